Context: an optimization exercise on an open-source flow, tuned for small area. The choices shown serve that exercise and are no tape-out recipe.
At most, simulation tests tie the RTL to the original design; equivalence was not proved.
Runs are listed by start time; runs that overlapped did not see each other's results, and the first one shown may already differ from the original design.
Some runs may be left out. An edit can pass the tests and still lose a function that they never use.
Function not checked in runs 5 to 8, 14, 16 and 22: the RTL went through the layout flow alone.
No driver is modelled on the clock port, so clocking that relies on it looks cheaper here than on a real chip.
Power and IR drop assume default switching activity.

--- design/flow/design.v ---
module two_bit_sync (
	input 	wire	clk				,
	input 	wire    rst           	,
	input	wire 	async_signal	,
	output  wire    sync_signal   
);
reg t1 , t2 ;  
always @(posedge clk or negedge rst) begin 
	if(!rst)begin
		t1 <= 'b0 ;
		t2 <= 'b0 ;
	end else begin
		t1 <= async_signal ;
		t2 <= t1 ;
	end
end
assign sync_signal = t2 ;
endmodule
module FSM (
	input 	wire 			clk  			, 
	input   wire            rst  			, 
	input   wire            load 			,
	output  reg             adder_en		,
	output 	reg		[1:0]	select_mux_1	,  
	output  reg     [1:0]   select_mux_2	,
	output  reg             valid_out      ,
	output  reg         	shift_load_en	
);
localparam state_reg_width 			=	3 ;
localparam [state_reg_width-1:0]	s0	= 3'd0,
									s1 	= 3'd1,
									s2  = 3'd2,
									s3  = 3'd3,
									s4  = 3'd4;
reg [state_reg_width-1:0] current_state , next_state ;
reg                       valid_comb ;
always @(posedge clk or negedge rst ) begin
    if (!rst) begin
        current_state <= s0;
        valid_out     <= 1'b0;
    end else begin
        current_state <= next_state;
        valid_out     <= valid_comb;
    end
end
always @(*) begin
	shift_load_en 	= 'b0 ;
	select_mux_1  	= 'b0 ;
	select_mux_2  	= 'b0 ;
	adder_en 	   	= 'b1 ;
	valid_comb    	= 'b0 ;
	next_state    	= s0  ;
    case (current_state)    
		s0:begin
			if(load == 'd1) begin
				next_state 	= s1	;
				shift_load_en	= 'd1	;
			end else begin 
				next_state 	= s0	;
			end		
		end
		s1:begin
			adder_en       	= 'b0 ;
			select_mux_1 	= 'd0 ;
			select_mux_2 	= 'd0 ;
			next_state		= s2  ; 
		end
		s2:begin
			select_mux_1 	= 'd1 ;
			select_mux_2 	= 'd1 ;
			next_state		= s3  ; 
		end
		s3:begin
			select_mux_1 	= 'd2 ;
			select_mux_2 	= 'd2 ;
			next_state  = s4 ;
		end
		s4:begin
			select_mux_1 	= 'd3 ;
			select_mux_2 	= 'd3 ;
			valid_comb    	= 'd1 ;
			if(load == 'd1) begin
				shift_load_en	= 'd1	;
				next_state		= s1  ;	
			end else begin
				next_state  = s0 ;
			end			
		end
    endcase
end								
endmodule
module shift_reg (
	input 	wire 						clk 			, 
	input 	wire 						rst 		  	,
	input 	wire 						shift_load_en 	,
	input 	wire signed 	[11:0] 		DATA_IN 		,
	output 	wire signed 	[47:0]		shift_reg_out
);
integer i ;
reg  [11:0]		DATA_OUT_BANK [3:0] ;
always @(posedge clk or negedge rst ) begin
	if (!rst) begin
		for(i = 0 ; i < 4 ; i = i + 1) begin
			DATA_OUT_BANK [i] <= 'b0 ;
		end
	end else if (shift_load_en) begin
		DATA_OUT_BANK [0] <= DATA_IN ;
		for(i = 1 ; i < 4 ; i = i + 1) begin
			DATA_OUT_BANK[i] <= DATA_OUT_BANK[i-1] ;
		end
    end
end
assign shift_reg_out = {DATA_OUT_BANK[3], DATA_OUT_BANK[2], DATA_OUT_BANK[1], DATA_OUT_BANK[0]} ;
endmodule
module Mux_4_to_1 ( 
	input 	wire [11:0] 	i1,i2,i3,i4 ,
	input	wire [1:0] 		select		 ,
	output 	reg  [11:0]		mux_out
);
	always @(*)begin
		case(select)
			'd0: 	mux_out =  i1;
			'd1:	mux_out =  i2;
			'd2:	mux_out =  i3;
			'd3:	mux_out =  i4;
			default:mux_out =  i1;
		endcase
	end
endmodule
module multilpier (
	input 	wire signed		[11:0] 	x,y,
	output  wire signed 	[23:0] 	mul_out
);
	assign  mul_out = x * y;
endmodule
module add(
	input 	wire 			    clk			, 
	input   wire                rst			,
	input   wire                adder_en	,
	input 	wire signed	[11:0] 	a 			,
	output 	reg  signed	[11:0] 	sum
);
always @(posedge clk or negedge rst ) begin
    if (!rst) begin
        sum <= 'b0 		;
    end else if (adder_en) begin
        sum <= a + sum	;
	end else begin
		sum <= a ;
	end  
end
endmodule
module top_FFE(
	input 	wire 						clk  			, 
	input   wire            			rst  			, 
	input   wire            			load 			,    
	input 	wire signed		[11:0]  	DATA_IN			,
	output  wire                        valid_out      ,
	output 	wire signed		[11:0]  	DATA_OUT  
);
	wire	[1:0]	select_mux_1 	;
	wire 	[1:0]	select_mux_2 	;
	wire    		shift_load_en 	; 
	wire            adder_en  	    ;
	wire 			sync_load     	;
	wire    signed   [11:0]	 mux1_out 		;
	wire 	signed	 [11:0]  mux2_out 		;
	wire signed	[23:0] 	mul_out	 ;
	wire signed	[11:0] 	reg_h0	=	12'h020	, 
						reg_h1	=	12'hff0	, 
						reg_h2	=	12'h00a	, 
						reg_h3	=	12'hffc	; 
	wire signed	[47:0] 	shift_reg      ;
	two_bit_sync U_sync_two_bit (
		.clk 			(clk)		,
		.rst 		   	(rst)      	,
		.async_signal 	(load)		,
		.sync_signal  	(sync_load)
	);
	FSM inst0 (
	  .clk				(clk)			,
	  .rst				(rst)			,
	  .adder_en        (adder_en)    	,
	  .load				(sync_load)	,
	  .valid_out       (valid_out)   	,
	  .select_mux_1	(select_mux_1)	,
	  .select_mux_2	(select_mux_2)	,
	  .shift_load_en	(shift_load_en)
	);
	shift_reg U_shift_reg(
		.clk				(clk)				,
		.rst				(rst)				,
		.shift_load_en		(shift_load_en)	,
		.DATA_IN			(DATA_IN)          	,
		.shift_reg_out   	(shift_reg)  
	);
	Mux_4_to_1  Mux_1(
		.i1			(shift_reg[11:0])	,
		.i2			(shift_reg[23:12])	,
		.i3			(shift_reg[35:24])	,
		.i4			(shift_reg[47:36]) ,
		.select		(select_mux_1)	,
		.mux_out	(mux1_out)
	);
	Mux_4_to_1  Mux_2(
		.i1			(reg_h0)		,
		.i2			(reg_h1)		,
		.i3			(reg_h2)		,
		.i4			(reg_h3) 		,
		.select		(select_mux_2)	,
		.mux_out	(mux2_out)
	);
	multilpier mul_inst (
		.x		 (mux1_out),
		.y		 (mux2_out),
		.mul_out(mul_out)
	);		
	add adder(
		.clk				(clk)			,
		.rst				(rst)			,
		.adder_en        	(adder_en)    	,	
		.a					(mul_out[17:6]),
		.sum				(DATA_OUT)
	);
endmodule
--- design/flow/run.sh ---
#!/bin/bash
# synth_recipe.tcl (not shown) runs the flow's synth.tcl, then flattens the netlist and writes it again
# the make line also repeats each setting of config.mk as NAME=value (left out here)
make -C /OpenROAD-flow-scripts/flow DESIGN_CONFIG=/design/flow/config.mk WORK_HOME=/design/flow/orfs CLKGATE_MAP_FILE= SYNTH_SCRIPT=/design/flow/synth_recipe.tcl finish
--- design/flow/config.mk ---
export PLATFORM = sky130hd
export DESIGN_NAME = top_FFE
export DESIGN_NICKNAME = top_FFE
export VERILOG_FILES = /design/flow/design.v
export SDC_FILE = /design/flow/constraint.sdc
export NUM_CORES = 4
export LEC_CHECK = 0
export CAP_MARGIN = 20
export CORE_MARGIN = 2
export CORE_UTILIZATION = 40
export PLACE_DENSITY = 0.6
export SLEW_MARGIN = 20
--- design/flow/constraint.sdc ---
create_clock -name core_clock -period 10.0 [get_ports {clk}]
set_input_delay 2.0000 -clock core_clock [delete_from_list [all_inputs] [get_ports {clk}]]
set_output_delay 2.0000 -clock core_clock [all_outputs]
set_load 0.01 [all_outputs]
==> results of run 1 <==
==> worst min path at each step <==
stage | startpoint | end | slack (ns) | depth (start not counted)
floorplan | U_sync_two_bit.t1 | U_sync_two_bit.t2 | 0.33 | 0
global placement | U_sync_two_bit.t1 | U_sync_two_bit.t2 | 0.34 | 0
detailed placement | U_sync_two_bit.t1 | U_sync_two_bit.t2 | 0.34 | 0
CTS | U_sync_two_bit.t1 | U_sync_two_bit.t2 | 0.35 | 0
global route | U_sync_two_bit.t1 | U_sync_two_bit.t2 | 0.35 | 0
finish | U_sync_two_bit.t1 | U_sync_two_bit.t2 | 0.35 | 0
==> state kept, by name, summed over array words and instances, names as in the netlist <==
name and flops:
inst0.current_state 3, U_sync_two_bit.t1 1, U_sync_two_bit.t2 1, adder.sum 12, inst0.valid_out 1, U_shift_reg.DATA_OUT_BANK 48
==> cell families after synthesis <==
logic type	share of synthesized area
AOI/OAI and AO/OA	0.08372
DFF	0.2434
adders and majority gates	0.3566
buffers and inverters	0.08224
and+or+nand+nor	0.08759
other	0.0005527
xor gates and xnor gates	0.05182
muxes	0.09404
==> synth_stat cells, drive strengths merged (8+ instances only) <==
master,count
dfrtp,66
o21ai,17
and2,22
a21oi,26
xnor2,28
nor3,8
a21o,10
inv,127
clkbuf,10
nand2,21
ha,67
nor2,42
mux2,54
fa,79
==> worst reg2reg max path, delay by kind of cell (launching register included) <==
kind	cells	cell delay (ns)
fa+ha+maj	7	2.88
simple gates	5	1.70
mux	1	0.08
buf+inv	3	0.18
compound gates	9	1.85
xor+xnor	3	0.51
flops	1	0.50
==> metrics by stage <==
step	instance area, um^2	utilization	setup WS [ns]	hold slack, ns	std cells
finish	7570	0.4565	2.174	0.3508	903
global route	7570	0.4565	1.527	0.3545	903
CTS	7570	0.4565	2.207	0.3527	903
detailed placement	7267	0.4382	2.207	0.3403	887
global placement	7267	0.4382	2.451	0.3352	887
floorplan	6785	-	2.982	0.3312	653
==> final cells by class <==
type | instances | area, um^2 | share of cell area
clock buffers | 9 | 225.2 | 0.02975
multi-input cells | 445 | 4583 | 0.6055
repair buffers | 29 | 280.3 | 0.03702
well taps | 220 | 275.3 | 0.03636
clock inverters | 7 | 77.57 | 0.01025
inverters | 127 | 476.7 | 0.06298
flip-flops and latches | 66 | 1652 | 0.2182
==> layer usage <==
layer | vias to the layer above | GRT usage | routed length, um
li1 | 2157 | - | -
met1 | 2207 | 0.2198 | 6112
met2 | 76 | 0.2815 | 6638
met3 | 12 | 0.03326 | 455
met4 | 0 | 0.03801 | 138
met5 | - | 0 | 0
==> impl_metrics.csv, run 1 <==
group,metric,value,unit
clock_tree,worst_skew_pair.late_latency,0.34,ns
logic_synthesis,ys_warn_count,6,
worst_setup_path,cpLargestDelayFamily,"adder cells",
layout,nFillCells,1576,
detailed_routing,antenna_left,0,
worst_setup_path,rr_startpoint,"inst0.current_state[1]",
logic_synthesis,synthFlopType,"dfrtp_1",
logic_synthesis,synthesis.nets,814,
timing,fin_crit,7.826,ns
detailed_routing,vias_per_cell,4.930,
global_routing,grt_pass1_wl,23730,um
layout,drive_gt1_frac,0.1288,
timing,finalSetupViolCount,0,
global_routing,grt_start_max_net_pins,67,
logic_synthesis,yosysUniqueCellTypes,49,
floorplan,design.die.area,18020,um^2
detailed_routing,drc,0,
worst_setup_path,cp.required,10.22,ns
clock_tree,post_cts_buffers,0,
layout,final_cell_mix,"127 x inv_1, 79 x fa_1, 67 x ha_1, 66 x dfrtp_1, 54 x mux2_2",
clock_tree,post_cts_resized,0,
global_routing,track_usage,0.1659,
worst_setup_path,cp_data_arrival_time,8.05,ns
placed_design,hpwl,11180,um
clock_tree,clkSlewWorstSetupHoldPaths,0.06,ns
floorplan,initial_core_util,0.4092,
timing,worst_pin_slew,0.8374,ns
worst_setup_path,critPathCapture,"adder.sum[11]",
detailed_routing,via_count,4452,
floorplan,placementRows,47,
detailed_routing,routedWlPerCell,14.78,um
worst_setup_path,cp-start-kind,"flip-flop",
logic_synthesis,async_flop_share,1.000,
floorplan,ios,28,
layout,nNetsFinal,839,
worst_setup_path,reg2reg_depth,28,
timing,post-route-period-util,0.7826,
logic_synthesis,syn_area_per_cell,10.39,um^2
worst_setup_path,startpoint,"inst0.current_state[1]",
floorplan,die_h,134.2,um
worst_setup_path,critical_path.max_fanout,11,
worst_setup_path,cpPeakStageDelay,0.64,ns
logic_synthesis,syn_area,6785,um^2
logic_synthesis,synthCells,653,
timing,maxSlewViolCount,0,
clock_tree,postCtsHoldBufs,0,
worst_setup_path,cp_num_buf_inv,3,
clock_tree,htreeDepth,3,
worst_setup_path,r2r_slack,2.17,ns
timing,rsz0062_at_grt,"no",
logic_synthesis,synth_edf_count,0,
timing,fmax,0.1278,GHz
clock_tree,cts-root-buf,"clkbuf_16",
detailed_routing,drt_iter0_markers,248,
timing,final_hold_viol_count,0,
layout,syn_to_final_growth,11.56,%
hold_path,hold_path_class,"flip-flop to flip-flop",
floorplan,die_x,134.2,um
clock_tree,max-clock-path-buffers,2,
logic_synthesis,ys_ff_latch,66,
global_routing,grt_pass1_vias,4829,
worst_setup_path,crit_top_cell,"fa_1",
layout,mostFrequentLayoutCell,"inv_1",
worst_setup_path,timing.rr.end,"adder.sum[11]",
clock_tree,cts_tree,"done",
logic_synthesis,ys_seq_area_frac,0.2434,
detailed_routing,drt-total-wl,13350,um
placed_design,port_buffers,27,
run,maxCapViolations,0,
timing,fin_tns_setup,0,ns
floorplan,design.core.area,16580,um^2
worst_setup_path,critical_path_class,"flip-flop to flip-flop",
run_status,status,"finished clean",
worst_setup_path,worst-path-stages,28,
logic_synthesis,synth_top_area_cell,"dfrtp_1",
logic_synthesis,synth_area_leaders,"dfrtp_1 24%, fa_1 23%, ha_1 12%, mux2_2 9.0%, inv_1 7.0%",
worst_setup_path,worst_path_max_delay_cell,"nor2_1",
layout,insertedDiodeCount,0,
clock_tree,cts_num_sinks,66,
worst_setup_path,end_kind,"flip-flop",
placed_design,place.gp.congestion,0.9615,
clock_tree,numCtsBuffers,9,
logic_synthesis,netlist.area_leader.share,0.2434,
timing,slew_headroom,0.4417,
global_routing,grt_antenna_before_repair,0,
detailed_routing,dr.pass1.iters,4,
global_routing,grt_overflow,0,
timing,clock_skew,0.007082,ns
Power of run 1 is not shown: default switching activity piles up to over one toggle a cycle in this logic, so the estimate is an artifact.
==> run 2: changes to the inputs <==
==> design/flow/design.v (replaced) <==
module top_FFE(
	input  wire               clk,
	input  wire               rst,
	input  wire               load,
	input  wire signed [11:0] DATA_IN,
	output reg                valid_out,
	output reg  signed [11:0] DATA_OUT
);
	reg t1, t2;
	always @(posedge clk or negedge rst) begin
		if (!rst) begin
			t1 <= 1'b0;
			t2 <= 1'b0;
		end else begin
			t1 <= load;
			t2 <= t1;
		end
	end
	reg  [2:0] s;
	wire       open_s = (s == 3'd0) | (s == 3'd4);
	wire       accept = open_s & t2;
	always @(posedge clk or negedge rst) begin
		if (!rst) begin
			s         <= 3'd0;
			valid_out <= 1'b0;
		end else begin
			valid_out <= (s == 3'd4);
			if (open_s) s <= accept ? 3'd1 : 3'd0;
			else        s <= s + 3'd1;
		end
	end
	reg [11:0] x0, x1;
	reg [8:0]  x2h;
	reg        c2, z2;
	reg [7:0]  x3h;
	reg        z3;
	wire       c1 = ({x1[2:0], 2'b00} + {1'b0, x1[4:0]}) >= 7'd32;
	always @(posedge clk or negedge rst) begin
		if (!rst) begin
			x0  <= 12'd0;
			x1  <= 12'd0;
			x2h <= 9'd0;
			c2  <= 1'b0;
			z2  <= 1'b1;
			x3h <= 8'd0;
			z3  <= 1'b1;
		end else if (accept) begin
			x0  <= DATA_IN;
			x1  <= x0;
			x2h <= x1[11:3];
			c2  <= c1;
			z2  <= (x1[3:0] == 4'd0);
			x3h <= x2h[8:1];
			z3  <= z2;
		end
	end
	wire [11:0] tA = {x0[11], x0[11:1]};
	wire [11:0] tB = ~{{2{x1[11]}}, x1[11:2]};
	wire        cB = (x1[1:0] == 2'd0);
	wire [11:0] tC = {{3{x2h[8]}}, x2h};
	wire [11:0] tD = {{5{x2h[8]}}, x2h[8:2]};
	wire [11:0] tE = ~{{4{x3h[7]}}, x3h};
	reg  [11:0] op1, op2;
	reg         cin;
	always @(*) begin
		op1 = DATA_OUT;
		op2 = tE;
		cin = z3;
		case (s)
			3'd1: begin op1 = tA; op2 = tD; cin = 1'b0; end
			3'd2: begin op2 = tB; cin = cB; end
			3'd3: begin op2 = tC; cin = c2; end
			default: ;
		endcase
	end
	always @(posedge clk) DATA_OUT <= op1 + op2 + {11'd0, cin};
endmodule
==> run 2 against run 1 <==
Compared with the run above:
- critical path depth is 16 lower
- flip-flop and latch count is 4 lower
- synthesized cell count is 58% lower
- register-to-register slack better by 4.4 ns
- sequential share of layout area is 20 points higher
- die area is 54% lower
- design area is 52% lower
- synthesized area is 55% lower
- routed wire length is 52% lower
- setup slack better by 4.4 ns
- core utilization is 3.9 points higher
- via count is 53% lower
- critical path type unchanged
- largest cell class is now registers
==> impl_metrics.csv, run 2 <==
group,metric,value,unit
detailed_routing,dr.pass1.iters,4,
floorplan,design.die.area,8288,um^2
floorplan,design.core.area,7292,um^2
layout,nNetsFinal,336,
detailed_routing,routedWlPerCell,15.69,um
placed_design,hpwl,4291,um
worst_setup_path,cp_num_buf_inv,0,
logic_synthesis,ys_seq_area_frac,0.4930,
timing,clock_skew,0.008984,ns
hold_path,worstHoldStart,"t1",
timing,whs,0.3523,ns
worst_setup_path,cpLargestDelayFamily,"compound AO/OA/AOI/OAI gates",
logic_synthesis,synth_most_common_cell,"dfrtp_1",
timing,maxSlewViolCount,0,
detailed_routing,drt_iter0_markers,76,
logic_synthesis,synthAdderAreaFrac,0.08753,
timing,fmax,0.2902,GHz
clock_tree,worst_skew_pair.late_latency,0.35,ns
worst_setup_path,rr_startpoint,"s[0]",
global_routing,grt_pass1_wl,10630,um
timing,finalSetupViolCount,0,
logic_synthesis,netlist.area_leader.share,0.3964,
clock_tree,max-clock-path-buffers,2,
logic_synthesis,ys_warn_count,1,
worst_setup_path,cp_data_arrival_time,3.69,ns
timing,worst_pin_slew,0.6713,ns
detailed_routing,via_count,2110,
worst_setup_path,cpPeakStageDelay,0.44,ns
floorplan,die_x,91.04,um
clock_tree,postCtsHoldBufs,0,
worst_setup_path,path_cells,"ha_1 -> ha_1 -> nor2_1 -> and2_1 -> a2111oi_0 -> a21oi_1 -> ha_1 -> and2_1 -> and3_1 -> a221o_1 -> a31o_1 -> xnor2_1",
layout,mostFrequentLayoutCell,"dfrtp_1",
clock_tree,cts_tree,"done",
logic_synthesis,synthesis.nets,306,
global_routing,track_usage,0.1669,
worst_setup_path,startpoint,"s[0]",
detailed_routing,antenna_left,0,
logic_synthesis,synth_commonest_cells,"48 x dfrtp_1, 41 x mux2_2, 38 x nand2_1, 18 x ha_1, 13 x nor2_1",
logic_synthesis,ys_ff_latch,62,
logic_synthesis,synthCells,271,
logic_synthesis,muxShareOfSynthArea,0.1590,
worst_setup_path,end_kind,"flip-flop",
logic_synthesis,async_flop_share,0.8065,
placed_design,place.gp.congestion,0.8270,
logic_synthesis,syn_area,3030,um^2
clock_tree,htreeDepth,3,
timing,fin_tns_setup,0,ns
hold_path,hold_path_class,"flip-flop to flip-flop",
logic_synthesis,synth_top_family_by_area,"multiplexers",
detailed_routing,drc,0,
timing,fin_crit,3.446,ns
timing,slew_headroom,0.5525,
global_routing,grt_pass1_vias,2111,
worst_setup_path,worst_path_max_delay_cell,"a2111oi_0",
layout,nFillCells,709,
worst_setup_path,critical_path_class,"flip-flop to flip-flop",
timing,post-route-period-util,0.3446,
clock_tree,post_cts_buffers,0,
timing,rsz0062_at_grt,"no",
layout,syn_to_final_growth,19.20,%
floorplan,placementRows,31,
layout,insertedDiodeCount,0,
layout,drive_gt1_frac,0.2157,
worst_setup_path,critical_path.max_fanout,12,
logic_synthesis,synth_area_leaders,"dfrtp_1 40%, mux2_2 15%, dfxtp_1 7.9%, ha_1 7.4%, nand2_1 4.7%",
global_routing,grt_start_max_net_pins,51,
worst_setup_path,crit_top_cell,"ha_1",
timing,final_hold_viol_count,0,
logic_synthesis,synthFlopType,"dfrtp_1",
clock_tree,clkSlewWorstSetupHoldPaths,0.07,ns
clock_tree,cts_num_sinks,62,
detailed_routing,drt-total-wl,6355,um
worst_setup_path,cp-start-kind,"flip-flop",
logic_synthesis,synth-compound-area-share,0.1111,
clock_tree,post_cts_resized,0,
floorplan,initial_core_util,0.4156,
placed_design,port_buffers,27,
layout,final_cell_mix,"48 x dfrtp_1, 41 x mux2_2, 37 x nand2_1, 26 x clkdlybuf4s50_1, 18 x ha_1",
logic_synthesis,synth_edf_count,0,
logic_synthesis,synth-simple-area-share,0.09703,
global_routing,grt_antenna_before_repair,0,
logic_synthesis,synthXorXnorAreaFrac,0.02890,
floorplan,ios,28,
global_routing,grt_overflow,0,
detailed_routing,vias_per_cell,5.210,
clock_tree,numCtsBuffers,9,
floorplan,die_h,91.04,um
logic_synthesis,yosysUniqueCellTypes,38,
layout,reg.largest.list,"DATA_OUT (12), x0 (12), x1 (12)",
worst_setup_path,cp.required,10.25,ns
run_status,status,"finished clean",
clock_tree,cts-root-buf,"clkbuf_8",
logic_synthesis,synth_top_area_cell,"dfrtp_1",
run,maxCapViolations,0,
logic_synthesis,syn_area_per_cell,11.18,um^2
run 2: changes by cell type in the layout (fill, tap and decap cells not counted), sizes merged, moves of 15 or more:
cell   change
inv      -120
fa        -77
ha        -49
nor2      -29
xnor2     -23
dfrtp     -18
and2      -17
nand2     +17
a21oi     -15
run 2: kinds of logic (layout without fill, tap and decap cells):
family                   count (synthesis)  in the layout
AND/OR/NAND/NOR                         68             68
AO/OA/AOI/OAI                           50             50
flip-flops                              62             62
buffers and inverters                   18             53
adder cells (fa/ha/maj)                 20             20
multiplexers                            43             43
XOR/XNOR                                10             10
run 2: path summary, 6_finish.rpt:
path / cells after the start / to / slack (ns)
worst max-delay path: 12 / DATA_OUT[11] / 6.55
worst min-delay path: 0 / t2 / 0.35
worst max register to register: 12 / DATA_OUT[11] / 6.55
worst min register to register: 0 / t2 / 0.35
max in group asynchronous: 2 / x3h[6] / 7.78
min in group asynchronous: 2 / valid_out / 1.75
run 2: area by class of cell:
cell class | instances | area, um^2 | share of cell area
clock inverters | 3 | 42.54 | 0.01178
multi-input cells | 191 | 1473 | 0.4077
flip-flops and latches | 62 | 1494 | 0.4136
clock buffers | 13 | 168.9 | 0.04676
repair buffers | 29 | 280.3 | 0.07759
inverters | 8 | 30.03 | 0.008313
well taps | 99 | 123.9 | 0.03429
run 2: worst register-to-register path, stage by stage, from the launching register on:
cell and delay [ns]:
dfrtp_1 0.39, ha_1 0.18, ha_1 0.39, nor2_1 0.11
and2_1 0.27, a2111oi_0 0.44, a21oi_1 0.08, ha_1 0.34
and2_1 0.21, and3_1 0.21, a221o_1 0.37, a31o_1 0.25
xnor2_1 0.12
run 2: stage by stage:
step	utilization	std cells	setup WS (ns)	cell area (um^2)
floorplan	-	271	6.881	3030
global placement	0.4657	389	6.687	3396
detailed placement	0.4657	389	6.602	3396
CTS	0.4947	405	6.550	3607
global route	0.4954	405	6.307	3612
finish	0.4954	405	6.554	3612
run 2: routing by layer:
layer,GRT usage,share of wire,up-vias
li1,-,-,1006
met5,0,0,-
met3,0.04149,0.039,15
met4,0.08586,0.028,0
met1,0.2104,0.45,1042
met2,0.2654,0.48,47
Power of run 2 is left out for the same reason.
==> run 3: changes to the inputs <==
==> design/flow/design.v (replaced) <==
module top_FFE(
	input  wire               clk,
	input  wire               rst,
	input  wire               load,
	input  wire signed [11:0] DATA_IN,
	output reg                valid_out,
	output reg  signed [11:0] DATA_OUT
);
	reg t1, t2;
	always @(posedge clk or negedge rst) begin
		if (!rst) begin
			t1 <= 1'b0;
			t2 <= 1'b0;
		end else begin
			t1 <= load;
			t2 <= t1;
		end
	end
	reg        busy;
	reg  [1:0] p;
	reg  [1:0] cnt;
	wire       last   = busy & (p == 2'd3);
	wire       accept = (~busy | last) & t2;
	always @(posedge clk or negedge rst) begin
		if (!rst) begin
			busy      <= 1'b0;
			p         <= 2'd0;
			valid_out <= 1'b0;
			cnt       <= 2'd0;
		end else begin
			busy      <= accept | (busy & ~last);
			p         <= p + {1'b0, busy};
			valid_out <= last;
			if (last & (cnt != 2'd3)) cnt <= cnt + 2'd1;
		end
	end
	reg [11:0] x0, x1;
	reg [8:0]  x2h;
	reg        c2, z2;
	reg [7:0]  x3h;
	reg        z3;
	wire       k2 = x1[2] & x1[0];
	wire       k3 = (x1[3] & x1[1]) | ((x1[3] ^ x1[1]) & k2);
	wire       c1 = (x1[4] & x1[2]) | ((x1[4] ^ x1[2]) & k3);
	always @(posedge clk) begin
		if (accept) begin
			x0  <= DATA_IN;
			x1  <= x0;
			x2h <= x1[11:3];
			c2  <= c1;
			z2  <= (x1[3:0] == 4'd0);
		end
		x3h <= x2h[8:1];
		z3  <= z2;
	end
	wire s1 = busy & (p == 2'd0);
	wire s2 = (p == 2'd1);
	wire s3 = (p == 2'd2);
	wire s4 = (p == 2'd3);
	wire m1 = (cnt != 2'd0);    
	wire m2 = cnt[1];           
	wire m3 = (cnt == 2'd3);    
	wire [11:0] tA = {x0[11], x0[11:1]};
	wire [11:0] tB = ~{{2{x1[11]}}, x1[11:2]};
	wire        cB = (x1[1:0] == 2'd0);
	wire [11:0] tC = {{3{x2h[8]}}, x2h};
	wire [11:0] tD = {{5{x2h[8]}}, x2h[8:2]};
	wire [11:0] tE = ~{{4{x3h[7]}}, x3h};
	wire        eE = s1 & m3;
	wire        eB = s2 & m1;
	wire        eC = s3 & m2;
	wire        eD = s4 & m2;
	wire [11:0] op1 = s1 ? tA : DATA_OUT;
	wire [11:0] op2 = ({12{eE}} & tE) | ({12{eB}} & tB) |
	                  ({12{eC}} & tC) | ({12{eD}} & tD);
	wire        cin = (eE & z3) | (eB & cB) | (eC & c2);
	wire [12:0] cy;
	wire [11:0] sum;
	assign cy[0] = cin;
	genvar i;
	generate
		for (i = 0; i < 12; i = i + 1) begin : g_add
			assign sum[i]  = op1[i] ^ op2[i] ^ cy[i];
			assign cy[i+1] = (op1[i] & op2[i]) | (cy[i] & (op1[i] ^ op2[i]));
		end
	endgenerate
	always @(posedge clk) DATA_OUT <= sum;
endmodule
==> run 3 against run 2 <==
Compared with the run above:
- register-to-register slack got worse by 2.8 ns
- sequential share of layout area increased by 12 points
- hold slack about the same
- core utilization increased by 0.35 points
- flip-flop and latch count increased by 2
- global-route usage decreased by 2.6 points
- non-clock buffer count decreased by 1
- die area decreased by 14%
==> impl_metrics.csv, run 3 <==
group,metric,value,unit
run_status,status,"finished clean",
logic_synthesis,synthFlopType,"edfxtp_1",
worst_setup_path,crit_top_cell,"fa_1",
logic_synthesis,synthCells,173,
pwr,powerDensity,349.5,nW/um^2
pwr,ir_worst_vdd,0.0001672,V
pwr,power_leakage,1.174,nW
layout,syn_to_final_growth,21.56,%
global_routing,grt_pass1_wl,7534,um
worst_setup_path,reg2reg_depth,18,
worst_setup_path,cp-start-kind,"flip-flop",
layout,nNetsFinal,238,
layout,nFillCells,547,
logic_synthesis,async_flop_share,0.1250,
detailed_routing,via_count,1458,
timing,final_hold_viol_count,0,
logic_synthesis,ys_ff_latch,64,
detailed_routing,vias_per_cell,5.045,
worst_setup_path,end_kind,"flip-flop",
worst_setup_path,worst_path_max_delay_cell,"nor3b_4",
timing,rsz0062_at_grt,"no",
layout,regArea,1672,um^2
clock_tree,numCtsBuffers,9,
logic_synthesis,synth_commonest_cells,"35 x edfxtp_1, 21 x dfxtp_1, 13 x nor2_1, 12 x inv_1, 12 x mux2i_1",
clock_tree,htreeDepth,3,
timing,fin_tns_setup,0,ns
timing,clock_skew,0.006577,ns
logic_synthesis,synth_area_leaders,"edfxtp_1 41%, dfxtp_1 16%, fa_1 8.5%, dfrtp_1 7.8%, mux2i_1 4.7%",
detailed_routing,antenna_left,0,
placed_design,hpwl,3063,um
logic_synthesis,synth_edf_count,35,
timing,maxSlewViolCount,0,
worst_setup_path,cpPeakStageDelay,0.85,ns
worst_setup_path,timing.rr.end,"DATA_OUT[11]",
layout,drive_gt1_frac,0.1321,
detailed_routing,dr.pass1.iters,4,
worst_setup_path,path_cells,"nor3b_4 -> nand2_2 -> o221ai_1 -> fa_1 -> inv_1 -> fa_1 -> fa_1 -> fa_1 -> fa_1 -> fa_1 -> fa_1 -> fa_1 -> fa_1 -> inv_1 -> fa_1 -> fa_1 -> xor2_1 -> xnor2_1",
timing,fin_crit,6.210,ns
worst_setup_path,rr_startpoint,"p[0]",
worst_setup_path,critical_path.max_fanout,19,
global_routing,grt_overflow,0,
run,maxCapViolations,0,
clock_tree,postCtsHoldBufs,0,
global_routing,grt_pass1_vias,1540,
timing,finalSetupViolCount,0,
layout,final_cell_mix,"35 x edfxtp_1, 27 x clkdlybuf4s50_1, 21 x dfxtp_1, 13 x nor2_1",
logic_synthesis,synthesis.nets,204,
worst_setup_path,critical_path_class,"flip-flop to flip-flop",
floorplan,placementRows,29,
timing,worst_pin_slew,0.9094,ns
logic_synthesis,synth_most_common_cell,"edfxtp_1",
worst_setup_path,r2r_slack,3.79,ns
floorplan,initial_core_util,0.4104,
hold_path,whs_path_depth,0,
global_routing,grt_antenna_before_repair,0,
clock_tree,worst_skew_pair.late_latency,0.35,ns
clock_tree,clkSlewWorstSetupHoldPaths,0.07,ns
layout,reg.largest.list,"DATA_OUT (12), x0 (12), x1 (12)",
worst_setup_path,cp_data_arrival_time,6.49,ns
clock_tree,max-clock-path-buffers,2,
timing,fmax,0.1610,GHz
detailed_routing,routedWlPerCell,15.22,um
floorplan,die_x,84.26,um
clock_tree,post_cts_buffers,0,
layout,mostFrequentLayoutCell,"edfxtp_1",
logic_synthesis,syn_area_per_cell,14.89,um^2
clock_tree,post_cts_resized,0,
placed_design,dp_cells,272,
logic_synthesis,yosysUniqueCellTypes,38,
floorplan,die_h,84.26,um
logic_synthesis,ys_seq_area_frac,0.6489,
detailed_routing,drt_iter0_markers,95,
hold_path,hold_path_class,"flip-flop to flip-flop",
timing,slew_headroom,0.3931,
layout,insertedDiodeCount,0,
floorplan,design.core.area,6277,um^2
logic_synthesis,syn_area,2576,um^2
global_routing,track_usage,0.1412,
floorplan,design.die.area,7099,um^2
hold_path,holdPathEnd,"t2",
logic_synthesis,netlist.area_leader.share,0.4080,
timing,post-route-period-util,0.6210,
floorplan,ios,28,
worst_setup_path,cp.required,10.28,ns
clock_tree,cts_tree,"done",
layout,layoutNonFillerInstCount,289,
clock_tree,cts_num_sinks,64,
clock_tree,cts-root-buf,"clkbuf_8",
hold_path,worstHoldStart,"t1",
logic_synthesis,synth_top_area_cell,"edfxtp_1",
layout,multi_input_area,833.3,um^2
logic_synthesis,ys_warn_count,1,
detailed_routing,drc,0,
placed_design,place.gp.congestion,0.8134,
placed_design,port_buffers,27,
global_routing,grt_start_max_net_pins,36,
detailed_routing,drt-total-wl,4399,um
==> run 3: cell count changes after synthesis, sizes merged, moves of 8 or more <==
cell and change:
ha -13, dfrtp -40, mux2 -37, o21ai -8, mux2i +10, nand2 -28
edfxtp +35, dfxtp +9, a21oi -9, fa +9
==> run 3: cells by family (layout without fill, tap and decap cells) <==
| kind of cell | Yosys count | after routing | synth area share |
|---|---|---|---|
| AOI/OAI and AO/OA | 21 | 21 | 0.06265 |
| and+or+nand+nor | 35 | 35 | 0.06897 |
| buffers and inverters | 17 | 56 | 0.03205 |
| adders and majority gates | 16 | 16 | 0.1098 |
| DFF | 64 | 64 | 0.6489 |
| xor gates and xnor gates | 4 | 4 | 0.01360 |
| muxes | 16 | 16 | 0.06411 |
==> run 3: stage by stage <==
stage / instance area, um^2 / utilization / hold WS (ns) / total power [W] / setup WS [ns]
2_1_floorplan: 2576 / - / 0.3233 / 0.0007488 / 4.555
3_3_place_gp: 2917 / 0.4646 / 0.3371 / 0.0008790 / 3.847
3_5_place_dp: 2917 / 0.4646 / 0.3388 / 0.0008897 / 3.744
4_1_cts: 3104 / 0.4945 / 0.3579 / 0.001106 / 3.723
5_1_grt: 3132 / 0.4989 / 0.3630 / 0.001188 / 3.503
6_report: 3132 / 0.4989 / 0.3523 / 0.001095 / 3.790
==> run 3: worst max-delay path by stage <==
stage	end	cells past startpoint	slack, ns	from
after detailed placement	DATA_OUT[11]	18	3.74	p[0]
final	DATA_OUT[11]	18	3.79	p[0]
after global placement	DATA_OUT[11]	18	3.85	p[0]
after CTS	DATA_OUT[11]	18	3.72	p[0]
after floorplan	DATA_OUT[11]	19	4.55	cnt[1]
after global routing	DATA_OUT[11]	18	3.50	p[0]
==> run 3: worst max-delay path, delay by kind of cell (launching register included) <==
| family | cells | cell delay, ns |
|---|---|---|
| and+or+nand+nor | 2 | 1.15 |
| AOI/OAI and AO/OA | 1 | 0.31 |
| xor gates and xnor gates | 2 | 0.30 |
| DFF | 1 | 0.62 |
| buffers and inverters | 2 | 0.13 |
| adders and majority gates | 11 | 3.62 |
==> run 3: metal layers <==
metal  vias to the layer above  wire, um  GRT usage
met5                         -         0          0
met4                         0        87    0.06598
met2                        42      2254     0.2330
met3                        10       277    0.05506
li1                        680         -          -
met1                       726      1780     0.1617
==> run 3: area by class of cell <==
type,instances,share of cell area
multi-input cells,92,0.2661
flip-flops and latches,64,0.5338
clock buffers,10,0.04075
clock inverters,6,0.01918
inverters,12,0.01438
well taps,77,0.03076
repair buffers,28,0.09509
==> run 3: power breakdown <==
| group | total (W) | internal (W) | switching (W) |
|---|---|---|---|
| logic | 0.000433 | 0.000213 | 0.000219 |
| clock network | 0.000211 | 0.000114 | 0.0000970 |
| registers | 0.000451 | 0.000385 | 0.0000670 |
| total | 0.00109 | 0.000712 | 0.000383 |
==> run 4: changes to the inputs <==
--- a/design/flow/config.mk
+++ b/design/flow/config.mk
@@ -9,4 +9,7 @@
 export CORE_MARGIN = 2
-export CORE_UTILIZATION = 40
-export PLACE_DENSITY = 0.6
+export CORE_UTILIZATION = 60
+export CTS_BUF_LIST = sky130_fd_sc_hd__clkbuf_4
+export CTS_CLUSTER_DIAMETER = 100
+export CTS_CLUSTER_SIZE = 30
+export PLACE_DENSITY = 0.8
 export SLEW_MARGIN = 20
==> run 4 against run 3 <==
Compared with the run above:
- still clean on timing, DRC and antenna
- flip-flop and latch count is the same
- clock skew grew 0.0027 ns
- die area shrank 32%
- design area shrank 2.9%
- core utilization grew 25 points
- via count grew 1.6%
- routed wire length grew 3.1%
- synthesized area is the same
- first-iteration DRC count grew 48%
- synthesized cell count is the same
- sequential share of layout area grew 1.6 points
- clock power shrank about 20%
- critical endpoint unchanged
- largest cell class unchanged
- largest power group unchanged
==> impl_metrics.csv, run 4 <==
group,metric,value,unit
run,maxCapViolations,0,
placed_design,dp_cells,245,
logic_synthesis,ys_seq_area_frac,0.6489,
detailed_routing,top_layer,"met4",
pwr,power.switching,0.0003856,W
pwr,intPower,0.0006800,W
clock_tree,post_cts_resized,0,
floorplan,die_x,69.53,um
global_routing,grt_start_max_net_pins,36,
clock_tree,max-clock-path-buffers,2,
worst_setup_path,cp_num_buf_inv,2,
layout,nFillCells,268,
layout,final_cell_mix,"35 x edfxtp_1, 27 x clkdlybuf4s50_1, 21 x dfxtp_1, 13 x nor2_1",
timing,whs,0.3575,ns
logic_synthesis,ys_ff_latch,64,
detailed_routing,routedWlPerCell,17.31,um
worst_setup_path,cpPeakStageDelay,0.83,ns
clock_tree,cts-root-buf,"clkbuf_4",
worst_setup_path,worst_path_max_delay_cell,"nor3b_4",
pwr,power_leakage,1.160,nW
logic_synthesis,synth_area_leaders,"edfxtp_1 41%, dfxtp_1 16%, fa_1 8.5%, dfrtp_1 7.8%, mux2i_1 4.7%",
layout,drive_gt1_frac,0.1321,
timing,finalSetupViolCount,0,
worst_setup_path,cp-start-kind,"flip-flop",
clock_tree,post_cts_buffers,0,
worst_setup_path,critical_path_class,"flip-flop to flip-flop",
layout,mostFrequentLayoutCell,"edfxtp_1",
pwr,p_comb_frac,0.418,
clock_tree,htreeDepth,3,
pwr,p_clk_frac,0.158,
worst_setup_path,cpLargestDelayFamily,"adder cells",
worst_setup_path,end_kind,"flip-flop",
logic_synthesis,synth_commonest_cells,"35 x edfxtp_1, 21 x dfxtp_1, 13 x nor2_1, 12 x inv_1, 12 x mux2i_1",
detailed_routing,dr_wl_met3,218,um
logic_synthesis,synth_top_area_cell,"edfxtp_1",
clock_tree,clkSlewWorstSetupHoldPaths,0.10,ns
placed_design,place.gp.congestion,0.8609,
placed_design,hpwl,3121,um
worst_setup_path,cp_data_arrival_time,6.62,ns
logic_synthesis,synthCells,173,
global_routing,grt_pass1_vias,1553,
worst_setup_path,critical_path.max_fanout,19,
logic_synthesis,async_flop_share,0.1250,
pwr,switching_share,0.3619,
detailed_routing,met1Wirelength,1739,um
timing,fmax,0.1594,GHz
detailed_routing,antenna_left,0,
clock_tree,cts_tree,"done",
timing,fin_crit,6.275,ns
worst_setup_path,reg2reg_depth,18,
global_routing,grt_overflow,0,
worst_setup_path,rr_startpoint,"p[0]",
floorplan,die_h,69.53,um
layout,layoutNonFillerInstCount,262,
logic_synthesis,synthFlopType,"edfxtp_1",
layout,syn_to_final_growth,18.07,%
logic_synthesis,yosysUniqueCellTypes,38,
placed_design,detailed_place.area,2883,um^2
floorplan,placementRows,23,
global_routing,grt_antenna_before_repair,0,
run_status,status,"finished clean",
hold_path,worstHoldStart,"z2",
worst_setup_path,cp.required,10.34,ns
timing,fin_ws,3.725,ns
hold_path,holdPathEnd,"z3",
layout,reg.largest.list,"DATA_OUT (12), x0 (12), x1 (12)",
timing,slew_headroom,0.4040,
detailed_routing,dr.pass1.iters,4,
timing,fin_tns_setup,0,ns
floorplan,initial_core_util,0.6349,
detailed_routing,drt-total-wl,4536,um
hold_path,hold_path_class,"flip-flop to flip-flop",
hold_path,whs_path_depth,0,
timing,rsz0062_at_grt,"no",
logic_synthesis,synth_edf_count,35,
layout,nNetsFinal,238,
timing,post-route-period-util,0.6275,
timing,clock_skew,0.009279,ns
logic_synthesis,syn_area,2576,um^2
pwr,ir_worst_vdd,0.0001986,V
clock_tree,worst_skew_pair.late_latency,0.41,ns
clock_tree,cts_num_sinks,64,
floorplan,design.die.area,4834,um^2
floorplan,design.core.area,4058,um^2
timing,worst_pin_slew,0.8931,ns
worst_setup_path,startpoint,"p[0]",
logic_synthesis,synthesis.nets,204,
global_routing,track_usage,0.2123,
placed_design,port_buffers,27,
pwr,powerDensity,350.3,nW/um^2
logic_synthesis,ys_warn_count,1,
detailed_routing,drt_iter0_markers,141,
worst_setup_path,timing.rr.end,"DATA_OUT[11]",
detailed_routing,met2_length,2419,um
global_routing,grt_pass1_wl,7555,um
worst_setup_path,crit_top_cell,"fa_1",
logic_synthesis,syn_area_per_cell,14.89,um^2
timing,maxSlewViolCount,0,
clock_tree,numCtsBuffers,9,
floorplan,ios,28,
detailed_routing,vias_per_cell,5.653,
timing,final_hold_viol_count,0,
clock_tree,postCtsHoldBufs,0,
layout,fin_area,3042,um^2
logic_synthesis,synth_most_common_cell,"edfxtp_1",
pwr,seq_power_share,0.424,
detailed_routing,drc,0,
worst_setup_path,r2r_slack,3.72,ns
detailed_routing,via_count,1481,
layout,insertedDiodeCount,0,
logic_synthesis,netlist.area_leader.share,0.4080,
placed_design,dp_slack,3.706,ns
worst_setup_path,path_cells,"nor3b_4 -> nand2_2 -> o221ai_1 -> fa_1 -> inv_1 -> fa_1 -> fa_1 -> fa_1 -> fa_1 -> fa_1 -> fa_1 -> fa_1 -> fa_1 -> inv_1 -> fa_1 -> fa_1 -> xor2_1 -> xnor2_1",
## run 4: cell counts after synthesis
No cell type changed its count.
## run 4: worst max-delay path by stage
stage | to | slack (ns) | depth (start not counted)
2_1_floorplan | DATA_OUT[11] | 4.55 | 19
3_3_place_gp | DATA_OUT[11] | 3.92 | 18
3_5_place_dp | DATA_OUT[11] | 3.71 | 18
4_1_cts | DATA_OUT[11] | 3.70 | 18
5_1_grt | DATA_OUT[11] | 3.35 | 18
6_report | DATA_OUT[11] | 3.72 | 18
## run 4: metrics by stage
| step | total power, W | utilization |
|---|---|---|
| global route | 0.001161 | 0.7496 |
| CTS | 0.001069 | 0.7428 |
| floorplan | 0.0007488 | - |
| global placement | 0.0008687 | 0.7105 |
| detailed placement | 0.0008913 | 0.7105 |
| finish | 0.001066 | 0.7496 |
## run 4: cells by family (layout without fill, tap and decap cells)
kind of cell,count (synthesis),in the layout,synth area share
AOI/OAI and AO/OA,21,21,0.06265
xor gates and xnor gates,4,4,0.01360
adders and majority gates,16,16,0.1098
buffers and inverters,17,56,0.03205
DFF,64,64,0.6489
muxes,16,16,0.06411
and+or+nand+nor,35,35,0.06897
## run 4: metal layers
layer  global-route usage  vias to the layer above
li1                     -                      686
met1               0.2487                      727
met2               0.3536                       53
met3              0.05669                       15
met4               0.1198                        0
met5                    0                        -
## run 4: layout make-up
class,count,area (um^2),area share
Sequential cell,64,1672,0.5496
Inverter,12,45.04,0.01481
Clock buffer,11,82.58,0.02715
Tap cell,50,62.56,0.02057
Multi-Input combinational cell,92,833.3,0.2740
Timing Repair Buffer,28,297.8,0.09790
Clock inverter,5,48.80,0.01604
## run 4: power by group through the flow
| stage | logic (W) | registers (W) | clock network, W |
|---|---|---|---|
| global route | 0.000513 | 0.000464 | 0.000184 |
| CTS | 0.000445 | 0.000453 | 0.000172 |
| detailed placement | 0.000434 | 0.000457 | 0 |
| finish | 0.000446 | 0.000452 | 0.000168 |
| floorplan | 0.000305 | 0.000444 | 0 |
| global placement | 0.000416 | 0.000453 | 0 |
==> run 5: changes to the inputs <==
==> design/flow/design.v (replaced) <==
module top_FFE(
	input  wire               clk,
	input  wire               rst,
	input  wire               load,
	input  wire signed [11:0] DATA_IN,
	output wire               valid_out,
	output reg  signed [11:0] DATA_OUT
);
	reg t1, t2;
	always @(posedge clk or negedge rst) begin
		if (!rst) begin
			t1 <= 1'b0;
			t2 <= 1'b0;
		end else begin
			t1 <= load;
			t2 <= t1;
		end
	end
	reg  a, b, c;
	wire open_s = ~c & (~b | a);           
	wire accept = open_s & t2;
	always @(posedge clk or negedge rst) begin
		if (!rst) begin
			a <= 1'b0;
			b <= 1'b0;
			c <= 1'b0;
		end else begin
			a <= b;
			b <= c;
			c <= (c & ~(a & b)) | accept;
		end
	end
	assign valid_out = a & ~b;
	wire s1 = ~b & c;
	wire s2 = ~a & b & c;
	wire s3 = a & b & c;
	wire s4 = a & b & ~c;
	reg  [1:0] cnt;
	always @(posedge clk or negedge rst) begin
		if (!rst) begin
			cnt <= 2'b00;
		end else if (s4) begin
			cnt[1] <= cnt[1] | cnt[0];
			cnt[0] <= ~cnt[1];
		end
	end
	wire m1 = cnt[1] | cnt[0];    
	wire m2 = cnt[1];             
	wire m3 = cnt[1] & ~cnt[0];   
	reg [11:0] x0, x1;
	reg [8:0]  x2h;
	reg        c2, z2;
	reg [7:0]  x3h;
	reg        z3;
	wire       k2 = x1[2] & x1[0];
	wire       k3 = (x1[3] & x1[1]) | ((x1[3] | x1[1]) & k2);
	wire       c1 = (x1[4] & x1[2]) | ((x1[4] | x1[2]) & k3);
	always @(posedge clk) begin
		if (accept) begin
			x0  <= DATA_IN;
			x1  <= x0;
			x2h <= x1[11:3];
			c2  <= c1;
			z2  <= ~|x1[3:0];
		end
		x3h <= x2h[8:1];
		z3  <= z2;
	end
	wire [11:0] tA = {x0[11], x0[11:1]};
	wire [11:0] tB = ~{{2{x1[11]}}, x1[11:2]};
	wire        cB = ~|x1[1:0];
	wire [11:0] tC = {{3{x2h[8]}}, x2h};
	wire [11:0] tD = {{5{x2h[8]}}, x2h[8:2]};
	wire [11:0] tE = ~{{4{x3h[7]}}, x3h};
	wire        eE = s1 & m3;
	wire        eB = s2 & m1;
	wire        eC = s3 & m2;
	wire        eD = s4 & m2;
	wire [11:0] op1 = s1 ? tA : DATA_OUT;
	wire [11:0] op2 = ({12{eE}} & tE) | ({12{eB}} & tB) |
	                  ({12{eC}} & tC) | ({12{eD}} & tD);
	wire        cin = (eE & z3) | (eB & cB) | (eC & c2);
	wire [12:0] cy;
	wire [11:0] sum;
	assign cy[0] = cin;
	genvar i;
	generate
		for (i = 0; i < 12; i = i + 1) begin : g_add
			assign sum[i]  = op1[i] ^ op2[i] ^ cy[i];
			assign cy[i+1] = (op1[i] & op2[i]) | (op1[i] & cy[i]) | (op2[i] & cy[i]);
		end
	endgenerate
	always @(posedge clk) DATA_OUT <= sum;
endmodule
==> design/flow/flow/run.sh (new file) <==
#!/bin/bash
# Standard layout (standard.sh), with two changes passed to ORFS's scripts:
# port buffers use the smallest buffer cell, and clock tree synthesis
# inserts no dummy loads and uses small clock buffers.
export BUFFER_PORTS_ARGS="-buffer_cell sky130_fd_sc_hd__buf_1"
export CTS_ARGS="-sink_clustering_enable -repair_clock_nets -dont_use_dummy_load -buf_list sky130_fd_sc_hd__clkbuf_4 -sink_clustering_size 30 -sink_clustering_max_diameter 100"
bash standard.sh > standard.log 2>&1
==> design/flow/standard.sh (new file) <==
#!/bin/bash
# synth_recipe.tcl (not shown) runs the flow's synth.tcl, then flattens the netlist and writes it again
# the make line also repeats each setting of config.mk as NAME=value (left out here)
make -C /OpenROAD-flow-scripts/flow DESIGN_CONFIG=/design/flow/config.mk WORK_HOME=/design/flow/orfs CLKGATE_MAP_FILE= SYNTH_SCRIPT=/design/flow/synth_recipe.tcl "${@:-finish}"
--- a/design/flow/config.mk
+++ b/design/flow/config.mk
@@ -10,5 +10,2 @@
 export CORE_UTILIZATION = 60
-export CTS_BUF_LIST = sky130_fd_sc_hd__clkbuf_4
-export CTS_CLUSTER_DIAMETER = 100
-export CTS_CLUSTER_SIZE = 30
 export PLACE_DENSITY = 0.8
removed: design/flow/run.sh
==> run 5 against run 4 <==
Compared with the run above:
- setup slack got worse by 0.27 ns
- critical path type unchanged
- synthesized area decreased by 3.8%
- non-clock buffer count unchanged
==> impl_metrics.csv, run 5 <==
group,metric,value,unit
placed_design,place.gp.congestion,0.7118,
clock_tree,cts-root-buf,"clkbuf_4",
worst_setup_path,r2r_slack,3.46,ns
worst_setup_path,end_kind,"flip-flop",
timing,fin_crit,6.541,ns
logic_synthesis,synth_most_common_cell,"edfxtp_1",
floorplan,placementRows,23,
timing,maxSlewViolCount,0,
hold_path,holdPathEnd,"z3",
detailed_routing,vias_per_cell,5.531,
logic_synthesis,synth_top_area_cell,"edfxtp_1",
floorplan,die_x,68.28,um
floorplan,design.core.area,4000,um^2
layout,syn_to_final_growth,8.278,%
detailed_routing,drt-total-wl,3895,um
layout,nNetsFinal,223,
logic_synthesis,synth_commonest_cells,"35 x edfxtp_1, 21 x dfxtp_1, 15 x mux2i_1, 15 x nor2_1, 13 x inv_1",
global_routing,grt_antenna_before_repair,0,
placed_design,hpwl,2649,um
worst_setup_path,cp_data_arrival_time,6.83,ns
floorplan,ios,28,
global_routing,track_usage,0.2021,
detailed_routing,dr.pass1.iters,4,
global_routing,grt_pass1_wl,6430,um
clock_tree,post_cts_resized,0,
floorplan,die_h,68.28,um
clock_tree,post_cts_buffers,0,
global_routing,grt_overflow,0,
logic_synthesis,synth_edf_count,35,
layout,insertedDiodeCount,0,
detailed_routing,drc,0,
clock_tree,numCtsBuffers,9,
timing,post-route-period-util,0.6541,
worst_setup_path,path_cells,"nand2b_4 -> nand3b_4 -> o22a_1 -> o21ai_1 -> fa_1 -> inv_1 -> fa_1 -> fa_1 -> fa_1 -> fa_1 -> fa_1 -> fa_1 -> fa_1 -> fa_1 -> fa_1 -> fa_1 -> xor2_1 -> xnor2_1",
layout,drive_gt1_frac,0.08718,
hold_path,whs_path_depth,0,
detailed_routing,via_count,1355,
hold_path,worstHoldStart,"z2",
clock_tree,worst_skew_pair.late_latency,0.39,ns
run_status,status,"finished clean",
timing,fin_ws,3.459,ns
logic_synthesis,ys_seq_area_frac,0.6643,
clock_tree,max-clock-path-buffers,2,
logic_synthesis,ys_ff_latch,63,
worst_setup_path,rr_startpoint,"c",
timing,fmax,0.1529,GHz
layout,reg.largest.list,"DATA_OUT (12), x0 (12), x1 (12)",
logic_synthesis,synthFlopType,"edfxtp_1",
placed_design,dp_slack,3.448,ns
timing,clock_skew,0.01693,ns
clock_tree,clkSlewWorstSetupHoldPaths,0.09,ns
logic_synthesis,yosysUniqueCellTypes,38,
timing,fin_tns_setup,0,ns
detailed_routing,routedWlPerCell,15.90,um
layout,final_cell_mix,"35 x edfxtp_1, 27 x buf_1, 21 x dfxtp_1, 15 x mux2i_1, 15 x nor2_1",
global_routing,grt_start_max_net_pins,36,
logic_synthesis,netlist.area_leader.share,0.4240,
detailed_routing,drt_iter0_markers,106,
worst_setup_path,worst_path_max_delay_cell,"dfrtp_1",
logic_synthesis,syn_area_per_cell,15.11,um^2
timing,worst_pin_slew,0.7379,ns
layout,mostFrequentLayoutCell,"edfxtp_1",
timing,final_hold_viol_count,0,
logic_synthesis,synth_area_leaders,"edfxtp_1 42%, dfxtp_1 17%, fa_1 8.9%, dfrtp_1 7.1%, mux2i_1 6.1%",
timing,finalSetupViolCount,0,
worst_setup_path,cp.required,10.28,ns
timing,slew_headroom,0.5081,
worst_setup_path,reg2reg_depth,18,
worst_setup_path,critical_path.max_fanout,18,
layout,nFillCells,299,
timing,rsz0062_at_grt,"no",
logic_synthesis,synthCells,164,
worst_setup_path,critical_path_class,"flip-flop to flip-flop",
hold_path,hold_path_class,"flip-flop to flip-flop",
clock_tree,htreeDepth,3,
run,maxCapViolations,0,
logic_synthesis,synthesis.nets,190,
clock_tree,cts_tree,"done",
floorplan,initial_core_util,0.6196,
logic_synthesis,ys_warn_count,1,
detailed_routing,antenna_left,0,
worst_setup_path,cp-start-kind,"flip-flop",
worst_setup_path,cpPeakStageDelay,0.83,ns
clock_tree,cts_num_sinks,63,
placed_design,port_buffers,27,
global_routing,grt_pass1_vias,1363,
floorplan,design.die.area,4661,um^2
worst_setup_path,timing.rr.end,"DATA_OUT[11]",
clock_tree,postCtsHoldBufs,0,
worst_setup_path,crit_top_cell,"fa_1",
logic_synthesis,syn_area,2479,um^2
logic_synthesis,async_flop_share,0.1111,
==> run 5: cell count changes after synthesis, sizes merged, moves of 3 or more <==
cell | before | now
mux2i | 12 | 15
a21oi | 2 | 5
ha | 5 | 0
nor2b | 0 | 3
mux2 | 4 | 1
nand2 | 10 | 2
o22ai | 3 | 7
buf | 3 | 6
o21ai | 5 | 2
==> run 5: critical path, delay by kind of cell (launching register included) <==
kind | cells | cell delay, ns
AOI/OAI and AO/OA | 2 | 0.34
adders and majority gates | 11 | 4.30
and+or+nand+nor | 2 | 0.59
DFF | 1 | 0.83
buffers and inverters | 1 | 0.06
xor gates and xnor gates | 2 | 0.31
==> run 5: worst max-delay path by stage <==
stage	from	endpoint	slack (ns)	depth (start not counted)
floorplan	b	DATA_OUT[11]	4.13	20
global placement	c	DATA_OUT[11]	3.57	18
detailed placement	c	DATA_OUT[11]	3.45	18
CTS	c	DATA_OUT[11]	3.46	18
global route	c	DATA_OUT[11]	3.11	18
finish	c	DATA_OUT[11]	3.46	18
==> run 5: layout make-up <==
type                    instances  area, um^2  share of cell area
clock buffers                   9       67.56             0.02517
inverters                      13       48.80             0.01818
well taps                      50       62.56             0.02331
repair buffers                 28       108.9             0.04056
multi-input cells              82       749.5              0.2793
flip-flops and latches         63        1647              0.6135
==> run 5: through the flow <==
step	area [um^2]	utilization	hold WS [ns]	cells
after floorplan	2479	-	0.3233	164
after global placement	2616	0.6541	0.3278	236
after detailed placement	2616	0.6541	0.3333	236
after CTS	2684	0.6709	0.3543	245
after global routing	2684	0.6709	0.3557	245
final	2684	0.6709	0.3512	245
==> run 5: cells by family (layout without fill, tap and decap cells) <==
kind of cell             Yosys count  after routing  share of synthesized area
AO/OA/AOI/OAI                     22             22                    0.06259
XOR/XNOR                           3              3                    0.01060
adder cells (fa/ha/maj)           12             12                    0.09288
AND/OR/NAND/NOR                   29             29                    0.06916
flip-flops                        63             63                     0.6643
multiplexers                      16             16                    0.06512
buffers and inverters             19             50                    0.03534
==> run 5: layer usage <==
layer	global-route usage	part of all wire	wire length, um
met5	0	0	0
met2	0.2816	0.46	1783
met4	0.1125	0.020	79
met3	0.06579	0.045	174
met1	0.2805	0.48	1857
Power of run 5 is not shown: the default activity estimate is doubtful for this run.
==> run 6: changes to the inputs <==
==> design/flow/flow/run.sh (replaced) <==
#!/bin/bash
# Standard layout (standard.sh), with two changes passed to ORFS's scripts:
# port buffers use the smallest buffer cell, and clock tree synthesis
# inserts no dummy loads and uses small clock buffers.
export BUFFER_PORTS_ARGS="-buffer_cell sky130_fd_sc_hd__buf_1"
export CTS_ARGS="-sink_clustering_enable -repair_clock_nets -dont_use_dummy_load -buf_list sky130_fd_sc_hd__clkbuf_8 -sink_clustering_size 64 -sink_clustering_max_diameter 200"
bash standard.sh > standard.log 2>&1
==> run 6 against run 5 <==
Compared with the run above:
- synthesized area is the same
- first-iteration DRC count decreased by 20%
- critical path type unchanged
- via count rose by 0.22%
- highest routed layer unchanged
- still clean on timing, DRC and antenna
- final cell count stayed put
- non-clock buffer count unchanged
- routed wire length grew 4.0%
- synthesized cell count unchanged
- critical path depth unchanged
- core utilization up 1.4 points
- maximum frequency is 0.15% higher
==> impl_metrics.csv, run 6 <==
group,metric,value,unit
run_status,status,"finished clean",
detailed_routing,top_layer,"met4",
detailed_routing,met1Wirelength,1867,um
clock_tree,cts_tree,"done",
detailed_routing,met2_length,1850,um
global_routing,grt_start_max_net_pins,36,
floorplan,placementRows,23,
layout,nNetsFinal,223,
floorplan,die_x,68.28,um
logic_synthesis,ys_seq_area_frac,0.6643,
placed_design,port_buffers,27,
timing,fin_crit,6.531,ns
global_routing,grt_pass1_vias,1384,
logic_synthesis,synthFlopType,"edfxtp_1",
logic_synthesis,synth_area_leaders,"edfxtp_1 42%, dfxtp_1 17%, fa_1 8.9%, dfrtp_1 7.1%, mux2i_1 6.1%",
detailed_routing,routedWlPerCell,16.53,um
worst_setup_path,critical_path_class,"flip-flop to flip-flop",
placed_design,hpwl,2649,um
layout,syn_to_final_growth,10.55,%
global_routing,grt_pass1_wl,6796,um
clock_tree,worst_skew_pair.late_latency,0.34,ns
detailed_routing,drc,0,
logic_synthesis,async_flop_share,0.1111,
logic_synthesis,synth_commonest_cells,"35 x edfxtp_1, 21 x dfxtp_1, 15 x mux2i_1, 15 x nor2_1, 13 x inv_1",
floorplan,die_h,68.28,um
clock_tree,post_cts_resized,0,
timing,post-route-period-util,0.6531,
layout,final_cell_mix,"35 x edfxtp_1, 27 x buf_1, 21 x dfxtp_1, 15 x mux2i_1, 15 x nor2_1",
detailed_routing,via_count,1358,
worst_setup_path,cp-start-kind,"flip-flop",
worst_setup_path,cp.required,10.22,ns
timing,fmax,0.1531,GHz
timing,fin_tns_setup,0,ns
worst_setup_path,cp_data_arrival_time,6.75,ns
timing,clock_skew,0.01356,ns
timing,slew_headroom,0.5217,
floorplan,design.core.area,4000,um^2
clock_tree,numCtsBuffers,9,
logic_synthesis,syn_area,2479,um^2
timing,maxSlewViolCount,0,
clock_tree,cts_num_sinks,63,
logic_synthesis,yosysUniqueCellTypes,38,
logic_synthesis,ys_warn_count,1,
global_routing,grt_overflow,0,
placed_design,place.gp.congestion,0.7118,
worst_setup_path,critical_path.max_fanout,18,
detailed_routing,drt_iter0_markers,85,
detailed_routing,dr_wl_met3,226,um
logic_synthesis,synthesis.nets,190,
layout,fin_area,2740,um^2
clock_tree,max-clock-path-buffers,2,
layout,drive_gt1_frac,0.08718,
clock_tree,htreeDepth,3,
logic_synthesis,synthCells,164,
floorplan,design.die.area,4661,um^2
worst_setup_path,crit_top_cell,"fa_1",
worst_setup_path,path_cells,"nand2b_4 -> nand3b_4 -> o22a_1 -> o21ai_1 -> fa_1 -> inv_1 -> fa_1 -> fa_1 -> fa_1 -> fa_1 -> fa_1 -> fa_1 -> fa_1 -> fa_1 -> fa_1 -> fa_1 -> xor2_1 -> xnor2_1",
timing,rsz0062_at_grt,"no",
logic_synthesis,netlist.area_leader.share,0.4240,
worst_setup_path,cpPeakStageDelay,0.80,ns
logic_synthesis,synth_most_common_cell,"edfxtp_1",
clock_tree,postCtsHoldBufs,0,
detailed_routing,vias_per_cell,5.543,
detailed_routing,drt-total-wl,4051,um
global_routing,track_usage,0.2144,
clock_tree,clkSlewWorstSetupHoldPaths,0.06,ns
clock_tree,post_cts_buffers,0,
hold_path,hold_path_class,"flip-flop to flip-flop",
worst_setup_path,worst_path_max_delay_cell,"dfrtp_1",
run,maxCapViolations,0,
logic_synthesis,synth_top_area_cell,"edfxtp_1",
floorplan,initial_core_util,0.6196,
placed_design,detailed_place.area,2616,um^2
floorplan,ios,28,
timing,finalSetupViolCount,0,
detailed_routing,antenna_left,0,
worst_setup_path,end_kind,"flip-flop",
clock_tree,cts-root-buf,"clkbuf_8",
global_routing,grt_antenna_before_repair,0,
detailed_routing,dr.pass1.iters,4,
logic_synthesis,ys_ff_latch,63,
layout,mostFrequentLayoutCell,"edfxtp_1",
timing,final_hold_viol_count,0,
logic_synthesis,synth_edf_count,35,
timing,worst_pin_slew,0.7174,ns
layout,insertedDiodeCount,0,
layout,nFillCells,292,
logic_synthesis,syn_area_per_cell,15.11,um^2
layout,reg.largest.list,"DATA_OUT (12), x0 (12), x1 (12)",
## run 6: changes by cell type in the layout (fill, tap and decap cells not counted)
cell,previous run,this run
clkbuf_8,0,9
clkbuf_4,9,0
## run 6: path summary, 6_finish.rpt
path                            startpoint            to  slack (ns)  depth (start not counted)
worst max-delay path                     c  DATA_OUT[11]        3.47                         18
worst min-delay path                    z2            z3        0.34                          0
worst max register to register           c  DATA_OUT[11]        3.47                         18
worst min register to register          z2            z3        0.34                          0
max in group asynchronous              rst        cnt[1]        8.19                          1
min in group asynchronous              rst            t2        1.54                          1
## run 6: through the flow
| step | util | worst slack, ns | hold WS [ns] | cells |
|---|---|---|---|---|
| after floorplan | - | 4.128 | 0.3233 | 164 |
| after global placement | 0.6541 | 3.575 | 0.3278 | 236 |
| after detailed placement | 0.6541 | 3.448 | 0.3333 | 236 |
| after CTS | 0.6850 | 3.458 | 0.3454 | 245 |
| after global routing | 0.6850 | 3.090 | 0.3454 | 245 |
| final | 0.6850 | 3.469 | 0.3429 | 245 |
## run 6: worst max-delay path: cells and delay by family (launching register included)
family	cells	cell delay [ns]
DFF	1	0.80
xor gates and xnor gates	2	0.32
AOI/OAI and AO/OA	2	0.34
adders and majority gates	11	4.31
and+or+nand+nor	2	0.59
buffers and inverters	1	0.06
## run 6: cell families (layout without fill, tap and decap cells)
group	count (synthesis)	in the layout	synth area share
flip-flops	63	63	0.6643
XOR/XNOR	3	3	0.01060
AO/OA/AOI/OAI	22	22	0.06259
adder cells (fa/ha/maj)	12	12	0.09288
AND/OR/NAND/NOR	29	29	0.06916
buffers and inverters	19	50	0.03534
multiplexers	16	16	0.06512
## run 6: layout make-up
class                      instances  area, um^2  share of cell area
inverter                          13       48.80             0.01781
tap                               50       62.56             0.02283
clock buffer                       9       123.9             0.04521
sequential                        63        1647              0.6009
multi-input combinational         82       749.5              0.2735
timing repair buffer              28       108.9             0.03973
## run 6: per-layer routing
| layer | GRT usage | up-vias |
|---|---|---|
| li1 | - | 639 |
| met1 | 0.2920 | 670 |
| met2 | 0.2985 | 38 |
| met3 | 0.08224 | 11 |
| met4 | 0.1125 | 0 |
| met5 | 0 | - |
Power of run 6 is not shown: the default activity estimate is doubtful for this run.
==> run 7: changes to the inputs <==
==> design/flow/flow/run.sh (replaced) <==
#!/bin/bash
# Standard layout (standard.sh), with two changes passed to ORFS's scripts:
# port buffers use the smallest buffer cell, and clock tree synthesis
# inserts no dummy loads and uses small clock buffers.
export BUFFER_PORTS_ARGS="-buffer_cell sky130_fd_sc_hd__buf_1"
export CTS_ARGS="-sink_clustering_enable -repair_clock_nets -dont_use_dummy_load -buf_list sky130_fd_sc_hd__clkbuf_16 -root_buf sky130_fd_sc_hd__clkbuf_16 -sink_clustering_size 100 -sink_clustering_max_diameter 500 -sink_clustering_levels 1"
bash standard.sh > standard.log 2>&1
==> run 7 against run 6 <==
Compared with the run above:
- via count up 1.0%
- first-iteration DRC count up 31%
- design area rose by 3.7%
- flip-flop and latch count unchanged
- sequential share of layout area shrank 2.1 points
- clock skew decreased by 0.0038 ns
- critical path depth unchanged
- synthesized cell count unchanged
- largest cell class unchanged
- register-to-register slack lost 0.13 ns
- synthesized area unchanged
- still clean on timing, DRC and antenna
- clock-buffer cell count stayed put
- final cell count stayed put
==> impl_metrics.csv, run 7 <==
group,metric,value,unit
worst_setup_path,cpPeakStageDelay,0.84,ns
detailed_routing,drc,0,
logic_synthesis,async_flop_share,0.1111,
floorplan,initial_core_util,0.6196,
timing,fin_tns_setup,0,ns
floorplan,die_x,68.28,um
global_routing,grt_start_max_net_pins,36,
layout,syn_to_final_growth,14.64,%
clock_tree,numCtsBuffers,9,
logic_synthesis,synthFlopType,"edfxtp_1",
global_routing,grt_overflow,0,
clock_tree,postCtsHoldBufs,0,
global_routing,grt_antenna_before_repair,0,
layout,mostFrequentLayoutCell,"edfxtp_1",
layout,final_cell_mix,"35 x edfxtp_1, 27 x buf_1, 21 x dfxtp_1, 15 x mux2i_1, 15 x nor2_1",
clock_tree,post_cts_buffers,0,
placed_design,place.gp.congestion,0.7118,
logic_synthesis,synth_edf_count,35,
detailed_routing,routedWlPerCell,17.73,um
worst_setup_path,cpLargestDelayFamily,"adder cells",
floorplan,placementRows,23,
logic_synthesis,syn_area,2479,um^2
layout,nNetsFinal,223,
worst_setup_path,path_cells,"nand2b_4 -> nand3b_4 -> o22a_1 -> o21ai_1 -> fa_1 -> inv_1 -> fa_1 -> fa_1 -> fa_1 -> fa_1 -> fa_1 -> fa_1 -> fa_1 -> fa_1 -> fa_1 -> fa_1 -> xor2_1 -> xnor2_1",
logic_synthesis,ys_ff_latch,63,
run_status,status,"finished clean",
clock_tree,worst_skew_pair.late_latency,0.32,ns
placed_design,dp_cells,236,
logic_synthesis,syn_area_per_cell,15.11,um^2
clock_tree,cts_tree,"done",
logic_synthesis,yosysUniqueCellTypes,38,
worst_setup_path,cp.required,10.20,ns
floorplan,design.core.area,4000,um^2
logic_synthesis,synthCells,164,
placed_design,port_buffers,27,
logic_synthesis,ys_warn_count,1,
worst_setup_path,end_kind,"flip-flop",
hold_path,hold_path_class,"flip-flop to flip-flop",
detailed_routing,drt-total-wl,4345,um
timing,final_hold_viol_count,0,
worst_setup_path,critical_path_class,"flip-flop to flip-flop",
timing,fmax,0.1502,GHz
worst_setup_path,timing.rr.end,"DATA_OUT[11]",
layout,reg.largest.list,"DATA_OUT (12), x0 (12), x1 (12)",
timing,rsz0062_at_grt,"no",
detailed_routing,via_count,1372,
layout,nFillCells,274,
worst_setup_path,reg2reg_depth,18,
logic_synthesis,synth_most_common_cell,"edfxtp_1",
logic_synthesis,ys_seq_area_frac,0.6643,
logic_synthesis,synth_area_leaders,"edfxtp_1 42%, dfxtp_1 17%, fa_1 8.9%, dfrtp_1 7.1%, mux2i_1 6.1%",
global_routing,track_usage,0.2236,
placed_design,hpwl,2649,um
floorplan,design.die.area,4661,um^2
timing,worst_pin_slew,0.7705,ns
timing,clock_skew,0.009757,ns
clock_tree,post_cts_resized,0,
worst_setup_path,crit_top_cell,"fa_1",
detailed_routing,vias_per_cell,5.600,
global_routing,grt_pass1_wl,7024,um
worst_setup_path,worst_path_max_delay_cell,"dfrtp_1",
worst_setup_path,rr_startpoint,"c",
logic_synthesis,synth_top_area_cell,"edfxtp_1",
hold_path,worstHoldStart,"z2",
worst_setup_path,critical_path.max_fanout,18,
clock_tree,cts_num_sinks,63,
floorplan,die_h,68.28,um
layout,insertedDiodeCount,0,
hold_path,holdPathEnd,"z3",
clock_tree,max-clock-path-buffers,2,
detailed_routing,dr.pass1.iters,5,
hold_path,whs_path_depth,0,
timing,post-route-period-util,0.6660,
logic_synthesis,netlist.area_leader.share,0.4240,
layout,drive_gt1_frac,0.08718,
layout,fin_area,2841,um^2
layout,layoutNonFillerInstCount,245,
floorplan,ios,28,
timing,finalSetupViolCount,0,
clock_tree,cts-root-buf,"clkbuf_16",
run,maxCapViolations,0,
detailed_routing,drt_iter0_markers,111,
logic_synthesis,synth_commonest_cells,"35 x edfxtp_1, 21 x dfxtp_1, 15 x mux2i_1, 15 x nor2_1, 13 x inv_1",
timing,maxSlewViolCount,0,
layout,fin_util,0.7104,
worst_setup_path,cp_num_buf_inv,1,
global_routing,grt_pass1_vias,1418,
timing,fin_crit,6.660,ns
worst_setup_path,cp_data_arrival_time,6.86,ns
detailed_routing,antenna_left,0,
worst_setup_path,r2r_slack,3.34,ns
clock_tree,clkSlewWorstSetupHoldPaths,0.05,ns
logic_synthesis,synthesis.nets,190,
worst_setup_path,cp-start-kind,"flip-flop",
clock_tree,htreeDepth,3,
placed_design,detailed_place.area,2616,um^2
timing,slew_headroom,0.4863,
## run 7: layout make-up
type | count | area, um^2 | share of cell area
clock buffer | 9 | 225.2 | 0.07926
tap | 50 | 62.56 | 0.02202
inverter | 13 | 48.80 | 0.01717
timing repair buffer | 28 | 108.9 | 0.03831
multi-input combinational | 82 | 749.5 | 0.2638
sequential | 63 | 1647 | 0.5795
## run 7: metal layers
layer | vias to the layer above | part of all wire | GRT usage | wire length, um
met4 | 0 | 0.013 | 0.1175 | 55
met1 | 701 | 0.46 | 0.2984 | 2020
met5 | - | 0 | 0 | 0
met2 | 26 | 0.49 | 0.3240 | 2114
met3 | 5 | 0.036 | 0.07730 | 155
li1 | 640 | - | - | -
## run 7: how the worst max path moves through the flow
stage | from | endpoint | slack, ns | cells after the start
after floorplan | b | DATA_OUT[11] | 4.13 | 20
after global placement | c | DATA_OUT[11] | 3.57 | 18
after detailed placement | c | DATA_OUT[11] | 3.45 | 18
after CTS | c | DATA_OUT[11] | 3.35 | 18
after global routing | c | DATA_OUT[11] | 3.03 | 18
final | c | DATA_OUT[11] | 3.34 | 18
## run 7: stage by stage
step	worst slack (ns)	hold slack, ns
after CTS	3.353	0.3450
final	3.340	0.3430
after detailed placement	3.448	0.3333
after floorplan	4.128	0.3233
after global routing	3.030	0.3449
after global placement	3.575	0.3278
## run 7: kinds of logic (layout without fill, tap and decap cells)
kind of cell	count (synthesis)	count (layout)	synth area share
flops	63	63	0.6643
mux	16	16	0.06512
compound gates	22	22	0.06259
simple gates	29	29	0.06916
fa+ha+maj	12	12	0.09288
xor+xnor	3	3	0.01060
buf+inv	19	50	0.03534
## run 7: worst register-to-register path, cell delays in order (launching register included)
cell	delay, ns
dfrtp_1	0.84
nand2b_4	0.30
nand3b_4	0.32
o22a_1	0.24
o21ai_1	0.11
fa_1	0.20
inv_1	0.06
fa_1	0.46
fa_1	0.46
fa_1	0.45
fa_1	0.39
fa_1	0.38
fa_1	0.41
fa_1	0.42
fa_1	0.41
fa_1	0.39
fa_1	0.39
xor2_1	0.18
xnor2_1	0.14
Power of run 7 is not shown: the default activity estimate is doubtful for this run.
==> run 8: changes to the inputs <==
--- a/design/flow/design.v
+++ b/design/flow/design.v
@@ -79,8 +79,8 @@
 	wire [11:0] op1 = s1 ? tA : DATA_OUT;
-	wire [11:0] op2 = ({12{eE}} & tE) | ({12{eB}} & tB) |
-	                  ({12{eC}} & tC) | ({12{eD}} & tD);
+	wire [11:0] op2 = ({12{eE}} & tE) | ({12{eB}} & tB) | ({12{eC}} & tC) | ({12{eD}} & tD);
 	wire        cin = (eE & z3) | (eB & cB) | (eC & c2);
-	wire [12:0] cy;
-	wire [11:0] sum;
-	assign cy[0] = cin;
+	wire [11:0] n1 = ~op1, n2 = ~op2;
+	wire [12:0] ncy;
+	wire [11:0] nsum;
+	assign ncy[0] = ~cin;
 	genvar i;
@@ -88,7 +88,7 @@
 		for (i = 0; i < 12; i = i + 1) begin : g_add
-			assign sum[i]  = op1[i] ^ op2[i] ^ cy[i];
-			assign cy[i+1] = (op1[i] & op2[i]) | (op1[i] & cy[i]) | (op2[i] & cy[i]);
+			assign nsum[i]  = n1[i] ^ n2[i] ^ ncy[i];
+			assign ncy[i+1] = (n1[i] & n2[i]) | (n1[i] & ncy[i]) | (n2[i] & ncy[i]);
 		end
 	endgenerate
-	always @(posedge clk) DATA_OUT <= sum;
+	always @(posedge clk) DATA_OUT <= ~nsum;
 endmodule
==> design/flow/flow/run.sh (replaced) <==
#!/bin/bash
# Standard layout (standard.sh), with two changes passed to ORFS's scripts:
# port buffers use the smallest buffer cell, and clock tree synthesis
# inserts no dummy loads and uses small clock buffers.
export BUFFER_PORTS_ARGS="-buffer_cell sky130_fd_sc_hd__buf_1"
export CTS_ARGS="-sink_clustering_enable -repair_clock_nets -dont_use_dummy_load -buf_list sky130_fd_sc_hd__clkbuf_4 -sink_clustering_size 30 -sink_clustering_max_diameter 100"
bash standard.sh > standard.log 2>&1
==> run 8 against run 7 <==
Compared with the run above:
- die area decreased by 1.4%
- critical path type unchanged
- sequential share of layout area increased by 4.0 points
- synthesized area decreased by 1.5%
- hold slack improved by 0.0086 ns
- still clean on timing, DRC and antenna
- core utilization decreased by 4.1 points
- first-iteration DRC count decreased by 50%
==> impl_metrics.csv, run 8 <==
group,metric,value,unit
run_status,status,"finished clean",
global_routing,track_usage,0.2086,
timing,fin_crit,7.306,ns
worst_setup_path,critical_path_class,"flip-flop to flip-flop",
detailed_routing,via_count,1336,
timing,worst_pin_slew,0.9227,ns
clock_tree,cts_num_sinks,63,
hold_path,whs_path_depth,0,
worst_setup_path,timing.rr.end,"DATA_OUT[11]",
worst_setup_path,end_kind,"flip-flop",
timing,post-route-period-util,0.7306,
logic_synthesis,ys_warn_count,1,
placed_design,hpwl,2776,um
timing,fin_tns_setup,0,ns
logic_synthesis,syn_area,2442,um^2
timing,slew_headroom,0.3843,
logic_synthesis,synth_top_area_cell,"edfxtp_1",
detailed_routing,routedWlPerCell,16.59,um
global_routing,grt_start_max_net_pins,22,
detailed_routing,drt-total-wl,4047,um
clock_tree,postCtsHoldBufs,0,
clock_tree,numCtsBuffers,9,
clock_tree,max-clock-path-buffers,2,
floorplan,ios,28,
logic_synthesis,async_flop_share,0.1111,
timing,maxSlewViolCount,0,
clock_tree,post_cts_resized,0,
floorplan,placementRows,23,
logic_synthesis,syn_area_per_cell,14.98,um^2
placed_design,place.gp.congestion,0.7991,
timing,finalSetupViolCount,0,
layout,drive_gt1_frac,0.07216,
clock_tree,cts_tree,"done",
layout,reg.largest.list,"DATA_OUT (12), x0 (12), x1 (12)",
logic_synthesis,ys_ff_latch,63,
global_routing,grt_pass1_wl,6555,um
logic_synthesis,synth_most_common_cell,"edfxtp_1",
clock_tree,clkSlewWorstSetupHoldPaths,0.10,ns
worst_setup_path,cp-start-kind,"flip-flop",
worst_setup_path,cp.required,10.29,ns
detailed_routing,drt_iter0_markers,55,
worst_setup_path,critical_path.max_fanout,19,
clock_tree,post_cts_buffers,0,
layout,fin_area,2658,um^2
worst_setup_path,reg2reg_depth,18,
logic_synthesis,synth_area_leaders,"edfxtp_1 43%, dfxtp_1 17%, fa_1 9.0%, dfrtp_1 7.2%, mux2i_1 6.1%",
layout,final_cell_mix,"35 x edfxtp_1, 27 x buf_1, 21 x dfxtp_1, 16 x nor2_1, 15 x mux2i_1",
detailed_routing,antenna_left,0,
placed_design,port_buffers,27,
worst_setup_path,cp_data_arrival_time,7.60,ns
floorplan,design.core.area,3971,um^2
global_routing,grt_antenna_before_repair,0,
layout,mostFrequentLayoutCell,"edfxtp_1",
timing,whs,0.3516,ns
layout,fin_util,0.6692,
floorplan,initial_core_util,0.6150,
layout,syn_to_final_growth,8.812,%
detailed_routing,vias_per_cell,5.475,
logic_synthesis,synthCells,163,
placed_design,detailed_place.area,2590,um^2
logic_synthesis,yosysUniqueCellTypes,37,
layout,nFillCells,266,
logic_synthesis,synthesis.nets,189,
global_routing,grt_pass1_vias,1414,
hold_path,hold_path_class,"flip-flop to flip-flop",
timing,fmax,0.1369,GHz
clock_tree,htreeDepth,3,
timing,rsz0062_at_grt,"no",
worst_setup_path,r2r_slack,2.69,ns
run,maxCapViolations,0,
worst_setup_path,rr_startpoint,"c",
logic_synthesis,synth_edf_count,35,
logic_synthesis,synth_commonest_cells,"35 x edfxtp_1, 21 x dfxtp_1, 16 x nor2_1, 15 x mux2i_1, 14 x inv_1",
timing,final_hold_viol_count,0,
hold_path,worstHoldStart,"z2",
floorplan,die_h,67.80,um
clock_tree,worst_skew_pair.late_latency,0.39,ns
detailed_routing,dr.pass1.iters,4,
floorplan,die_x,67.80,um
clock_tree,cts-root-buf,"clkbuf_4",
global_routing,grt_overflow,0,
timing,clock_skew,0.02641,ns
logic_synthesis,synthFlopType,"edfxtp_1",
logic_synthesis,ys_seq_area_frac,0.6742,
floorplan,design.die.area,4597,um^2
logic_synthesis,netlist.area_leader.share,0.4303,
hold_path,holdPathEnd,"z3",
detailed_routing,drc,0,
layout,nNetsFinal,222,
layout,insertedDiodeCount,0,
[run 8: worst max-delay path by stage]
stage | endpoint | start | slack, ns
5_1_grt | DATA_OUT[11] | c | 2.37
4_1_cts | DATA_OUT[11] | c | 2.68
6_report | DATA_OUT[11] | c | 2.69
3_3_place_gp | DATA_OUT[11] | c | 2.84
3_5_place_dp | DATA_OUT[11] | c | 2.71
2_1_floorplan | DATA_OUT[11] | b | 3.50
[run 8: cell families after synthesis]
group	share of synthesized area
flip-flops	0.6742
AND/OR/NAND/NOR	0.05277
AO/OA/AOI/OAI	0.06916
buffers and inverters	0.03637
multiplexers	0.06608
adder cells (fa/ha/maj)	0.09426
XOR/XNOR	0.007173
[run 8: layer usage]
| metal | vias up | global-route usage | part of all wire |
|---|---|---|---|
| met1 | 652 | 0.2511 | 0.46 |
| met5 | - | 0 | 0 |
| met3 | 6 | 0.09500 | 0.049 |
| met2 | 38 | 0.3186 | 0.48 |
| met4 | 0 | 0.1025 | 0.0099 |
| li1 | 640 | - | - |
[run 8: cell type report]
type	instances	area [um^2]	share of cell area
Timing Repair Buffer	28	108.9	0.04096
Tap cell	50	62.56	0.02354
Sequential cell	63	1647	0.6196
Inverter	14	52.55	0.01977
Clock buffer	9	67.56	0.02542
Multi-Input combinational cell	80	719.4	0.2707
[run 8: worst max-delay path, cell delays in order (launching register included)]
cell	delay [ns]
dfrtp_1	0.83
nand2b_4	0.29
or3b_1	0.59
o22a_1	0.27
o21ai_0	0.11
fa_1	0.22
inv_1	0.05
fa_1	0.38
fa_1	0.43
fa_1	0.46
fa_1	0.47
fa_1	0.47
fa_1	0.47
fa_1	0.47
fa_1	0.47
fa_1	0.47
fa_1	0.45
xor2_1	0.19
xnor2_1	0.13
[run 8: stage by stage]
step | cells | setup slack [ns]
after floorplan | 163 | 3.501
after global placement | 235 | 2.842
after detailed placement | 235 | 2.712
after CTS | 244 | 2.680
after global routing | 244 | 2.371
final | 244 | 2.694
Power of run 8 is not shown: the default activity estimate is doubtful for this run.
==> run 9: changes to the inputs <==
--- a/design/flow/design.v
+++ b/design/flow/design.v
@@ -75,8 +75,8 @@
 	wire        eE = s1 & m3;
-	wire        eB = s2 & m1;
-	wire        eC = s3 & m2;
+	wire        eC = s2 & m2;
+	wire        eB = s3 & m1;
 	wire        eD = s4 & m2;
 	wire [11:0] op1 = s1 ? tA : DATA_OUT;
-	wire [11:0] op2 = ({12{eE}} & tE) | ({12{eB}} & tB) | ({12{eC}} & tC) | ({12{eD}} & tD);
-	wire        cin = (eE & z3) | (eB & cB) | (eC & c2);
+	wire [11:0] op2 = ({12{eE}} & tE) | ({12{eC}} & tC) | ({12{eB}} & tB) | ({12{eD}} & tD);
+	wire        cin = (eE & z3) | (eC & c2) | (eB & cB);
 	wire [11:0] n1 = ~op1, n2 = ~op2;
==> run 9 against run 8 <==
Compared with the run above:
- via count up 1.6%
- flip-flop and latch count unchanged
- routed wire length down 1.3%
- first-iteration DRC count up 58%
- non-clock buffer count unchanged
- synthesized cell count down 4.3%
- clock-buffer cell count unchanged
- setup slack better by 0.55 ns
- clock skew up 0.0081 ns
- hold slack worse by 0.00068 ns
- critical endpoint unchanged
- highest routed layer unchanged
==> impl_metrics.csv, run 9 <==
group,metric,value,unit
timing,final_hold_viol_count,0,
layout,nNetsFinal,217,
timing,fin_tns_setup,0,ns
worst_setup_path,end_kind,"flip-flop",
detailed_routing,vias_per_cell,5.682,
logic_synthesis,synth_area_leaders,"edfxtp_1 43%, dfxtp_1 17%, fa_1 9.1%, dfrtp_1 7.2%, mux2i_1 3.7%",
clock_tree,postCtsHoldBufs,0,
timing,finalSetupViolCount,0,
layout,nFillCells,274,
logic_synthesis,synthCells,156,
timing,post-route-period-util,0.6760,
logic_synthesis,yosysUniqueCellTypes,34,
logic_synthesis,synth_commonest_cells,"35 x edfxtp_1, 21 x dfxtp_1, 13 x nor2_1, 12 x inv_1, 11 x fa_1",
detailed_routing,via_count,1358,
layout,drive_gt1_frac,0.07937,
worst_setup_path,reg2reg_depth,16,
detailed_routing,antenna_left,0,
logic_synthesis,synthesis.nets,182,
timing,maxSlewViolCount,0,
timing,slew_headroom,0.4363,
clock_tree,max-clock-path-buffers,2,
logic_synthesis,synth_edf_count,35,
floorplan,placementRows,23,
placed_design,hpwl,2785,um
detailed_routing,drt_iter0_markers,87,
clock_tree,htreeDepth,3,
logic_synthesis,ys_seq_area_frac,0.6780,
global_routing,grt_overflow,0,
placed_design,detailed_place.area,2570,um^2
logic_synthesis,ys_warn_count,1,
floorplan,initial_core_util,0.6160,
global_routing,track_usage,0.2097,
clock_tree,worst_skew_pair.late_latency,0.40,ns
logic_synthesis,async_flop_share,0.1111,
detailed_routing,routedWlPerCell,16.71,um
worst_setup_path,critical_path_class,"flip-flop to flip-flop",
floorplan,die_h,67.62,um
hold_path,whs_path_depth,0,
layout,reg.largest.list,"DATA_OUT (12), x0 (12), x1 (12)",
global_routing,grt_pass1_vias,1426,
clock_tree,cts-root-buf,"clkbuf_4",
timing,clock_skew,0.03451,ns
clock_tree,cts_num_sinks,63,
floorplan,design.die.area,4572,um^2
layout,multi_input_area,706.9,um^2
worst_setup_path,cp-start-kind,"flip-flop",
run,maxCapViolations,0,
layout,regArea,1647,um^2
detailed_routing,drc,0,
logic_synthesis,synth_top_area_cell,"edfxtp_1",
logic_synthesis,synthFlopType,"edfxtp_1",
floorplan,die_x,67.62,um
placed_design,port_buffers,27,
worst_setup_path,critical_path.max_fanout,11,
layout,syn_to_final_growth,8.604,%
logic_synthesis,netlist.area_leader.share,0.4328,
clock_tree,post_cts_buffers,0,
layout,fin_util,0.6690,
run_status,status,"finished clean",
clock_tree,clkSlewWorstSetupHoldPaths,0.09,ns
global_routing,grt_start_max_net_pins,23,
floorplan,design.core.area,3943,um^2
logic_synthesis,ys_ff_latch,63,
placed_design,place.gp.congestion,0.8638,
layout,final_cell_mix,"35 x edfxtp_1, 27 x buf_1, 21 x dfxtp_1, 12 x nor2_1, 12 x inv_1",
layout,insertedDiodeCount,0,
detailed_routing,dr.pass1.iters,4,
hold_path,hold_path_class,"flip-flop to flip-flop",
clock_tree,post_cts_resized,0,
clock_tree,numCtsBuffers,9,
logic_synthesis,syn_area_per_cell,15.57,um^2
timing,fin_crit,6.760,ns
logic_synthesis,syn_area,2429,um^2
worst_setup_path,cp_data_arrival_time,7.04,ns
detailed_routing,drt-total-wl,3994,um
timing,worst_pin_slew,0.8446,ns
global_routing,grt_antenna_before_repair,0,
global_routing,grt_pass1_wl,6672,um
clock_tree,cts_tree,"done",
layout,fin_area,2638,um^2
logic_synthesis,synth_most_common_cell,"edfxtp_1",
timing,rsz0062_at_grt,"no",
layout,mostFrequentLayoutCell,"edfxtp_1",
floorplan,ios,28,
worst_setup_path,cp.required,10.28,ns
timing,fmax,0.1479,GHz
## run 9: cell types whose count changed after synthesis, sizes merged, moves of 2 or more
cell   change
a21oi      -2
a22o       +5
inv        -2
mux2i      -6
nor2       -2
o21ai      -2
o221a      -2
## run 9: worst paths after layout
path | slack (ns) | end | startpoint
max | 3.24 | DATA_OUT[11] | c
min | 0.35 | z3 | z2
max reg2reg | 3.24 | DATA_OUT[11] | c
min reg2reg | 0.35 | z3 | z2
max in group asynchronous | 8.24 | t1 | rst
min in group asynchronous | 1.49 | c | rst
## run 9: metrics by stage
step                hold slack (ns)  std cells  setup slack (ns)
CTS                          0.3559        239             3.206
global route                 0.3618        239             2.875
floorplan                    0.3233        156             3.832
finish                       0.3509        239             3.240
global placement             0.3335        230             3.429
detailed placement           0.3289        230             3.215
## run 9: metal layers
metal,part of all wire,track usage,wire [um],vias to the layer above
met4,0.014,0.09439,56,0
li1,-,-,-,623
met1,0.43,0.2623,1702,692
met2,0.50,0.3186,1992,38
met3,0.061,0.08833,243,5
met5,0,0,0,-
## run 9: cell families (layout without fill, tap and decap cells)
kind of cell	count (synthesis)	after routing	synth area share
buffers and inverters	16	49	0.03194
AO/OA/AOI/OAI	25	25	0.08192
XOR/XNOR	3	3	0.01082
AND/OR/NAND/NOR	27	27	0.06080
flip-flops	63	63	0.6780
adder cells (fa/ha/maj)	12	12	0.09480
multiplexers	10	10	0.04173
## run 9: area by class of cell
| class | count | share of cell area |
|---|---|---|
| Sequential cell | 63 | 0.6243 |
| Multi-Input combinational cell | 77 | 0.2680 |
| Timing Repair Buffer | 28 | 0.04127 |
| Clock buffer | 9 | 0.02562 |
| Tap cell | 50 | 0.02372 |
| Inverter | 12 | 0.01708 |
## run 9: critical path, stage by stage (launching register included)
cell	delay [ns]
dfrtp_1	0.61
nand4bb_1	0.51
o221ai_1	0.42
fa_1	0.23
inv_1	0.05
fa_1	0.39
fa_1	0.44
fa_1	0.46
fa_1	0.46
fa_1	0.46
fa_1	0.48
fa_1	0.47
fa_1	0.47
fa_1	0.46
fa_1	0.44
xor2_1	0.18
xnor2_1	0.13
Power of run 9 is not shown: the default activity estimate is doubtful for this run.
==> run 10: changes to the inputs <==
--- a/design/flow/config.mk
+++ b/design/flow/config.mk
@@ -7,2 +7,3 @@
 export LEC_CHECK = 0
+export ABC_AREA = 1
 export CAP_MARGIN = 20
==> run 10 against run 9 <==
Compared with the run above:
- still clean
- first-iteration DRC count rose by 66%
- routed wire length rose by 4.0%
- die area rose by 1.7%
- synthesized cell count rose by 27%
- flip-flop and latch count did not move
- global-route usage rose by 0.43 points
- register-to-register slack improved by 0.20 ns
- critical path depth rose by 4
- via count rose by 9.4%
- core utilization rose by 1.2 points
- highest routed layer unchanged
==> impl_metrics.csv, run 10 <==
group,metric,value,unit
run_status,status,"finished clean",
clock_tree,htreeDepth,3,
timing,clock_skew,0.02775,ns
layout,mostFrequentLayoutCell,"edfxtp_1",
clock_tree,cts_tree,"done",
logic_synthesis,synth_top_family_by_area,"simple AND/OR/NAND/NOR gates",
logic_synthesis,synth-compound-area-share,0.04150,
logic_synthesis,yosysUniqueCellTypes,25,
detailed_routing,drc,0,
detailed_routing,routedWlPerCell,14.63,um
clock_tree,max-clock-path-buffers,2,
logic_synthesis,synth_edf_count,35,
logic_synthesis,synthFlopType,"edfxtp_1",
worst_setup_path,cp-start-kind,"flip-flop",
floorplan,ios,28,
detailed_routing,dr.pass1.iters,4,
detailed_routing,drt-total-wl,4155,um
global_routing,grt_overflow,0,
logic_synthesis,synth_commonest_cells,"35 x edfxtp_1, 31 x nand2_1, 24 x inv_1, 21 x dfxtp_1, 18 x nor2_1",
logic_synthesis,syn_area_per_cell,12.49,um^2
floorplan,die_x,68.19,um
layout,nNetsFinal,262,
floorplan,design.die.area,4650,um^2
worst_setup_path,end_kind,"flip-flop",
detailed_routing,via_count,1485,
worst_setup_path,critical_path_class,"flip-flop to flip-flop",
logic_synthesis,synthAdderAreaFrac,0.08907,
logic_synthesis,synth_top_area_cell,"edfxtp_1",
logic_synthesis,ys_ff_latch,63,
clock_tree,post_cts_buffers,0,
logic_synthesis,synth_most_common_cell,"edfxtp_1",
placed_design,port_buffers,27,
timing,finalSetupViolCount,0,
detailed_routing,vias_per_cell,5.229,
floorplan,design.core.area,3971,um^2
detailed_routing,drt_iter0_markers,144,
worst_setup_path,reg2reg_depth,20,
global_routing,grt_start_max_net_pins,25,
layout,layoutNonFillerInstCount,284,
timing,whs,0.3532,ns
logic_synthesis,muxShareOfSynthArea,0.04099,
global_routing,grt_antenna_before_repair,0,
worst_setup_path,cp_data_arrival_time,6.84,ns
placed_design,place.gp.congestion,0.8639,
timing,worst_pin_slew,0.6350,ns
global_routing,track_usage,0.2140,
detailed_routing,antenna_left,0,
timing,fin_tns_setup,0,ns
timing,rsz0062_at_grt,"no",
floorplan,initial_core_util,0.6226,
logic_synthesis,synthesis.nets,224,
logic_synthesis,syn_area,2472,um^2
logic_synthesis,synthXorXnorAreaFrac,0,
floorplan,die_h,68.19,um
clock_tree,cts_num_sinks,63,
clock_tree,numCtsBuffers,9,
run,maxCapViolations,0,
timing,fmax,0.1524,GHz
clock_tree,cts-root-buf,"clkbuf_4",
floorplan,placementRows,23,
logic_synthesis,synth-simple-area-share,0.1154,
worst_setup_path,critical_path.max_fanout,12,
layout,reg.largest.list,"DATA_OUT (12), x0 (12), x1 (12)",
hold_path,hold_path_class,"flip-flop to flip-flop",
clock_tree,clkSlewWorstSetupHoldPaths,0.08,ns
logic_synthesis,netlist.area_leader.share,0.4251,
worst_setup_path,cp.required,10.28,ns
logic_synthesis,ys_warn_count,1,
placed_design,dp_cells,275,
layout,fin_util,0.6815,
hold_path,whs_path_depth,0,
logic_synthesis,async_flop_share,0.1111,
timing,final_hold_viol_count,0,
clock_tree,postCtsHoldBufs,0,
layout,insertedDiodeCount,0,
layout,nFillCells,306,
timing,fin_crit,6.560,ns
layout,syn_to_final_growth,9.464,%
placed_design,hpwl,3000,um
logic_synthesis,synth_area_leaders,"edfxtp_1 43%, dfxtp_1 17%, fa_1 8.9%, dfrtp_1 7.1%, nand2_1 4.7%",
timing,maxSlewViolCount,0,
logic_synthesis,ys_seq_area_frac,0.6660,
layout,final_cell_mix,"35 x edfxtp_1, 31 x nand2_1, 27 x buf_1, 24 x inv_1, 21 x dfxtp_1",
global_routing,grt_pass1_vias,1457,
clock_tree,worst_skew_pair.late_latency,0.39,ns
timing,post-route-period-util,0.6560,
global_routing,grt_pass1_wl,6713,um
timing,slew_headroom,0.5757,
logic_synthesis,synthCells,198,
clock_tree,post_cts_resized,0,
layout,drive_gt1_frac,0.09402,
==> run 10: kinds of logic after synthesis <==
family,Yosys count
buf+inv,30
simple gates,65
fa+ha+maj,11
compound gates,19
flops,63
mux,10
==> run 10: worst paths after layout <==
check	start	end	slack, ns
max	b	DATA_OUT[11]	3.44
min	t1	t2	0.35
max reg2reg	b	DATA_OUT[11]	3.44
min reg2reg	t1	t2	0.35
max in group asynchronous	rst	t1	8.22
min in group asynchronous	rst	cnt[0]	1.50
==> run 10: metal layers <==
| layer | vias up | share of wire | track usage |
|---|---|---|---|
| met3 | 7 | 0.051 | 0.07237 |
| met1 | 708 | 0.46 | 0.2886 |
| met5 | - | 0 | 0 |
| met2 | 40 | 0.48 | 0.3083 |
| li1 | 730 | - | - |
| met4 | 0 | 0.016 | 0.1125 |
==> run 10: area by class of cell <==
class                   count  area [um^2]  share of cell area
clock buffers               9        67.56             0.02497
repair buffers             28        108.9             0.04022
well taps                  50        62.56             0.02312
flip-flops and latches     63         1647              0.6084
inverters                  29        108.9             0.04022
multi-input cells         105        711.9              0.2631
==> run 10: worst max-delay path, cell delays in order, from the launching register on <==
cell and delay [ns]:
dfrtp_1 0.44, inv_2 0.12, nand2_1 0.38, mux2_2 0.38, fa_1 0.17, inv_1 0.05
fa_1 0.38, fa_1 0.44, fa_1 0.47, fa_1 0.46, fa_1 0.46, fa_1 0.47
fa_1 0.47, fa_1 0.46, fa_1 0.47, fa_1 0.45, nand3b_1 0.17, nand2_1 0.09
inv_1 0.04, nand2_1 0.06, nand2_1 0.05
==> run 10: per-stage QoR <==
step,instance area (um^2),worst slack [ns]
after global placement,2639,3.557
after CTS,2706,3.380
final,2706,3.440
after global routing,2706,3.058
after detailed placement,2639,3.384
after floorplan,2472,3.965
Power of run 10 is not shown: the default activity estimate is doubtful for this run.
==> run 11: changes to the inputs <==
--- a/design/flow/config.mk
+++ b/design/flow/config.mk
@@ -7,7 +7,6 @@
 export LEC_CHECK = 0
-export ABC_AREA = 1
 export CAP_MARGIN = 20
 export CORE_MARGIN = 2
-export CORE_UTILIZATION = 60
-export PLACE_DENSITY = 0.8
+export CORE_UTILIZATION = 75
+export PLACE_DENSITY = 0.9
 export SLEW_MARGIN = 20
==> run 11 against run 10 <==
Compared with the run above:
- sequential share of layout area grew 1.8 points
- global-route usage grew 4.5 points
- first-iteration DRC count grew 6.9%
- still clean
==> impl_metrics.csv, run 11 <==
group,metric,value,unit
run_status,status,"finished clean",
floorplan,initial_core_util,0.7890,
detailed_routing,vias_per_cell,5.798,
clock_tree,max-clock-path-buffers,2,
worst_setup_path,critical_path_class,"flip-flop to flip-flop",
placed_design,port_buffers,27,
floorplan,die_h,60.91,um
layout,syn_to_final_growth,8.295,%
worst_setup_path,critical_path.max_fanout,11,
layout,nNetsFinal,217,
timing,post-route-period-util,0.6812,
clock_tree,numCtsBuffers,9,
detailed_routing,via_count,1351,
logic_synthesis,ys_seq_area_frac,0.6780,
clock_tree,cts-root-buf,"clkbuf_4",
logic_synthesis,synthCells,156,
timing,worst_pin_slew,0.8720,ns
worst_setup_path,cp-start-kind,"flip-flop",
global_routing,grt_pass1_vias,1338,
detailed_routing,top_layer,"met4",
logic_synthesis,synth_top_area_cell,"edfxtp_1",
hold_path,whs_path_depth,0,
clock_tree,worst_skew_pair.late_latency,0.39,ns
timing,rsz0062_at_grt,"no",
placed_design,hpwl,2785,um
global_routing,grt_overflow,0,
detailed_routing,met1Wirelength,1636,um
logic_synthesis,ys_ff_latch,63,
timing,fin_ws,3.188,ns
clock_tree,cts_num_sinks,63,
worst_setup_path,cpLargestDelayFamily,"adder cells",
logic_synthesis,syn_area,2429,um^2
floorplan,ios,28,
global_routing,grt_antenna_before_repair,0,
logic_synthesis,synth_edf_count,35,
timing,finalSetupViolCount,0,
detailed_routing,dr_wl_met3,369,um
worst_setup_path,path_cells,"nand2_1 -> nor2_1 -> a22oi_1 -> o221ai_1 -> fa_1 -> inv_1 -> fa_1 -> fa_1 -> fa_1 -> fa_1 -> fa_1 -> fa_1 -> fa_1 -> fa_1 -> fa_1 -> fa_1 -> xor2_1 -> xnor2_1",
timing,fin_crit,6.812,ns
layout,mostFrequentLayoutCell,"edfxtp_1",
floorplan,die_x,60.91,um
worst_setup_path,worst_path_max_delay_cell,"dfrtp_1",
floorplan,placementRows,20,
logic_synthesis,ys_warn_count,1,
logic_synthesis,synthFlopType,"edfxtp_1",
worst_setup_path,cp_num_buf_inv,1,
logic_synthesis,syn_area_per_cell,15.57,um^2
detailed_routing,drt_iter0_markers,154,
layout,nFillCells,164,
layout,fin_area,2630,um^2
clock_tree,postCtsHoldBufs,0,
placed_design,dp_slack,3.201,ns
layout,layoutNonFillerInstCount,233,
timing,maxSlewViolCount,0,
worst_setup_path,reg2reg_depth,18,
global_routing,grt_pass1_wl,6389,um
timing,fin_tns_setup,0,ns
logic_synthesis,synthesis.nets,182,
layout,drive_gt1_frac,0.07937,
hold_path,hold_path_class,"flip-flop to flip-flop",
detailed_routing,drt-total-wl,3969,um
clock_tree,post_cts_resized,0,
logic_synthesis,synth_area_leaders,"edfxtp_1 43%, dfxtp_1 17%, fa_1 9.1%, dfrtp_1 7.2%, mux2i_1 3.7%",
clock_tree,clkSlewWorstSetupHoldPaths,0.08,ns
logic_synthesis,netlist.area_leader.share,0.4328,
floorplan,design.die.area,3709,um^2
placed_design,detailed_place.area,2562,um^2
run,maxCapViolations,0,
worst_setup_path,cpPeakStageDelay,0.59,ns
floorplan,design.core.area,3078,um^2
layout,final_cell_mix,"35 x edfxtp_1, 27 x buf_1, 21 x dfxtp_1, 12 x nor2_1, 12 x inv_1",
global_routing,track_usage,0.2590,
logic_synthesis,synth_most_common_cell,"edfxtp_1",
detailed_routing,routedWlPerCell,17.03,um
detailed_routing,dr.pass1.iters,4,
worst_setup_path,worst-path-stages,18,
layout,insertedDiodeCount,0,
timing,final_hold_viol_count,0,
layout,reg.largest.list,"DATA_OUT (12), x0 (12), x1 (12)",
timing,fmax,0.1468,GHz
detailed_routing,drc,0,
worst_setup_path,crit_top_cell,"fa_1",
logic_synthesis,async_flop_share,0.1111,
global_routing,grt_start_max_net_pins,37,
worst_setup_path,cp_data_arrival_time,7.08,ns
clock_tree,htreeDepth,3,
timing,clock_skew,0.03621,ns
clock_tree,cts_tree,"done",
detailed_routing,met2_length,1910,um
logic_synthesis,synth_commonest_cells,"35 x edfxtp_1, 21 x dfxtp_1, 13 x nor2_1, 12 x inv_1, 11 x fa_1",
logic_synthesis,yosysUniqueCellTypes,34,
placed_design,place.gp.congestion,0.8358,
clock_tree,post_cts_buffers,0,
worst_setup_path,end_kind,"flip-flop",
placed_design,dp_cells,224,
worst_setup_path,cp.required,10.26,ns
detailed_routing,antenna_left,0,
timing,slew_headroom,0.4181,
## run 11: path summary, 6_finish.rpt
check / from / end / slack (ns)
worst min-delay path: z2 / z3 / 0.35
max in group asynchronous: rst / a / 8.22
worst max-delay path: c / DATA_OUT[11] / 3.19
worst max register to register: c / DATA_OUT[11] / 3.19
min in group asynchronous: rst / t2 / 1.50
worst min register to register: z2 / z3 / 0.35
## run 11: worst register-to-register path, delay by kind of cell (launching register included)
family / cells / cell delay, ns
and+or+nand+nor: 2 / 0.64
DFF: 1 / 0.59
AOI/OAI and AO/OA: 2 / 0.36
adders and majority gates: 11 / 4.76
xor gates and xnor gates: 2 / 0.31
buffers and inverters: 1 / 0.06
## run 11: logic make-up after synthesis
group / synth area share
flops: 0.6780
mux: 0.04173
compound gates: 0.08192
fa+ha+maj: 0.09480
buf+inv: 0.03194
xor+xnor: 0.01082
simple gates: 0.06080
## run 11: per-layer routing
layer | track usage | vias up
met5 | 0 | -
met4 | 0.08696 | 0
met3 | 0.1407 | 8
met2 | 0.3825 | 68
met1 | 0.3314 | 648
li1 | - | 627
## run 11: cell type report
type                    instances  area, um^2  share of cell area
clock buffers                   9       67.56             0.02569
inverters                      12       45.04             0.01713
multi-input cells              77       706.9              0.2688
flip-flops and latches         63        1647              0.6261
well taps                      44       55.05             0.02093
repair buffers                 28       108.9             0.04139
## run 11: metrics by stage
stage,utilization,hold slack [ns]
3_5_place_dp,0.8325,0.3306
6_report,0.8545,0.3516
3_3_place_gp,0.8325,0.3366
5_1_grt,0.8545,0.3562
2_1_floorplan,-,0.3233
4_1_cts,0.8545,0.3540
Power of run 11 is not shown: the default activity estimate is doubtful for this run.
==> run 12: changes to the inputs <==
==> design/flow/flow/run.sh (replaced) <==
#!/bin/bash
# Standard layout (standard.sh), with these changes:
# - ABC maps the logic with an area-oriented script (a copy of ORFS's
#   scripts folder with only abc_speed.script replaced),
# - port buffers use the smallest buffer cell,
# - clock tree synthesis inserts no dummy loads and uses clkbuf_4.
set -e
rm -rf scripts_abc
cp -r "$FLOW_HOME/scripts" scripts_abc
cp flow/abc.script scripts_abc/abc_speed.script
export BUFFER_PORTS_ARGS="-buffer_cell sky130_fd_sc_hd__buf_1"
export CTS_ARGS="-sink_clustering_enable -repair_clock_nets -dont_use_dummy_load -buf_list sky130_fd_sc_hd__clkbuf_4 -sink_clustering_size 30 -sink_clustering_max_diameter 100"
bash standard.sh SCRIPTS_DIR="$PWD/scripts_abc" finish > standard.log 2>&1
==> design/flow/flow/abc.script (new file) <==
&get -n
&st
&dch
&nf -a
&put
--- a/design/flow/config.mk
+++ b/design/flow/config.mk
@@ -9,4 +9,4 @@
 export CORE_MARGIN = 2
-export CORE_UTILIZATION = 75
-export PLACE_DENSITY = 0.9
+export CORE_UTILIZATION = 60
+export PLACE_DENSITY = 0.8
 export SLEW_MARGIN = 20
==> run 12 against run 11 <==
Compared with the run above:
- still clean
- final cell count is 3.9% higher
- via count is 1.7% higher
- non-clock buffer count is 1 higher
- routed wire length is 0.76% lower
- die area is 20% higher
- critical path depth stayed put
- synthesized area is 2.6% lower
- setup slack better by 0.15 ns
- design area is 0.71% lower
- global-route usage is 4.6 points lower
- flip-flop and latch count stayed put
- synthesized cell count stayed put
- critical path type unchanged
- highest routed layer unchanged
==> impl_metrics.csv, run 12 <==
group,metric,value,unit
run_status,status,"finished clean",
detailed_routing,drt_iter0_markers,91,
worst_setup_path,critical_path.max_fanout,10,
global_routing,grt_overflow,0,
timing,fin_tns_setup,0,ns
timing,final_hold_viol_count,0,
detailed_routing,routedWlPerCell,16.28,um
logic_synthesis,syn_area_per_cell,15.16,um^2
timing,worst_pin_slew,0.8488,ns
worst_setup_path,worst_path_max_delay_cell,"nand4bb_1",
detailed_routing,antenna_left,0,
timing,rsz0062_at_grt,"no",
timing,clock_skew,0.03246,ns
placed_design,detailed_place.area,2544,um^2
global_routing,grt_start_max_net_pins,20,
placed_design,port_buffers,27,
timing,fin_crit,6.659,ns
logic_synthesis,synth_commonest_cells,"35 x edfxtp_1, 21 x dfxtp_1, 15 x clkinv_1, 11 x fa_1, 10 x nand2_1",
layout,nNetsFinal,222,
logic_synthesis,synth_top_area_cell,"edfxtp_1",
worst_setup_path,crit_top_cell,"fa_1",
worst_setup_path,startpoint,"b",
layout,syn_to_final_growth,10.42,%
floorplan,design.die.area,4460,um^2
timing,post-route-period-util,0.6659,
worst_setup_path,cpPeakStageDelay,0.51,ns
global_routing,grt_antenna_before_repair,0,
timing,fin_ws,3.341,ns
logic_synthesis,ys_warn_count,1,
timing,slew_headroom,0.4335,
clock_tree,clkSlewWorstSetupHoldPaths,0.08,ns
hold_path,worstHoldStart,"t1",
logic_synthesis,syn_area,2365,um^2
floorplan,ios,28,
logic_synthesis,synth_most_common_cell,"edfxtp_1",
layout,final_cell_mix,"35 x edfxtp_1, 27 x buf_1, 21 x dfxtp_1, 15 x clkinv_1, 11 x fa_1",
floorplan,die_x,66.78,um
clock_tree,postCtsHoldBufs,0,
detailed_routing,vias_per_cell,5.678,
floorplan,die_h,66.78,um
worst_setup_path,critical_path_class,"flip-flop to flip-flop",
layout,reg.largest.list,"DATA_OUT (12), x0 (12), x1 (12)",
worst_setup_path,end_kind,"flip-flop",
layout,mostFrequentLayoutCell,"edfxtp_1",
global_routing,track_usage,0.2131,
clock_tree,cts-root-buf,"clkbuf_4",
worst_setup_path,cp_data_arrival_time,6.97,ns
logic_synthesis,ys_ff_latch,63,
logic_synthesis,synth_area_leaders,"edfxtp_1 44%, dfxtp_1 18%, fa_1 9.3%, dfrtp_1 7.4%, mux2i_1 3.8%",
worst_setup_path,path_cells,"nand4bb_1 -> nor2_1 -> a221oi_1 -> o21ai_0 -> fa_1 -> clkinv_1 -> fa_1 -> fa_1 -> fa_1 -> fa_1 -> fa_1 -> fa_1 -> fa_1 -> fa_1 -> fa_1 -> fa_1 -> xnor2_1 -> xnor2_1",
hold_path,hold_path_class,"flip-flop to flip-flop",
clock_tree,cts_num_sinks,63,
layout,drive_gt1_frac,0.06186,
clock_tree,cts_tree,"done",
clock_tree,worst_skew_pair.late_latency,0.39,ns
placed_design,place.gp.congestion,0.8196,
global_routing,grt_pass1_vias,1419,
layout,fin_util,0.7027,
clock_tree,numCtsBuffers,9,
logic_synthesis,ys_seq_area_frac,0.6963,
clock_tree,post_cts_buffers,0,
logic_synthesis,synthCells,156,
placed_design,dp_slack,3.353,ns
logic_synthesis,async_flop_share,0.1111,
logic_synthesis,yosysUniqueCellTypes,27,
logic_synthesis,synthesis.nets,182,
worst_setup_path,cp.required,10.31,ns
timing,fmax,0.1502,GHz
logic_synthesis,synth_edf_count,35,
timing,maxSlewViolCount,0,
placed_design,hpwl,2823,um
clock_tree,htreeDepth,3,
global_routing,grt_pass1_wl,6472,um
detailed_routing,via_count,1374,
floorplan,design.core.area,3716,um^2
detailed_routing,dr.pass1.iters,4,
detailed_routing,drc,0,
run,maxCapViolations,0,
worst_setup_path,cp-start-kind,"flip-flop",
logic_synthesis,synthFlopType,"edfxtp_1",
clock_tree,max-clock-path-buffers,2,
layout,insertedDiodeCount,0,
floorplan,placementRows,22,
logic_synthesis,netlist.area_leader.share,0.4444,
timing,finalSetupViolCount,0,
clock_tree,post_cts_resized,0,
layout,fin_area,2611,um^2
worst_setup_path,rr_startpoint,"b",
floorplan,initial_core_util,0.6364,
detailed_routing,drt-total-wl,3939,um
run 12: cell type report:
class                      count  area (um^2)
clock buffer                   9        67.56
fill                         273         1105
inverter                      15        56.30
multi-input combinational     78        664.4
sequential                    63         1647
tap                           48        60.06
timing repair buffer          29        116.4
run 12: final timing paths:
path | slack [ns] | cells after the start | to
worst max-delay path | 3.34 | 18 | DATA_OUT[11]
min in group asynchronous | 1.49 | 1 | c
max in group asynchronous | 8.26 | 1 | b
worst min register to register | 0.36 | 0 | t2
worst min-delay path | 0.36 | 0 | t2
worst max register to register | 3.34 | 18 | DATA_OUT[11]
run 12: worst max-delay path, delay by kind of cell (launching register included):
kind            cells  cell delay (ns)
compound gates      2             0.21
xor+xnor            2             0.33
fa+ha+maj          11             4.76
buf+inv             1             0.08
flops               1             0.48
simple gates        2             0.72
run 12: layer usage:
layer	vias to the layer above	track usage	share of wire
met1	684	0.2324	0.39
met5	-	0	0
met3	7	0.1064	0.054
met2	43	0.3525	0.53
li1	640	-	-
met4	0	0.08673	0.018
run 12: cells by family (layout without fill, tap and decap cells):
kind of cell             count (synthesis)  in the layout  synth area share
AND/OR/NAND/NOR                         26             26           0.05556
XOR/XNOR                                 2              2          0.007409
multiplexers                            10             10           0.04286
AO/OA/AOI/OAI                           29             29           0.08096
buffers and inverters                   15             53           0.02381
flip-flops                              63             63            0.6963
adder cells (fa/ha/maj)                 11             11           0.09312
run 12: per-stage QoR:
stage	std cells	hold slack, ns
detailed placement	233	0.3411
global placement	233	0.3325
finish	242	0.3633
global route	242	0.3750
floorplan	156	0.3233
CTS	242	0.3617
Power of run 12 is not shown: the default activity estimate is doubtful for this run.
==> run 13: changes to the inputs <==
==> design/flow/flow/abc.script (replaced) <==
&get -n
&st
&dch
&nf -a
&st
&syn2
&if -g -K 6
&synch2
&nf -a
&st
&dch
&nf -a
&put
==> run 13 against run 12 <==
Compared with the run above:
- setup slack got worse by 0.069 ns
- first-iteration DRC count decreased by 33%
- global-route usage increased by 0.68 points
- via count decreased by 1.8%
- non-clock buffer count decreased by 1
- flip-flop and latch count unchanged
==> impl_metrics.csv, run 13 <==
group,metric,value,unit
logic_synthesis,synthFlopType,"edfxtp_1",
logic_synthesis,ys_seq_area_frac,0.6956,
timing,fin_crit,6.728,ns
timing,clock_skew,0.02617,ns
worst_setup_path,cp-start-kind,"flip-flop",
worst_setup_path,critical_path.max_fanout,11,
clock_tree,cts-root-buf,"clkbuf_4",
floorplan,design.core.area,3716,um^2
clock_tree,cts_num_sinks,63,
global_routing,grt_start_max_net_pins,23,
clock_tree,worst_skew_pair.late_latency,0.39,ns
worst_setup_path,cp_data_arrival_time,6.99,ns
timing,fmax,0.1486,GHz
logic_synthesis,synth_edf_count,35,
logic_synthesis,synth_area_leaders,"edfxtp_1 44%, dfxtp_1 18%, fa_1 9.3%, dfrtp_1 7.4%, mux2i_1 3.8%",
layout,syn_to_final_growth,10.10,%
worst_setup_path,worst_path_max_delay_cell,"dfrtp_1",
clock_tree,postCtsHoldBufs,0,
timing,final_hold_viol_count,0,
clock_tree,clkSlewWorstSetupHoldPaths,0.09,ns
layout,multi_input_area,670.6,um^2
worst_setup_path,crit_top_cell,"fa_1",
layout,final_cell_mix,"35 x edfxtp_1, 27 x buf_1, 21 x dfxtp_1, 14 x clkinv_1",
floorplan,placementRows,22,
clock_tree,cts_tree,"done",
global_routing,track_usage,0.2198,
worst_setup_path,end_kind,"flip-flop",
detailed_routing,vias_per_cell,5.598,
clock_tree,htreeDepth,3,
worst_setup_path,cpPeakStageDelay,0.53,ns
layout,drive_gt1_frac,0.05699,
floorplan,die_x,66.81,um
logic_synthesis,synthesis.nets,182,
timing,worst_pin_slew,0.9542,ns
detailed_routing,drt_iter0_markers,61,
logic_synthesis,synth_most_common_cell,"edfxtp_1",
timing,fin_tns_setup,0,ns
logic_synthesis,ys_ff_latch,63,
logic_synthesis,syn_area,2367,um^2
logic_synthesis,synth_top_area_cell,"edfxtp_1",
floorplan,initial_core_util,0.6370,
global_routing,grt_antenna_before_repair,0,
clock_tree,max-clock-path-buffers,2,
logic_synthesis,synthCells,156,
floorplan,die_h,66.81,um
timing,rsz0062_at_grt,"no",
timing,maxSlewViolCount,0,
hold_path,hold_path_class,"flip-flop to flip-flop",
worst_setup_path,cpLargestDelayFamily,"adder cells",
logic_synthesis,syn_area_per_cell,15.17,um^2
detailed_routing,dr.pass1.iters,4,
worst_setup_path,critical_path_class,"flip-flop to flip-flop",
layout,mostFrequentLayoutCell,"edfxtp_1",
layout,reg.largest.list,"DATA_OUT (12), x0 (12), x1 (12)",
timing,post-route-period-util,0.6728,
global_routing,grt_pass1_vias,1403,
detailed_routing,via_count,1349,
logic_synthesis,async_flop_share,0.1111,
detailed_routing,routedWlPerCell,16.31,um
placed_design,hpwl,2794,um
layout,regArea,1647,um^2
layout,insertedDiodeCount,0,
worst_setup_path,cp_num_buf_inv,1,
run,maxCapViolations,0,
logic_synthesis,synth_commonest_cells,"35 x edfxtp_1, 21 x dfxtp_1, 14 x clkinv_1, 11 x a21oi_1, 11 x fa_1",
logic_synthesis,yosysUniqueCellTypes,28,
clock_tree,post_cts_resized,0,
logic_synthesis,ys_warn_count,1,
detailed_routing,drt-total-wl,3930,um
global_routing,grt_overflow,0,
worst_setup_path,path_cells,"o2111ai_1 -> o211ai_1 -> fa_1 -> clkinv_1 -> fa_1 -> fa_1 -> fa_1 -> fa_1 -> fa_1 -> fa_1 -> fa_1 -> fa_1 -> fa_1 -> fa_1 -> xor2_1 -> xnor2_1",
floorplan,design.die.area,4464,um^2
run_status,status,"finished clean",
clock_tree,numCtsBuffers,9,
detailed_routing,antenna_left,0,
placed_design,port_buffers,27,
timing,slew_headroom,0.3632,
timing,finalSetupViolCount,0,
layout,nNetsFinal,221,
floorplan,ios,28,
layout,nFillCells,257,
placed_design,place.gp.congestion,0.8327,
worst_setup_path,cp.required,10.26,ns
logic_synthesis,netlist.area_leader.share,0.4440,
clock_tree,post_cts_buffers,0,
global_routing,grt_pass1_wl,6665,um
detailed_routing,drc,0,
run 13: cell types whose count changed after synthesis, moves of 2 or more:
cell / before / now
a21oi_1: 9 / 11
nand2_1: 10 / 8
nor2_1: 8 / 10
o21ai_0: 6 / 3
o22ai_1: 0 / 2
run 13: metrics by stage:
stage	util	area [um^2]	hold WS (ns)	cells	worst slack [ns]
after floorplan	-	2367	0.3233	156	3.761
after global placement	0.6832	2539	0.3346	232	3.463
after detailed placement	0.6832	2539	0.3440	232	3.227
after CTS	0.7013	2606	0.3515	241	3.229
after global routing	0.7013	2606	0.3709	241	2.851
final	0.7013	2606	0.3447	241	3.272
run 13: routing by layer:
metal | track usage | wire length [um] | vias up
met2 | 0.3538 | 2078 | 38
li1 | - | - | 639
met5 | 0 | 0 | -
met3 | 0.09122 | 223 | 6
met4 | 0.08418 | 55 | 0
met1 | 0.2648 | 1573 | 666
run 13: worst reg2reg max path, delay by kind of cell, from the launching register on:
family | cells | cell delay (ns)
xor gates and xnor gates | 2 | 0.31
buffers and inverters | 1 | 0.08
AOI/OAI and AO/OA | 2 | 0.96
adders and majority gates | 11 | 4.75
DFF | 1 | 0.53
run 13: worst paths after layout:
kind,endpoint,from,depth (start not counted),slack (ns)
setup / recovery,DATA_OUT[11],c,16,3.27
hold / removal,t2,t1,0,0.34
setup reg to reg,DATA_OUT[11],c,16,3.27
hold reg to reg,t2,t1,0,0.34
max in group asynchronous,c,rst,1,8.24
min in group asynchronous,cnt[0],rst,1,1.48
run 13: cell families after synthesis:
kind of cell	after synthesis	share of synthesized area
compound gates	28	0.07769
fa+ha+maj	11	0.09302
mux	10	0.04281
buf+inv	14	0.02220
simple gates	27	0.05761
xor+xnor	3	0.01110
flops	63	0.6956
run 13: area by class of cell:
class                      instances  area share
inverter                          14     0.02016
timing repair buffer              28     0.04177
clock buffer                       9     0.02592
sequential                        63      0.6318
multi-input combinational         79      0.2573
tap                               48     0.02304
Power of run 13 is not shown: the default activity estimate is doubtful for this run.
==> run 14: changes to the inputs <==
--- a/design/flow/design.v
+++ b/design/flow/design.v
@@ -74,3 +74,3 @@
 	wire [11:0] tE = ~{{4{x3h[7]}}, x3h};
-	wire        eE = s1 & m3;
+	wire        eA = s1 & 1'b1;
 	wire        eC = s2 & m2;
@@ -78,9 +78,8 @@
 	wire        eD = s4 & m2;
-	wire [11:0] op1 = s1 ? tA : DATA_OUT;
-	wire [11:0] op2 = ({12{eE}} & tE) | ({12{eC}} & tC) | ({12{eB}} & tB) | ({12{eD}} & tD);
-	wire        cin = (eE & z3) | (eC & c2) | (eB & cB);
-	wire [11:0] n1 = ~op1, n2 = ~op2;
-	wire [12:0] ncy;
-	wire [11:0] nsum;
-	assign ncy[0] = ~cin;
+	wire [11:0] op1 = s1 ? (tE & {12{m3}}) : DATA_OUT;
+	wire [11:0] op2 = ({12{eA}} & tA) | ({12{eC}} & tC) | ({12{eB}} & tB) | ({12{eD}} & tD);
+	wire        cin = (eC & c2) | (eB & cB) | (s1 & m3 & z3);
+	wire [12:0] cy;
+	wire [11:0] sum;
+	assign cy[0] = cin;
 	genvar i;
@@ -88,7 +87,7 @@
 		for (i = 0; i < 12; i = i + 1) begin : g_add
-			assign nsum[i]  = n1[i] ^ n2[i] ^ ncy[i];
-			assign ncy[i+1] = (n1[i] & n2[i]) | (n1[i] & ncy[i]) | (n2[i] & ncy[i]);
+			assign sum[i]  = op1[i] ^ op2[i] ^ cy[i];
+			assign cy[i+1] = (op1[i] & op2[i]) | (op1[i] & cy[i]) | (op2[i] & cy[i]);
 		end
 	endgenerate
-	always @(posedge clk) DATA_OUT <= ~nsum;
+	always @(posedge clk) DATA_OUT <= sum;
 endmodule
==> run 14 against run 13 <==
Compared with the run above:
- maximum frequency is 2.9% higher
- sequential share of layout area is 0.30 points higher
- setup slack improved by 0.19 ns
- register-to-register slack improved by 0.19 ns
- critical path depth up 1
- largest cell class unchanged
- non-clock buffer count unchanged
- synthesized area decreased by 0.53%
- first-iteration DRC count is 9.8% higher
- routed wire length shrank 11%
- flip-flop and latch count is the same
- final cell count is 3.7% higher
==> impl_metrics.csv, run 14 <==
group,metric,value,unit
clock_tree,cts_num_sinks,63,
logic_synthesis,synth_edf_count,35,
floorplan,placementRows,22,
logic_synthesis,synth_most_common_cell,"edfxtp_1",
worst_setup_path,cp.required,10.30,ns
worst_setup_path,end_kind,"flip-flop",
clock_tree,postCtsHoldBufs,0,
global_routing,grt_pass1_wl,5913,um
timing,worst_pin_slew,0.7274,ns
layout,syn_to_final_growth,10.15,%
logic_synthesis,netlist.area_leader.share,0.4463,
detailed_routing,via_count,1364,
placed_design,port_buffers,27,
clock_tree,htreeDepth,3,
layout,nNetsFinal,230,
floorplan,initial_core_util,0.6337,
clock_tree,post_cts_buffers,0,
timing,fin_tns_setup,0,ns
logic_synthesis,async_flop_share,0.1111,
detailed_routing,vias_per_cell,5.456,
timing,finalSetupViolCount,0,
worst_setup_path,critical_path.max_fanout,11,
timing,slew_headroom,0.5141,
timing,fmax,0.1529,GHz
clock_tree,cts-root-buf,"clkbuf_4",
logic_synthesis,ys_warn_count,1,
global_routing,track_usage,0.1926,
layout,final_cell_mix,"35 x edfxtp_1, 27 x buf_1, 22 x a21oi_1, 21 x dfxtp_1, 14 x nor2_1",
layout,regArea,1647,um^2
logic_synthesis,synthFlopType,"edfxtp_1",
hold_path,hold_path_class,"flip-flop to flip-flop",
clock_tree,post_cts_resized,0,
clock_tree,numCtsBuffers,9,
global_routing,grt_antenna_before_repair,0,
layout,mostFrequentLayoutCell,"edfxtp_1",
worst_setup_path,critical_path_class,"flip-flop to flip-flop",
run_status,status,"finished clean",
floorplan,design.core.area,3716,um^2
detailed_routing,dr.pass1.iters,4,
logic_synthesis,synth_commonest_cells,"35 x edfxtp_1, 22 x a21oi_1, 21 x dfxtp_1, 15 x nor2_1",
logic_synthesis,synth_area_leaders,"edfxtp_1 45%, dfxtp_1 18%, fa_1 9.4%, dfrtp_1 7.4%, a21oi_1 4.7%",
clock_tree,clkSlewWorstSetupHoldPaths,0.09,ns
clock_tree,max-clock-path-buffers,2,
global_routing,grt_overflow,0,
logic_synthesis,ys_seq_area_frac,0.6993,
placed_design,hpwl,2548,um
global_routing,grt_start_max_net_pins,36,
run,maxCapViolations,0,
timing,maxSlewViolCount,0,
detailed_routing,drt-total-wl,3483,um
clock_tree,worst_skew_pair.late_latency,0.37,ns
placed_design,place.gp.congestion,0.8226,
worst_setup_path,cp-start-kind,"flip-flop",
global_routing,grt_pass1_vias,1369,
detailed_routing,routedWlPerCell,13.93,um
logic_synthesis,syn_area_per_cell,14.27,um^2
logic_synthesis,synth_top_area_cell,"edfxtp_1",
logic_synthesis,ys_ff_latch,63,
floorplan,design.die.area,4442,um^2
logic_synthesis,synthCells,165,
layout,nFillCells,274,
clock_tree,cts_tree,"done",
layout,multi_input_area,661.9,um^2
layout,reg.largest.list,"DATA_OUT (12), x0 (12), x1 (12)",
detailed_routing,antenna_left,0,
layout,insertedDiodeCount,0,
worst_setup_path,cp_data_arrival_time,6.84,ns
floorplan,ios,28,
logic_synthesis,syn_area,2355,um^2
logic_synthesis,synthesis.nets,191,
timing,rsz0062_at_grt,"no",
timing,post-route-period-util,0.6541,
layout,drive_gt1_frac,0.05446,
timing,clock_skew,0.02308,ns
timing,fin_crit,6.541,ns
detailed_routing,drt_iter0_markers,67,
detailed_routing,drc,0,
logic_synthesis,yosysUniqueCellTypes,24,
floorplan,die_h,66.65,um
timing,final_hold_viol_count,0,
floorplan,die_x,66.65,um
## run 14: layout make-up
cell class / instances / share of cell area
inverters: 13 / 0.01881
repair buffers: 28 / 0.04197
flip-flops and latches: 63 / 0.6348
multi-input cells: 89 / 0.2552
clock buffers: 9 / 0.02605
well taps: 48 / 0.02315
## run 14: layer usage
metal	vias to the layer above	GRT usage	wire length, um
li1	675	-	-
met1	636	0.2415	1617
met2	47	0.2938	1623
met3	6	0.06081	197
met4	0	0.1148	44
met5	-	0	0
## run 14: worst paths after layout
path | from | to | slack (ns) | cells after the start
max | c | DATA_OUT[11] | 3.46 | 17
min | z2 | z3 | 0.35 | 0
max reg2reg | c | DATA_OUT[11] | 3.46 | 17
min reg2reg | z2 | z3 | 0.35 | 0
max in group asynchronous | rst | t2 | 8.25 | 1
min in group asynchronous | rst | b | 1.49 | 1
## run 14: metrics by stage
| step | utilization | setup WS (ns) | instance area (um^2) | hold slack, ns | instances |
|---|---|---|---|---|---|
| after CTS | 0.6980 | 3.437 | 2594 | 0.3463 | 250 |
| after global placement | 0.6798 | 3.672 | 2526 | 0.3249 | 241 |
| after global routing | 0.6980 | 3.136 | 2594 | 0.3857 | 250 |
| after detailed placement | 0.6798 | 3.474 | 2526 | 0.3269 | 241 |
| final | 0.6980 | 3.459 | 2594 | 0.3461 | 250 |
| after floorplan | - | 3.981 | 2355 | 0.3233 | 165 |
## run 14: cells by family after synthesis
kind of cell	Yosys count	share of synthesized area
AOI/OAI and AO/OA	49	0.1201
adders and majority gates	11	0.09352
DFF	63	0.6993
xor gates and xnor gates	3	0.01116
buffers and inverters	13	0.02072
and+or+nand+nor	26	0.05526
## run 14: worst max-delay path: stages, from the launching register on
cell and delay, ns:
dfrtp_1 0.54, nor2b_1 0.65, a222oi_1 0.22, o21ai_0 0.16, fa_1 0.24, clkinv_1 0.09
fa_1 0.46, fa_1 0.46, fa_1 0.46, fa_1 0.45, fa_1 0.42, fa_1 0.39
fa_1 0.39, fa_1 0.41, fa_1 0.41, fa_1 0.39, xnor2_1 0.20, xnor2_1 0.13
Power of run 14 is not shown: the default activity estimate is doubtful for this run.
==> run 15: changes to the inputs <==
--- a/design/flow/design.v
+++ b/design/flow/design.v
@@ -75,8 +75,8 @@
 	wire        eA = s1 & 1'b1;
-	wire        eC = s2 & m2;
-	wire        eB = s3 & m1;
-	wire        eD = s4 & m2;
+	wire        eB = s2 & m1;
+	wire        eD = s3 & m2;
+	wire        eC = s4 & m2;
 	wire [11:0] op1 = s1 ? (tE & {12{m3}}) : DATA_OUT;
-	wire [11:0] op2 = ({12{eA}} & tA) | ({12{eC}} & tC) | ({12{eB}} & tB) | ({12{eD}} & tD);
-	wire        cin = (eC & c2) | (eB & cB) | (s1 & m3 & z3);
+	wire [11:0] op2 = ({12{eA}} & tA) | ({12{eB}} & tB) | ({12{eD}} & tD) | ({12{eC}} & tC);
+	wire        cin = (eB & cB) | (eC & c2) | (s1 & m3 & z3);
 	wire [12:0] cy;
--- a/design/flow/flow/run.sh
+++ b/design/flow/flow/run.sh
@@ -2,4 +2,6 @@
 # Standard layout (standard.sh), with these changes:
+# - synthesis runs Yosys's synth without its quick ABC pass (SYNTH_ARGS
+#   -noabc), so full adders are extracted from the plain gates,
 # - ABC maps the logic with an area-oriented script (a copy of ORFS's
-#   scripts folder with only abc_speed.script replaced),
+#   scripts folder with only abc_speed.script replaced by flow/abc.script),
 # - port buffers use the smallest buffer cell,
@@ -12,2 +14,2 @@
 export CTS_ARGS="-sink_clustering_enable -repair_clock_nets -dont_use_dummy_load -buf_list sky130_fd_sc_hd__clkbuf_4 -sink_clustering_size 30 -sink_clustering_max_diameter 100"
-bash standard.sh SCRIPTS_DIR="$PWD/scripts_abc" finish > standard.log 2>&1
+bash standard.sh SCRIPTS_DIR="$PWD/scripts_abc" SYNTH_ARGS=-noabc finish > standard.log 2>&1
==> design/flow/flow/abc.script (replaced) <==
&get -n
&st
&dch -f
&nf -a -R 1000
&put
==> run 15 against run 14 <==
Compared with the run above:
- first-iteration DRC count grew 85%
- clock-buffer cell count is the same
- final cell count shrank 8.0%
- setup slack gained 0.12 ns
- critical path depth grew 1
- core utilization shrank 0.90 points
- hold slack is essentially flat
- die area shrank 2.9%
- flip-flop and latch count is the same
- synthesized area shrank 3.1%
- routed wire length grew 5.8%
- maximum frequency grew 1.9%
- largest cell class unchanged
==> impl_metrics.csv, run 15 <==
group,metric,value,unit
logic_synthesis,yosysUniqueCellTypes,22,
clock_tree,worst_skew_pair.late_latency,0.38,ns
worst_setup_path,path_cells,"nand2_1 -> nor2_1 -> and2_0 -> a222oi_1 -> o21ai_0 -> fa_1 -> fa_1 -> fa_1 -> fa_1 -> fa_1 -> fa_1 -> fa_1 -> fa_1 -> fa_1 -> fa_1 -> fa_1 -> xor2_1 -> xnor2_1",
detailed_routing,routedWlPerCell,16.02,um
timing,post-route-period-util,0.6417,
run_status,status,"finished clean",
logic_synthesis,syn_area,2281,um^2
logic_synthesis,syn_area_per_cell,15.73,um^2
timing,rsz0062_at_grt,"no",
clock_tree,post_cts_buffers,0,
worst_setup_path,reg2reg_depth,18,
timing,fmax,0.1558,GHz
clock_tree,cts_tree,"done",
detailed_routing,drt_iter0_markers,124,
logic_synthesis,netlist.area_leader.share,0.4608,
layout,reg.largest.list,"DATA_OUT (12), x0 (12), x1 (12)",
floorplan,ios,28,
detailed_routing,dr.pass1.iters,5,
clock_tree,post_cts_resized,0,
timing,whs,0.3458,ns
floorplan,design.core.area,3661,um^2
logic_synthesis,synthFlopType,"edfxtp_1",
floorplan,die_x,65.66,um
hold_path,holdPathEnd,"z3",
logic_synthesis,async_flop_share,0.1111,
timing,fin_ws,3.583,ns
placed_design,hpwl,2613,um
clock_tree,numCtsBuffers,9,
floorplan,die_h,65.66,um
floorplan,design.die.area,4311,um^2
worst_setup_path,critical_path.max_fanout,11,
timing,maxSlewViolCount,0,
detailed_routing,drc,0,
pwr,total_power,0.0008405,W
layout,mostFrequentLayoutCell,"edfxtp_1",
logic_synthesis,ys_seq_area_frac,0.7219,
worst_setup_path,cpPeakStageDelay,0.44,ns
timing,fin_tns_setup,0,ns
worst_setup_path,r2r_slack,3.58,ns
placed_design,dp_slack,3.694,ns
layout,regArea,1647,um^2
hold_path,hold_path_class,"flip-flop to flip-flop",
worst_setup_path,cp-start-kind,"flip-flop",
logic_synthesis,synth_edf_count,35,
layout,multi_input_area,635.6,um^2
global_routing,grt_overflow,0,
clock_tree,cts_num_sinks,63,
clock_tree,cts-root-buf,"clkbuf_4",
placed_design,port_buffers,27,
pwr,power_leakage,0.9356,nW
worst_setup_path,cp.required,10.25,ns
worst_setup_path,cpLargestDelayFamily,"adder cells",
worst_setup_path,worst_path_max_delay_cell,"dfrtp_1",
detailed_routing,drt-total-wl,3685,um
worst_setup_path,end_kind,"flip-flop",
logic_synthesis,synth_area_leaders,"edfxtp_1 46%, dfxtp_1 18%, fa_1 9.7%, dfrtp_1 7.7%, o21ai_0 3.9%",
logic_synthesis,synthesis.nets,171,
worst_setup_path,cp_num_buf_inv,0,
pwr,powerDensity,333.2,nW/um^2
layout,final_cell_mix,"35 x edfxtp_1, 27 x buf_1, 21 x dfxtp_1, 18 x o21ai_0, 13 x nand2_1",
detailed_routing,vias_per_cell,5.830,
timing,slew_headroom,0.4678,
clock_tree,postCtsHoldBufs,0,
floorplan,initial_core_util,0.6230,
timing,finalSetupViolCount,0,
layout,syn_to_final_growth,10.59,%
global_routing,grt_start_max_net_pins,37,
global_routing,grt_pass1_vias,1321,
hold_path,worstHoldStart,"z2",
logic_synthesis,ys_ff_latch,63,
clock_tree,htreeDepth,3,
worst_setup_path,cp_data_arrival_time,6.67,ns
clock_tree,max-clock-path-buffers,2,
global_routing,track_usage,0.1980,
logic_synthesis,synth_most_common_cell,"edfxtp_1",
timing,final_hold_viol_count,0,
timing,fin_crit,6.417,ns
clock_tree,clkSlewWorstSetupHoldPaths,0.09,ns
worst_setup_path,rr_startpoint,"b",
detailed_routing,antenna_left,0,
worst_setup_path,crit_top_cell,"fa_1",
logic_synthesis,ys_warn_count,1,
worst_setup_path,timing.rr.end,"DATA_OUT[11]",
global_routing,grt_antenna_before_repair,0,
placed_design,place.gp.congestion,0.7966,
global_routing,grt_pass1_wl,6016,um
logic_synthesis,synthCells,145,
floorplan,placementRows,22,
layout,nFillCells,262,
layout,nNetsFinal,210,
layout,drive_gt1_frac,0.06044,
worst_setup_path,critical_path_class,"flip-flop to flip-flop",
logic_synthesis,synth_commonest_cells,"35 x edfxtp_1, 21 x dfxtp_1, 18 x o21ai_0, 13 x nand2_1, 11 x fa_1",
pwr,ir_worst_vdd,0.0001745,V
logic_synthesis,synth_top_area_cell,"edfxtp_1",
run,maxCapViolations,0,
hold_path,whs_path_depth,0,
layout,insertedDiodeCount,0,
timing,clock_skew,0.02461,ns
detailed_routing,via_count,1341,
timing,worst_pin_slew,0.7948,ns
run 15: report_power, final:
group | switching [W] | total (W) | internal (W)
Sequential | 0.0000485 | 0.000423 | 0.000375
Clock | 0.0000703 | 0.000112 | 0.0000418
Combinational | 0.000186 | 0.000305 | 0.000119
run 15: through the flow:
step                area, um^2  utilization  instances
floorplan                 2281            -        145
global placement          2455       0.6705        221
detailed placement        2455       0.6705        221
CTS                       2522       0.6890        230
global route              2522       0.6890        230
finish                    2522       0.6890        230
run 15: worst max-delay path by stage:
stage	from	to	slack [ns]	cells past startpoint
floorplan	b	DATA_OUT[11]	4.09	18
global placement	b	DATA_OUT[11]	3.90	18
detailed placement	b	DATA_OUT[11]	3.69	18
CTS	b	DATA_OUT[11]	3.65	18
global route	b	DATA_OUT[11]	3.28	18
finish	b	DATA_OUT[11]	3.58	18
run 15: layer usage:
layer | global-route usage | share of wire
met3 | 0.05822 | 0.050
met1 | 0.2714 | 0.43
met4 | 0.1172 | 0.018
met5 | 0 | 0
met2 | 0.2816 | 0.51
run 15: final cells by class:
type | count | share of cell area
Sequential cell | 63 | 0.6528
Multi-Input combinational cell | 81 | 0.2520
Timing Repair Buffer | 28 | 0.04315
Clock buffer | 9 | 0.02679
Tap cell | 48 | 0.02381
Inverter | 1 | 0.001488
run 15: cell families after synthesis:
logic type	after synthesis	synth area share
flops	63	0.7219
fa+ha+maj	11	0.09654
buf+inv	1	0.001644
compound gates	40	0.1163
simple gates	28	0.05596
xor+xnor	2	0.007681
==> run 16: changes to the inputs <==
--- a/design/flow/design.v
+++ b/design/flow/design.v
@@ -75,8 +75,8 @@
 	wire        eA = s1 & 1'b1;
-	wire        eB = s2 & m1;
-	wire        eD = s3 & m2;
-	wire        eC = s4 & m2;
+	wire        eC = s2 & m2;
+	wire        eB = s3 & m1;
+	wire        eD = s4 & m2;
 	wire [11:0] op1 = s1 ? (tE & {12{m3}}) : DATA_OUT;
-	wire [11:0] op2 = ({12{eA}} & tA) | ({12{eB}} & tB) | ({12{eD}} & tD) | ({12{eC}} & tC);
-	wire        cin = (eB & cB) | (eC & c2) | (s1 & m3 & z3);
+	wire [11:0] op2 = ({12{eA}} & tA) | ({12{eC}} & tC) | ({12{eB}} & tB) | ({12{eD}} & tD);
+	wire        cin = (eC & c2) | (eB & cB) | (s1 & m3 & z3);
 	wire [12:0] cy;
==> run 16 against run 15 <==
Compared with the run above:
- largest cell class unchanged
- clock power is essentially flat
- synthesized cell count is the same
- global-route usage grew 1.2 points
- die area is the same
- routed wire length grew 0.84%
- critical path depth is the same
- synthesized area is the same
- hold slack gained 0.014 ns
- maximum frequency grew 0.40%
- flip-flop and latch count is the same
==> impl_metrics.csv, run 16 <==
group,metric,value,unit
timing,fin_tns_setup,0,ns
run_status,status,"finished clean",
clock_tree,cts_tree,"done",
clock_tree,post_cts_resized,0,
worst_setup_path,worst_path_max_delay_cell,"fa_1",
worst_setup_path,critical_path.max_fanout,10,
detailed_routing,dr.pass1.iters,7,
logic_synthesis,ys_seq_area_frac,0.7219,
logic_synthesis,synth_commonest_cells,"35 x edfxtp_1, 21 x dfxtp_1, 19 x o21ai_0, 14 x nand2_1, 11 x fa_1",
clock_tree,cts-root-buf,"clkbuf_4",
logic_synthesis,async_flop_share,0.1111,
layout,fin_util,0.6897,
placed_design,detailed_place.area,2452,um^2
worst_setup_path,end_kind,"flip-flop",
floorplan,die_h,65.66,um
clock_tree,cts_num_sinks,63,
detailed_routing,drc,0,
layout,regArea,1647,um^2
logic_synthesis,syn_area,2281,um^2
logic_synthesis,syn_area_per_cell,15.73,um^2
layout,reg.largest.list,"DATA_OUT (12), x0 (12), x1 (12)",
floorplan,die_x,65.66,um
clock_tree,max-clock-path-buffers,2,
worst_setup_path,cp_data_arrival_time,6.66,ns
placed_design,hpwl,2682,um
worst_setup_path,path_cells,"nand2_1 -> nor2_1 -> and2_0 -> a222oi_1 -> o21ai_0 -> fa_1 -> fa_1 -> fa_1 -> fa_1 -> fa_1 -> fa_1 -> fa_1 -> fa_1 -> fa_1 -> fa_1 -> fa_1 -> xor2_1 -> xnor2_1",
logic_synthesis,synthFlopType,"edfxtp_1",
global_routing,grt_antenna_before_repair,0,
clock_tree,worst_skew_pair.late_latency,0.39,ns
clock_tree,post_cts_buffers,0,
floorplan,initial_core_util,0.6230,
timing,clock_skew,0.02400,ns
timing,post-route-period-util,0.6392,
hold_path,hold_path_class,"flip-flop to flip-flop",
timing,finalSetupViolCount,0,
worst_setup_path,cp.required,10.27,ns
logic_synthesis,ys_ff_latch,63,
clock_tree,postCtsHoldBufs,0,
global_routing,grt_start_max_net_pins,29,
layout,nFillCells,255,
layout,nNetsFinal,210,
logic_synthesis,synthesis.nets,171,
logic_synthesis,synth_top_area_cell,"edfxtp_1",
worst_setup_path,cp-start-kind,"flip-flop",
detailed_routing,via_count,1356,
clock_tree,htreeDepth,3,
logic_synthesis,synth_edf_count,35,
logic_synthesis,ys_warn_count,1,
global_routing,track_usage,0.2099,
detailed_routing,vias_per_cell,5.896,
worst_setup_path,cpPeakStageDelay,0.47,ns
detailed_routing,drt_iter0_markers,125,
layout,multi_input_area,634.4,um^2
clock_tree,clkSlewWorstSetupHoldPaths,0.08,ns
global_routing,grt_pass1_vias,1332,
pwr,ir_worst_vdd,0.0001804,V
timing,final_hold_viol_count,0,
floorplan,design.core.area,3661,um^2
logic_synthesis,synth_area_leaders,"edfxtp_1 46%, dfxtp_1 18%, fa_1 9.7%, dfrtp_1 7.7%, o21ai_0 4.2%",
timing,rsz0062_at_grt,"no",
worst_setup_path,critical_path_class,"flip-flop to flip-flop",
layout,insertedDiodeCount,0,
global_routing,grt_overflow,0,
floorplan,placementRows,22,
placed_design,port_buffers,27,
clock_tree,numCtsBuffers,9,
layout,drive_gt1_frac,0.06593,
detailed_routing,drt-total-wl,3716,um
logic_synthesis,synth_most_common_cell,"edfxtp_1",
layout,mostFrequentLayoutCell,"edfxtp_1",
logic_synthesis,synthCells,145,
worst_setup_path,r2r_slack,3.61,ns
run,maxCapViolations,0,
logic_synthesis,netlist.area_leader.share,0.4608,
logic_synthesis,yosysUniqueCellTypes,21,
detailed_routing,routedWlPerCell,16.16,um
timing,fmax,0.1565,GHz
pwr,powerDensity,334.4,nW/um^2
timing,fin_crit,6.392,ns
floorplan,design.die.area,4311,um^2
global_routing,grt_pass1_wl,6279,um
layout,syn_to_final_growth,10.70,%
worst_setup_path,crit_top_cell,"fa_1",
layout,fin_area,2525,um^2
timing,maxSlewViolCount,0,
pwr,power_leakage,0.9274,nW
placed_design,place.gp.congestion,0.8292,
timing,slew_headroom,0.4107,
timing,worst_pin_slew,0.8831,ns
floorplan,ios,28,
layout,final_cell_mix,"35 x edfxtp_1, 27 x buf_1, 21 x dfxtp_1, 19 x o21ai_0, 14 x nand2_1",
detailed_routing,antenna_left,0,
-- run 16: worst paths after layout --
path,depth (start not counted),endpoint,startpoint
hold reg to reg,0,t2,t1
hold / removal,0,t2,t1
setup reg to reg,18,DATA_OUT[11],b
max in group asynchronous,1,t2,rst
setup / recovery,18,DATA_OUT[11],b
min in group asynchronous,1,c,rst
-- run 16: area by class of cell --
type | count | share of cell area
flip-flops and latches | 63 | 0.6521
well taps | 48 | 0.02379
repair buffers | 28 | 0.04311
clock buffers | 9 | 0.02676
inverters | 2 | 0.002973
multi-input cells | 80 | 0.2512
-- run 16: critical path: cells and delay by family (launching register included) --
| family | cells | cell delay [ns] |
|---|---|---|
| compound gates | 2 | 0.57 |
| flops | 1 | 0.45 |
| fa+ha+maj | 11 | 4.38 |
| xor+xnor | 2 | 0.31 |
| simple gates | 3 | 0.57 |
-- run 16: metrics by stage --
stage | instances | hold WS (ns) | setup WS (ns) | total power (W)
final | 230 | 0.3596 | 3.608 | 0.0008444
after global routing | 230 | 0.3654 | 3.369 | 0.0009212
after CTS | 230 | 0.3620 | 3.608 | 0.0008515
after detailed placement | 221 | 0.3434 | 3.604 | 0.0007380
after global placement | 221 | 0.3276 | 3.802 | 0.0007082
after floorplan | 145 | 0.3233 | 4.042 | 0.0006351
-- run 16: logic make-up (layout without fill, tap and decap cells) --
| family | Yosys count | after routing | synth area share |
|---|---|---|---|
| flops | 63 | 63 | 0.7219 |
| compound gates | 41 | 41 | 0.1212 |
| buf+inv | 2 | 39 | 0.003293 |
| fa+ha+maj | 11 | 11 | 0.09654 |
| xor+xnor | 2 | 2 | 0.007681 |
| simple gates | 26 | 26 | 0.04937 |
-- run 16: report_power, final --
part	internal (W)	total, W	leakage [nW]	switching, W
logic	0.000119	0.000306	0.304	0.000187
registers	0.000375	0.000424	0.582	0.0000489
clock network	0.0000417	0.000115	0.0414	0.0000730
-- run 16: metal layers --
layer	global-route usage	part of all wire
met1	0.2546	0.39
met2	0.3245	0.52
met4	0.09896	0.025
met5	0	0
met3	0.09075	0.059
==> run 17: changes to the inputs <==
--- a/design/flow/design.v
+++ b/design/flow/design.v
@@ -75,8 +75,8 @@
 	wire        eA = s1 & 1'b1;
-	wire        eC = s2 & m2;
-	wire        eB = s3 & m1;
-	wire        eD = s4 & m2;
+	wire        eB = s2 & m1;
+	wire        eD = s3 & m2;
+	wire        eC = s4 & m2;
 	wire [11:0] op1 = s1 ? (tE & {12{m3}}) : DATA_OUT;
-	wire [11:0] op2 = ({12{eA}} & tA) | ({12{eC}} & tC) | ({12{eB}} & tB) | ({12{eD}} & tD);
-	wire        cin = (eC & c2) | (eB & cB) | (s1 & m3 & z3);
+	wire [11:0] op2 = ({12{eA}} & tA) | ({12{eB}} & tB) | ({12{eD}} & tD) | ({12{eC}} & tC);
+	wire        cin = (eB & cB) | (eC & c2) | (s1 & m3 & z3);
 	wire [12:0] cy;
--- a/design/flow/flow/run.sh
+++ b/design/flow/flow/run.sh
@@ -7,3 +7,5 @@
 # - port buffers use the smallest buffer cell,
-# - clock tree synthesis inserts no dummy loads and uses clkbuf_4.
+# - the clock tree is built by flow/clktree.tcl before the CTS step: the
+#   clock port drives one root buffer, which drives two leaf buffers, each
+#   driving half of the flip-flops; CTS then has nothing left to build.
 set -e
@@ -13,3 +15,7 @@
 export BUFFER_PORTS_ARGS="-buffer_cell sky130_fd_sc_hd__buf_1"
-export CTS_ARGS="-sink_clustering_enable -repair_clock_nets -dont_use_dummy_load -buf_list sky130_fd_sc_hd__clkbuf_4 -sink_clustering_size 30 -sink_clustering_max_diameter 100"
+export PRE_CTS_TCL="$PWD/flow/clktree.tcl"
+export CLKTREE_N=2
+export CLKTREE_LEAF=sky130_fd_sc_hd__clkbuf_16
+export CLKTREE_ROOT=sky130_fd_sc_hd__clkbuf_2
+export CTS_ARGS="-dont_use_dummy_load -clk_nets clk"
 bash standard.sh SCRIPTS_DIR="$PWD/scripts_abc" SYNTH_ARGS=-noabc finish > standard.log 2>&1
==> design/flow/flow/clktree.tcl (new file) <==
# PRE_CTS hook: a small clock tree built by hand.
# The clock port drives one root clock buffer; the root drives CLKTREE_N
# leaf clock buffers, each driving the flip-flops of one region of the
# core (the sinks split at the median x, and for 4 leaves each half again
# at the median y). With a single sink left on the clock port's net, the
# CTS step that follows (CTS_ARGS -clk_nets clk) leaves the tree as it is.
proc clktree_centre { insts } {
  set sx 0; set sy 0
  foreach e $insts { incr sx [lindex $e 1]; incr sy [lindex $e 2] }
  set n [llength $insts]
  return [list [expr {$sx / $n}] [expr {$sy / $n}]]
}

proc clktree_split { group index } {
  set s [lsort -integer -index $index $group]
  set h [expr {[llength $s] / 2}]
  return [list [lrange $s 0 [expr {$h - 1}]] [lrange $s $h end]]
}

proc clktree_build { ngroups leaf_master root_master } {
  set block [ord::get_db_block]
  set db [ord::get_db]
  set clknet [$block findNet clk]
  set sinks {}
  foreach iterm [$clknet getITerms] {
    set bb [[$iterm getInst] getBBox]
    lappend sinks [list $iterm [expr {([$bb xMin] + [$bb xMax]) / 2}] \
                     [expr {([$bb yMin] + [$bb yMax]) / 2}]]
  }
  set groups [list $sinks]
  if { $ngroups >= 2 } { set groups [clktree_split $sinks 1] }
  if { $ngroups >= 4 } {
    set g4 {}
    foreach g $groups { lappend g4 {*}[clktree_split $g 2] }
    set groups $g4
  }

  set root [odb::dbInst_create $block [$db findMaster $root_master] clkbuf_root]
  set rootnet [odb::dbNet_create $block clk_root]
  $rootnet setSigType CLOCK
  [$root findITerm A] connect $clknet
  [$root findITerm X] connect $rootnet
  set leaves {}
  set k 0
  foreach g $groups {
    set leaf [odb::dbInst_create $block [$db findMaster $leaf_master] "clkbuf_leaf_$k"]
    set net [odb::dbNet_create $block "clk_leaf_$k"]
    $net setSigType CLOCK
    foreach e $g {
      set it [lindex $e 0]
      $it disconnect
      $it connect $net
    }
    [$leaf findITerm A] connect $rootnet
    [$leaf findITerm X] connect $net
    set c [clktree_centre $g]
    $leaf setLocation [lindex $c 0] [lindex $c 1]
    $leaf setPlacementStatus PLACED
    lappend leaves [list $leaf {*}$c]
    puts "clktree: leaf $k ($leaf_master) drives [llength $g] sinks"
    incr k
  }
  set c [clktree_centre $leaves]
  $root setLocation [lindex $c 0] [lindex $c 1]
  $root setPlacementStatus PLACED
  detailed_placement
  set_propagated_clock [all_clocks]
}

clktree_build $::env(CLKTREE_N) $::env(CLKTREE_LEAF) $::env(CLKTREE_ROOT)
==> run 17 against run 16 <==
Compared with the run above:
- sequential share of layout area is 0.39 points higher
- clock skew is 0.012 ns lower
- synthesized area stayed put
- critical path depth stayed put
- synthesized cell count stayed put
- clock power is 9% lower
- via count is 4.4% lower
- first-iteration DRC count is 21% higher
- register-to-register slack worse by 0.02 ns
- final cell count is 2.6% lower
- highest routed layer unchanged
==> impl_metrics.csv, run 17 <==
group,metric,value,unit
run_status,status,"finished clean",
worst_setup_path,cp-start-kind,"flip-flop",
clock_tree,clkSlewWorstSetupHoldPaths,0.11,ns
logic_synthesis,yosysUniqueCellTypes,22,
floorplan,die_h,65.66,um
floorplan,design.core.area,3661,um^2
worst_setup_path,cp_num_buf_inv,0,
timing,final_hold_viol_count,0,
worst_setup_path,critical_path_class,"flip-flop to flip-flop",
logic_synthesis,ys_warn_count,1,
logic_synthesis,async_flop_share,0.1111,
detailed_routing,routedWlPerCell,16.25,um
layout,mostFrequentLayoutCell,"edfxtp_1",
layout,reg.largest.list,"DATA_OUT (12), x0 (12), x1 (12)",
timing,clock_skew,0.01183,ns
logic_synthesis,ys_seq_area_frac,0.7219,
logic_synthesis,synth_commonest_cells,"35 x edfxtp_1, 21 x dfxtp_1, 18 x o21ai_0, 13 x nand2_1, 11 x fa_1",
worst_setup_path,path_cells,"nand2_1 -> nor2_1 -> and2_0 -> a222oi_1 -> o21ai_0 -> fa_1 -> fa_1 -> fa_1 -> fa_1 -> fa_1 -> fa_1 -> fa_1 -> fa_1 -> fa_1 -> fa_1 -> fa_1 -> xor2_1 -> xnor2_1",
global_routing,track_usage,0.1780,
layout,final_cell_mix,"35 x edfxtp_1, 27 x buf_1, 21 x dfxtp_1, 18 x o21ai_0, 13 x nand2_1",
detailed_routing,drc,0,
global_routing,grt_start_max_net_pins,37,
timing,whs,0.3538,ns
logic_synthesis,synth_edf_count,35,
global_routing,grt_overflow,0,
layout,syn_to_final_growth,10.04,%
layout,multi_input_area,635.6,um^2
clock_tree,postCtsHoldBufs,0,
logic_synthesis,ys_ff_latch,63,
logic_synthesis,synthCells,145,
detailed_routing,drt-total-wl,3639,um
timing,fmax,0.1559,GHz
logic_synthesis,netlist.area_leader.share,0.4608,
worst_setup_path,cp.required,10.26,ns
logic_synthesis,synth_most_common_cell,"edfxtp_1",
clock_tree,post_cts_buffers,0,
global_routing,grt_pass1_vias,1274,
floorplan,design.die.area,4311,um^2
timing,worst_pin_slew,0.7916,ns
hold_path,hold_path_class,"flip-flop to flip-flop",
timing,rsz0062_at_grt,"no",
timing,fin_tns_setup,0,ns
floorplan,placementRows,22,
pwr,power_leakage,0.9229,nW
worst_setup_path,crit_top_cell,"fa_1",
worst_setup_path,end_kind,"flip-flop",
placed_design,port_buffers,27,
detailed_routing,via_count,1296,
run,maxCapViolations,0,
detailed_routing,antenna_left,0,
pwr,ir_worst_vdd,0.0001909,V
layout,nNetsFinal,204,
timing,fin_crit,6.415,ns
detailed_routing,drt_iter0_markers,151,
worst_setup_path,critical_path.max_fanout,11,
timing,finalSetupViolCount,0,
timing,slew_headroom,0.4712,
logic_synthesis,synth_top_area_cell,"edfxtp_1",
clock_tree,post_cts_resized,0,
worst_setup_path,cpLargestDelayFamily,"adder cells",
placed_design,place.gp.congestion,0.7966,
layout,nFillCells,259,
clock_tree,worst_skew_pair.late_latency,0.37,ns
layout,drive_gt1_frac,0.02841,
pwr,powerDensity,333.2,nW/um^2
placed_design,hpwl,2613,um
worst_setup_path,cpPeakStageDelay,0.44,ns
global_routing,grt_antenna_before_repair,0,
detailed_routing,vias_per_cell,5.786,
logic_synthesis,synthFlopType,"edfxtp_1",
detailed_routing,dr.pass1.iters,7,
logic_synthesis,synthesis.nets,171,
floorplan,ios,28,
layout,insertedDiodeCount,0,
global_routing,grt_pass1_wl,5954,um
worst_setup_path,cp_data_arrival_time,6.68,ns
worst_setup_path,worst_path_max_delay_cell,"dfrtp_1",
logic_synthesis,syn_area_per_cell,15.73,um^2
layout,regArea,1647,um^2
logic_synthesis,synth_area_leaders,"edfxtp_1 46%, dfxtp_1 18%, fa_1 9.7%, dfrtp_1 7.7%, o21ai_0 3.9%",
timing,maxSlewViolCount,0,
floorplan,die_x,65.66,um
timing,post-route-period-util,0.6415,
logic_synthesis,syn_area,2281,um^2
floorplan,initial_core_util,0.6230,
worst_setup_path,r2r_slack,3.59,ns
==> run 17: worst reg2reg max path: stages (launching register included) <==
cell and delay (ns):
dfrtp_1 0.44, nand2_1 0.15, nor2_1 0.09, and2_0 0.38, a222oi_1 0.39, o21ai_0 0.19, fa_1 0.44, fa_1 0.38
fa_1 0.40, fa_1 0.40, fa_1 0.38, fa_1 0.39, fa_1 0.39, fa_1 0.41, fa_1 0.39, fa_1 0.39
fa_1 0.38, xor2_1 0.18, xnor2_1 0.13
==> run 17: final cells by class <==
type / instances / area share
Buffer: 3 / 0.02193
Multi-Input combinational cell: 81 / 0.2532
Inverter: 1 / 0.001496
Tap cell: 48 / 0.02393
Timing Repair Buffer: 28 / 0.04337
Sequential cell: 63 / 0.6560
==> run 17: cells by family after synthesis <==
logic type      Yosys count  share of synthesized area
simple gates             28                    0.05596
flops                    63                     0.7219
compound gates           40                     0.1163
xor+xnor                  2                   0.007681
buf+inv                   1                   0.001644
fa+ha+maj                11                    0.09654
==> run 17: report_power, final <==
part	switching [W]	internal, W	total [W]
registers	0.0000484	0.000375	0.000423
logic	0.000188	0.000120	0.000309
clock network	0.0000657	0.0000391	0.000105
==> run 17: through the flow <==
step | cell area, um^2 | total power, W | instances | setup slack (ns) | util
finish | 2510 | 0.0008363 | 224 | 3.585 | 0.6856
global route | 2510 | 0.0009043 | 224 | 3.302 | 0.6856
CTS | 2510 | 0.0008419 | 224 | 3.647 | 0.6856
detailed placement | 2455 | 0.0007380 | 221 | 3.694 | 0.6705
global placement | 2455 | 0.0007092 | 221 | 3.902 | 0.6705
floorplan | 2281 | 0.0006370 | 145 | 4.088 | -
==> run 17: per-layer routing <==
| layer | part of all wire | track usage | vias to the layer above |
|---|---|---|---|
| met5 | 0 | 0 | - |
| met1 | 0.41 | 0.2627 | 633 |
| met4 | 0.0099 | 0.02865 | 0 |
| li1 | - | - | 608 |
| met2 | 0.53 | 0.2929 | 49 |
| met3 | 0.057 | 0.02226 | 6 |
==> run 17: final timing paths <==
kind                       cells after the start  start            to
max                                           18      b  DATA_OUT[11]
min in group asynchronous                      1    rst            t2
min                                            0     z2            z3
min reg2reg                                    0     z2            z3
max reg2reg                                   18      b  DATA_OUT[11]
max in group asynchronous                      1    rst             a
==> run 18: changes to the inputs <==
--- a/design/flow/config.mk
+++ b/design/flow/config.mk
@@ -9,4 +9,4 @@
 export CORE_MARGIN = 2
-export CORE_UTILIZATION = 60
-export PLACE_DENSITY = 0.8
+export CORE_UTILIZATION = 75
+export PLACE_DENSITY = 0.9
 export SLEW_MARGIN = 20
==> run 18 against run 17 <==
Compared with the run above:
- sequential share of layout area rose by 0.49 points
- core utilization grew 15 points
- critical endpoint unchanged
- power rose by 0.93%
- critical path depth did not move
- first-iteration DRC count down 6.0%
- via count increased by 1.9%
==> impl_metrics.csv, run 18 <==
group,metric,value,unit
run_status,status,"finished clean",
placed_design,dp_cells,206,
logic_synthesis,syn_area,2281,um^2
pwr,ir_worst_vdd,0.0001874,V
pwr,p_clk_frac,0.122,
detailed_routing,vias_per_cell,6.321,
timing,fmax,0.1549,GHz
pwr,intPower,0.0005370,W
layout,syn_to_final_growth,9.216,%
logic_synthesis,netlist.area_leader.share,0.4608,
clock_tree,post_cts_resized,0,
clock_tree,clkSlewWorstSetupHoldPaths,0.11,ns
detailed_routing,via_count,1321,
pwr,switching_share,0.3638,
timing,clock_skew,0.007055,ns
placed_design,port_buffers,27,
logic_synthesis,synth_top_area_cell,"edfxtp_1",
detailed_routing,met1Wirelength,1524,um
detailed_routing,routedWlPerCell,17.85,um
detailed_routing,drt_iter0_markers,142,
timing,fin_crit,6.454,ns
floorplan,placementRows,20,
pwr,power_leakage,0.9229,nW
worst_setup_path,cp.required,10.26,ns
logic_synthesis,synth_commonest_cells,"35 x edfxtp_1, 21 x dfxtp_1, 18 x o21ai_0, 13 x nand2_1, 11 x fa_1",
global_routing,grt_start_max_net_pins,37,
floorplan,die_x,59.15,um
floorplan,design.die.area,3498,um^2
layout,nFillCells,150,
floorplan,ios,28,
detailed_routing,top_layer,"met4",
placed_design,place.gp.congestion,0.7953,
pwr,seq_power_share,0.502,
clock_tree,postCtsHoldBufs,0,
timing,fin_tns_setup,0,ns
detailed_routing,drc,0,
global_routing,grt_pass1_wl,5747,um
floorplan,initial_core_util,0.7660,
placed_design,hpwl,2709,um
logic_synthesis,yosysUniqueCellTypes,22,
pwr,p_comb_frac,0.376,
clock_tree,post_cts_buffers,0,
worst_setup_path,critical_path_class,"flip-flop to flip-flop",
clock_tree,worst_skew_pair.late_latency,0.36,ns
hold_path,worstHoldStart,"z2",
pwr,total_power,0.0008441,W
worst_setup_path,cp_data_arrival_time,6.71,ns
logic_synthesis,ys_seq_area_frac,0.7219,
logic_synthesis,synthCells,145,
detailed_routing,antenna_left,0,
layout,nNetsFinal,204,
worst_setup_path,rr_startpoint,"b",
logic_synthesis,synth_most_common_cell,"edfxtp_1",
global_routing,grt_overflow,0,
logic_synthesis,synthesis.nets,171,
logic_synthesis,syn_area_per_cell,15.73,um^2
timing,slew_headroom,0.4290,
detailed_routing,dr_wl_met3,225,um
layout,mostFrequentLayoutCell,"edfxtp_1",
logic_synthesis,ys_warn_count,1,
layout,drive_gt1_frac,0.02841,
floorplan,design.core.area,2978,um^2
logic_synthesis,ys_ff_latch,63,
pwr,power.switching,0.0003071,W
worst_setup_path,end_kind,"flip-flop",
layout,layoutNonFillerInstCount,209,
timing,final_hold_viol_count,0,
worst_setup_path,critical_path.max_fanout,11,
timing,worst_pin_slew,0.8527,ns
logic_synthesis,async_flop_share,0.1111,
placed_design,detailed_place.area,2436,um^2
logic_synthesis,synth_edf_count,35,
floorplan,die_h,59.15,um
logic_synthesis,synthFlopType,"edfxtp_1",
worst_setup_path,cp-start-kind,"flip-flop",
layout,insertedDiodeCount,0,
run,maxCapViolations,0,
detailed_routing,drt-total-wl,3731,um
timing,rsz0062_at_grt,"no",
logic_synthesis,synth_area_leaders,"edfxtp_1 46%, dfxtp_1 18%, fa_1 9.7%, dfrtp_1 7.7%, o21ai_0 3.9%",
layout,final_cell_mix,"35 x edfxtp_1, 27 x buf_1, 21 x dfxtp_1, 18 x o21ai_0, 13 x nand2_1",
pwr,powerDensity,338.8,nW/um^2
timing,maxSlewViolCount,0,
detailed_routing,dr.pass1.iters,5,
worst_setup_path,startpoint,"b",
hold_path,hold_path_class,"flip-flop to flip-flop",
global_routing,grt_pass1_vias,1265,
layout,reg.largest.list,"DATA_OUT (12), x0 (12), x1 (12)",
timing,post-route-period-util,0.6454,
placed_design,dp_slack,3.592,ns
layout,fin_area,2491,um^2
global_routing,track_usage,0.2202,
detailed_routing,met2_length,1965,um
timing,finalSetupViolCount,0,
timing,fin_ws,3.546,ns
global_routing,grt_antenna_before_repair,0,
-- run 18: through the flow --
stage / hold WS, ns / util
4_1_cts: 0.3607 / 0.8366
2_1_floorplan: 0.3233 / -
3_5_place_dp: 0.3350 / 0.8181
6_report: 0.3575 / 0.8366
3_3_place_gp: 0.3308 / 0.8181
5_1_grt: 0.3756 / 0.8366
-- run 18: path summary, 6_finish.rpt --
check                      slack [ns]  cells past startpoint            to
min in group asynchronous        1.51                      1             a
setup / recovery                 3.55                     18  DATA_OUT[11]
max in group asynchronous        8.22                      1        cnt[0]
setup reg to reg                 3.55                     18  DATA_OUT[11]
hold reg to reg                  0.36                      0            z3
hold / removal                   0.36                      0            z3
-- run 18: final cells by class --
class                      instances  area (um^2)  share of cell area
buffer                             3        55.05             0.02210
tap                               33        41.29             0.01657
timing repair buffer              28        108.9             0.04370
multi-input combinational         81        635.6              0.2551
sequential                        63         1647              0.6610
inverter                           1        3.754            0.001507
-- run 18: routing by layer --
| metal | up-vias | GRT usage |
|---|---|---|
| li1 | 610 | - |
| met3 | 2 | 0.01528 |
| met5 | - | 0 |
| met1 | 661 | 0.3079 |
| met2 | 48 | 0.3968 |
| met4 | 0 | 0.02922 |
-- run 18: cell families after synthesis --
logic type,Yosys count,synth area share
compound gates,40,0.1163
fa+ha+maj,11,0.09654
xor+xnor,2,0.007681
flops,63,0.7219
simple gates,28,0.05596
buf+inv,1,0.001644
-- run 18: critical path, cell delays in order (launching register included) --
cell and delay [ns]:
dfrtp_1 0.45, nand2_1 0.15, nor2_1 0.08, and2_0 0.38
a222oi_1 0.37, o21ai_0 0.19, fa_1 0.46, fa_1 0.40
fa_1 0.39, fa_1 0.39, fa_1 0.39, fa_1 0.40
fa_1 0.40, fa_1 0.42, fa_1 0.40, fa_1 0.39
fa_1 0.38, xor2_1 0.18, xnor2_1 0.13
-- run 18: power by group through the flow --
stage / clock, W / sequential, W / combinational [W]
3_5_place_dp: 0 / 0.000429 / 0.000311
5_1_grt: 0.000112 / 0.000432 / 0.000355
2_1_floorplan: 0 / 0.000429 / 0.000208
6_report: 0.000103 / 0.000424 / 0.000317
4_1_cts: 0.000105 / 0.000423 / 0.000316
3_3_place_gp: 0 / 0.000421 / 0.000284
==> run 19: changes to the inputs <==
--- a/design/flow/flow/run.sh
+++ b/design/flow/flow/run.sh
@@ -16,5 +16,5 @@
 export PRE_CTS_TCL="$PWD/flow/clktree.tcl"
-export CLKTREE_N=2
-export CLKTREE_LEAF=sky130_fd_sc_hd__clkbuf_16
-export CLKTREE_ROOT=sky130_fd_sc_hd__clkbuf_2
+export CLKTREE_N=3
+export CLKTREE_LEAF=sky130_fd_sc_hd__clkbuf_8
+export CLKTREE_ROOT=sky130_fd_sc_hd__clkbuf_1
 export CTS_ARGS="-dont_use_dummy_load -clk_nets clk"
--- a/design/flow/flow/clktree.tcl
+++ b/design/flow/flow/clktree.tcl
@@ -3,4 +3,4 @@
 # leaf clock buffers, each driving the flip-flops of one region of the
-# core (the sinks split at the median x, and for 4 leaves each half again
-# at the median y). With a single sink left on the clock port's net, the
+# core (the sinks split into CLKTREE_N strips of equal count along x, or
+# for 4 leaves into 2 x 2 regions). With a single sink left on the clock port's net, the
 # CTS step that follows (CTS_ARGS -clk_nets clk) leaves the tree as it is.
@@ -29,8 +29,13 @@
   }
-  set groups [list $sinks]
-  if { $ngroups >= 2 } { set groups [clktree_split $sinks 1] }
-  if { $ngroups >= 4 } {
-    set g4 {}
-    foreach g $groups { lappend g4 {*}[clktree_split $g 2] }
-    set groups $g4
+  # split into ngroups strips along x; 4 groups are 2 x 2 (x, then y)
+  if { $ngroups == 4 } {
+    set groups {}
+    foreach g [clktree_split $sinks 1] { lappend groups {*}[clktree_split $g 2] }
+  } else {
+    set s [lsort -integer -index 1 $sinks]
+    set n [llength $s]
+    set groups {}
+    for {set k 0} {$k < $ngroups} {incr k} {
+      lappend groups [lrange $s [expr {$k * $n / $ngroups}] [expr {($k + 1) * $n / $ngroups - 1}]]
+    }
   }
==> run 19 against run 18 <==
Compared with the run above:
- clock power decreased by about 10%
- design area decreased by 0.40%
- power fell by 1.9%
- critical path depth unchanged
- first-iteration DRC count fell by 8.5%
- combinational power down 1%
- hold slack gained 0.0028 ns
- synthesized area is the same
- global-route usage about the same
- final cell count increased by 0.48%
- synthesized cell count stayed put
- core utilization down 0.34 points
- critical path type unchanged
- critical endpoint unchanged
==> impl_metrics.csv, run 19 <==
group,metric,value,unit
hold_path,worstHoldStart,"z2",
worst_setup_path,cp_data_arrival_time,6.83,ns
hold_path,hold_path_class,"flip-flop to flip-flop",
logic_synthesis,yosysUniqueCellTypes,22,
clock_tree,worst_skew_pair.late_latency,0.49,ns
detailed_routing,drc,0,
layout,syn_to_final_growth,8.777,%
layout,final_cell_mix,"35 x edfxtp_1, 27 x buf_1, 21 x dfxtp_1, 18 x o21ai_0, 13 x nand2_1",
logic_synthesis,synthesis.nets,171,
timing,final_hold_viol_count,0,
timing,finalSetupViolCount,0,
timing,fin_ws,3.561,ns
clock_tree,postCtsHoldBufs,0,
clock_tree,clkSlewWorstSetupHoldPaths,0.12,ns
layout,reg.largest.list,"DATA_OUT (12), x0 (12), x1 (12)",
global_routing,grt_start_max_net_pins,37,
layout,insertedDiodeCount,0,
clock_tree,post_cts_resized,0,
logic_synthesis,synth_commonest_cells,"35 x edfxtp_1, 21 x dfxtp_1, 18 x o21ai_0, 13 x nand2_1, 11 x fa_1",
logic_synthesis,ys_warn_count,1,
logic_synthesis,async_flop_share,0.1111,
clock_tree,post_cts_buffers,0,
worst_setup_path,critical_path.max_fanout,11,
worst_setup_path,end_kind,"flip-flop",
detailed_routing,drt_iter0_markers,130,
run_status,status,"finished clean",
worst_setup_path,rr_startpoint,"b",
timing,clock_skew,0.01309,ns
placed_design,port_buffers,27,
logic_synthesis,synthCells,145,
logic_synthesis,synthFlopType,"edfxtp_1",
pwr,power_leakage,0.9169,nW
layout,nFillCells,151,
logic_synthesis,ys_ff_latch,63,
timing,maxSlewViolCount,0,
run,maxCapViolations,0,
placed_design,hpwl,2709,um
worst_setup_path,critical_path_class,"flip-flop to flip-flop",
placed_design,dp_slack,3.592,ns
global_routing,grt_antenna_before_repair,0,
worst_setup_path,cp-start-kind,"flip-flop",
floorplan,placementRows,20,
timing,fin_tns_setup,0,ns
logic_synthesis,syn_area_per_cell,15.73,um^2
timing,fin_crit,6.439,ns
detailed_routing,routedWlPerCell,17.56,um
global_routing,grt_overflow,0,
detailed_routing,vias_per_cell,6.190,
detailed_routing,antenna_left,0,
detailed_routing,drt-total-wl,3687,um
pwr,ir_worst_vdd,0.0002229,V
logic_synthesis,ys_seq_area_frac,0.7219,
layout,nNetsFinal,205,
timing,worst_pin_slew,0.8439,ns
floorplan,ios,28,
logic_synthesis,synth_top_area_cell,"edfxtp_1",
layout,mostFrequentLayoutCell,"edfxtp_1",
timing,slew_headroom,0.4349,
placed_design,place.gp.congestion,0.7953,
worst_setup_path,startpoint,"b",
floorplan,die_h,59.15,um
logic_synthesis,synth_most_common_cell,"edfxtp_1",
worst_setup_path,cp.required,10.39,ns
timing,rsz0062_at_grt,"no",
timing,fmax,0.1553,GHz
logic_synthesis,synth_area_leaders,"edfxtp_1 46%, dfxtp_1 18%, fa_1 9.7%, dfrtp_1 7.7%, o21ai_0 3.9%",
layout,drive_gt1_frac,0.02825,
logic_synthesis,netlist.area_leader.share,0.4608,
timing,post-route-period-util,0.6439,
global_routing,grt_pass1_vias,1280,
logic_synthesis,synth_edf_count,35,
global_routing,track_usage,0.2197,
detailed_routing,dr.pass1.iters,4,
floorplan,die_x,59.15,um
global_routing,grt_pass1_wl,5754,um
floorplan,design.die.area,3498,um^2
floorplan,design.core.area,2978,um^2
pwr,powerDensity,333.6,nW/um^2
logic_synthesis,syn_area,2281,um^2
detailed_routing,via_count,1300,
floorplan,initial_core_util,0.7660,
-- run 19: final cells by class --
| type | count | area [um^2] | area share |
|---|---|---|---|
| inverter | 1 | 3.754 | 0.001513 |
| tap | 33 | 41.29 | 0.01664 |
| buffer | 4 | 45.04 | 0.01815 |
| sequential | 63 | 1647 | 0.6636 |
| multi-input combinational | 81 | 635.6 | 0.2562 |
| timing repair buffer | 28 | 108.9 | 0.04387 |
-- run 19: report_power, final --
part / leakage, nW / internal [W] / switching [W]
registers: 0.582 / 0.000375 / 0.0000483
logic: 0.312 / 0.000122 / 0.000190
clock network: 0.0228 / 0.0000285 / 0.0000639
-- run 19: kinds of logic after synthesis --
kind of cell               after synthesis  synth area share
adders and majority gates               11           0.09654
AOI/OAI and AO/OA                       40            0.1163
and+or+nand+nor                         28           0.05596
DFF                                     63            0.7219
buffers and inverters                    1          0.001644
xor gates and xnor gates                 2          0.007681
-- run 19: worst paths after layout --
kind / depth (start not counted) / slack, ns / to
setup / recovery: 18 / 3.56 / DATA_OUT[11]
hold / removal: 0 / 0.36 / z3
setup reg to reg: 18 / 3.56 / DATA_OUT[11]
hold reg to reg: 0 / 0.36 / z3
max in group asynchronous: 1 / 8.36 / cnt[0]
min in group asynchronous: 1 / 1.38 / a
-- run 19: per-stage QoR --
step | instances | total power, W | hold WS, ns | area, um^2 | utilization
after global placement | 206 | 0.0007054 | 0.3308 | 2436 | 0.8181
final | 210 | 0.0008278 | 0.3603 | 2481 | 0.8332
after detailed placement | 206 | 0.0007406 | 0.3350 | 2436 | 0.8181
after floorplan | 145 | 0.0006370 | 0.3233 | 2281 | -
after CTS | 210 | 0.0008295 | 0.3627 | 2481 | 0.8332
after global routing | 210 | 0.0008865 | 0.3775 | 2481 | 0.8332
-- run 19: routing by layer --
| layer | track usage | vias to the layer above | wire length, um |
|---|---|---|---|
| met2 | 0.3825 | 51 | 1886 |
| li1 | - | 611 | - |
| met5 | 0 | - | 0 |
| met1 | 0.3095 | 632 | 1524 |
| met4 | 0.04221 | 0 | 42 |
| met3 | 0.02183 | 6 | 232 |
-- run 19: critical path, cell delays in order (launching register included) --
cell	delay, ns
dfrtp_1	0.45
nand2_1	0.15
nor2_1	0.08
and2_0	0.37
a222oi_1	0.37
o21ai_0	0.19
fa_1	0.46
fa_1	0.39
fa_1	0.39
fa_1	0.39
fa_1	0.38
fa_1	0.40
fa_1	0.41
fa_1	0.42
fa_1	0.40
fa_1	0.39
fa_1	0.38
xor2_1	0.18
xnor2_1	0.13
==> run 20: changes to the inputs <==
--- a/design/flow/flow/run.sh
+++ b/design/flow/flow/run.sh
@@ -18,3 +18,3 @@
 export CLKTREE_LEAF=sky130_fd_sc_hd__clkbuf_8
-export CLKTREE_ROOT=sky130_fd_sc_hd__clkbuf_1
+export CLKTREE_ROOT=sky130_fd_sc_hd__clkbuf_2
 export CTS_ARGS="-dont_use_dummy_load -clk_nets clk"
==> run 20 against run 19 <==
Compared with the run above:
- routed wire length barely moved
- die area unchanged
- setup slack worse by 0.0073 ns
- critical endpoint unchanged
- critical path type unchanged
- still clean on timing, DRC and antenna
- via count rose by 0.92%
- register-to-register slack hardly changed
==> impl_metrics.csv, run 20 <==
group,metric,value,unit
detailed_routing,antenna_left,0,
logic_synthesis,synth_top_area_cell,"edfxtp_1",
floorplan,ios,28,
layout,fin_util,0.8336,
run,maxCapViolations,0,
timing,fin_crit,6.446,ns
detailed_routing,dr.pass1.iters,4,
hold_path,hold_path_class,"flip-flop to flip-flop",
placed_design,place.gp.congestion,0.7953,
logic_synthesis,syn_area,2281,um^2
layout,insertedDiodeCount,0,
floorplan,design.core.area,2978,um^2
timing,post-route-period-util,0.6446,
layout,drive_gt1_frac,0.03390,
clock_tree,post_cts_resized,0,
timing,fmax,0.1551,GHz
floorplan,die_h,59.15,um
global_routing,grt_antenna_before_repair,0,
clock_tree,postCtsHoldBufs,0,
layout,final_cell_mix,"35 x edfxtp_1, 27 x buf_1, 21 x dfxtp_1, 18 x o21ai_0, 13 x nand2_1",
worst_setup_path,reg2reg_depth,18,
logic_synthesis,synthCells,145,
global_routing,grt_start_max_net_pins,37,
timing,rsz0062_at_grt,"no",
detailed_routing,drc,0,
placed_design,port_buffers,27,
worst_setup_path,cp_data_arrival_time,6.72,ns
logic_synthesis,synthesis.nets,171,
worst_setup_path,critical_path.max_fanout,11,
worst_setup_path,cpPeakStageDelay,0.46,ns
pwr,power_leakage,0.9199,nW
logic_synthesis,netlist.area_leader.share,0.4608,
clock_tree,clkSlewWorstSetupHoldPaths,0.12,ns
worst_setup_path,timing.rr.end,"DATA_OUT[11]",
worst_setup_path,cp.required,10.27,ns
worst_setup_path,worst_path_max_delay_cell,"fa_1",
logic_synthesis,synth_most_common_cell,"edfxtp_1",
layout,regArea,1647,um^2
global_routing,grt_overflow,0,
layout,nNetsFinal,205,
global_routing,track_usage,0.2197,
worst_setup_path,r2r_slack,3.55,ns
floorplan,placementRows,20,
global_routing,grtUsageMet2,0.3825,
detailed_routing,via_count,1312,
run_status,status,"finished clean",
global_routing,grt_pass1_wl,5754,um
pwr,powerDensity,334.2,nW/um^2
logic_synthesis,ys_warn_count,1,
worst_setup_path,cp_num_buf_inv,0,
logic_synthesis,syn_area_per_cell,15.73,um^2
logic_synthesis,ys_ff_latch,63,
logic_synthesis,synth_area_leaders,"edfxtp_1 46%, dfxtp_1 18%, fa_1 9.7%, dfrtp_1 7.7%, o21ai_0 3.9%",
detailed_routing,drt-total-wl,3684,um
layout,nFillCells,152,
logic_synthesis,async_flop_share,0.1111,
layout,reg.largest.list,"DATA_OUT (12), x0 (12), x1 (12)",
floorplan,die_x,59.15,um
global_routing,grtUsageMet3,0.02183,
pwr,ir_worst_vdd,0.0002245,V
clock_tree,worst_skew_pair.late_latency,0.37,ns
timing,clock_skew,0.01252,ns
worst_setup_path,startpoint,"b",
worst_setup_path,cp-start-kind,"flip-flop",
layout,syn_to_final_growth,8.832,%
logic_synthesis,yosysUniqueCellTypes,22,
floorplan,initial_core_util,0.7660,
timing,fin_tns_setup,0,ns
worst_setup_path,critPathCapture,"DATA_OUT[11]",
worst_setup_path,end_kind,"flip-flop",
clock_tree,post_cts_buffers,0,
worst_setup_path,critical_path_class,"flip-flop to flip-flop",
timing,maxSlewViolCount,0,
layout,mostFrequentLayoutCell,"edfxtp_1",
logic_synthesis,synth_commonest_cells,"35 x edfxtp_1, 21 x dfxtp_1, 18 x o21ai_0, 13 x nand2_1, 11 x fa_1",
timing,finalSetupViolCount,0,
detailed_routing,vias_per_cell,6.248,
detailed_routing,routedWlPerCell,17.54,um
worst_setup_path,cpLargestDelayFamily,"adder cells",
placed_design,hpwl,2709,um
logic_synthesis,synthFlopType,"edfxtp_1",
worst_setup_path,rr_startpoint,"b",
worst_setup_path,worst-path-stages,18,
global_routing,busiest_layer,"met2",
global_routing,grt_pass1_vias,1280,
timing,final_hold_viol_count,0,
logic_synthesis,synth_edf_count,35,
detailed_routing,drt_iter0_markers,115,
global_routing,met1_usage,0.3095,
timing,worst_pin_slew,0.8287,ns
floorplan,design.die.area,3498,um^2
worst_setup_path,path_cells,"nand2_1 -> nor2_1 -> and2_0 -> a222oi_1 -> o21ai_0 -> fa_1 -> fa_1 -> fa_1 -> fa_1 -> fa_1 -> fa_1 -> fa_1 -> fa_1 -> fa_1 -> fa_1 -> fa_1 -> xor2_1 -> xnor2_1",
layout,multi_input_area,635.6,um^2
logic_synthesis,ys_seq_area_frac,0.7219,
timing,slew_headroom,0.4451,
worst_setup_path,crit_top_cell,"fa_1",
## run 20: changes by cell type in the layout (fill, tap and decap cells not counted)
cell,change
clkbuf_1,-1
clkbuf_2,+1
## run 20: final cells by class
class / instances / area share
Multi-Input combinational cell: 81 / 0.2560
Inverter: 1 / 0.001512
Buffer: 4 / 0.01865
Tap cell: 33 / 0.01663
Sequential cell: 63 / 0.6633
Timing Repair Buffer: 28 / 0.04385
## run 20: report_power, final
group          switching [W]  leakage [nW]  internal [W]
registers          0.0000482         0.582      0.000375
clock network      0.0000642        0.0257     0.0000301
logic               0.000190         0.312      0.000122
total               0.000303         0.920      0.000527
## run 20: how the worst min path moves through the flow
stage | cells past startpoint | slack [ns] | to | start
after CTS | 0 | 0.36 | z3 | z2
after detailed placement | 0 | 0.33 | z3 | z2
final | 0 | 0.36 | z3 | z2
after global routing | 0 | 0.38 | z3 | z2
after global placement | 0 | 0.33 | z3 | z2
after floorplan | 0 | 0.32 | z3 | z2
## run 20: logic make-up after synthesis
| logic type | after synthesis | share of synthesized area |
|---|---|---|
| adders and majority gates | 11 | 0.09654 |
| AOI/OAI and AO/OA | 40 | 0.1163 |
| DFF | 63 | 0.7219 |
| xor gates and xnor gates | 2 | 0.007681 |
| and+or+nand+nor | 28 | 0.05596 |
| buffers and inverters | 1 | 0.001644 |
## run 20: metrics by stage
stage	hold WS (ns)	cells	instance area [um^2]	total power, W	setup WS [ns]
after floorplan	0.3233	145	2281	0.0006370	4.088
after global placement	0.3308	206	2436	0.0007054	3.906
after detailed placement	0.3350	206	2436	0.0007406	3.592
after CTS	0.3623	210	2482	0.0008309	3.577
after global routing	0.3772	210	2482	0.0008880	3.311
final	0.3600	210	2482	0.0008295	3.554
## run 20: per-layer routing
metal | wire (um) | share of wire
met1 | 1531 | 0.42
met2 | 1882 | 0.51
met3 | 222 | 0.060
met4 | 48 | 0.013
met5 | 0 | 0
==> run 21: changes to the inputs <==
--- a/design/flow/design.v
+++ b/design/flow/design.v
@@ -74,3 +74,3 @@
 	wire [11:0] tE = ~{{4{x3h[7]}}, x3h};
-	wire        eA = s1 & 1'b1;
+	wire        eA = s1;
 	wire        eB = s2 & m1;
--- a/design/flow/flow/run.sh
+++ b/design/flow/flow/run.sh
@@ -8,4 +8,5 @@
 # - the clock tree is built by flow/clktree.tcl before the CTS step: the
-#   clock port drives one root buffer, which drives two leaf buffers, each
-#   driving half of the flip-flops; CTS then has nothing left to build.
+#   clock port drives one root buffer (clkbuf_1), which drives three leaf
+#   buffers (clkbuf_8), each driving a third of the flip-flops; CTS then has
+#   nothing left to build (its only clock net, the port's, has one sink).
 set -e
@@ -18,3 +19,3 @@
 export CLKTREE_LEAF=sky130_fd_sc_hd__clkbuf_8
-export CLKTREE_ROOT=sky130_fd_sc_hd__clkbuf_2
+export CLKTREE_ROOT=sky130_fd_sc_hd__clkbuf_1
 export CTS_ARGS="-dont_use_dummy_load -clk_nets clk"
==> run 21 against run 20 <==
Compared with the run above:
- still clean
- clock skew increased by 0.00057 ns
- sequential power barely moved
- synthesized cell count did not move
- global-route usage is the same
- flip-flop and latch count stayed put
- largest cell class unchanged
- largest power group unchanged
==> impl_metrics.csv, run 21 <==
group,metric,value,unit
run_status,status,"finished clean",
global_routing,grt_start_max_net_pins,37,
layout,mostFrequentLayoutCell,"edfxtp_1",
logic_synthesis,netlist.area_leader.share,0.4608,
logic_synthesis,synth_area_leaders,"edfxtp_1 46%, dfxtp_1 18%, fa_1 9.7%, dfrtp_1 7.7%, o21ai_0 3.9%",
logic_synthesis,synthesis.nets,171,
placed_design,place.gp.congestion,0.7953,
floorplan,ios,28,
worst_setup_path,cp.required,10.39,ns
clock_tree,post_cts_buffers,0,
global_routing,met1_usage,0.3095,
layout,nFillCells,151,
logic_synthesis,ys_seq_area_frac,0.7219,
global_routing,grtUsageMet2,0.3825,
logic_synthesis,synth_edf_count,35,
layout,reg.largest.list,"DATA_OUT (12), x0 (12), x1 (12)",
timing,fin_crit,6.439,ns
detailed_routing,vias_per_cell,6.190,
layout,layoutNonFillerInstCount,210,
floorplan,die_x,59.15,um
detailed_routing,dr.pass1.iters,4,
layout,drive_gt1_frac,0.02825,
worst_setup_path,end_kind,"flip-flop",
floorplan,placementRows,20,
placed_design,hpwl,2709,um
floorplan,die_h,59.15,um
global_routing,grt_overflow,0,
detailed_routing,drt_iter0_markers,130,
layout,nNetsFinal,205,
global_routing,grt_antenna_before_repair,0,
worst_setup_path,cp_data_arrival_time,6.83,ns
clock_tree,clkSlewWorstSetupHoldPaths,0.12,ns
pwr,power_leakage,0.9169,nW
logic_synthesis,syn_area_per_cell,15.73,um^2
timing,final_hold_viol_count,0,
timing,post-route-period-util,0.6439,
global_routing,busiest_layer,"met2",
detailed_routing,antenna_left,0,
logic_synthesis,syn_area,2281,um^2
timing,fmax,0.1553,GHz
detailed_routing,drt-total-wl,3687,um
detailed_routing,routedWlPerCell,17.56,um
timing,rsz0062_at_grt,"no",
timing,maxSlewViolCount,0,
detailed_routing,via_count,1300,
floorplan,initial_core_util,0.7660,
timing,slew_headroom,0.4349,
logic_synthesis,synthCells,145,
timing,whs,0.3603,ns
run,maxCapViolations,0,
layout,final_cell_mix,"35 x edfxtp_1, 27 x buf_1, 21 x dfxtp_1, 18 x o21ai_0, 13 x nand2_1",
logic_synthesis,yosysUniqueCellTypes,22,
logic_synthesis,synthFlopType,"edfxtp_1",
logic_synthesis,synth_most_common_cell,"edfxtp_1",
floorplan,design.die.area,3498,um^2
floorplan,design.core.area,2978,um^2
hold_path,hold_path_class,"flip-flop to flip-flop",
worst_setup_path,critical_path.max_fanout,11,
global_routing,grt_pass1_wl,5754,um
timing,fin_tns_setup,0,ns
placed_design,port_buffers,27,
layout,syn_to_final_growth,8.777,%
worst_setup_path,critical_path_class,"flip-flop to flip-flop",
layout,insertedDiodeCount,0,
logic_synthesis,synth_top_area_cell,"edfxtp_1",
logic_synthesis,ys_warn_count,1,
worst_setup_path,cp-start-kind,"flip-flop",
global_routing,grtUsageMet3,0.02183,
global_routing,track_usage,0.2197,
clock_tree,postCtsHoldBufs,0,
pwr,ir_worst_vdd,0.0002229,V
logic_synthesis,async_flop_share,0.1111,
timing,worst_pin_slew,0.8439,ns
logic_synthesis,ys_ff_latch,63,
detailed_routing,drc,0,
global_routing,grt_pass1_vias,1280,
logic_synthesis,synth_commonest_cells,"35 x edfxtp_1, 21 x dfxtp_1, 18 x o21ai_0, 13 x nand2_1, 11 x fa_1",
timing,finalSetupViolCount,0,
pwr,powerDensity,333.6,nW/um^2
clock_tree,post_cts_resized,0,
clock_tree,worst_skew_pair.late_latency,0.49,ns
timing,clock_skew,0.01309,ns
placed_design,dp_cells,206,
[run 21: cell families after synthesis]
| kind of cell | count (synthesis) | share of synthesized area |
|---|---|---|
| adder cells (fa/ha/maj) | 11 | 0.09654 |
| AND/OR/NAND/NOR | 28 | 0.05596 |
| AO/OA/AOI/OAI | 40 | 0.1163 |
| buffers and inverters | 1 | 0.001644 |
| XOR/XNOR | 2 | 0.007681 |
| flip-flops | 63 | 0.7219 |
[run 21: area by class of cell]
type	instances	area, um^2	area share
Sequential cell	63	1647	0.6636
Multi-Input combinational cell	81	635.6	0.2562
Timing Repair Buffer	28	108.9	0.04387
Buffer	4	45.04	0.01815
Tap cell	33	41.29	0.01664
Inverter	1	3.754	0.001513
[run 21: metal layers]
layer  up-vias  wire [um]
met5         -          0
met2        51       1886
met3         6        232
met1       632       1524
li1        611          -
met4         0         42
[run 21: critical path, stage by stage, from the launching register on]
cell      delay (ns)
dfrtp_1         0.45
nand2_1         0.15
nor2_1          0.08
and2_0          0.37
a222oi_1        0.37
o21ai_0         0.19
fa_1            0.46
fa_1            0.39
fa_1            0.39
fa_1            0.39
fa_1            0.38
fa_1            0.40
fa_1            0.41
fa_1            0.42
fa_1            0.40
fa_1            0.39
fa_1            0.38
xor2_1          0.18
xnor2_1         0.13
[run 21: final timing paths]
check | slack, ns | end | startpoint | depth (start not counted)
max | 3.56 | DATA_OUT[11] | b | 18
min reg2reg | 0.36 | z3 | z2 | 0
max in group asynchronous | 8.36 | cnt[0] | rst | 1
max reg2reg | 3.56 | DATA_OUT[11] | b | 18
min | 0.36 | z3 | z2 | 0
min in group asynchronous | 1.38 | a | rst | 1
[run 21: power breakdown]
part	internal, W	switching (W)
Combinational	0.000122	0.000190
Sequential	0.000375	0.0000483
Clock	0.0000285	0.0000639
Total	0.000525	0.000303
[run 21: metrics by stage]
step	instance area (um^2)	util	power, W	setup slack [ns]
after detailed placement	2436	0.8181	0.0007406	3.592
after CTS	2481	0.8332	0.0008295	3.577
after global routing	2481	0.8332	0.0008865	3.311
after floorplan	2281	-	0.0006370	4.088
final	2481	0.8332	0.0008278	3.561
after global placement	2436	0.8181	0.0007054	3.906
==> run 22: changes to the inputs <==
--- a/design/flow/design.v
+++ b/design/flow/design.v
@@ -74,12 +74,13 @@
 	wire [11:0] tE = ~{{4{x3h[7]}}, x3h};
-	wire        eA = s1;
+	wire        eA = s1 & 1'b1;
 	wire        eB = s2 & m1;
-	wire        eD = s3 & m2;
-	wire        eC = s4 & m2;
+	wire        eC = s3 & m2;
+	wire        eD = s4 & m2;
 	wire [11:0] op1 = s1 ? (tE & {12{m3}}) : DATA_OUT;
-	wire [11:0] op2 = ({12{eA}} & tA) | ({12{eB}} & tB) | ({12{eD}} & tD) | ({12{eC}} & tC);
+	wire [11:0] op2 = ({12{eA}} & tA) | ({12{eB}} & tB) | ({12{eC}} & tC) | ({12{eD}} & tD);
 	wire        cin = (eB & cB) | (eC & c2) | (s1 & m3 & z3);
-	wire [12:0] cy;
-	wire [11:0] sum;
-	assign cy[0] = cin;
+	wire [11:0] n1 = ~op1, n2 = ~op2;
+	wire [12:0] ncy;
+	wire [11:0] nsum;
+	assign ncy[0] = ~cin;
 	genvar i;
@@ -87,7 +88,7 @@
 		for (i = 0; i < 12; i = i + 1) begin : g_add
-			assign sum[i]  = op1[i] ^ op2[i] ^ cy[i];
-			assign cy[i+1] = (op1[i] & op2[i]) | (op1[i] & cy[i]) | (op2[i] & cy[i]);
+			assign nsum[i]  = n1[i] ^ n2[i] ^ ncy[i];
+			assign ncy[i+1] = (n1[i] & n2[i]) | (n1[i] & ncy[i]) | (n2[i] & ncy[i]);
 		end
 	endgenerate
-	always @(posedge clk) DATA_OUT <= sum;
+	always @(posedge clk) DATA_OUT <= ~nsum;
 endmodule
==> run 22 against run 21 <==
Compared with the run above:
- sequential power is essentially flat
- maximum frequency shrank 0.10%
- synthesized area is essentially flat
- flip-flop and latch count is the same
- via count grew 2.8%
- critical endpoint unchanged
==> impl_metrics.csv, run 22 <==
group,metric,value,unit
run_status,status,"finished clean",
pwr,powerDensity,335.7,nW/um^2
timing,maxSlewViolCount,0,
logic_synthesis,synth_top_area_cell,"edfxtp_1",
floorplan,ios,28,
global_routing,grt_overflow,0,
layout,mostFrequentLayoutCell,"edfxtp_1",
logic_synthesis,synthCells,146,
timing,slew_headroom,0.3810,
detailed_routing,drt_iter0_markers,106,
worst_setup_path,path_cells,"nand2_1 -> nor2_1 -> and2_0 -> a222oi_1 -> o21ai_0 -> fa_1 -> fa_1 -> fa_1 -> fa_1 -> fa_1 -> fa_1 -> fa_1 -> fa_1 -> fa_1 -> fa_1 -> fa_1 -> xor2_1 -> xnor2_1",
floorplan,design.die.area,3500,um^2
detailed_routing,via_count,1337,
detailed_routing,drt-total-wl,4031,um
placed_design,port_buffers,27,
logic_synthesis,ys_warn_count,1,
clock_tree,worst_skew_pair.late_latency,0.49,ns
logic_synthesis,synthFlopType,"edfxtp_1",
hold_path,hold_path_class,"flip-flop to flip-flop",
floorplan,die_x,59.16,um
detailed_routing,antenna_left,0,
pwr,total_power,0.0008334,W
logic_synthesis,async_flop_share,0.1111,
floorplan,placementRows,20,
clock_tree,clkSlewWorstSetupHoldPaths,0.12,ns
logic_synthesis,synthesis.nets,172,
worst_setup_path,worst_path_max_delay_cell,"fa_1",
pwr,p_comb_frac,0.377,
logic_synthesis,syn_area_per_cell,15.63,um^2
floorplan,design.core.area,2978,um^2
global_routing,grt_pass1_vias,1302,
pwr,power_leakage,0.9184,nW
worst_setup_path,critical_path.max_fanout,10,
layout,nNetsFinal,206,
global_routing,grt_antenna_before_repair,0,
worst_setup_path,cp-start-kind,"flip-flop",
worst_setup_path,cp.required,10.39,ns
timing,fin_tns_setup,0,ns
timing,post-route-period-util,0.6446,
timing,rsz0062_at_grt,"no",
detailed_routing,dr.pass1.iters,4,
logic_synthesis,netlist.area_leader.share,0.4605,
worst_setup_path,critical_path_class,"flip-flop to flip-flop",
logic_synthesis,syn_area,2282,um^2
clock_tree,postCtsHoldBufs,0,
run,maxCapViolations,0,
floorplan,initial_core_util,0.7664,
clock_tree,post_cts_resized,0,
pwr,p_clk_frac,0.112,
timing,fin_crit,6.446,ns
logic_synthesis,yosysUniqueCellTypes,22,
pwr,intPower,0.0005252,W
layout,syn_to_final_growth,8.772,%
layout,insertedDiodeCount,0,
floorplan,die_h,59.16,um
timing,finalSetupViolCount,0,
layout,final_cell_mix,"35 x edfxtp_1, 27 x buf_1, 21 x dfxtp_1, 19 x o21ai_0, 13 x nand2_1",
layout,reg.largest.list,"DATA_OUT (12), x0 (12), x1 (12)",
timing,worst_pin_slew,0.9265,ns
logic_synthesis,synth_commonest_cells,"35 x edfxtp_1, 21 x dfxtp_1, 19 x o21ai_0, 13 x nand2_1, 11 x fa_1",
placed_design,place.gp.congestion,0.8471,
worst_setup_path,cpPeakStageDelay,0.50,ns
pwr,seq_power_share,0.511,
logic_synthesis,synth_area_leaders,"edfxtp_1 46%, dfxtp_1 18%, fa_1 9.6%, dfrtp_1 7.7%, o21ai_0 4.2%",
detailed_routing,vias_per_cell,6.336,
placed_design,hpwl,2917,um
worst_setup_path,crit_top_cell,"fa_1",
layout,drive_gt1_frac,0.02809,
pwr,ir_worst_vdd,0.0002412,V
pwr,power.switching,0.0003082,W
timing,final_hold_viol_count,0,
global_routing,grt_start_max_net_pins,37,
global_routing,track_usage,0.2493,
timing,fmax,0.1551,GHz
logic_synthesis,ys_ff_latch,63,
detailed_routing,drc,0,
logic_synthesis,synth_edf_count,35,
worst_setup_path,end_kind,"flip-flop",
worst_setup_path,cp_data_arrival_time,6.84,ns
global_routing,grt_pass1_wl,6423,um
clock_tree,post_cts_buffers,0,
detailed_routing,routedWlPerCell,19.10,um
logic_synthesis,synth_most_common_cell,"edfxtp_1",
pwr,switching_share,0.3698,
logic_synthesis,ys_seq_area_frac,0.7215,
timing,clock_skew,0.007647,ns
[run 22: through the flow]
step                      hold slack (ns)    util  instance area (um^2)  instances  setup WS [ns]
after floorplan                    0.3233       -                  2282        146          4.070
after global placement             0.3284  0.8185                  2437        207          3.841
after detailed placement           0.3312  0.8185                  2437        207          3.585
after CTS                          0.3671  0.8336                  2482        211          3.571
after global routing               0.3716  0.8336                  2482        211          3.256
final                              0.3602  0.8336                  2482        211          3.554
[run 22: worst max-delay path, delay by kind of cell (launching register included)]
family	cells	cell delay, ns
adder cells (fa/ha/maj)	11	4.40
AO/OA/AOI/OAI	2	0.59
flip-flops	1	0.46
XOR/XNOR	2	0.30
AND/OR/NAND/NOR	3	0.57
[run 22: power by group through the flow]
| stage | logic, W | clock network, W | registers (W) |
|---|---|---|---|
| floorplan | 0.000207 | 0 | 0.000429 |
| global route | 0.000363 | 0.000106 | 0.000433 |
| finish | 0.000314 | 0.0000933 | 0.000426 |
| CTS | 0.000319 | 0.0000943 | 0.000425 |
| detailed placement | 0.000317 | 0 | 0.000431 |
| global placement | 0.000288 | 0 | 0.000420 |
[run 22: final timing paths]
check,slack [ns],end,cells past startpoint,start
min in group asynchronous,1.38,t2,1,rst
hold reg to reg,0.36,z3,0,z2
max in group asynchronous,8.35,a,1,rst
hold / removal,0.36,z3,0,z2
setup reg to reg,3.55,DATA_OUT[11],18,b
setup / recovery,3.55,DATA_OUT[11],18,b
[run 22: routing by layer]
layer  vias to the layer above  track usage  routed length, um
li1                        616            -                  -
met1                       660       0.3439               1529
met2                        53       0.4444               2207
met3                         8      0.02620                230
met4                         0      0.03896                 63
met5                         -            0                  0
[run 22: area by class of cell]
type | instances | area, um^2
inverter | 2 | 7.507
buffer | 4 | 45.04
multi-input combinational | 81 | 633.1
timing repair buffer | 28 | 108.9
tap | 33 | 41.29
fill | 163 | 495.5
sequential | 63 | 1647
[run 22: kinds of logic after synthesis]
logic type	Yosys count	synth area share
flops	63	0.7215
compound gates	40	0.1151
simple gates	28	0.05593
fa+ha+maj	11	0.09649
xor+xnor	2	0.007677
buf+inv	2	0.003291
==> run 23: changes to the inputs <==
--- a/design/flow/design.v
+++ b/design/flow/design.v
@@ -74,13 +74,12 @@
 	wire [11:0] tE = ~{{4{x3h[7]}}, x3h};
-	wire        eA = s1 & 1'b1;
+	wire        eA = s1;
 	wire        eB = s2 & m1;
-	wire        eC = s3 & m2;
-	wire        eD = s4 & m2;
+	wire        eD = s3 & m2;
+	wire        eC = s4 & m2;
 	wire [11:0] op1 = s1 ? (tE & {12{m3}}) : DATA_OUT;
-	wire [11:0] op2 = ({12{eA}} & tA) | ({12{eB}} & tB) | ({12{eC}} & tC) | ({12{eD}} & tD);
+	wire [11:0] op2 = ({12{eA}} & tA) | ({12{eB}} & tB) | ({12{eD}} & tD) | ({12{eC}} & tC);
 	wire        cin = (eB & cB) | (eC & c2) | (s1 & m3 & z3);
-	wire [11:0] n1 = ~op1, n2 = ~op2;
-	wire [12:0] ncy;
-	wire [11:0] nsum;
-	assign ncy[0] = ~cin;
+	wire [12:0] cy;
+	wire [11:0] sum;
+	assign cy[0] = cin;
 	genvar i;
@@ -88,7 +87,7 @@
 		for (i = 0; i < 12; i = i + 1) begin : g_add
-			assign nsum[i]  = n1[i] ^ n2[i] ^ ncy[i];
-			assign ncy[i+1] = (n1[i] & n2[i]) | (n1[i] & ncy[i]) | (n2[i] & ncy[i]);
+			assign sum[i]  = op1[i] ^ op2[i] ^ cy[i];
+			assign cy[i+1] = (op1[i] & op2[i]) | (op1[i] & cy[i]) | (op2[i] & cy[i]);
 		end
 	endgenerate
-	always @(posedge clk) DATA_OUT <= ~nsum;
+	always @(posedge clk) DATA_OUT <= sum;
 endmodule
--- a/design/flow/config.mk
+++ b/design/flow/config.mk
@@ -7,3 +7,3 @@
 export LEC_CHECK = 0
-export CAP_MARGIN = 20
+export CAP_MARGIN = 0
 export CORE_MARGIN = 2
@@ -11,2 +11,2 @@
 export PLACE_DENSITY = 0.9
-export SLEW_MARGIN = 20
+export SLEW_MARGIN = 0
==> run 23 against run 22 <==
Compared with the run above:
- die area is essentially flat
- maximum frequency is 0.10% higher
- still clean
- combinational power about the same
- design area hardly changed
- largest cell class unchanged
- setup slack gained 0.0066 ns
- routed wire length fell by 8.5%
- synthesized area hardly changed
- first-iteration DRC count is 23% higher
- hold slack about the same
- largest power group unchanged
==> impl_metrics.csv, run 23 <==
group,metric,value,unit
floorplan,design.core.area,2978,um^2
timing,slew_headroom,0.4349,
floorplan,ios,28,
global_routing,grt_pass1_vias,1280,
floorplan,placementRows,20,
detailed_routing,routedWlPerCell,17.56,um
logic_synthesis,ys_ff_latch,63,
detailed_routing,antenna_left,0,
run_status,status,"finished clean",
logic_synthesis,async_flop_share,0.1111,
logic_synthesis,synth_most_common_cell,"edfxtp_1",
logic_synthesis,syn_area,2281,um^2
timing,maxSlewViolCount,0,
clock_tree,post_cts_buffers,0,
floorplan,die_h,59.15,um
layout,fin_area,2481,um^2
worst_setup_path,crit_top_cell,"fa_1",
logic_synthesis,synth_commonest_cells,"35 x edfxtp_1, 21 x dfxtp_1, 18 x o21ai_0, 13 x nand2_1, 11 x fa_1",
logic_synthesis,ys_seq_area_frac,0.7219,
logic_synthesis,synth_area_leaders,"edfxtp_1 46%, dfxtp_1 18%, fa_1 9.7%, dfrtp_1 7.7%, o21ai_0 3.9%",
worst_setup_path,end_kind,"flip-flop",
layout,layoutNonFillerInstCount,210,
detailed_routing,drc,0,
detailed_routing,drt_iter0_markers,130,
logic_synthesis,synthFlopType,"edfxtp_1",
layout,final_cell_mix,"35 x edfxtp_1, 27 x buf_1, 21 x dfxtp_1, 18 x o21ai_0, 13 x nand2_1",
detailed_routing,vias_per_cell,6.190,
timing,finalSetupViolCount,0,
logic_synthesis,synthCells,145,
floorplan,initial_core_util,0.7660,
layout,mostFrequentLayoutCell,"edfxtp_1",
worst_setup_path,cp.required,10.39,ns
worst_setup_path,path_cells,"nand2_1 -> nor2_1 -> and2_0 -> a222oi_1 -> o21ai_0 -> fa_1 -> fa_1 -> fa_1 -> fa_1 -> fa_1 -> fa_1 -> fa_1 -> fa_1 -> fa_1 -> fa_1 -> fa_1 -> xor2_1 -> xnor2_1",
global_routing,grt_pass1_wl,5754,um
logic_synthesis,netlist.area_leader.share,0.4608,
worst_setup_path,critical_path_class,"flip-flop to flip-flop",
logic_synthesis,synthesis.nets,171,
pwr,power_leakage,0.9169,nW
global_routing,grt_antenna_before_repair,0,
logic_synthesis,muxShareOfSynthArea,0,
global_routing,grt_overflow,0,
worst_setup_path,cpPeakStageDelay,0.46,ns
clock_tree,post_cts_resized,0,
timing,clock_skew,0.01309,ns
layout,drive_gt1_frac,0.02825,
timing,worst_pin_slew,0.8439,ns
logic_synthesis,synth_edf_count,35,
pwr,ir_worst_vdd,0.0002229,V
placed_design,hpwl,2709,um
run,maxCapViolations,0,
clock_tree,worst_skew_pair.late_latency,0.49,ns
layout,syn_to_final_growth,8.777,%
worst_setup_path,cpLargestDelayFamily,"adder cells",
placed_design,port_buffers,27,
clock_tree,clkSlewWorstSetupHoldPaths,0.12,ns
timing,rsz0062_at_grt,"no",
layout,reg.largest.list,"DATA_OUT (12), x0 (12), x1 (12)",
timing,fin_tns_setup,0,ns
detailed_routing,drt-total-wl,3687,um
floorplan,die_x,59.15,um
logic_synthesis,synth-compound-area-share,0.1163,
logic_synthesis,synth_top_area_cell,"edfxtp_1",
logic_synthesis,synth-simple-area-share,0.05595,
timing,final_hold_viol_count,0,
placed_design,place.gp.congestion,0.7953,
worst_setup_path,worst-path-stages,18,
logic_synthesis,syn_area_per_cell,15.73,um^2
timing,post-route-period-util,0.6439,
global_routing,track_usage,0.2197,
clock_tree,postCtsHoldBufs,0,
worst_setup_path,cp-start-kind,"flip-flop",
worst_setup_path,worst_path_max_delay_cell,"fa_1",
timing,fin_ws,3.561,ns
placed_design,dp_slack,3.592,ns
layout,nNetsFinal,205,
hold_path,hold_path_class,"flip-flop to flip-flop",
timing,fin_crit,6.439,ns
detailed_routing,dr.pass1.iters,4,
global_routing,grt_start_max_net_pins,37,
pwr,powerDensity,333.6,nW/um^2
timing,fmax,0.1553,GHz
logic_synthesis,synthAdderAreaFrac,0.09654,
placed_design,dp_cells,206,
detailed_routing,via_count,1300,
worst_setup_path,reg2reg_depth,18,
logic_synthesis,ys_warn_count,1,
logic_synthesis,synth_top_family_by_area,"compound AO/OA/AOI/OAI gates",
floorplan,design.die.area,3498,um^2
placed_design,detailed_place.area,2436,um^2
worst_setup_path,critical_path.max_fanout,11,
hold_path,whs_path_depth,0,
worst_setup_path,cp_num_buf_inv,0,
layout,insertedDiodeCount,0,
logic_synthesis,yosysUniqueCellTypes,22,
worst_setup_path,cp_data_arrival_time,6.83,ns
logic_synthesis,synthXorXnorAreaFrac,0.007680,
==> run 23: changes by cell type after synthesis, sizes merged <==
| cell | delta |
|---|---|
| a21oi | +1 |
| o21ai | -1 |
| a22oi | -1 |
| a32o | +1 |
| clkinv | -1 |
==> run 23: cell families after synthesis <==
group | Yosys count
flops | 63
compound gates | 40
simple gates | 28
fa+ha+maj | 11
xor+xnor | 2
buf+inv | 1
==> run 23: final cells by class <==
type / count / area (um^2)
sequential: 63 / 1647
tap: 33 / 41.29
buffer: 4 / 45.04
inverter: 1 / 3.754
fill: 151 / 496.7
multi-input combinational: 81 / 635.6
timing repair buffer: 28 / 108.9
==> run 23: metal layers <==
metal  up-vias  wire [um]  track usage
met5         -          0            0
li1        611          -            -
met2        51       1886       0.3825
met4         0         42      0.04221
met3         6        232      0.02183
met1       632       1524       0.3095
==> run 23: metrics by stage <==
stage                     total power, W    util  hold slack (ns)
after floorplan                0.0006370       -           0.3233
after global placement         0.0007054  0.8181           0.3308
after detailed placement       0.0007406  0.8181           0.3350
after CTS                      0.0008295  0.8332           0.3627
after global routing           0.0008865  0.8332           0.3775
final                          0.0008278  0.8332           0.3603
==> run 23: final timing paths <==
check | startpoint | end | slack (ns)
min reg2reg | z2 | z3 | 0.36
min in group asynchronous | rst | a | 1.38
max | b | DATA_OUT[11] | 3.56
max reg2reg | b | DATA_OUT[11] | 3.56
min | z2 | z3 | 0.36
max in group asynchronous | rst | cnt[0] | 8.36
==> run 23: power by group <==
group          switching (W)   total, W  internal [W]  leakage, nW
clock              0.0000639  0.0000924     0.0000285       0.0228
sequential         0.0000483   0.000423      0.000375        0.582
combinational       0.000190   0.000313      0.000122        0.312

-- separate check: timing with driven ports --
The results above use ideal ports. As a check the final layouts listed here were re-extracted and re-timed, cells and wires unchanged. Step 1 sets driving cells, clkbuf_16 on the clock port and buf_2 on the other inputs (assumed; they add their load-dependent delay and slew). Step 2 adds t to the input delays and takes it off the output delays; t is the mean of the earliest and latest rising clock arrival at the registers after step 1. Input paths then give back, and output paths get back, about the clock's delay inside the block. a / b / c = ideal ports / drivers / drivers and shift; a / b = the first two.
run | t (ns) | setup slack, ns | worst setup path at the end | clock arrival spread, ns | worst slew at a driven data input, ns
run 1 | 0.382 | 2.174 / 2.174 / 2.174 | register to register | 0.007 / 0.007 | 0.03
run 2 | 0.373 | 6.554 / 6.554 / 6.554 | register to register | 0.009 / 0.009 | 0.03
run 3 | 0.372 | 3.790 / 3.790 / 3.790 | register to register | 0.007 / 0.006 | 0.03
run 4 | 0.429 | 3.725 / 3.725 / 3.725 | register to register | 0.009 / 0.009 | 0.04
run 5 | 0.408 | 3.459 / 3.459 / 3.459 | register to register | 0.017 / 0.017 | 0.03
run 6 | 0.355 | 3.469 / 3.469 / 3.469 | register to register | 0.014 / 0.014 | 0.03
run 7 | 0.345 | 3.340 / 3.340 / 3.340 | register to register | 0.010 / 0.009 | 0.03
run 8 | 0.403 | 2.694 / 2.694 / 2.694 | register to register | 0.027 / 0.027 | 0.03
run 9 | 0.408 | 3.240 / 3.240 / 3.240 | register to register | 0.034 / 0.034 | 0.03
run 10 | 0.399 | 3.440 / 3.440 / 3.440 | register to register | 0.028 / 0.028 | 0.03
run 11 | 0.394 | 3.188 / 3.188 / 3.188 | register to register | 0.036 / 0.036 | 0.04
run 12 | 0.400 | 3.341 / 3.341 / 3.341 | register to register | 0.033 / 0.033 | 0.03
run 13 | 0.403 | 3.272 / 3.272 / 3.272 | register to register | 0.026 / 0.027 | 0.03
run 14 | 0.383 | 3.459 / 3.459 / 3.459 | register to register | 0.023 / 0.024 | 0.03
run 15 | 0.387 | 3.583 / 3.583 / 3.583 | register to register | 0.025 / 0.025 | 0.03
run 16 | 0.406 | 3.608 / 3.608 / 3.608 | register to register | 0.027 / 0.027 | 0.03
run 17 | 0.383 | 3.585 / 3.585 / 3.585 | register to register | 0.014 / 0.013 | 0.03
run 18 | 0.373 | 3.546 / 3.546 / 3.546 | register to register | 0.008 / 0.007 | 0.03
run 19 | 0.502 | 3.561 / 3.561 / 3.561 | register to register | 0.013 / 0.013 | 0.03
run 20 | 0.387 | 3.554 / 3.554 / 3.554 | register to register | 0.012 / 0.013 | 0.03
run 21 | 0.502 | 3.561 / 3.561 / 3.561 | register to register | 0.013 / 0.013 | 0.03
run 22 | 0.512 | 3.554 / 3.554 / 3.554 | register to register | 0.008 / 0.008 | 0.03
run 23 | 0.502 | 3.561 / 3.561 / 3.561 | register to register | 0.013 / 0.013 | 0.03
After both steps setup and hold are still met in every run listed.
